This design comes from an exercise in tuning for small area on the open sky130 flow, not from production work.
The RTL was checked by simulation tests, not by an equivalence proof against the original design.
The runs stand in the order in which they began. Some may have run side by side, so a run need not build on the results above it, and the first need not be the original design.
Some runs may be left out. An edit can pass the tests and still lose a function that they never use.
In run 27 the design's own scripts or RTL, not TritonCTS, make the clock network.
The clock port is modelled as an ideal driver, which makes a skipped or thinned clock tree look cheaper than it is; a real chip needs a root buffer or a tree.
Power is estimated from default activity; no workload was simulated.

===== design.v =====
module adc128spiController (
input  wire        clk_40MHz,
input  wire        nReset,
output reg         spi_cs_n,      
output reg         spi_sclk,      
output reg         spi_din,       
input  wire        spi_dout,      
output reg  [11:0] audio_left,
output reg  [11:0] audio_right,
output reg         audio_ready    
);
reg [2:0] clk_div;
wire sclk_tick = (clk_div == 3'd7);
always @(posedge clk_40MHz or negedge nReset) begin
	if (!nReset)
		clk_div <= 3'd0;
	else
		clk_div <= clk_div + 3'd1;  
end
localparam ST_IDLE  = 2'd0;
localparam ST_PREP  = 2'd1;  
localparam ST_SHIFT = 2'd2;  
reg [1:0]  state;
reg [7:0] ctrl;
reg [4:0] rise_count;
reg [11:0] shift_reg;
reg [11:0] sample_word;
reg [2:0] prev_channel;
reg [2:0] next_channel;
always @(posedge clk_40MHz or negedge nReset) begin
	if (!nReset) begin
		spi_cs_n     <= 1'b1;
		spi_sclk     <= 1'b0;
		spi_din      <= 1'b0;
		audio_left   <= 12'd0;
		audio_right  <= 12'd0;
		audio_ready  <= 1'b0;
		state        <= ST_IDLE;
		rise_count   <= 5'd0;
		shift_reg    <= 12'd0;
		sample_word  <= 12'd0;
		ctrl         <= 8'h00;
		prev_channel <= 3'd0;  
		next_channel <= 3'd0;  
	end else begin
		audio_ready <= 1'b0;  
		case (state)
			ST_IDLE: begin
				ctrl       <= {2'b00, next_channel, 3'b000};
				spi_cs_n   <= 1'b0;
				spi_sclk   <= 1'b0;
				spi_din    <= ctrl[7];
				rise_count <= 5'd0;
				shift_reg  <= 12'd0;
				state <= ST_PREP;
			end
			ST_PREP: begin
				if (sclk_tick) begin
					state <= ST_SHIFT;
				end
			end
			ST_SHIFT: begin
				if (sclk_tick) begin
					if (spi_sclk == 1'b0) begin
						if (rise_count >= 5'd4 && rise_count <= 5'd15) begin
							shift_reg <= {shift_reg[10:0], spi_dout};
							if (rise_count == 5'd15) begin
								sample_word <= {shift_reg[10:0], spi_dout};
							end
						end
						ctrl <= {ctrl[6:0], 1'b0};
						rise_count <= rise_count + 5'd1;
						if (rise_count == 5'd15) begin
							case (prev_channel)
								3'd0: audio_left  <= sample_word;  
								3'd1: audio_right <= sample_word;  
								default: ;  
							endcase
							if (prev_channel == 3'd1) begin
								audio_ready <= 1'b1;
							end
							prev_channel <= next_channel;
							next_channel <= (next_channel == 3'd0) ? 3'd1 : 3'd0;
							spi_cs_n <= 1'b1;
							spi_sclk <= 1'b0;
							state    <= ST_IDLE;
						end else begin
							spi_sclk <= 1'b1;
						end
					end else begin
						spi_din  <= ctrl[7];
						spi_sclk <= 1'b0;
					end
				end
			end
			default: state <= ST_IDLE;
		endcase
	end
end
endmodule
module pcm1802Slave (
input  wire        clk_40MHz,
input  wire        nReset,
output reg         bck,
output reg         lrck,
output reg         scki,
input  wire        dout,
output reg  [23:0] left_out,
output reg  [23:0] right_out,
output reg         sample_ready
);
always @(posedge clk_40MHz or negedge nReset) begin
    if (!nReset)
        scki <= 1'b0;
    else
        scki <= ~scki;
end
reg [2:0] bck_div;
wire bck_tick = (bck_div == 3'd3);  
wire bck_rise = bck_tick & ~bck;
always @(posedge clk_40MHz or negedge nReset) begin
    if (!nReset) begin
        bck_div <= 3'd0;
        bck <= 1'b0;
    end else begin
        bck_div <= bck_div + 3'd1;
        if (bck_tick) begin
            bck_div <= 3'd0;
            bck <= ~bck;
        end
    end
end
reg [5:0] bck_count;
always @(posedge clk_40MHz or negedge nReset) begin
    if (!nReset) begin
        bck_count <= 6'd0;
        lrck <= 1'b0;
    end else if (bck_rise) begin
        if (bck_count == 6'd31) begin
            bck_count <= 6'd0;
            lrck <= ~lrck;
        end else begin
            bck_count <= bck_count + 6'd1;
        end
    end
end
reg [4:0] bit_index;
reg [23:0] shift_reg;
reg        capture_active;
reg        lrck_d;
reg        current_left;
always @(posedge clk_40MHz or negedge nReset) begin
    if (!nReset) begin
        bit_index <= 5'd0;
        shift_reg <= 24'd0;
        left_out <= 24'd0;
        right_out <= 24'd0;
        sample_ready <= 1'b0;
        capture_active <= 1'b0;
        lrck_d <= 1'b0;
        current_left <= 1'b1;
    end else if (bck_rise) begin
        sample_ready <= 1'b0;
        lrck_d <= lrck;
        if (lrck_d != lrck) begin
            capture_active <= 1'b1;
            shift_reg <= {shift_reg[22:0], dout};
            bit_index <= 5'd1;  
            current_left <= (lrck == 1'b0);
        end else if (capture_active) begin
            if (bit_index < 5'd24) begin
                shift_reg <= {shift_reg[22:0], dout};
                if (bit_index == 5'd23) begin
                    if (current_left) begin
                        left_out <= {shift_reg[22:0], dout};
                    end else begin
                        right_out <= {shift_reg[22:0], dout};
                        sample_ready <= 1'b1;  
                    end
                    capture_active <= 1'b0;  
                end
                bit_index <= bit_index + 5'd1;
            end
        end
    end
end
endmodule
module dataGenerator (
	input nReset,
	input clock,
	input [9:0] adc_databus,
	input testModeFlag,
	input seqLoad,           
	input [11:0] audio_left_in,
	input [11:0] audio_right_in,
	input audio_ready,
	input [23:0] pcm_left_in,
	input [23:0] pcm_right_in,
	input pcm_ready,
	output [15:0] dataOut
);
reg [9:0] adcData;
reg [9:0] testData;
reg [47:0] sequenceCount;
reg [8:0] sample_in_frame;
reg [11:0] audio_left_latch;
reg [11:0] audio_right_latch;
reg [23:0] pcm_left_latch;
reg [23:0] pcm_right_latch;
reg [5:0] top_6_bits;
localparam [191:0] SYNC_PATTERN = 192'hDDDF20251015DDDF20251015DDDF20251016FEDCBA987654;
assign dataOut[15:10] = top_6_bits;
assign dataOut[9:0] = testModeFlag ? testData : adcData;
always @ (posedge clock, negedge nReset) begin
	if (!nReset) begin
		adcData <= 10'd0;
		testData <= 10'd0;
		sequenceCount <= 48'd0;
		sample_in_frame <= 9'd0;
		audio_left_latch <= 12'd0;
		audio_right_latch <= 12'd0;
		pcm_left_latch <= 24'd0;
		pcm_right_latch <= 24'd0;
		top_6_bits <= 6'd0;
	end else begin
		adcData <= adc_databus;
		if (testData == 10'd1021 - 1)
			testData <= 10'd0;
		else
			testData <= testData + 10'd1;
		if (audio_ready) begin
			audio_left_latch <= audio_left_in;
			audio_right_latch <= audio_right_in;
		end
		if (pcm_ready) begin
			pcm_left_latch <= pcm_left_in;
			pcm_right_latch <= pcm_right_in;
		end
        case (sample_in_frame)
            9'd0:  top_6_bits <= SYNC_PATTERN[5:0];
            9'd1:  top_6_bits <= SYNC_PATTERN[11:6];
            9'd2:  top_6_bits <= SYNC_PATTERN[17:12];
            9'd3:  top_6_bits <= SYNC_PATTERN[23:18];
            9'd4:  top_6_bits <= SYNC_PATTERN[29:24];
            9'd5:  top_6_bits <= SYNC_PATTERN[35:30];
            9'd6:  top_6_bits <= SYNC_PATTERN[41:36];
            9'd7:  top_6_bits <= SYNC_PATTERN[47:42];
            9'd8:  top_6_bits <= SYNC_PATTERN[53:48];
            9'd9:  top_6_bits <= SYNC_PATTERN[59:54];
            9'd10: top_6_bits <= SYNC_PATTERN[65:60];
            9'd11: top_6_bits <= SYNC_PATTERN[71:66];
            9'd12: top_6_bits <= SYNC_PATTERN[77:72];
            9'd13: top_6_bits <= SYNC_PATTERN[83:78];
            9'd14: top_6_bits <= SYNC_PATTERN[89:84];
            9'd15: top_6_bits <= SYNC_PATTERN[95:90];
            9'd16: top_6_bits <= SYNC_PATTERN[101:96];
            9'd17: top_6_bits <= SYNC_PATTERN[107:102];
            9'd18: top_6_bits <= SYNC_PATTERN[113:108];
            9'd19: top_6_bits <= SYNC_PATTERN[119:114];
            9'd20: top_6_bits <= SYNC_PATTERN[125:120];
            9'd21: top_6_bits <= SYNC_PATTERN[131:126];
            9'd22: top_6_bits <= SYNC_PATTERN[137:132];
            9'd23: top_6_bits <= SYNC_PATTERN[143:138];
            9'd24: top_6_bits <= SYNC_PATTERN[149:144];
            9'd25: top_6_bits <= SYNC_PATTERN[155:150];
            9'd26: top_6_bits <= SYNC_PATTERN[161:156];
            9'd27: top_6_bits <= SYNC_PATTERN[167:162];
            9'd28: top_6_bits <= SYNC_PATTERN[173:168];
            9'd29: top_6_bits <= SYNC_PATTERN[179:174];
            9'd30: top_6_bits <= SYNC_PATTERN[185:180];
            9'd31: top_6_bits <= SYNC_PATTERN[191:186];
            9'd32: top_6_bits <= audio_left_latch[11:6];
            9'd33: top_6_bits <= audio_left_latch[5:0];
            9'd34: top_6_bits <= audio_right_latch[11:6];
            9'd35: top_6_bits <= audio_right_latch[5:0];
            9'd36: top_6_bits <= 6'd0;
            9'd37: top_6_bits <= 6'd0;
            9'd38: top_6_bits <= pcm_left_latch[23:18];
            9'd39: top_6_bits <= pcm_left_latch[17:12];
            9'd40: top_6_bits <= pcm_left_latch[11:6];
            9'd41: top_6_bits <= pcm_left_latch[5:0];
            9'd42: top_6_bits <= pcm_right_latch[23:18];
            9'd43: top_6_bits <= pcm_right_latch[17:12];
            9'd44: top_6_bits <= pcm_right_latch[11:6];
            9'd45: top_6_bits <= pcm_right_latch[5:0];
            9'd46: top_6_bits <= 6'd0;
            9'd47: top_6_bits <= 6'd0;
            default: begin
                case ((sample_in_frame - 9'd48) % 9'd8)
                    9'd0: top_6_bits <= sequenceCount[5:0];
                    9'd1: top_6_bits <= sequenceCount[11:6];
                    9'd2: top_6_bits <= sequenceCount[17:12];
                    9'd3: top_6_bits <= sequenceCount[23:18];
                    9'd4: top_6_bits <= sequenceCount[29:24];
                    9'd5: top_6_bits <= sequenceCount[35:30];
                    9'd6: top_6_bits <= sequenceCount[41:36];
                    9'd7: top_6_bits <= sequenceCount[47:42];
                endcase
            end
        endcase
		if (sample_in_frame == 9'd511) begin
			sample_in_frame <= 9'd0;
		end else begin
			sample_in_frame <= sample_in_frame + 9'd1;
		end
		if (seqLoad) begin
			sequenceCount <= {sequenceCount[37:0], adc_databus};
		end else if (sample_in_frame >= 9'd48 && ((sample_in_frame - 9'd48) % 9'd8 == 9'd7)) begin
			sequenceCount <= sequenceCount + 48'd1;
		end
	end
end
endmodule
module ddCapture (
	input         clk,           
	input         nReset,        
	input  [9:0]  adc_databus,   
	input         testMode,      
	input         seqLoad,       
	input         adc128_sdat,   
	input         pcm_dout,      
	output [15:0] dataOut,       
	output        adc128_cs_n,
	output        adc128_sclk,
	output        adc128_din,
	output        pcm_bck,
	output        pcm_lrck,
	output        pcm_scki
);
wire [11:0] audio_left;
wire [11:0] audio_right;
wire        audio_ready;
wire [23:0] pcm_left;
wire [23:0] pcm_right;
wire        pcm_ready;
adc128spiController audioController0 (
	.clk_40MHz(clk),
	.nReset(nReset),
	.spi_dout(adc128_sdat),
	.spi_cs_n(adc128_cs_n),
	.spi_sclk(adc128_sclk),
	.spi_din(adc128_din),
	.audio_left(audio_left),
	.audio_right(audio_right),
	.audio_ready(audio_ready)
);
pcm1802Slave pcm1802_0 (
	.clk_40MHz(clk),
	.nReset(nReset),
	.bck(pcm_bck),
	.lrck(pcm_lrck),
	.scki(pcm_scki),
	.dout(pcm_dout),
	.left_out(pcm_left),
	.right_out(pcm_right),
	.sample_ready(pcm_ready)
);
dataGenerator dataGenerator0 (
	.nReset(nReset),
	.clock(clk),
	.adc_databus(adc_databus),
	.testModeFlag(testMode),
	.seqLoad(seqLoad),
	.audio_left_in(audio_left),
	.audio_right_in(audio_right),
	.audio_ready(audio_ready),
	.pcm_left_in(pcm_left),
	.pcm_right_in(pcm_right),
	.pcm_ready(pcm_ready),
	.dataOut(dataOut)
);
endmodule

===== constraint.sdc =====
create_clock -name core_clock -period 25.0 [get_ports {clk}]
set_input_delay 5.0000 -clock core_clock [delete_from_list [all_inputs] [get_ports {clk}]]
set_output_delay 5.0000 -clock core_clock [all_outputs]
set_load 0.01 [all_outputs]

===== config.mk =====
export PLATFORM = sky130hd
export DESIGN_NAME = ddCapture
export DESIGN_NICKNAME = ddCapture
export VERILOG_FILES = /design/flow/design.v
export SDC_FILE = /design/flow/constraint.sdc
export NUM_CORES = 4
export LEC_CHECK = 0
export CAP_MARGIN = 20
export CORE_MARGIN = 2
export CORE_UTILIZATION = 40
export SLEW_MARGIN = 20

===== run.sh =====
#!/bin/bash
# synth_recipe.tcl (not shown) runs the flow's synth.tcl, then flattens the netlist and writes it again
# the make line also repeats each setting of config.mk as NAME=value (left out here)
make -C /OpenROAD-flow-scripts/flow DESIGN_CONFIG=/design/flow/config.mk WORK_HOME=/design/flow/orfs CLKGATE_MAP_FILE= SYNTH_SCRIPT=/design/flow/synth_recipe.tcl finish

==> results of run 1 <==
report_power, final:
| group | internal [mW] | switching (mW) | total (mW) | leakage [nW] |
|---|---|---|---|---|
| combinational | 0.0183 | 0.0235 | 0.0418 | 2.71 |
| sequential | 0.521 | 0.0188 | 0.540 | 4.21 |
| clock | 0.319 | 0.210 | 0.528 | 0.603 |
| total | 0.859 | 0.252 | 1.11 | 7.52 |
final cells by class:
type	instances	area [um2]	share of cell area (%)
inverters	24	90.1	0.545
clock inverters	13	134	0.810
flip-flops and latches	315	7890	47.8
well taps	461	577	3.49
repair buffers	50	468	2.83
multi-input cells	883	6290	38.1
clock buffers	51	1070	6.46
logic make-up (layout without fill, tap and decap cells):
kind of cell	after synthesis	in the layout	synth area share, %
mux	185	185	14.3
buf+inv	100	138	3.03
flops	315	315	54.0
simple gates	395	395	12.9
compound gates	222	222	10.5
xor+xnor	63	63	3.78
fa+ha+maj	18	18	1.54
worst max-delay path: stages:
cell             delay (ns)
clkdlybuf4s50_1        0.71
mux2_2                 0.39
clkdlybuf4s50_1        0.49
worst min-delay path by stage:
stage | from | endpoint | depth (start not counted)
floorplan | audioController0.clk_div[0]$_DFF_PN0_ | audioController0.clk_div[0]$_DFF_PN0_ | 1
global placement | pcm1802_0.scki$_DFF_PN0_ | pcm1802_0.scki$_DFF_PN0_ | 1
detailed placement | pcm1802_0.scki$_DFF_PN0_ | pcm1802_0.scki$_DFF_PN0_ | 1
CTS | pcm1802_0.scki$_DFF_PN0_ | pcm1802_0.scki$_DFF_PN0_ | 1
global route | pcm1802_0.bck_div[0]$_DFF_PN0_ | pcm1802_0.bck_div[0]$_DFF_PN0_ | 1
finish | audioController0.clk_div[0]$_DFF_PN0_ | audioController0.clk_div[0]$_DFF_PN0_ | 1
layout by cell type, fill, tap and decap left out, drive strengths merged, types with 9 or more instances in the layout:
cell	count
a211oi	10
a21oi	32
a221oi	9
a222oi	11
a22o	28
a22oi	18
and3	12
buf	15
clkbuf	51
clkdlybuf4s50	35
clkinv	10
dfrtp	313
ha	18
inv	25
mux2	176
nand2	177
nand3	38
nand4	22
nor2	60
nor3	34
o21ai	70
xnor2	40
xor2	23
metrics by stage:
| step | worst slack (ns) | utilization (%) |
|---|---|---|
| 2_1_floorplan | 14.28 | - |
| 3_3_place_gp | 13.46 | 42.8 |
| 3_5_place_dp | 13.41 | 42.8 |
| 4_1_cts | 13.41 | 46.2 |
| 5_1_grt | 13.36 | 46.2 |
| 6_report | 13.41 | 46.2 |
metal layers:
metal | wire length [um] | part of all wire, % | vias to the layer above | global-route usage [%]
li1 | - | - | 4661 | -
met1 | 15900 | 47 | 5001 | 26.2
met2 | 15000 | 45 | 264 | 28.1
met3 | 1780 | 5.3 | 63 | 3.21
met4 | 991 | 2.9 | 0 | 6.25
met5 | 0 | 0 | - | 0
==> flow_summary.yaml, run 1 <==
sta:
  whs_ns: 0.427
  rsz0062_at_grt: "false"
  final_max_slew_viol_count: 0
  tns_ns: 0
  slew_headroom_pct: 30.9
  setup_viol: 0
  clock.fmax_mhz: 86.3
  min_period_ns: 11.59
  fin_crit_sh_pct: 46.4
  fin_skew_ns: 0.00730
  worst_pin_slew_ns: 1.04
  report.final.hold_viol_count: 0
worst_setup_path:
  crit_end: "dataOut[4]"
  crit_start: "testMode"
  critPathLaunchType: "input pin"
  required_ns: 20.00
  critical_path_class: "in2out"
  r2r-start: "dataGenerator0.sample_in_frame[1]$_DFF_PN0_"
  cp.arrival_ns: 6.59
  cp-end-kind: "output port"
  cp_max_fo: 10
  r2r_slack_ns: 21.87
  r2r_cells: 9
  r2r_end: "dataGenerator0.top_6_bits[0]$_DFFE_PN0P_"
die:
  dieWidth_um: 195
  die_h_um: 195
  die-area_um2: 38100
  row_count: 69
  initial_core_util_pct: 40.9
  io_pins: 38
  core_um2: 35700
global_routing:
  gr-total-overflow: 0
  grt_first_pass_wirelength_um: 56500
  grt_max_degree: 109
  grt_use_total_pct: 18.3
  antenna_found_initial: 0
  grt_pass1_vias: 10100
logic_synthesis:
  avgSynthCellArea_um2: 11.3
  ys_top_cells_by_area: "dfrtp_1 54%, mux2_2 14%, nand2_1 4.5%, xnor2_1 2.4%, o21ai_0 2.3%"
  synth_cell_types: 77
  synthTopCellsByCount: "313 x dfrtp_1, 177 x nand2_1, 176 x mux2_2"
  synthArstFlopShare_pct: 100
  synth_nets: 1332
  ys_warn_count: 3
  synth_edf_count: 0
  syn_inst: 1298
  synth.cell_area_um2: 14600
  synthFlopType: "dfrtp_1"
  synth_most_common_cell: "dfrtp_1"
  yosys.area.top_type_share_pct: 53.6
  ys_seq_elements: 315
  yosysSeqAreaShare_pct: 54.0
  synth_top_cell_by_area: "dfrtp_1"
route:
  drtIter0Drc: 811
  wl_per_cell_um: 18.7
  drc: 0
  ant_nets: 0
  routed_wl_um: 33700
  vias_per_cell: 5.56
  num_vias: 9989
  drt_first_pass_iters: 6
layout:
  drive_gt1_share_pct: 21.0
  area_growth_pct: 13.1
  fin_area_um2: 16500
  largest_reg_flops: 48
  fillers: 3282
  antenna_cells: 0
  final_cells: 1797
  max_flop_register: "dataGenerator0.sequenceCount"
  nets: 1344
clock_tree:
  clkSlewWorstSetupHoldPaths_ns: 0.05
  root_buffer: "clkbuf_16"
  cts_tree: "yes"
  clock_latency_ns: 0.53
  clk_path_buf_depth: 3
  post_cts_resized: 0
  clock-sinks: 315
  cts_buffers: 36
  htree_levels: 2
  postCtsSetupBuffers: 0
  postCtsHoldBufs: 0
flow_run:
  cap_violations: 0
power:
  power.leakage_nw: 7.52
  p_per_area_nw_per_um2: 67.2
  vdd_drop_max_mv: 0.0434
  fin_total_pwr_mw: 1.11
placed_design:
  io_buffers: 37
  dp_hpwl_um: 21500
  placed_area_um2: 15300
  routabilityCongestion: 0.874
  place_inst: 1733
outcome:
  outcome: "finished clean"
worst_hold_path:
  min_path_type: "reg2reg"
==> run 2, diff against run 1 <==
==> design.v (replaced) <==
module adc128spiController (
input  wire        clk_40MHz,
input  wire [8:0]  pos,
output wire        spi_cs_n,
output wire        spi_sclk,
output wire        spi_din,
input  wire        spi_dout,
output reg  [47:0] words
);
assign spi_cs_n = (pos[7:0] == 8'd0);
assign spi_sclk = ~pos[3] & (pos[7:4] != 4'd0);
assign spi_din  = pos[8] & (pos[7:0] >= 8'd72) & (pos[7:0] <= 8'd87);
wire sample = (pos[3:0] == 4'd15) & (pos[7:6] != 2'd0);
always @(posedge clk_40MHz) begin
	if (sample)
		words <= {words[46:0], spi_dout};
end
endmodule
module pcm1802Slave (
input  wire        clk_40MHz,
input  wire [8:0]  pos,
output wire        bck,
output wire        lrck,
output wire        scki,
input  wire        dout,
output reg  [52:0] words
);
assign scki = pos[0];
assign bck  = pos[2];
assign lrck = pos[8] ? (pos[7:0] < 8'd252) : (pos[7:0] >= 8'd252);
wire sample = (pos[2:0] == 3'd3) & ~(pos[7] & pos[6]);
always @(posedge clk_40MHz) begin
	if (sample)
		words <= {words[51:0], dout};
end
endmodule
module dataGenerator (
	input nReset,
	input clock,
	input [8:0] pos,          
	input frame1,             
	input frame2,             
	input [9:0] adc_databus,
	input testModeFlag,
	input seqLoad,           
	input [23:0] adc_words,
	input [52:0] pcm_words,
	output [15:0] dataOut
);
reg [9:0] adcData;
reg [9:0] testData;
reg [47:0] sequenceCount;
reg [5:0] top_6_bits;
localparam [191:0] SYNC_PATTERN = 192'hDDDF20251015DDDF20251015DDDF20251016FEDCBA987654;
assign dataOut[15:10] = top_6_bits;
assign dataOut[9:0] = testModeFlag ? testData : adcData;
wire [23:0] adc_shown   = frame2 ? adc_words : 24'd0;
wire [23:0] pcm_l_shown = frame2 ? pcm_words[52:29] : 24'd0;
reg [5:0] field;
always @(*) begin
	field = 6'd0;
	if (pos < 9'd32)
		field = SYNC_PATTERN[pos[4:0]*6 +: 6];
	else if (pos >= 9'd48)
		field = sequenceCount[pos[2:0]*6 +: 6];
	else case (pos[3:0])
		4'd0:  field = adc_shown[23:18];
		4'd1:  field = adc_shown[17:12];
		4'd2:  field = adc_shown[11:6];
		4'd3:  field = adc_shown[5:0];
		4'd6:  field = pcm_l_shown[23:18];
		4'd7:  field = pcm_l_shown[17:12];
		4'd8:  field = pcm_l_shown[11:6];
		4'd9:  field = pcm_l_shown[5:0];
		4'd10: field = frame1 ? pcm_words[28:23] : 6'd0;
		4'd11: field = frame1 ? pcm_words[22:17] : 6'd0;
		4'd12: field = frame1 ? pcm_words[17:12] : 6'd0;
		4'd13: field = frame1 ? pcm_words[11:6]  : 6'd0;
		default: field = 6'd0;
	endcase
end
always @ (posedge clock, negedge nReset) begin
	if (!nReset) begin
		adcData <= 10'd0;
		testData <= 10'd0;
		sequenceCount <= 48'd0;
		top_6_bits <= 6'd0;
	end else begin
		adcData <= adc_databus;
		if (testData == 10'd1020)
			testData <= 10'd0;
		else
			testData <= testData + 10'd1;
		top_6_bits <= field;
		if (seqLoad)
			sequenceCount <= {sequenceCount[37:0], adc_databus};
		else if (pos >= 9'd48 && pos[2:0] == 3'd7)
			sequenceCount <= sequenceCount + 48'd1;
	end
end
endmodule
module ddCapture (
	input         clk,           
	input         nReset,        
	input  [9:0]  adc_databus,   
	input         testMode,      
	input         seqLoad,       
	input         adc128_sdat,   
	input         pcm_dout,      
	output [15:0] dataOut,       
	output        adc128_cs_n,
	output        adc128_sclk,
	output        adc128_din,
	output        pcm_bck,
	output        pcm_lrck,
	output        pcm_scki
);
reg [8:0] pos;
reg       frame1, frame2;
always @(posedge clk or negedge nReset) begin
	if (!nReset) begin
		pos    <= 9'd0;
		frame1 <= 1'b0;
		frame2 <= 1'b0;
	end else begin
		pos <= pos + 9'd1;
		if (pos == 9'd511) begin
			frame1 <= 1'b1;
			frame2 <= frame1;
		end
	end
end
wire [47:0] adc_words;
wire [52:0] pcm_words;
adc128spiController audioController0 (
	.clk_40MHz(clk),
	.pos(pos),
	.spi_dout(adc128_sdat),
	.spi_cs_n(adc128_cs_n),
	.spi_sclk(adc128_sclk),
	.spi_din(adc128_din),
	.words(adc_words)
);
pcm1802Slave pcm1802_0 (
	.clk_40MHz(clk),
	.pos(pos),
	.bck(pcm_bck),
	.lrck(pcm_lrck),
	.scki(pcm_scki),
	.dout(pcm_dout),
	.words(pcm_words)
);
dataGenerator dataGenerator0 (
	.nReset(nReset),
	.clock(clk),
	.pos(pos),
	.frame1(frame1),
	.frame2(frame2),
	.adc_databus(adc_databus),
	.testModeFlag(testMode),
	.seqLoad(seqLoad),
	.adc_words(adc_words[47:24]),
	.pcm_words(pcm_words),
	.dataOut(dataOut)
);
endmodule
==> run 2 against run 1 <==
  * Highest routed layer unchanged
  * Combinational power is 9.3% lower
  * Clock power is 45% lower
  * Via count is 42% lower
  * Still clean
  * Sequential share of layout area is 4.9 points higher
  * Design area is 41% lower
  * Clock skew is 0.0051 ns higher
  * Fmax is 0.46% lower
  * Critical path type unchanged
  * Die area is 41% lower
  * Largest cell class unchanged
  * Synthesized area is 41% lower
  * Count of clock-buffer cells in the layout is 34 lower
==> flow_summary.yaml, run 2 <==
outcome:
  outcome: "finished clean"
sta:
  final_max_slew_viol_count: 0
  report.final.hold_viol_count: 0
  setup_viol: 0
  whs_ns: 0.416
  rsz0062_at_grt: "false"
  slew_headroom_pct: 41.0
  finalWorstSetupSlack_ns: 13.36
  fin_skew_ns: 0.0124
  min_period_ns: 11.64
  tns_ns: 0
  worst_pin_slew_ns: 0.882
  fin_crit_sh_pct: 46.6
  clock.fmax_mhz: 85.9
logic_synthesis:
  ys_warn_count: 4
  avgSynthCellArea_um2: 12.2
  synthFlopType: "edfxtp_1"
  ys_top_cells_by_area: "edfxtp_1 35%, dfrtp_1 25%, xnor2_1 3.6%, mux4_2 3.4%, nand2_1 3.3%"
  synthTopCellsByCount: "101 x edfxtp_1, 85 x dfrtp_1, 75 x nand2_1"
  synthArstFlopShare_pct: 45.7
  yosysSeqAreaShare_pct: 60.3
  yosys.area.top_type_share_pct: 35.5
  synth_most_common_cell: "edfxtp_1"
  synth_edf_count: 101
  syn_inst: 699
  synth_cell_types: 56
  synth.cell_area_um2: 8550
  synth_nets: 726
  synth_top_cell_by_area: "edfxtp_1"
  ys_seq_elements: 186
global_routing:
  antenna_found_initial: 0
  grt_max_degree: 87
  gr-total-overflow: 0
  grt_first_pass_wirelength_um: 31200
  grt_pass1_vias: 5602
  grt_use_total_pct: 17.8
layout:
  antenna_cells: 0
  fillers: 1845
  nets: 742
  largest_reg_flops: 53
  drive_gt1_share_pct: 11.0
  final_common_cell: "edfxtp_1"
  final_cell_mix: "101 x edfxtp_1, 85 x dfrtp_1, 75 x nand2_1"
  final_util_pct: 46.6
  max_flop_register: "pcm1802_0.words"
  fin_area_um2: 9800
  area_growth_pct: 14.6
  reg_top3: "pcm1802_0.words: 53 flops, audioController0.words: 48 flops, dataGenerator0.sequenceCount: 48 flops"
placed_design:
  pre_cts_slack_ns: 13.35
  io_buffers: 37
  routabilityCongestion: 0.820
  dp_hpwl_um: 12300
  placed_area_um2: 9150
die:
  dieWidth_um: 150
  io_pins: 38
  row_count: 53
  die_h_um: 150
  die-area_um2: 22600
  initial_core_util_pct: 40.7
  core_um2: 21000
route:
  ant_nets: 0
  drtIter0Drc: 758
  routed_wl_um: 19000
  vias_per_cell: 5.73
  wl_per_cell_um: 19.0
  num_vias: 5748
  drt_first_pass_iters: 6
  drc: 0
power:
  p_comb_share_pct: 5.6
  switchingPower_uw: 166
  p_per_area_nw_per_um2: 69.6
  vdd_drop_max_mv: 0.0372
  p_int_uw: 516
  p_clk_share_pct: 42.9
  swShare_pct: 24.3
  power.leakage_nw: 3.44
  seqPwrFrac_pct: 51.6
worst_setup_path:
  cp_slowest_cell: "clkdlybuf4s50_1"
  critical_path_class: "in2out"
  crit_buf_inv: 2
  cp_max_fo: 10
  required_ns: 20.00
  critPathTopFamily: "buffers and inverters"
  critPathLaunchType: "input pin"
  cp-end-kind: "output port"
  max_stage_delay_ns: 0.75
  cpMostUsedCell: "clkdlybuf4s50_1"
  cp_cell_sequence: "clkdlybuf4s50_1 -> mux2_2 -> clkdlybuf4s50_1"
  cp.arrival_ns: 6.64
clock_tree:
  clock-sinks: 186
  clock_latency_ns: 0.43
  postCtsHoldBufs: 0
  cts_tree: "yes"
  htree_levels: 4
  postCtsSetupBuffers: 0
  post_cts_resized: 0
  clkSlewWorstSetupHoldPaths_ns: 0.08
  clk_path_buf_depth: 2
  cts_buffers: 17
  root_buffer: "clkbuf_16"
flow_run:
  cap_violations: 0
worst_hold_path:
  min_path_type: "reg2reg"
## run 2: changes by cell type after synthesis, moves of 10 or more
| cell | before | now |
|---|---|---|
| nand2_1 | 177 | 75 |
| dfrtp_1 | 313 | 85 |
| mux2_2 | 176 | 16 |
| o211ai_1 | 2 | 12 |
| edfxtp_1 | 0 | 101 |
| a22o_1 | 28 | 1 |
| buf_2 | 19 | 3 |
| a21oi_1 | 32 | 10 |
| nor4_1 | 7 | 18 |
| o21ai_0 | 67 | 45 |
| mux4_2 | 1 | 13 |
| nor3_1 | 30 | 14 |
| nor2_1 | 58 | 27 |
## run 2: kinds of logic (layout without fill, tap and decap cells)
| kind of cell | count (synthesis) | in the layout | synth area share [%] |
|---|---|---|---|
| simple gates | 229 | 229 | 13.7 |
| buf+inv | 62 | 91 | 2.76 |
| flops | 186 | 186 | 60.3 |
| xor+xnor | 52 | 52 | 5.32 |
| mux | 38 | 38 | 6.58 |
| fa+ha+maj | 11 | 11 | 1.61 |
| compound gates | 121 | 121 | 9.73 |
## run 2: worst paths after layout
check,depth (start not counted),to,slack (ns),startpoint
setup / recovery,3,dataOut[1],13.36,testMode
hold / removal,0,audioController0.words[16]$_DFFE_PP_,0.42,audioController0.words[15]$_DFFE_PP_
setup reg to reg,6,dataGenerator0.sequenceCount[43]$_DFFE_PN0P_,20.64,pos[1]$_DFF_PN0_
hold reg to reg,0,audioController0.words[16]$_DFFE_PP_,0.42,audioController0.words[15]$_DFFE_PP_
max in group asynchronous,1,dataGenerator0.adcData[2]$_DFF_PN0_,19.85,nReset
min in group asynchronous,1,dataGenerator0.sequenceCount[33]$_DFFE_PN0P_,4.63,nReset
## run 2: layer usage
layer	vias up	track usage, %	share of wire, %
li1	2672	-	-
met1	2876	26.1	47
met2	177	26.4	46
met3	23	3.18	4.9
met4	0	6.70	1.9
met5	-	0	0
## run 2: per-stage QoR
step                      instances  power (mW)
after global placement          971       0.394
after CTS                      1003       0.687
after detailed placement        971       0.396
after floorplan                 699       0.375
after global routing           1003       0.707
final                          1003       0.682
## run 2: power by group through the flow
stage | Clock, mW | Sequential (mW) | Combinational (mW)
6_report | 0.292 | 0.352 | 0.0379
3_5_place_dp | 0 | 0.358 | 0.0380
5_1_grt | 0.311 | 0.354 | 0.0428
4_1_cts | 0.298 | 0.351 | 0.0382
2_1_floorplan | 0 | 0.350 | 0.0255
3_3_place_gp | 0 | 0.357 | 0.0369
## run 2: layout make-up
class                      count  area, um2  area share, %
sequential                   186       5160           52.6
timing repair buffer          44        419           4.28
clock buffer                  17        425           4.34
clock inverter                15        218           2.22
tap                          275        344           3.51
multi-input combinational    451       3180           32.4
inverter                      15       56.3          0.574
==> run 3, diff against run 2 <==
--- a/config.mk
+++ b/config.mk
@@ -9,3 +9,6 @@
 export CORE_MARGIN = 2
-export CORE_UTILIZATION = 40
+export CORE_UTILIZATION = 70
+export CTS_BUF_LIST = sky130_fd_sc_hd__clkbuf_8
+export CTS_CLUSTER_DIAMETER = 100
+export CTS_CLUSTER_SIZE = 30
 export SLEW_MARGIN = 20
==> run 3 against run 2 <==
  * Count of clock-buffer cells in the layout unchanged
  * First-iteration DRC count grew 7.1%
  * Worst setup slack lost 0.0011 ns
  * Worst hold slack better by 0.0056 ns
  * Sequential share of layout area up 2.3 points
  * Synthesized area unchanged
  * Highest routed layer unchanged
  * Clock skew down 0.0032 ns
  * Design area fell by 4.2%
  * Synthesized cell count stayed put
  * Still clean on timing, DRC and antenna
  * Routed wire length is 4.3% lower
==> flow_summary.yaml, run 3 <==
layout:
  max_flop_register: "pcm1802_0.words"
  fillers: 736
  drive_gt1_share_pct: 10.3
  area_growth_pct: 9.80
  multiInputGateArea_um2: 3170
  reg_top3: "pcm1802_0.words: 53 flops, audioController0.words: 48 flops, dataGenerator0.sequenceCount: 48 flops"
  final_common_cell: "edfxtp_1"
  largest_reg_flops: 53
  ff_latch_area_um2: 5160
  final_cell_mix: "101 x edfxtp_1, 85 x dfrtp_1, 75 x nand2_1"
  nets: 740
  final_cells: 873
  antenna_cells: 0
  final_util_pct: 78.5
  fin_area_um2: 9390
logic_synthesis:
  ys_warn_count: 4
  yosysSeqAreaShare_pct: 60.3
  synth.cell_area_um2: 8550
  synthTopCellsByCount: "101 x edfxtp_1, 85 x dfrtp_1, 75 x nand2_1"
  syn_inst: 699
  synth_edf_count: 101
  avgSynthCellArea_um2: 12.2
  synth_top_cell_by_area: "edfxtp_1"
  synth_cell_types: 56
  synthFlopType: "edfxtp_1"
  synth_nets: 726
  synthArstFlopShare_pct: 45.7
  yosys.area.top_type_share_pct: 35.5
  synth_most_common_cell: "edfxtp_1"
  ys_seq_elements: 186
  ys_top_cells_by_area: "edfxtp_1 35%, dfrtp_1 25%, xnor2_1 3.6%, mux4_2 3.4%, nand2_1 3.3%"
clock_tree:
  clkSlewWorstSetupHoldPaths_ns: 0.10
  clock-sinks: 186
  clk_path_buf_depth: 2
  htree_levels: 4
  root_buffer: "clkbuf_8"
  cts_buffers: 17
  clock_latency_ns: 0.47
  post_cts_resized: 0
  cts_tree: "yes"
  postCtsSetupBuffers: 0
  postCtsHoldBufs: 0
placed_design:
  place_inst: 840
  io_buffers: 37
  routabilityCongestion: 0.925
  placed_area_um2: 8960
  dp_hpwl_um: 11700
sta:
  worst_pin_slew_ns: 1.01
  fin_crit_sh_pct: 46.6
  tns_ns: 0
  slew_headroom_pct: 32.7
  setup_viol: 0
  fin_skew_ns: 0.00917
  min_period_ns: 11.65
  clock.fmax_mhz: 85.9
  final_max_slew_viol_count: 0
  report.final.hold_viol_count: 0
  rsz0062_at_grt: "false"
route:
  vias_per_cell: 6.78
  num_vias: 5916
  drt_first_pass_iters: 5
  routed_wl_um: 18200
  wl_per_cell_um: 20.9
  ant_nets: 0
  drc: 0
  drtIter0Drc: 812
global_routing:
  grt_max_degree: 87
  grt_use_total_pct: 29.7
  grt_pass1_vias: 5766
  gr-total-overflow: 0
  antenna_found_initial: 0
  grt_first_pass_wirelength_um: 29900
worst_setup_path:
  cp.arrival_ns: 6.65
  cp-end-kind: "output port"
  cpMostUsedCell: "clkdlybuf4s50_1"
  cp_cell_sequence: "clkdlybuf4s50_1 -> mux2_2 -> clkdlybuf4s50_1"
  critical_path_class: "in2out"
  required_ns: 20.00
  cp_slowest_cell: "clkdlybuf4s50_1"
  max_stage_delay_ns: 0.74
  critPathLaunchType: "input pin"
  cp_max_fo: 10
die:
  initial_core_util_pct: 71.5
  row_count: 40
  core_um2: 12000
  io_pins: 38
  die_h_um: 115
  dieWidth_um: 115
  die-area_um2: 13100
power:
  p_per_area_nw_per_um2: 63.5
  fin_total_pwr_uw: 596
  power.leakage_nw: 3.33
  vdd_drop_max_mv: 0.0482
outcome:
  outcome: "finished clean"
worst_hold_path:
  min_path_type: "reg2reg"
flow_run:
  cap_violations: 0
==> run 3: cell counts after synthesis <==
No cell type changed its count.
==> run 3: final timing paths <==
path	start	to	slack [ns]	depth (start not counted)
setup / recovery	testMode	dataOut[3]	13.35	3
hold / removal	audioController0.words[2]$_DFFE_PP_	audioController0.words[3]$_DFFE_PP_	0.42	0
setup reg to reg	pos[0]$_DFF_PN0_	dataGenerator0.sequenceCount[43]$_DFFE_PN0P_	20.56	6
hold reg to reg	audioController0.words[2]$_DFFE_PP_	audioController0.words[3]$_DFFE_PP_	0.42	0
max in group asynchronous	nReset	pos[2]$_DFF_PN0_	19.90	1
min in group asynchronous	nReset	dataGenerator0.testData[8]$_DFF_PN0_	4.58	1
==> run 3: power by group <==
part	total, mW	switching [mW]	internal, mW
Sequential	0.352	0.0196	0.332
Combinational	0.0373	0.0168	0.0205
Clock	0.207	0.114	0.0931
==> run 3: cells by family (layout without fill, tap and decap cells) <==
family,count (synthesis),count (layout),share of synthesized area (%)
XOR/XNOR,52,52,5.32
multiplexers,38,38,6.58
buffers and inverters,62,89,2.76
adder cells (fa/ha/maj),11,11,1.61
flip-flops,186,186,60.3
AND/OR/NAND/NOR,229,229,13.7
AO/OA/AOI/OAI,121,121,9.73
==> run 3: critical path, delay by kind of cell <==
family	cells	cell delay, ns
mux	1	0.40
buf+inv	2	1.24
==> run 3: area by class of cell <==
class	count	share of cell area, %
clock buffer	17	2.49
clock inverter	15	1.96
inverter	15	0.599
multi-input combinational	451	33.8
sequential	186	54.9
tap	147	1.96
timing repair buffer	42	4.28
==> run 3: per-layer routing <==
| metal | wire length [um] | track usage [%] | share of wire (%) |
|---|---|---|---|
| met4 | 376 | 9.11 | 2.1 |
| met5 | 0 | 0 | 0 |
| met1 | 7540 | 42.5 | 41 |
| met3 | 1410 | 6.03 | 7.7 |
| met2 | 8900 | 46.8 | 49 |
==> run 3: metrics by stage <==
stage | setup WS [ns] | hold WS, ns
floorplan | 14.28 | 0.400
global placement | 13.42 | 0.406
detailed placement | 13.36 | 0.405
CTS | 13.35 | 0.427
global route | 13.30 | 0.430
finish | 13.35 | 0.422
==> run 4, diff against run 3 <==
--- a/design.v
+++ b/design.v
@@ -7,3 +7,3 @@
 input  wire        spi_dout,
-output reg  [47:0] words
+output reg  [60:0] loop
 );
@@ -13,6 +13,4 @@
 wire sample = (pos[3:0] == 4'd15) & (pos[7:6] != 2'd0);
-always @(posedge clk_40MHz) begin
-	if (sample)
-		words <= {words[46:0], spi_dout};
-end
+always @(posedge clk_40MHz)
+	loop <= {loop[59:0], sample ? spi_dout : loop[60]};
 endmodule
@@ -25,3 +23,4 @@
 input  wire        dout,
-output reg  [52:0] words
+output reg  [34:0] left_loop,
+output reg  [24:0] right_loop
 );
@@ -32,4 +31,4 @@
 always @(posedge clk_40MHz) begin
-	if (sample)
-		words <= {words[51:0], dout};
+	left_loop  <= {left_loop[33:0],  (sample & ~pos[8]) ? dout : left_loop[34]};
+	right_loop <= {right_loop[23:0], (sample &  pos[8]) ? dout : right_loop[24]};
 end
@@ -45,4 +44,5 @@
 	input seqLoad,           
-	input [23:0] adc_words,
-	input [52:0] pcm_words,
+	input [60:0] adc_loop,
+	input [34:0] pcm_left_loop,
+	input [24:0] pcm_right_loop,
 	output [15:0] dataOut
@@ -56,27 +56,67 @@
 assign dataOut[9:0] = testModeFlag ? testData : adcData;
-wire [23:0] adc_shown   = frame2 ? adc_words : 24'd0;
-wire [23:0] pcm_l_shown = frame2 ? pcm_words[52:29] : 24'd0;
-reg [5:0] field;
-always @(*) begin
-	field = 6'd0;
-	if (pos < 9'd32)
-		field = SYNC_PATTERN[pos[4:0]*6 +: 6];
-	else if (pos >= 9'd48)
-		field = sequenceCount[pos[2:0]*6 +: 6];
-	else case (pos[3:0])
-		4'd0:  field = adc_shown[23:18];
-		4'd1:  field = adc_shown[17:12];
-		4'd2:  field = adc_shown[11:6];
-		4'd3:  field = adc_shown[5:0];
-		4'd6:  field = pcm_l_shown[23:18];
-		4'd7:  field = pcm_l_shown[17:12];
-		4'd8:  field = pcm_l_shown[11:6];
-		4'd9:  field = pcm_l_shown[5:0];
-		4'd10: field = frame1 ? pcm_words[28:23] : 6'd0;
-		4'd11: field = frame1 ? pcm_words[22:17] : 6'd0;
-		4'd12: field = frame1 ? pcm_words[17:12] : 6'd0;
-		4'd13: field = frame1 ? pcm_words[11:6]  : 6'd0;
-		default: field = 6'd0;
-	endcase
-end
+wire [11:0] adc_left, adc_right;
+wire [23:0] pcm_left, pcm_right;
+genvar b;
+generate
+	for (b = 0; b < 12; b = b + 1) begin : adc_bits
+		assign adc_left[b]  = adc_loop[(1024 + 32 + (b < 6) - (79 + 16 * (11 - b)) - 1) % 61];
+		assign adc_right[b] = adc_loop[(1024 + 34 + (b < 6) - (335 + 16 * (11 - b)) - 1) % 61];
+	end
+	for (b = 0; b < 24; b = b + 1) begin : pcm_bits
+		assign pcm_left[b]  = pcm_left_loop[(512 + 38 + (23 - b) / 6 - (3 + 8 * (23 - b)) - 1) % 35];
+		assign pcm_right[b] = pcm_right_loop[(512 + 42 + (23 - b) / 6 - (259 + 8 * (23 - b)) - 1) % 25];
+	end
+endgenerate
+wire        in_sync = (pos[8:5] == 4'd0);
+wire        in_seq  = (pos[8:4] >= 5'd3);
+wire        in_aud  = (pos[8:4] == 5'd2);
+wire [5:0]  sync_field = SYNC_PATTERN[pos[4:0]*6 +: 6];
+wire [7:0]  seq_sel;
+wire [15:0] aud_sel;
+generate
+	for (b = 0; b < 8; b = b + 1) begin : seq_sels
+		assign seq_sel[b] = in_seq & (pos[2:0] == b);
+	end
+	for (b = 0; b < 16; b = b + 1) begin : aud_sels
+		assign aud_sel[b] = in_aud & (pos[3:0] == b);
+	end
+endgenerate
+wire adc_on = frame2;
+wire pl_on  = frame2;
+wire pr_on  = frame1;
+wire [5:0] field =
+	({6{in_sync}} & sync_field) |
+	({6{seq_sel[0]}} & sequenceCount[5:0]) |
+	({6{seq_sel[1]}} & sequenceCount[11:6]) |
+	({6{seq_sel[2]}} & sequenceCount[17:12]) |
+	({6{seq_sel[3]}} & sequenceCount[23:18]) |
+	({6{seq_sel[4]}} & sequenceCount[29:24]) |
+	({6{seq_sel[5]}} & sequenceCount[35:30]) |
+	({6{seq_sel[6]}} & sequenceCount[41:36]) |
+	({6{seq_sel[7]}} & sequenceCount[47:42]) |
+	({6{aud_sel[0]  & adc_on}} & adc_left[11:6]) |
+	({6{aud_sel[1]  & adc_on}} & adc_left[5:0]) |
+	({6{aud_sel[2]  & adc_on}} & adc_right[11:6]) |
+	({6{aud_sel[3]  & adc_on}} & adc_right[5:0]) |
+	({6{aud_sel[6]  & pl_on}}  & pcm_left[23:18]) |
+	({6{aud_sel[7]  & pl_on}}  & pcm_left[17:12]) |
+	({6{aud_sel[8]  & pl_on}}  & pcm_left[11:6]) |
+	({6{aud_sel[9]  & pl_on}}  & pcm_left[5:0]) |
+	({6{aud_sel[10] & pr_on}}  & pcm_right[23:18]) |
+	({6{aud_sel[11] & pr_on}}  & pcm_right[17:12]) |
+	({6{aud_sel[12] & pr_on}}  & pcm_right[11:6]) |
+	({6{aud_sel[13] & pr_on}}  & pcm_right[5:0]);
+wire        seq_inc = in_seq & (pos[2:0] == 3'd7);
+wire [48:0] seq_carry;
+wire [10:0] test_carry;
+assign seq_carry[0]  = seq_inc;
+assign test_carry[0] = 1'b1;
+generate
+	for (b = 0; b < 48; b = b + 1) begin : seq_add
+		assign seq_carry[b+1] = seq_carry[b] & sequenceCount[b];
+	end
+	for (b = 0; b < 10; b = b + 1) begin : test_add
+		assign test_carry[b+1] = test_carry[b] & testData[b];
+	end
+endgenerate
 always @ (posedge clock, negedge nReset) begin
@@ -92,3 +132,3 @@
 		else
-			testData <= testData + 10'd1;
+			testData <= testData ^ test_carry[9:0];
 		top_6_bits <= field;
@@ -96,4 +136,4 @@
 			sequenceCount <= {sequenceCount[37:0], adc_databus};
-		else if (pos >= 9'd48 && pos[2:0] == 3'd7)
-			sequenceCount <= sequenceCount + 48'd1;
+		else
+			sequenceCount <= sequenceCount ^ seq_carry[47:0];
 	end
@@ -119,2 +159,9 @@
 reg       frame1, frame2;
+wire [9:0] pos_carry;
+assign pos_carry[0] = 1'b1;
+genvar i;
+generate for (i = 0; i < 9; i = i + 1) begin : pos_inc
+	assign pos_carry[i+1] = pos_carry[i] & pos[i];
+end endgenerate
+wire [8:0] pos_next = pos ^ pos_carry[8:0];
 always @(posedge clk or negedge nReset) begin
@@ -125,3 +172,3 @@
 	end else begin
-		pos <= pos + 9'd1;
+		pos <= pos_next;
 		if (pos == 9'd511) begin
@@ -132,4 +179,5 @@
 end
-wire [47:0] adc_words;
-wire [52:0] pcm_words;
+wire [60:0] adc_loop;
+wire [34:0] pcm_left_loop;
+wire [24:0] pcm_right_loop;
 adc128spiController audioController0 (
@@ -141,3 +189,3 @@
 	.spi_din(adc128_din),
-	.words(adc_words)
+	.loop(adc_loop)
 );
@@ -150,3 +198,4 @@
 	.dout(pcm_dout),
-	.words(pcm_words)
+	.left_loop(pcm_left_loop),
+	.right_loop(pcm_right_loop)
 );
@@ -161,4 +210,5 @@
 	.seqLoad(seqLoad),
-	.adc_words(adc_words[47:24]),
-	.pcm_words(pcm_words),
+	.adc_loop(adc_loop),
+	.pcm_left_loop(pcm_left_loop),
+	.pcm_right_loop(pcm_right_loop),
 	.dataOut(dataOut)
--- a/config.mk
+++ b/config.mk
@@ -9,6 +9,4 @@
 export CORE_MARGIN = 2
-export CORE_UTILIZATION = 70
+export CORE_UTILIZATION = 40
 export CTS_BUF_LIST = sky130_fd_sc_hd__clkbuf_8
-export CTS_CLUSTER_DIAMETER = 100
-export CTS_CLUSTER_SIZE = 30
 export SLEW_MARGIN = 20
==> run 4 against run 3 <==
  * Final cell count rose by 2.2%
  * Synthesized area is 10% lower
  * Worst setup slack better by 0.051 ns
  * Register-to-register slack worse by 6.8 ns
  * Worst hold slack got worse by 0.12 ns
  * Fmax up 0.44%
  * Critical endpoint is now dataOut[8]
==> flow_summary.yaml, run 4 <==
route:
  drt_first_pass_iters: 5
  ant_nets: 0
  vias_per_cell: 5.38
  wl_per_cell_um: 18.6
  num_vias: 4795
  drc: 0
  drtIter0Drc: 421
  routed_wl_um: 16600
logic_synthesis:
  synth.cell_area_um2: 7670
  syn_inst: 585
  synth_nets: 673
  synth_most_common_cell: "dfxtp_1"
  synthTopCellsByCount: "121 x dfxtp_1, 85 x dfrtp_1, 72 x ha_1"
  yosysSeqAreaShare_pct: 59.3
  synth_edf_count: 0
  avgSynthCellArea_um2: 13.1
  ys_top_cells_by_area: "dfxtp_1 32%, dfrtp_1 28%, ha_1 12%, mux2_2 9.2%, a22oi_1 2.0%"
  ys_warn_count: 4
  yosys.area.top_type_share_pct: 31.6
  ys_seq_elements: 206
  synth_top_cell_by_area: "dfxtp_1"
  synthArstFlopShare_pct: 41.3
  synth_cell_types: 52
  synthFlopType: "dfxtp_1"
worst_setup_path:
  crit_start: "testMode"
  required_ns: 20.00
  cp_max_fo: 10
  critical_path_class: "in2out"
  critPathLaunchType: "input pin"
  r2r-start: "pos[2]$_DFF_PN0_"
  cp.arrival_ns: 6.59
  cp-end-kind: "output port"
die:
  initial_core_util_pct: 40.9
  die_h_um: 142
  io_pins: 38
  dieWidth_um: 142
  die-area_um2: 20300
  core_um2: 18800
  row_count: 50
sta:
  report.final.hold_viol_count: 0
  min_period_ns: 11.59
  setup_viol: 0
  rsz0062_at_grt: "false"
  clock.fmax_mhz: 86.2
  fin_skew_ns: 0.0218
  final_max_slew_viol_count: 0
  fin_crit_sh_pct: 46.4
  slew_headroom_pct: 40.2
  tns_ns: 0
  worst_pin_slew_ns: 0.897
layout:
  area_growth_pct: 16.4
  max_flop_register: "audioController0.loop"
  final_common_cell: "dfxtp_1"
  final_cells: 892
  nets: 721
  largest_reg_flops: 61
  final_cell_mix: "121 x dfxtp_1, 85 x dfrtp_1, 72 x ha_1"
  fillers: 1686
  antenna_cells: 0
  drive_gt1_share_pct: 20.1
  reg_top3: "audioController0.loop: 61 flops, dataGenerator0.sequenceCount: 48 flops, pcm1802_0.left_loop: 35 flops"
clock_tree:
  htree_levels: 2
  clk_path_buf_depth: 3
  cts_buffers: 34
  clkSlewWorstSetupHoldPaths_ns: 0.06
  postCtsSetupBuffers: 0
  cts_tree: "yes"
  clock-sinks: 206
  postCtsHoldBufs: 0
  post_cts_resized: 0
  root_buffer: "clkbuf_8"
  clock_latency_ns: 0.53
global_routing:
  gr-total-overflow: 0
  grt_pass1_vias: 4919
  grt_first_pass_wirelength_um: 26800
  grt_use_total_pct: 17.0
  grt_max_degree: 69
  antenna_found_initial: 0
power:
  vdd_drop_max_mv: 0.0446
  p_per_area_nw_per_um2: 77.9
  power.leakage_nw: 3.92
worst_hold_path:
  min_path_type: "reg2reg"
  hold_start: "audioController0.loop[16]$_DFF_P_"
placed_design:
  io_buffers: 37
  place_inst: 831
  dp_hpwl_um: 11100
  routabilityCongestion: 0.841
outcome:
  outcome: "finished clean"
flow_run:
  cap_violations: 0
run 4: changes by cell type in the layout (fill, tap and decap cells not counted), moves of 30 or more:
cell and change:
ha_1 +61, xnor2_1 -32, nand2_1 -54, dfxtp_1 +121, mux2_2 +47, o21ai_0 -30, edfxtp_1 -101
run 4: path summary, 6_finish.rpt:
kind	end	slack (ns)	cells past startpoint
worst min register to register	audioController0.loop[17]$_DFF_P_	0.31	0
worst max-delay path	dataOut[8]	13.41	3
worst min-delay path	audioController0.loop[17]$_DFF_P_	0.31	0
worst max register to register	dataGenerator0.sequenceCount[46]$_DFF_PN0_	13.77	51
max in group asynchronous	dataGenerator0.sequenceCount[41]$_DFF_PN0_	19.50	2
min in group asynchronous	dataGenerator0.testData[4]$_DFF_PN0_	4.34	1
run 4: stage by stage:
| step | power [mW] | cell area, um2 | util (%) | setup WS [ns] | hold slack (ns) |
|---|---|---|---|---|---|
| finish | 0.696 | 8930 | 47.6 | 13.41 | 0.306 |
| global placement | 0.409 | 8230 | 43.8 | 13.43 | 0.310 |
| floorplan | 0.389 | 7670 | - | 14.28 | 0.310 |
| detailed placement | 0.411 | 8230 | 43.8 | 13.39 | 0.312 |
| CTS | 0.706 | 8920 | 47.5 | 13.38 | 0.304 |
| global route | 0.730 | 8930 | 47.6 | 13.21 | 0.312 |
run 4: logic make-up (layout without fill, tap and decap cells):
| family | Yosys count | in the layout | share of synthesized area [%] |
|---|---|---|---|
| and+or+nand+nor | 96 | 96 | 6.57 |
| DFF | 206 | 206 | 59.3 |
| muxes | 66 | 66 | 9.64 |
| xor gates and xnor gates | 5 | 5 | 0.571 |
| adders and majority gates | 72 | 72 | 11.7 |
| buffers and inverters | 42 | 115 | 2.46 |
| AOI/OAI and AO/OA | 98 | 98 | 9.71 |
run 4: cell type report:
class	instances	area (um2)	area share [%]
clock buffers	41	564	6.32
clock inverters	20	130	1.46
inverters	10	37.5	0.420
multi-input cells	337	2940	32.9
flip-flops and latches	206	4550	50.9
well taps	234	293	3.28
repair buffers	44	418	4.68
run 4: routing by layer:
| layer | GRT usage (%) | up-vias | part of all wire, % |
|---|---|---|---|
| met5 | 0 | - | 0 |
| met4 | 6.15 | 0 | 1.9 |
| met3 | 3.90 | 24 | 4.9 |
| met2 | 26.7 | 120 | 47 |
| met1 | 23.2 | 2397 | 46 |
| li1 | - | 2254 | - |
run 4: critical path, cell delays in order:
cell and delay [ns]:
clkdlybuf4s50_1 0.73, mux2_2 0.39, clkdlybuf4s50_1 0.48
run 4: report_power, final:
group          internal, mW  switching, mW
Sequential            0.348         0.0153
Clock                 0.161          0.131
Combinational        0.0237         0.0167
==> run 5, diff against run 4 <==
--- a/config.mk
+++ b/config.mk
@@ -10,3 +10,3 @@
 export CORE_UTILIZATION = 40
-export CTS_BUF_LIST = sky130_fd_sc_hd__clkbuf_8
+export CTS_BUF_LIST = sky130_fd_sc_hd__clkbuf_4 sky130_fd_sc_hd__clkbuf_8
 export SLEW_MARGIN = 20
==> run 5 against run 4 <==
  * Clock skew is 0.0024 ns lower
  * Global-route usage hardly changed
  * Clock power is 5% higher
  * Non-clock buffer count stayed put
  * Largest power group unchanged
  * Count of clock-buffer cells in the layout is 11 higher
  * Register-to-register slack hardly changed
  * Sequential share of layout area is 0.23 points lower
  * Final cell count stayed put
  * Fmax hardly changed
==> flow_summary.yaml, run 5 <==
outcome:
  outcome: "finished clean"
clock_tree:
  postCtsSetupBuffers: 0
  clkSlewWorstSetupHoldPaths_ns: 0.06
  cts_buffers: 34
  cts_tree: "yes"
  clock-sinks: 206
  clock_latency_ns: 0.52
  htree_levels: 2
  postCtsHoldBufs: 0
  post_cts_resized: 0
  clk_path_buf_depth: 3
  root_buffer: "clkbuf_8"
placed_design:
  routabilityCongestion: 0.841
  pre_cts_slack_ns: 13.39
  place_inst: 831
  dp_hpwl_um: 11100
  io_buffers: 37
layout:
  max_flop_register: "audioController0.loop"
  fillers: 1682
  largest_reg_flops: 61
  final_common_cell: "dfxtp_1"
  reg_top3: "audioController0.loop: 61 flops, dataGenerator0.sequenceCount: 48 flops, pcm1802_0.left_loop: 35 flops"
  area_growth_pct: 16.9
  nets: 721
  drive_gt1_share_pct: 21.7
  final_cell_mix: "121 x dfxtp_1, 85 x dfrtp_1, 72 x ha_1"
  ff_latch_area_um2: 4550
  final_util_pct: 47.8
  final_cells: 892
  multiInputGateArea_um2: 2940
  antenna_cells: 0
logic_synthesis:
  ys_top_cells_by_area: "dfxtp_1 32%, dfrtp_1 28%, ha_1 12%, mux2_2 9.2%, a22oi_1 2.0%"
  synthFlopType: "dfxtp_1"
  yosys.area.top_type_share_pct: 31.6
  ys_seq_elements: 206
  synth_edf_count: 0
  synth_cell_types: 52
  ys_warn_count: 4
  synth_top_cell_by_area: "dfxtp_1"
  synthArstFlopShare_pct: 41.3
  avgSynthCellArea_um2: 13.1
  synth_nets: 673
  synth_most_common_cell: "dfxtp_1"
  synth.cell_area_um2: 7670
  yosysSeqAreaShare_pct: 59.3
  synthTopCellsByCount: "121 x dfxtp_1, 85 x dfrtp_1, 72 x ha_1"
  syn_inst: 585
power:
  power.leakage_nw: 3.91
  vdd_drop_max_mv: 0.0445
  p_per_area_nw_per_um2: 79.3
worst_setup_path:
  critPathLaunchType: "input pin"
  r2r_cells: 51
  cp_max_fo: 10
  cp-end-kind: "output port"
  required_ns: 20.00
  cp.arrival_ns: 6.60
  r2r_end: "dataGenerator0.sequenceCount[46]$_DFF_PN0_"
  critical_path_class: "in2out"
  r2r_slack_ns: 13.76
  r2r-start: "pos[8]$_DFF_PN0_"
sta:
  finalWorstSetupSlack_ns: 13.40
  setup_viol: 0
  report.final.hold_viol_count: 0
  fin_crit_sh_pct: 46.4
  slew_headroom_pct: 39.8
  final_max_slew_viol_count: 0
  worst_pin_slew_ns: 0.903
  min_period_ns: 11.60
  fin_skew_ns: 0.0194
  tns_ns: 0
  whs_ns: 0.306
  rsz0062_at_grt: "false"
  clock.fmax_mhz: 86.2
route:
  vias_per_cell: 5.37
  num_vias: 4794
  wl_met2_um: 7830
  wl_met3_um: 936
  routed_wl_um: 16600
  drtIter0Drc: 404
  wl_per_cell_um: 18.6
  wl_met1_um: 7560
  drc: 0
  dr.max_layer_used: "met4"
  ant_nets: 0
  drt_first_pass_iters: 6
global_routing:
  grt_max_degree: 69
  grt_first_pass_wirelength_um: 26800
  grt_pass1_vias: 4921
  antenna_found_initial: 0
  grt_use_total_pct: 17.1
  gr-total-overflow: 0
die:
  initial_core_util_pct: 40.9
  core_um2: 18800
  die_h_um: 142
  die-area_um2: 20300
  row_count: 50
  io_pins: 38
  dieWidth_um: 142
flow_run:
  cap_violations: 0
worst_hold_path:
  min_path_type: "reg2reg"
  min_to: "audioController0.loop[17]$_DFF_P_"
  hold_start: "audioController0.loop[16]$_DFF_P_"
  holdPathStages: 0
## run 5: logic make-up after synthesis
logic type      after synthesis  synth area share (%)
simple gates                 96                  6.57
buf+inv                      42                  2.46
fa+ha+maj                    72                  11.7
mux                          66                  9.64
xor+xnor                      5                 0.571
compound gates               98                  9.71
flops                       206                  59.3
## run 5: worst max-delay path by stage
stage                                start                                    endpoint  slack (ns)  cells after the start
after floorplan                   testMode                                  dataOut[0]       14.28                      2
after global placement            testMode                                  dataOut[4]       13.43                      3
after detailed placement          testMode                                  dataOut[8]       13.39                      3
after CTS                         testMode                                  dataOut[8]       13.38                      3
after global routing      pos[8]$_DFF_PN0_  dataGenerator0.sequenceCount[47]$_DFF_PN0_       13.21                     52
final                             testMode                                  dataOut[8]       13.40                      3
## run 5: metal layers
layer  track usage (%)  vias to the layer above
li1                  -                     2254
met1              23.1                     2389
met2              26.8                      131
met3              4.17                       20
met4              6.10                        0
met5                 0                        -
## run 5: critical path: stages
cell             delay [ns]
clkdlybuf4s50_1        0.73
mux2_2                 0.39
clkdlybuf4s50_1        0.48
## run 5: cell type report
| type | count | share of cell area [%] |
|---|---|---|
| sequential | 206 | 50.7 |
| multi-input combinational | 337 | 32.7 |
| clock buffer | 52 | 7.21 |
| timing repair buffer | 44 | 4.66 |
| tap | 234 | 3.26 |
| clock inverter | 9 | 0.990 |
| inverter | 10 | 0.418 |
## run 5: power breakdown
part	switching, mW	leakage (nW)	internal (mW)
Clock	0.130	0.395	0.178
Combinational	0.0167	1.52	0.0238
Sequential	0.0152	2.00	0.348
## run 5: through the flow
stage	power (mW)	instance area, um2
detailed placement	0.411	8230
global route	0.746	8970
global placement	0.409	8230
floorplan	0.389	7670
CTS	0.723	8960
finish	0.711	8970
==> run 6, diff against run 5 <==
--- a/design.v
+++ b/design.v
@@ -7,4 +7,6 @@
 input  wire        spi_dout,
-output reg  [60:0] loop
-);
+output wire [11:0] left_shown,
+output wire [11:0] right_shown
+);
+localparam integer LEN = 51;
 assign spi_cs_n = (pos[7:0] == 8'd0);
@@ -13,4 +15,24 @@
 wire sample = (pos[3:0] == 4'd15) & (pos[7:6] != 2'd0);
-always @(posedge clk_40MHz)
-	loop <= {loop[59:0], sample ? spi_dout : loop[60]};
+wire first6 = (pos[7:4] <= 4'd9);
+wire [3:0] ins;
+assign ins[0] = sample & ~pos[8] &  first6;
+assign ins[1] = sample & ~pos[8] & ~first6;
+assign ins[2] = sample &  pos[8] &  first6;
+assign ins[3] = sample &  pos[8] & ~first6;
+reg [LEN-1:0] loop;
+wire [LEN-1:0] prev = {loop[LEN-2:0], loop[LEN-1]};
+always @(posedge clk_40MHz) begin
+	loop    <= prev;
+	loop[0] <= ins[0] ? spi_dout : prev[0];
+	loop[2] <= ins[1] ? spi_dout : prev[2];
+	loop[5] <= ins[2] ? spi_dout : prev[5];
+	loop[7] <= ins[3] ? spi_dout : prev[7];
+end
+genvar i;
+generate
+	for (i = 0; i < 12; i = i + 1) begin : shown
+		assign left_shown[11-i]  = loop[((i < 6 ? 0 : 2) + 1024 + 32 + (i >= 6) - (79 + 16 * i) - 1) % LEN];
+		assign right_shown[11-i] = loop[((i < 6 ? 5 : 7) + 1024 + 34 + (i >= 6) - (335 + 16 * i) - 1) % LEN];
+	end
+endgenerate
 endmodule
@@ -23,5 +45,7 @@
 input  wire        dout,
-output reg  [34:0] left_loop,
-output reg  [24:0] right_loop
-);
+output wire [23:0] left_shown,
+output wire [23:0] right_shown
+);
+localparam integer LLEN = 29;
+localparam integer RLEN = 25;
 assign scki = pos[0];
@@ -30,6 +54,24 @@
 wire sample = (pos[2:0] == 3'd3) & ~(pos[7] & pos[6]);
+wire [2:0] lins;
+assign lins[0] = sample & ~pos[8] & (pos[7:3] <= 5'd5);
+assign lins[1] = sample & ~pos[8] & (pos[7:3] >= 5'd6) & (pos[7:3] <= 5'd11);
+assign lins[2] = sample & ~pos[8] & (pos[7:3] >= 5'd12);
+wire rins = sample & pos[8];
+reg [LLEN-1:0] lloop;
+reg [RLEN-1:0] rloop;
+wire [LLEN-1:0] lprev = {lloop[LLEN-2:0], lloop[LLEN-1]};
 always @(posedge clk_40MHz) begin
-	left_loop  <= {left_loop[33:0],  (sample & ~pos[8]) ? dout : left_loop[34]};
-	right_loop <= {right_loop[23:0], (sample &  pos[8]) ? dout : right_loop[24]};
-end
+	lloop    <= lprev;
+	lloop[0] <= lins[0] ? dout : lprev[0];
+	lloop[9] <= lins[1] ? dout : lprev[9];
+	lloop[8] <= lins[2] ? dout : lprev[8];
+	rloop    <= {rloop[RLEN-2:0], rins ? dout : rloop[RLEN-1]};
+end
+genvar i;
+generate
+	for (i = 0; i < 24; i = i + 1) begin : shown
+		assign left_shown[23-i]  = lloop[((i < 6 ? 0 : i < 12 ? 9 : 8) + 512 + 38 + i / 6 - (3 + 8 * i) - 1) % LLEN];
+		assign right_shown[23-i] = rloop[(512 + 42 + i / 6 - (259 + 8 * i) - 1) % RLEN];
+	end
+endgenerate
 endmodule
@@ -44,5 +86,6 @@
 	input seqLoad,           
-	input [60:0] adc_loop,
-	input [34:0] pcm_left_loop,
-	input [24:0] pcm_right_loop,
+	input [11:0] adc_left,
+	input [11:0] adc_right,
+	input [23:0] pcm_left,
+	input [23:0] pcm_right,
 	output [15:0] dataOut
@@ -56,15 +99,3 @@
 assign dataOut[9:0] = testModeFlag ? testData : adcData;
-wire [11:0] adc_left, adc_right;
-wire [23:0] pcm_left, pcm_right;
 genvar b;
-generate
-	for (b = 0; b < 12; b = b + 1) begin : adc_bits
-		assign adc_left[b]  = adc_loop[(1024 + 32 + (b < 6) - (79 + 16 * (11 - b)) - 1) % 61];
-		assign adc_right[b] = adc_loop[(1024 + 34 + (b < 6) - (335 + 16 * (11 - b)) - 1) % 61];
-	end
-	for (b = 0; b < 24; b = b + 1) begin : pcm_bits
-		assign pcm_left[b]  = pcm_left_loop[(512 + 38 + (23 - b) / 6 - (3 + 8 * (23 - b)) - 1) % 35];
-		assign pcm_right[b] = pcm_right_loop[(512 + 42 + (23 - b) / 6 - (259 + 8 * (23 - b)) - 1) % 25];
-	end
-endgenerate
 wire        in_sync = (pos[8:5] == 4'd0);
@@ -179,5 +210,4 @@
 end
-wire [60:0] adc_loop;
-wire [34:0] pcm_left_loop;
-wire [24:0] pcm_right_loop;
+wire [11:0] adc_left, adc_right;
+wire [23:0] pcm_left, pcm_right;
 adc128spiController audioController0 (
@@ -189,3 +219,4 @@
 	.spi_din(adc128_din),
-	.loop(adc_loop)
+	.left_shown(adc_left),
+	.right_shown(adc_right)
 );
@@ -198,4 +229,4 @@
 	.dout(pcm_dout),
-	.left_loop(pcm_left_loop),
-	.right_loop(pcm_right_loop)
+	.left_shown(pcm_left),
+	.right_shown(pcm_right)
 );
@@ -210,5 +241,6 @@
 	.seqLoad(seqLoad),
-	.adc_loop(adc_loop),
-	.pcm_left_loop(pcm_left_loop),
-	.pcm_right_loop(pcm_right_loop),
+	.adc_left(adc_left),
+	.adc_right(adc_right),
+	.pcm_left(pcm_left),
+	.pcm_right(pcm_right),
 	.dataOut(dataOut)
--- a/config.mk
+++ b/config.mk
@@ -10,3 +10,5 @@
 export CORE_UTILIZATION = 40
-export CTS_BUF_LIST = sky130_fd_sc_hd__clkbuf_4 sky130_fd_sc_hd__clkbuf_8
+export CTS_BUF_LIST = sky130_fd_sc_hd__clkbuf_8
+export CTS_CLUSTER_DIAMETER = 200
+export CTS_CLUSTER_SIZE = 40
 export SLEW_MARGIN = 20
==> run 6 against run 5 <==
  * Still clean on timing, DRC and antenna
  * Clock skew fell by 0.0069 ns
  * Worst setup slack got worse by 0.050 ns
  * Via count fell by 2.8%
  * Design area is 5.8% lower
  * Clock power decreased by 38%
  * Final cell count fell by 3.1%
  * Synthesized cell count decreased by 0.34%
  * Critical path type unchanged
==> flow_summary.yaml, run 6 <==
outcome:
  outcome: "finished clean"
sta:
  whs_ns: 0.328
  fin_crit_sh_pct: 46.6
  setup_viol: 0
  rsz0062_at_grt: "false"
  tns_ns: 0
  slew_headroom_pct: 47.0
  worst_pin_slew_ns: 0.788
  fin_skew_ns: 0.0125
  report.final.hold_viol_count: 0
  clock.fmax_mhz: 85.9
  final_max_slew_viol_count: 0
  min_period_ns: 11.65
worst_setup_path:
  r2r-start: "pos[4]$_DFF_PN0_"
  cp_cell_sequence: "clkdlybuf4s50_1 -> mux2_2 -> clkdlybuf4s50_1"
  cp.depth: 3
  critPathTopFamily: "buffers and inverters"
  r2r_cells: 50
  max_stage_delay_ns: 0.77
  cp.arrival_ns: 6.65
  r2r_slack_ns: 14.19
  r2r_end: "dataGenerator0.sequenceCount[46]$_DFF_PN0_"
  crit_buf_inv: 2
  cp_max_fo: 10
  crit_end: "dataOut[6]"
  cpMostUsedCell: "clkdlybuf4s50_1"
  cp-end-kind: "output port"
  cp_slowest_cell: "clkdlybuf4s50_1"
  critical_path_class: "in2out"
  critPathLaunchType: "input pin"
  crit_start: "testMode"
  required_ns: 20.00
die:
  core_um2: 18500
  io_pins: 38
  initial_core_util_pct: 40.5
  dieWidth_um: 141
  die-area_um2: 19800
  row_count: 50
  die_h_um: 141
power:
  p_int_uw: 422
  vdd_drop_max_mv: 0.0342
  swShare_pct: 26.1
  p_clk_share_pct: 33.5
  seqPwrFrac_pct: 59.1
  fin_total_pwr_uw: 571
  switchingPower_uw: 149
  p_per_area_nw_per_um2: 67.6
  p_comb_share_pct: 7.4
  power.leakage_nw: 3.66
global_routing:
  antenna_found_initial: 0
  grt_use_total_pct: 17.2
  grt_first_pass_wirelength_um: 26400
  gr-total-overflow: 0
  grt_max_degree: 86
  grt_pass1_vias: 4813
route:
  num_vias: 4662
  ant_nets: 0
  drt_first_pass_iters: 8
  drtIter0Drc: 439
  routed_wl_um: 16100
  drc: 0
  wl_per_cell_um: 18.6
  vias_per_cell: 5.40
clock_tree:
  cts_tree: "yes"
  cts_buffers: 17
  post_cts_resized: 0
  postCtsHoldBufs: 0
  postCtsSetupBuffers: 0
  root_buffer: "clkbuf_8"
  clk_path_buf_depth: 2
  clock_latency_ns: 0.47
  htree_levels: 4
  clkSlewWorstSetupHoldPaths_ns: 0.11
  clock-sinks: 190
logic_synthesis:
  synth_most_common_cell: "dfxtp_1"
  synth_nets: 671
  ys_top_cells_by_area: "dfrtp_1 28%, dfxtp_1 28%, ha_1 12%, mux2_2 9.8%, a22oi_1 2.0%"
  synthFlopType: "dfxtp_1"
  synthTopCellsByCount: "105 x dfxtp_1, 85 x dfrtp_1, 72 x ha_1"
  ys_seq_elements: 190
  synth_top_cell_by_area: "dfrtp_1"
  syn_inst: 583
  synth_cell_types: 58
  synthArstFlopShare_pct: 44.7
  avgSynthCellArea_um2: 12.8
  yosys.area.top_type_share_pct: 28.4
  synth.cell_area_um2: 7490
  yosysSeqAreaShare_pct: 56.5
  ys_warn_count: 4
  synth_edf_count: 0
layout:
  area_growth_pct: 12.8
  final_cell_mix: "105 x dfxtp_1, 85 x dfrtp_1, 72 x ha_1"
  drive_gt1_share_pct: 18.7
  fillers: 1694
  nets: 705
  final_common_cell: "dfxtp_1"
  reg_top3: "audioController0.loop: 51 flops, dataGenerator0.sequenceCount: 48 flops, pcm1802_0.lloop: 29 flops"
  antenna_cells: 0
  max_flop_register: "audioController0.loop"
  largest_reg_flops: 51
placed_design:
  routabilityCongestion: 0.888
  dp_hpwl_um: 11200
  io_buffers: 37
worst_hold_path:
  min_path_type: "reg2reg"
flow_run:
  cap_violations: 0
-- run 6: cell types whose count changed after synthesis, sizes merged, moves of 4 or more --
cell / previous run / this run
buf: 17 / 11
nand2: 21 / 17
o21ai: 15 / 9
nor3: 6 / 11
nand3: 18 / 13
dfxtp: 121 / 105
a21oi: 11 / 20
nand2b: 1 / 6
a22o: 3 / 7
-- run 6: cell type report --
| class | count | area [um2] | area share (%) |
|---|---|---|---|
| Clock buffer | 18 | 248 | 2.93 |
| Tap cell | 234 | 293 | 3.47 |
| Multi-Input combinational cell | 354 | 3100 | 36.7 |
| Inverter | 11 | 41.3 | 0.489 |
| Clock inverter | 14 | 126 | 1.50 |
| Sequential cell | 190 | 4230 | 50.1 |
| Timing Repair Buffer | 43 | 412 | 4.87 |
-- run 6: cell families (layout without fill, tap and decap cells) --
| group | after synthesis | in the layout | synth area share, % |
|---|---|---|---|
| adder cells (fa/ha/maj) | 72 | 72 | 12.0 |
| AND/OR/NAND/NOR | 113 | 113 | 8.52 |
| XOR/XNOR | 5 | 5 | 0.585 |
| flip-flops | 190 | 190 | 56.5 |
| AO/OA/AOI/OAI | 94 | 94 | 9.45 |
| buffers and inverters | 39 | 86 | 2.17 |
| multiplexers | 70 | 70 | 10.8 |
-- run 6: through the flow --
step	cells	area (um2)	util [%]	worst slack (ns)
3_5_place_dp	831	8060	43.5	13.36
2_1_floorplan	583	7490	-	14.28
5_1_grt	864	8450	45.6	13.27
3_3_place_gp	831	8060	43.5	13.39
6_report	864	8450	45.6	13.35
4_1_cts	863	8440	45.6	13.35
-- run 6: power by group through the flow --
stage                     Sequential [mW]  Clock [mW]  Combinational (mW)
after detailed placement            0.345           0              0.0429
after global placement              0.344           0              0.0414
after CTS                           0.338       0.198              0.0430
after global routing                0.340       0.211              0.0485
after floorplan                     0.338           0              0.0273
final                               0.338       0.191              0.0421
-- run 6: metal layers --
layer,wire length [um],global-route usage (%),vias up
met3,638,4.04,25
met4,367,7.11,0
li1,-,-,2206
met2,7490,26.4,122
met5,0,0,-
met1,7560,23.6,2309
-- run 6: how the worst min path moves through the flow --
stage	start	end	slack [ns]	cells past startpoint
global route	audioController0.loop[11]$_DFF_P_	audioController0.loop[12]$_DFF_P_	0.33	0
global placement	pcm1802_0.lloop[5]$_DFF_P_	pcm1802_0.lloop[6]$_DFF_P_	0.31	0
detailed placement	audioController0.loop[23]$_DFF_P_	audioController0.loop[24]$_DFF_P_	0.31	0
CTS	audioController0.loop[36]$_DFF_P_	audioController0.loop[37]$_DFF_P_	0.33	0
floorplan	audioController0.loop[11]$_DFF_P_	audioController0.loop[12]$_DFF_P_	0.31	0
finish	audioController0.loop[11]$_DFF_P_	audioController0.loop[12]$_DFF_P_	0.33	0
==> run 7, diff against run 6 <==
--- a/config.mk
+++ b/config.mk
@@ -10,5 +10,5 @@
 export CORE_UTILIZATION = 40
-export CTS_BUF_LIST = sky130_fd_sc_hd__clkbuf_8
-export CTS_CLUSTER_DIAMETER = 200
-export CTS_CLUSTER_SIZE = 40
+export CTS_BUF_LIST = sky130_fd_sc_hd__clkbuf_16
+export CTS_CLUSTER_DIAMETER = 300
+export CTS_CLUSTER_SIZE = 50
 export SLEW_MARGIN = 20
==> run 7 against run 6 <==
  * Count of clock-buffer cells in the layout shrank 1
  * Sequential share of layout area shrank 1.1 points
  * Critical endpoint is now dataOut[0]
  * Worst hold slack worse by 0.0013 ns
  * Register-to-register slack improved by 0.04 ns
  * Total power increased by 11%
  * Largest power group unchanged
  * Fmax about the same
  * Synthesized area is the same
==> flow_summary.yaml, run 7 <==
outcome:
  outcome: "finished clean"
sta:
  report.final.hold_viol_count: 0
  tns_ns: 0
  finalWorstSetupSlack_ns: 13.36
  fin_skew_ns: 0.00668
  worst_pin_slew_ns: 0.801
  clock.fmax_mhz: 85.9
  setup_viol: 0
  fin_crit_sh_pct: 46.6
  final_max_slew_viol_count: 0
  slew_headroom_pct: 46.6
  min_period_ns: 11.64
  rsz0062_at_grt: "false"
layout:
  largest_reg_flops: 51
  antenna_cells: 0
  max_flop_register: "audioController0.loop"
  fillers: 1669
  drive_gt1_share_pct: 18.6
  multiInputGateArea_um2: 3100
  fin_area_um2: 8630
  final_common_cell: "dfxtp_1"
  area_growth_pct: 15.2
  final_cells: 864
  reg_top3: "audioController0.loop: 51 flops, dataGenerator0.sequenceCount: 48 flops, pcm1802_0.lloop: 29 flops"
  final_cell_mix: "105 x dfxtp_1, 85 x dfrtp_1, 72 x ha_1"
  nets: 705
  ff_latch_area_um2: 4230
placed_design:
  pre_cts_slack_ns: 13.36
  placed_area_um2: 8060
  dp_hpwl_um: 11200
  routabilityCongestion: 0.888
  io_buffers: 37
  place_inst: 831
global_routing:
  gr-total-overflow: 0
  grt_pass1_vias: 4804
  grt_first_pass_wirelength_um: 26500
  antenna_found_initial: 0
  grt_use_total_pct: 17.3
  grt_max_degree: 86
flow_run:
  cap_violations: 0
clock_tree:
  clock-sinks: 190
  postCtsHoldBufs: 0
  cts_tree: "yes"
  postCtsSetupBuffers: 0
  clk_path_buf_depth: 2
  clkSlewWorstSetupHoldPaths_ns: 0.07
  cts_buffers: 17
  clock_latency_ns: 0.43
  root_buffer: "clkbuf_16"
  htree_levels: 4
  post_cts_resized: 0
route:
  drc: 0
  drtIter0Drc: 418
  ant_nets: 0
  drt_first_pass_iters: 7
  wl_per_cell_um: 18.8
  num_vias: 4652
  vias_per_cell: 5.38
  routed_wl_um: 16200
logic_synthesis:
  yosys.area_share.xor_xnor_pct: 0.585
  synthArstFlopShare_pct: 44.7
  syn_inst: 583
  synth_most_common_cell: "dfxtp_1"
  ys_seq_elements: 190
  ys_warn_count: 4
  synth.cell_area_um2: 7490
  avgSynthCellArea_um2: 12.8
  yosys.area.top_type_share_pct: 28.4
  synth_top_family_by_area: "adder cells"
  synth_compound_area_share_pct: 9.45
  synthTopCellsByCount: "105 x dfxtp_1, 85 x dfrtp_1, 72 x ha_1"
  synth_top_cell_by_area: "dfrtp_1"
  synth_edf_count: 0
  synth_cell_types: 58
  synthFlopType: "dfxtp_1"
  synth_mux_area_share_pct: 10.8
  ys_top_cells_by_area: "dfrtp_1 28%, dfxtp_1 28%, ha_1 12%, mux2_2 9.8%, a22oi_1 2.0%"
  synth_nets: 671
  yosysSeqAreaShare_pct: 56.5
  synthAdderAreaFrac_pct: 12.0
  synthSimpleGateAreaFrac_pct: 8.52
power:
  p_per_area_nw_per_um2: 73.7
  power.leakage_nw: 3.74
  vdd_drop_max_mv: 0.0448
worst_setup_path:
  crit_start: "testMode"
  r2r_slack_ns: 14.23
  critPathLaunchType: "input pin"
  cp-end-kind: "output port"
  required_ns: 20.00
  r2r-start: "pos[4]$_DFF_PN0_"
  cp_max_fo: 10
  r2r_end: "dataGenerator0.sequenceCount[46]$_DFF_PN0_"
  critical_path_class: "in2out"
  cp.arrival_ns: 6.64
  r2r_cells: 50
  crit_end: "dataOut[0]"
die:
  row_count: 50
  die-area_um2: 19800
  io_pins: 38
  core_um2: 18500
  die_h_um: 141
  initial_core_util_pct: 40.5
  dieWidth_um: 141
worst_hold_path:
  min_path_type: "reg2reg"
==> run 7: logic make-up (layout without fill, tap and decap cells) <==
family	count (synthesis)	count (layout)
flops	190	190
simple gates	113	113
compound gates	94	94
fa+ha+maj	72	72
mux	70	70
buf+inv	39	86
xor+xnor	5	5
==> run 7: worst min path at each step <==
stage | cells after the start | from | slack (ns) | end
2_1_floorplan | 0 | audioController0.loop[11]$_DFF_P_ | 0.31 | audioController0.loop[12]$_DFF_P_
3_3_place_gp | 0 | pcm1802_0.lloop[5]$_DFF_P_ | 0.31 | pcm1802_0.lloop[6]$_DFF_P_
3_5_place_dp | 0 | audioController0.loop[23]$_DFF_P_ | 0.31 | audioController0.loop[24]$_DFF_P_
4_1_cts | 0 | audioController0.loop[36]$_DFF_P_ | 0.32 | audioController0.loop[37]$_DFF_P_
5_1_grt | 0 | audioController0.loop[11]$_DFF_P_ | 0.33 | audioController0.loop[12]$_DFF_P_
6_report | 0 | pcm1802_0.rloop[2]$_DFF_P_ | 0.33 | pcm1802_0.rloop[3]$_DFF_P_
==> run 7: area by class of cell <==
| class | instances | area share [%] |
|---|---|---|
| Sequential cell | 190 | 49.0 |
| Multi-Input combinational cell | 354 | 35.9 |
| Clock buffer | 17 | 4.93 |
| Timing Repair Buffer | 43 | 4.77 |
| Tap cell | 234 | 3.39 |
| Clock inverter | 15 | 1.51 |
| Inverter | 11 | 0.478 |
==> run 7: per-stage QoR <==
step / power, mW / util [%] / hold slack [ns]
floorplan: 0.365 / - / 0.310
global placement: 0.386 / 43.5 / 0.311
detailed placement: 0.388 / 43.5 / 0.312
CTS: 0.643 / 46.5 / 0.324
global route: 0.664 / 46.6 / 0.330
finish: 0.636 / 46.6 / 0.327
==> run 7: worst max-delay path, stage by stage <==
cell,delay (ns)
clkdlybuf4s50_1,0.76
mux2_2,0.40
clkdlybuf4s50_1,0.49
==> run 7: power breakdown <==
| group | switching, mW | internal (mW) | total (mW) |
|---|---|---|---|
| combinational | 0.0176 | 0.0247 | 0.0423 |
| sequential | 0.0160 | 0.322 | 0.338 |
| clock | 0.124 | 0.131 | 0.256 |
| total | 0.158 | 0.478 | 0.636 |
==> run 7: layer usage <==
metal | track usage (%) | share of wire [%] | up-vias
met5 | 0 | 0 | -
met1 | 23.6 | 46 | 2291
met4 | 6.21 | 1.8 | 0
met3 | 4.14 | 4.5 | 19
li1 | - | - | 2208
met2 | 27.0 | 47 | 134
==> run 8, diff against run 7 <==
--- a/config.mk
+++ b/config.mk
@@ -10,5 +10,3 @@
 export CORE_UTILIZATION = 40
-export CTS_BUF_LIST = sky130_fd_sc_hd__clkbuf_16
-export CTS_CLUSTER_DIAMETER = 300
-export CTS_CLUSTER_SIZE = 50
+export CTS_BUF_LIST = sky130_fd_sc_hd__clkbuf_8
 export SLEW_MARGIN = 20
==> run 8 against run 7 <==
  * Sequential power barely moved
  * Critical path depth unchanged
  * Synthesized cell count stayed put
  * Synthesized area unchanged
  * Global-route usage is 0.068 points lower
  * Die area unchanged
  * Flip-flop and latch count unchanged
  * Critical path type unchanged
  * Largest power group unchanged
==> flow_summary.yaml, run 8 <==
logic_synthesis:
  syn_inst: 583
  ys_warn_count: 4
  synth_cell_types: 58
  synthTopCellsByCount: "105 x dfxtp_1, 85 x dfrtp_1, 72 x ha_1"
  synth_top_cell_by_area: "dfrtp_1"
  synthArstFlopShare_pct: 44.7
  yosys.area.top_type_share_pct: 28.4
  synth_most_common_cell: "dfxtp_1"
  synth_edf_count: 0
  synth_nets: 671
  synth.cell_area_um2: 7490
  ys_top_cells_by_area: "dfrtp_1 28%, dfxtp_1 28%, ha_1 12%, mux2_2 9.8%, a22oi_1 2.0%"
  synthFlopType: "dfxtp_1"
  yosysSeqAreaShare_pct: 56.5
  ys_seq_elements: 190
  avgSynthCellArea_um2: 12.8
sta:
  final_max_slew_viol_count: 0
  tns_ns: 0
  fin_skew_ns: 0.0125
  setup_viol: 0
  min_period_ns: 11.65
  worst_pin_slew_ns: 0.788
  clock.fmax_mhz: 85.9
  report.final.hold_viol_count: 0
  fin_crit_sh_pct: 46.6
  slew_headroom_pct: 47.0
  rsz0062_at_grt: "false"
clock_tree:
  post_cts_resized: 0
  root_buffer: "clkbuf_8"
  cts_tree: "yes"
  postCtsSetupBuffers: 0
  clk_path_buf_depth: 2
  htree_levels: 4
  postCtsHoldBufs: 0
  cts_buffers: 17
  clkSlewWorstSetupHoldPaths_ns: 0.11
  clock-sinks: 190
  clock_latency_ns: 0.47
die:
  row_count: 50
  die_h_um: 141
  core_um2: 18500
  dieWidth_um: 141
  io_pins: 38
  die-area_um2: 19800
  initial_core_util_pct: 40.5
worst_setup_path:
  r2r_slack_ns: 14.19
  critical_path_class: "in2out"
  required_ns: 20.00
  r2r_cells: 50
  cp_max_fo: 10
  crit_end: "dataOut[6]"
  r2r-start: "pos[4]$_DFF_PN0_"
  cp.arrival_ns: 6.65
  r2r_end: "dataGenerator0.sequenceCount[46]$_DFF_PN0_"
  critPathLaunchType: "input pin"
  crit_start: "testMode"
  cp-end-kind: "output port"
power:
  power.leakage_nw: 3.66
  p_per_area_nw_per_um2: 67.6
  swShare_pct: 26.1
  vdd_drop_max_mv: 0.0342
  seqPwrFrac_pct: 59.1
  switchingPower_uw: 149
  p_clk_share_pct: 33.5
  p_comb_share_pct: 7.4
  p_int_uw: 422
global_routing:
  antenna_found_initial: 0
  grt_pass1_vias: 4813
  grt_use_total_pct: 17.2
  top_usage_layer: "met2"
  grt_first_pass_wirelength_um: 26400
  gr-total-overflow: 0
  grt_max_degree: 86
  met1_usage_pct: 23.6
  use_met3_pct: 4.04
  grt_use_met2_pct: 26.4
route:
  drt_first_pass_iters: 8
  num_vias: 4662
  vias_per_cell: 5.40
  drtIter0Drc: 439
  routed_wl_um: 16100
  drc: 0
  ant_nets: 0
  wl_per_cell_um: 18.6
placed_design:
  dp_hpwl_um: 11200
  routabilityCongestion: 0.888
  io_buffers: 37
  place_inst: 831
flow_run:
  cap_violations: 0
layout:
  nets: 705
  final_common_cell: "dfxtp_1"
  final_cells: 864
  drive_gt1_share_pct: 18.7
  reg_top3: "audioController0.loop: 51 flops, dataGenerator0.sequenceCount: 48 flops, pcm1802_0.lloop: 29 flops"
  largest_reg_flops: 51
  final_cell_mix: "105 x dfxtp_1, 85 x dfrtp_1, 72 x ha_1"
  area_growth_pct: 12.8
  max_flop_register: "audioController0.loop"
  antenna_cells: 0
worst_hold_path:
  holdPathStages: 0
  min_path_type: "reg2reg"
outcome:
  outcome: "finished clean"
## run 8: worst max-delay path, cell delays in order
cell and delay (ns):
clkdlybuf4s50_1 0.77, mux2_2 0.39, clkdlybuf4s50_1 0.48
## run 8: metal layers
metal,routed length (um),up-vias
li1,-,2206
met1,7560,2309
met2,7490,122
met3,638,25
met4,367,0
met5,0,-
## run 8: final cells by class
class	count	area, um2
clock buffers	18	248
well taps	234	293
inverters	11	41.3
repair buffers	43	412
multi-input cells	354	3100
flip-flops and latches	190	4230
fillers	1694	10100
clock inverters	14	126
## run 8: cell families after synthesis
kind of cell	after synthesis	share of synthesized area, %
buffers and inverters	39	2.17
multiplexers	70	10.8
AO/OA/AOI/OAI	94	9.45
adder cells (fa/ha/maj)	72	12.0
AND/OR/NAND/NOR	113	8.52
flip-flops	190	56.5
XOR/XNOR	5	0.585
## run 8: power groups by stage
stage | Sequential, mW | Combinational (mW) | Clock (mW)
2_1_floorplan | 0.338 | 0.0273 | 0
3_3_place_gp | 0.344 | 0.0414 | 0
5_1_grt | 0.340 | 0.0485 | 0.211
4_1_cts | 0.338 | 0.0430 | 0.198
6_report | 0.338 | 0.0421 | 0.191
3_5_place_dp | 0.345 | 0.0429 | 0
## run 8: how the worst min path moves through the flow
stage | from | to | slack, ns
2_1_floorplan | audioController0.loop[11]$_DFF_P_ | audioController0.loop[12]$_DFF_P_ | 0.31
3_3_place_gp | pcm1802_0.lloop[5]$_DFF_P_ | pcm1802_0.lloop[6]$_DFF_P_ | 0.31
3_5_place_dp | audioController0.loop[23]$_DFF_P_ | audioController0.loop[24]$_DFF_P_ | 0.31
4_1_cts | audioController0.loop[36]$_DFF_P_ | audioController0.loop[37]$_DFF_P_ | 0.33
5_1_grt | audioController0.loop[11]$_DFF_P_ | audioController0.loop[12]$_DFF_P_ | 0.33
6_report | audioController0.loop[11]$_DFF_P_ | audioController0.loop[12]$_DFF_P_ | 0.33
## run 8: through the flow
step	cell area [um2]	setup WS, ns	hold WS, ns	util, %	power [mW]
6_report	8450	13.35	0.328	45.6	0.571
5_1_grt	8450	13.27	0.329	45.6	0.600
4_1_cts	8440	13.35	0.328	45.6	0.579
3_5_place_dp	8060	13.36	0.312	43.5	0.388
3_3_place_gp	8060	13.39	0.311	43.5	0.386
2_1_floorplan	7490	14.28	0.310	-	0.365
==> run 9, diff against run 8 <==
==> flow/run.sh (new file) <==
#!/bin/bash
# Own layout flow: the standard flow (standard.sh), with two changes to how
# the layout is made:
#  - clock tree: larger sink clusters and no dummy loads (CTS_ARGS)
#  - port buffers: the smallest buffer cell (BUFFER_PORTS_ARGS)
# Everything else (synthesis, floorplan, power grid, taps, placement, routing,
# finish) is the standard flow unchanged. Full tool logs stay under orfs/logs/;
# the make output goes to flow_make.log in the work folder.
set -euo pipefail
export CTS_ARGS="-sink_clustering_enable -repair_clock_nets -dont_use_dummy_load -buf_list sky130_fd_sc_hd__clkbuf_8"
export BUFFER_PORTS_ARGS="-buffer_cell sky130_fd_sc_hd__buf_1"
bash standard.sh > flow_make.log 2>&1
==> standard.sh (new file) <==
#!/bin/bash
# synth_recipe.tcl (not shown) runs the flow's synth.tcl, then flattens the netlist and writes it again
# the make line also repeats each setting of config.mk as NAME=value (left out here)
make -C /OpenROAD-flow-scripts/flow DESIGN_CONFIG=/design/flow/config.mk WORK_HOME=/design/flow/orfs CLKGATE_MAP_FILE= SYNTH_SCRIPT=/design/flow/synth_recipe.tcl "${@:-finish}"
--- a/config.mk
+++ b/config.mk
@@ -10,3 +10,2 @@
 export CORE_UTILIZATION = 40
-export CTS_BUF_LIST = sky130_fd_sc_hd__clkbuf_8
 export SLEW_MARGIN = 20
removed: run.sh
==> run 9 against run 8 <==
  * Fmax is 5.9% higher
  * Synthesized area stayed put
  * Sequential share of layout area is 2.2 points higher
  * Critical path type unchanged
  * Still clean
==> flow_summary.yaml, run 9 <==
logic_synthesis:
  synth_edf_count: 0
  synth.cell_area_um2: 7490
  ys_seq_elements: 190
  synth_top_family_by_area: "adder cells"
  avgSynthCellArea_um2: 12.8
  synth_nets: 671
  yosysSeqAreaShare_pct: 56.5
  synth_top_cell_by_area: "dfrtp_1"
  syn_inst: 583
  synthFlopType: "dfxtp_1"
  synth_most_common_cell: "dfxtp_1"
  synthTopCellsByCount: "105 x dfxtp_1, 85 x dfrtp_1, 72 x ha_1"
  yosys.area.top_type_share_pct: 28.4
  synth_mux_area_share_pct: 10.8
  yosys.area_share.xor_xnor_pct: 0.585
  ys_warn_count: 4
  ys_top_cells_by_area: "dfrtp_1 28%, dfxtp_1 28%, ha_1 12%, mux2_2 9.8%, a22oi_1 2.0%"
  synthArstFlopShare_pct: 44.7
  synthAdderAreaFrac_pct: 12.0
  synth_compound_area_share_pct: 9.45
  synthSimpleGateAreaFrac_pct: 8.52
  synth_cell_types: 58
worst_setup_path:
  cp.arrival_ns: 6.00
  cp_max_fo: 10
  critPathLaunchType: "input pin"
  required_ns: 20.00
  cp-end-kind: "output port"
  critical_path_class: "in2out"
flow_run:
  cap_violations: 0
clock_tree:
  clkSlewWorstSetupHoldPaths_ns: 0.10
  postCtsSetupBuffers: 0
  post_cts_resized: 0
  cts_buffers: 17
  clk_path_buf_depth: 2
  root_buffer: "clkbuf_8"
  clock_latency_ns: 0.46
  cts_tree: "yes"
  clock-sinks: 190
  htree_levels: 4
  postCtsHoldBufs: 0
layout:
  drive_gt1_share_pct: 17.1
  area_growth_pct: 8.00
  max_flop_register: "audioController0.loop"
  final_common_cell: "dfxtp_1"
  antenna_cells: 0
  fin_area_um2: 8090
  final_cells: 849
  fillers: 1731
  largest_reg_flops: 51
  nets: 705
  final_cell_mix: "105 x dfxtp_1, 85 x dfrtp_1, 72 x ha_1"
  reg_top3: "audioController0.loop: 51 flops, dataGenerator0.sequenceCount: 48 flops, pcm1802_0.lloop: 29 flops"
route:
  ant_nets: 0
  vias_per_cell: 5.56
  num_vias: 4720
  wl_per_cell_um: 19.1
  drt_first_pass_iters: 6
  drc: 0
  drtIter0Drc: 350
  routed_wl_um: 16200
placed_design:
  io_buffers: 37
  placed_area_um2: 7850
  place_inst: 832
  routabilityCongestion: 0.917
  dp_hpwl_um: 11400
worst_hold_path:
  min_path_type: "reg2reg"
die:
  row_count: 50
  io_pins: 38
  initial_core_util_pct: 40.5
  dieWidth_um: 141
  core_um2: 18500
  die-area_um2: 19800
  die_h_um: 141
global_routing:
  grt_pass1_vias: 4996
  grt_max_degree: 57
  gr-total-overflow: 0
  grt_use_total_pct: 17.5
  antenna_found_initial: 0
  grt_first_pass_wirelength_um: 26900
power:
  power.leakage_nw: 3.49
  vdd_drop_max_mv: 0.0345
  p_per_area_nw_per_um2: 65.1
sta:
  report.final.hold_viol_count: 0
  clock.fmax_mhz: 90.9
  fin_skew_ns: 0.0299
  min_period_ns: 11.00
  fin_crit_sh_pct: 44.0
  rsz0062_at_grt: "false"
  tns_ns: 0
  final_max_slew_viol_count: 0
  worst_pin_slew_ns: 0.899
  slew_headroom_pct: 40.1
  setup_viol: 0
  whs_ns: 0.294
outcome:
  outcome: "finished clean"
## run 9: cell counts after synthesis
Identical to the previous run, type by type.
## run 9: path summary, 6_finish.rpt
kind                                             from                                         end  slack, ns  depth (start not counted)
max                                          testMode                                  dataOut[7]      14.00                          3
min                        pcm1802_0.lloop[5]$_DFF_P_                  pcm1802_0.lloop[6]$_DFF_P_       0.29                          0
max reg2reg                          pos[1]$_DFF_PN0_  dataGenerator0.sequenceCount[46]$_DFF_PN0_      14.11                         51
min reg2reg                pcm1802_0.lloop[5]$_DFF_P_                  pcm1802_0.lloop[6]$_DFF_P_       0.29                          0
max in group asynchronous                      nReset  dataGenerator0.sequenceCount[12]$_DFF_PN0_      19.42                          2
min in group asynchronous                      nReset      dataGenerator0.top_6_bits[4]$_DFF_PN0_       4.50                          1
## run 9: layout make-up
type                    count  area (um2)  share of cell area [%]
flip-flops and latches    190        4230                    52.3
multi-input cells         354        3100                    38.4
well taps                 234         293                    3.62
clock buffers              17         234                    2.89
repair buffers             43         189                    2.34
inverters                  11        41.3                   0.510
## run 9: cells by family (layout without fill, tap and decap cells)
logic type	after synthesis	count (layout)
AO/OA/AOI/OAI	94	94
adder cells (fa/ha/maj)	72	72
multiplexers	70	70
XOR/XNOR	5	5
flip-flops	190	190
AND/OR/NAND/NOR	113	113
buffers and inverters	39	71
## run 9: power breakdown
group          internal (mW)  switching, mW
combinational         0.0212         0.0176
sequential             0.322         0.0157
clock                 0.0602         0.0900
total                  0.404          0.123
## run 9: per-layer routing
| layer | wire length [um] | track usage, % | vias to the layer above |
|---|---|---|---|
| li1 | - | - | 2185 |
| met1 | 7320 | 23.3 | 2347 |
| met2 | 7590 | 27.1 | 145 |
| met3 | 825 | 4.86 | 43 |
| met4 | 506 | 7.37 | 0 |
| met5 | 0 | 0 | - |
## run 9: critical path: stages
cell and delay, ns:
buf_1 0.45, mux2_2 0.41, buf_1 0.13
## run 9: through the flow
stage | utilization (%) | power [mW] | setup slack, ns
after floorplan | - | 0.365 | 14.28
after global placement | 42.4 | 0.382 | 14.08
after detailed placement | 42.4 | 0.384 | 14.01
after CTS | 43.7 | 0.533 | 14.01
after global routing | 43.7 | 0.553 | 13.56
final | 43.7 | 0.527 | 14.00
==> run 10, diff against run 9 <==
--- a/design.v
+++ b/design.v
@@ -7,11 +7,10 @@
 input  wire        spi_dout,
-output wire [11:0] left_shown,
-output wire [11:0] right_shown
-);
-localparam integer LEN = 51;
+output wire [5:0]  shown
+);
+localparam integer LEN = 52;
 assign spi_cs_n = (pos[7:0] == 8'd0);
 assign spi_sclk = ~pos[3] & (pos[7:4] != 4'd0);
-assign spi_din  = pos[8] & (pos[7:0] >= 8'd72) & (pos[7:0] <= 8'd87);
+assign spi_din  = pos[8] & ~pos[7] & pos[6] & ~pos[5] & (pos[4] ^ pos[3]);
 wire sample = (pos[3:0] == 4'd15) & (pos[7:6] != 2'd0);
-wire first6 = (pos[7:4] <= 4'd9);
+wire first6 = ~pos[7] | ~(pos[6] | pos[5]);    
 wire [3:0] ins;
@@ -25,14 +24,8 @@
 	loop    <= prev;
-	loop[0] <= ins[0] ? spi_dout : prev[0];
-	loop[2] <= ins[1] ? spi_dout : prev[2];
-	loop[5] <= ins[2] ? spi_dout : prev[5];
-	loop[7] <= ins[3] ? spi_dout : prev[7];
-end
-genvar i;
-generate
-	for (i = 0; i < 12; i = i + 1) begin : shown
-		assign left_shown[11-i]  = loop[((i < 6 ? 0 : 2) + 1024 + 32 + (i >= 6) - (79 + 16 * i) - 1) % LEN];
-		assign right_shown[11-i] = loop[((i < 6 ? 5 : 7) + 1024 + 34 + (i >= 6) - (335 + 16 * i) - 1) % LEN];
-	end
-endgenerate
+	loop[12] <= ins[0] ? spi_dout : prev[12];
+	loop[3]  <= ins[1] ? spi_dout : prev[3];
+	loop[6]  <= ins[2] ? spi_dout : prev[6];
+	loop[49] <= ins[3] ? spi_dout : prev[49];
+end
+assign shown = {loop[0], loop[36], loop[20], loop[4], loop[40], loop[24]};
 endmodule
@@ -52,8 +45,10 @@
 assign bck  = pos[2];
-assign lrck = pos[8] ? (pos[7:0] < 8'd252) : (pos[7:0] >= 8'd252);
+assign lrck = pos[8] ^ (&pos[7:2]);    
 wire sample = (pos[2:0] == 3'd3) & ~(pos[7] & pos[6]);
 wire [2:0] lins;
-assign lins[0] = sample & ~pos[8] & (pos[7:3] <= 5'd5);
-assign lins[1] = sample & ~pos[8] & (pos[7:3] >= 5'd6) & (pos[7:3] <= 5'd11);
-assign lins[2] = sample & ~pos[8] & (pos[7:3] >= 5'd12);
+wire lfirst  = ~pos[7] & ~pos[6] & ~(pos[5] & pos[4]);
+wire lsecond = ~pos[7] & ((~pos[6] & pos[5] & pos[4]) | (pos[6] & ~pos[5]));
+assign lins[0] = sample & ~pos[8] & lfirst;
+assign lins[1] = sample & ~pos[8] & lsecond;
+assign lins[2] = sample & ~pos[8] & ~lfirst & ~lsecond;
 wire rins = sample & pos[8];
@@ -86,4 +81,3 @@
 	input seqLoad,           
-	input [11:0] adc_left,
-	input [11:0] adc_right,
+	input [5:0] adc_shown,         
 	input [23:0] pcm_left,
@@ -100,6 +94,42 @@
 genvar b;
-wire        in_sync = (pos[8:5] == 4'd0);
-wire        in_seq  = (pos[8:4] >= 5'd3);
-wire        in_aud  = (pos[8:4] == 5'd2);
-wire [5:0]  sync_field = SYNC_PATTERN[pos[4:0]*6 +: 6];
+wire        in_sync = ~(pos[8] | pos[7] | pos[6] | pos[5]);                 
+wire        in_aud  = ~(pos[8] | pos[7] | pos[6]) & pos[5] & ~pos[4];        
+wire        in_seq  = pos[8] | pos[7] | pos[6] | (pos[5] & pos[4]);         
+reg [5:0] sync_field;
+always @(*) begin
+	case (pos[4:0])
+		5'd0: sync_field = SYNC_PATTERN[5:0];
+		5'd1: sync_field = SYNC_PATTERN[11:6];
+		5'd2: sync_field = SYNC_PATTERN[17:12];
+		5'd3: sync_field = SYNC_PATTERN[23:18];
+		5'd4: sync_field = SYNC_PATTERN[29:24];
+		5'd5: sync_field = SYNC_PATTERN[35:30];
+		5'd6: sync_field = SYNC_PATTERN[41:36];
+		5'd7: sync_field = SYNC_PATTERN[47:42];
+		5'd8: sync_field = SYNC_PATTERN[53:48];
+		5'd9: sync_field = SYNC_PATTERN[59:54];
+		5'd10: sync_field = SYNC_PATTERN[65:60];
+		5'd11: sync_field = SYNC_PATTERN[71:66];
+		5'd12: sync_field = SYNC_PATTERN[77:72];
+		5'd13: sync_field = SYNC_PATTERN[83:78];
+		5'd14: sync_field = SYNC_PATTERN[89:84];
+		5'd15: sync_field = SYNC_PATTERN[95:90];
+		5'd16: sync_field = SYNC_PATTERN[101:96];
+		5'd17: sync_field = SYNC_PATTERN[107:102];
+		5'd18: sync_field = SYNC_PATTERN[113:108];
+		5'd19: sync_field = SYNC_PATTERN[119:114];
+		5'd20: sync_field = SYNC_PATTERN[125:120];
+		5'd21: sync_field = SYNC_PATTERN[131:126];
+		5'd22: sync_field = SYNC_PATTERN[137:132];
+		5'd23: sync_field = SYNC_PATTERN[143:138];
+		5'd24: sync_field = SYNC_PATTERN[149:144];
+		5'd25: sync_field = SYNC_PATTERN[155:150];
+		5'd26: sync_field = SYNC_PATTERN[161:156];
+		5'd27: sync_field = SYNC_PATTERN[167:162];
+		5'd28: sync_field = SYNC_PATTERN[173:168];
+		5'd29: sync_field = SYNC_PATTERN[179:174];
+		5'd30: sync_field = SYNC_PATTERN[185:180];
+		5'd31: sync_field = SYNC_PATTERN[191:186];
+	endcase
+end
 wire [7:0]  seq_sel;
@@ -127,6 +157,3 @@
 	({6{seq_sel[7]}} & sequenceCount[47:42]) |
-	({6{aud_sel[0]  & adc_on}} & adc_left[11:6]) |
-	({6{aud_sel[1]  & adc_on}} & adc_left[5:0]) |
-	({6{aud_sel[2]  & adc_on}} & adc_right[11:6]) |
-	({6{aud_sel[3]  & adc_on}} & adc_right[5:0]) |
+	({6{(aud_sel[0] | aud_sel[1] | aud_sel[2] | aud_sel[3]) & adc_on}} & adc_shown) |
 	({6{aud_sel[6]  & pl_on}}  & pcm_left[23:18]) |
@@ -210,3 +237,3 @@
 end
-wire [11:0] adc_left, adc_right;
+wire [5:0]  adc_shown;
 wire [23:0] pcm_left, pcm_right;
@@ -219,4 +246,3 @@
 	.spi_din(adc128_din),
-	.left_shown(adc_left),
-	.right_shown(adc_right)
+	.shown(adc_shown)
 );
@@ -241,4 +267,3 @@
 	.seqLoad(seqLoad),
-	.adc_left(adc_left),
-	.adc_right(adc_right),
+	.adc_shown(adc_shown),
 	.pcm_left(pcm_left),
==> run 10 against run 9 <==
  * Still clean on timing, DRC and antenna
  * Total power is 0.76% higher
  * Fmax is 2.1% lower
  * Flip-flop and latch count up 1
  * Die area shrank 2.7%
  * Synthesized cell count shrank 5.5%
  * First-iteration DRC count rose by 1.1%
  * Synthesized area down 2.8%
  * Core utilization rose by 0.31 points
  * Final cell count is 4.5% lower
  * Routed wire length fell by 7.0%
  * Worst hold slack got worse by 0.00067 ns
  * Critical path type is now reg2reg
  * Largest cell class unchanged
  * Largest power group unchanged
==> flow_summary.yaml, run 10 <==
outcome:
  outcome: "finished clean"
die:
  dieWidth_um: 139
  core_um2: 17900
  die-area_um2: 19300
  row_count: 49
  initial_core_util_pct: 40.7
  die_h_um: 139
  io_pins: 38
placed_design:
  pre_cts_slack_ns: 13.79
  io_buffers: 37
  routabilityCongestion: 0.857
  placed_area_um2: 7610
  dp_hpwl_um: 10700
logic_synthesis:
  synthArstFlopShare_pct: 44.5
  synthFlopType: "dfxtp_1"
  synth_edf_count: 0
  yosys.area.top_type_share_pct: 29.2
  synth.cell_area_um2: 7280
  synth_nets: 637
  ys_top_cells_by_area: "dfrtp_1 29%, dfxtp_1 29%, ha_1 12%, mux2_2 11%, a221oi_1 2.0%"
  synth_top_cell_by_area: "dfrtp_1"
  synthTopCellsByCount: "106 x dfxtp_1, 85 x dfrtp_1, 70 x ha_1"
  yosysSeqAreaShare_pct: 58.3
  synth_cell_types: 56
  synth_most_common_cell: "dfxtp_1"
  syn_inst: 551
  ys_warn_count: 4
  ys_seq_elements: 191
  avgSynthCellArea_um2: 13.2
global_routing:
  grt_pass1_vias: 4611
  grt_max_degree: 86
  grt_first_pass_wirelength_um: 24600
  antenna_found_initial: 0
  gr-total-overflow: 0
  grt_use_total_pct: 16.3
layout:
  fillers: 1693
  area_growth_pct: 8.12
  max_flop_register: "audioController0.loop"
  drive_gt1_share_pct: 16.8
  nets: 670
  fin_area_um2: 7880
  final_common_cell: "dfxtp_1"
  antenna_cells: 0
  final_cell_mix: "106 x dfxtp_1, 85 x dfrtp_1, 70 x ha_1"
  largest_reg_flops: 52
  reg_top3: "audioController0.loop: 52 flops, dataGenerator0.sequenceCount: 48 flops, pcm1802_0.lloop: 29 flops"
worst_setup_path:
  critical_path_class: "reg2reg"
  cp-end-kind: "flop"
  r2r_cells: 52
  cp_slowest_cell: "ha_1"
  cp.arrival_ns: 11.55
  crit_buf_inv: 1
  max_stage_delay_ns: 0.48
  critPathTopFamily: "adder cells"
  cp.depth: 52
  required_ns: 25.31
  cpMostUsedCell: "ha_1"
  cp_max_fo: 20
  critPathLaunchType: "flop"
sta:
  final_max_slew_viol_count: 0
  min_period_ns: 11.23
  fin_crit_sh_pct: 44.9
  finalWorstSetupSlack_ns: 13.77
  fin_skew_ns: 0.0434
  tns_ns: 0
  slew_headroom_pct: 35.9
  setup_viol: 0
  worst_pin_slew_ns: 0.962
  clock.fmax_mhz: 89.0
  report.final.hold_viol_count: 0
  rsz0062_at_grt: "false"
clock_tree:
  clk_path_buf_depth: 2
  clock_latency_ns: 0.47
  postCtsSetupBuffers: 0
  clock-sinks: 191
  clkSlewWorstSetupHoldPaths_ns: 0.11
  cts_tree: "yes"
  post_cts_resized: 0
  htree_levels: 4
  cts_buffers: 17
  postCtsHoldBufs: 0
  root_buffer: "clkbuf_8"
power:
  p_per_area_nw_per_um2: 67.4
  p_comb_share_pct: 7.4
  vdd_drop_max_mv: 0.0373
  seqPwrFrac_pct: 64.5
  power.leakage_nw: 3.35
  p_int_uw: 406
  swShare_pct: 23.6
  switchingPower_uw: 125
  fin_total_pwr_uw: 531
  p_clk_share_pct: 28.1
worst_hold_path:
  holdPathStages: 0
  min_path_type: "reg2reg"
route:
  ant_nets: 0
  drtIter0Drc: 354
  num_vias: 4470
  routed_wl_um: 15100
  drc: 0
  drt_first_pass_iters: 5
  wl_per_cell_um: 18.6
  vias_per_cell: 5.51
flow_run:
  cap_violations: 0
[run 10: cell types whose count changed in the layout (fill, tap and decap cells not counted), sizes merged, moves of 4 or more]
cell    previous run  this run
nand2             17        22
a22oi             20        13
nand3             13         8
and3               7         3
a21oi             20        16
o22ai              2         6
mux2              66        72
nor2              20         9
a22o               7         1
a221oi            11        17
[run 10: routing by layer]
layer / vias to the layer above / track usage [%] / wire length (um)
met2: 139 / 24.9 / 6900
li1: 2073 / - / -
met3: 22 / 3.25 / 655
met1: 2236 / 23.1 / 7250
met5: - / 0 / 0
met4: 0 / 6.22 / 308
[run 10: worst paths after layout]
path | slack (ns) | startpoint | to
setup / recovery | 13.77 | pos[1]$_DFF_PN0_ | dataGenerator0.sequenceCount[46]$_DFF_PN0_
hold / removal | 0.29 | pcm1802_0.lloop[10]$_DFF_P_ | pcm1802_0.lloop[11]$_DFF_P_
min in group asynchronous | 4.70 | nReset | dataGenerator0.adcData[9]$_DFF_PN0_
hold reg to reg | 0.29 | pcm1802_0.lloop[10]$_DFF_P_ | pcm1802_0.lloop[11]$_DFF_P_
setup reg to reg | 13.77 | pos[1]$_DFF_PN0_ | dataGenerator0.sequenceCount[46]$_DFF_PN0_
max in group asynchronous | 19.70 | nReset | dataGenerator0.sequenceCount[39]$_DFF_PN0_
[run 10: through the flow]
stage,hold slack [ns],util (%),std cells
floorplan,0.310,-,551
global placement,0.310,42.5,793
detailed placement,0.312,42.5,793
CTS,0.298,43.8,810
global route,0.302,44.0,811
finish,0.293,44.0,811
[run 10: layout make-up]
class                           instances  area, um2  share of cell area, %
Inverter                               10       37.5                  0.477
Sequential cell                       191       4250                   53.9
Multi-Input combinational cell        324       2890                   36.6
Tap cell                              229        287                   3.64
Clock buffer                           17        234                   2.97
Timing Repair Buffer                   40        183                   2.32
[run 10: logic make-up (layout without fill, tap and decap cells)]
family,count (synthesis),count (layout),synth area share (%)
compound gates,90,90,9.09
xor+xnor,5,5,0.601
fa+ha+maj,70,70,12.0
buf+inv,36,67,2.11
flops,191,191,58.3
mux,73,73,11.3
simple gates,86,86,6.58
[run 10: power by group through the flow]
| stage | clock, mW | combinational (mW) | sequential [mW] |
|---|---|---|---|
| floorplan | 0 | 0.0266 | 0.339 |
| CTS | 0.154 | 0.0400 | 0.342 |
| finish | 0.149 | 0.0395 | 0.342 |
| global placement | 0 | 0.0386 | 0.349 |
| detailed placement | 0 | 0.0398 | 0.349 |
| global route | 0.166 | 0.0450 | 0.344 |
==> run 11, diff against run 10 <==
--- a/design.v
+++ b/design.v
@@ -38,4 +38,7 @@
 input  wire        dout,
-output wire [23:0] left_shown,
-output wire [23:0] right_shown
+output wire [5:0]  left_g01,
+output wire [5:0]  left_g2,
+output wire [5:0]  left_g3,
+output wire [5:0]  right_g02,
+output wire [5:0]  right_g13
 );
@@ -47,9 +50,6 @@
 wire sample = (pos[2:0] == 3'd3) & ~(pos[7] & pos[6]);
-wire [2:0] lins;
-wire lfirst  = ~pos[7] & ~pos[6] & ~(pos[5] & pos[4]);
-wire lsecond = ~pos[7] & ((~pos[6] & pos[5] & pos[4]) | (pos[6] & ~pos[5]));
-assign lins[0] = sample & ~pos[8] & lfirst;
-assign lins[1] = sample & ~pos[8] & lsecond;
-assign lins[2] = sample & ~pos[8] & ~lfirst & ~lsecond;
-wire rins = sample & pos[8];
+wire g0 = ~pos[7] & ~pos[6] & ~(pos[5] & pos[4]);
+wire g3 = pos[7] & ~(~pos[6] & ~pos[5] & ~pos[4]);
+wire lsample = sample & ~pos[8];
+wire rsample = sample &  pos[8];
 reg [LLEN-1:0] lloop;
@@ -57,16 +57,17 @@
 wire [LLEN-1:0] lprev = {lloop[LLEN-2:0], lloop[LLEN-1]};
+wire [RLEN-1:0] rprev = {rloop[RLEN-2:0], rloop[RLEN-1]};
 always @(posedge clk_40MHz) begin
-	lloop    <= lprev;
-	lloop[0] <= lins[0] ? dout : lprev[0];
-	lloop[9] <= lins[1] ? dout : lprev[9];
-	lloop[8] <= lins[2] ? dout : lprev[8];
-	rloop    <= {rloop[RLEN-2:0], rins ? dout : rloop[RLEN-1]};
-end
-genvar i;
-generate
-	for (i = 0; i < 24; i = i + 1) begin : shown
-		assign left_shown[23-i]  = lloop[((i < 6 ? 0 : i < 12 ? 9 : 8) + 512 + 38 + i / 6 - (3 + 8 * i) - 1) % LLEN];
-		assign right_shown[23-i] = rloop[(512 + 42 + i / 6 - (259 + 8 * i) - 1) % RLEN];
-	end
-endgenerate
+	lloop     <= lprev;
+	lloop[0]  <= (lsample &  g0) ? dout : lprev[0];
+	lloop[18] <= (lsample & ~g0) ? dout : lprev[18];
+	rloop     <= rprev;
+	rloop[0]  <= (rsample &  g0) ? dout : rprev[0];
+	rloop[19] <= (rsample & ~g0 & ~g3) ? dout : rprev[19];
+	rloop[13] <= (rsample &  g3) ? dout : rprev[13];
+end
+assign left_g01  = {lloop[24], lloop[16], lloop[8],  lloop[0],  lloop[21], lloop[13]};
+assign left_g2   = {lloop[6],  lloop[27], lloop[19], lloop[11], lloop[3],  lloop[24]};
+assign left_g3   = {lloop[17], lloop[9],  lloop[1],  lloop[22], lloop[14], lloop[6]};
+assign right_g02 = {rloop[19], rloop[11], rloop[3],  rloop[20], rloop[12], rloop[4]};
+assign right_g13 = {rloop[16], rloop[8],  rloop[0],  rloop[17], rloop[9],  rloop[1]};
 endmodule
@@ -82,4 +83,7 @@
 	input [5:0] adc_shown,         
-	input [23:0] pcm_left,
-	input [23:0] pcm_right,
+	input [5:0] pcm_left_g01,
+	input [5:0] pcm_left_g2,
+	input [5:0] pcm_left_g3,
+	input [5:0] pcm_right_g02,
+	input [5:0] pcm_right_g13,
 	output [15:0] dataOut
@@ -158,10 +162,7 @@
 	({6{(aud_sel[0] | aud_sel[1] | aud_sel[2] | aud_sel[3]) & adc_on}} & adc_shown) |
-	({6{aud_sel[6]  & pl_on}}  & pcm_left[23:18]) |
-	({6{aud_sel[7]  & pl_on}}  & pcm_left[17:12]) |
-	({6{aud_sel[8]  & pl_on}}  & pcm_left[11:6]) |
-	({6{aud_sel[9]  & pl_on}}  & pcm_left[5:0]) |
-	({6{aud_sel[10] & pr_on}}  & pcm_right[23:18]) |
-	({6{aud_sel[11] & pr_on}}  & pcm_right[17:12]) |
-	({6{aud_sel[12] & pr_on}}  & pcm_right[11:6]) |
-	({6{aud_sel[13] & pr_on}}  & pcm_right[5:0]);
+	({6{(aud_sel[6] | aud_sel[7]) & pl_on}} & pcm_left_g01) |
+	({6{aud_sel[8] & pl_on}} & pcm_left_g2) |
+	({6{aud_sel[9] & pl_on}} & pcm_left_g3) |
+	({6{(aud_sel[10] | aud_sel[12]) & pr_on}} & pcm_right_g02) |
+	({6{(aud_sel[11] | aud_sel[13]) & pr_on}} & pcm_right_g13);
 wire        seq_inc = in_seq & (pos[2:0] == 3'd7);
@@ -238,3 +239,3 @@
 wire [5:0]  adc_shown;
-wire [23:0] pcm_left, pcm_right;
+wire [5:0]  pcm_left_g01, pcm_left_g2, pcm_left_g3, pcm_right_g02, pcm_right_g13;
 adc128spiController audioController0 (
@@ -255,4 +256,7 @@
 	.dout(pcm_dout),
-	.left_shown(pcm_left),
-	.right_shown(pcm_right)
+	.left_g01(pcm_left_g01),
+	.left_g2(pcm_left_g2),
+	.left_g3(pcm_left_g3),
+	.right_g02(pcm_right_g02),
+	.right_g13(pcm_right_g13)
 );
@@ -268,4 +272,7 @@
 	.adc_shown(adc_shown),
-	.pcm_left(pcm_left),
-	.pcm_right(pcm_right),
+	.pcm_left_g01(pcm_left_g01),
+	.pcm_left_g2(pcm_left_g2),
+	.pcm_left_g3(pcm_left_g3),
+	.pcm_right_g02(pcm_right_g02),
+	.pcm_right_g13(pcm_right_g13),
 	.dataOut(dataOut)
==> run 11 against run 10 <==
  * Design area decreased by 1.4%
  * Critical path type unchanged
  * Synthesized area fell by 1.6%
  * Clock power about the same
  * Critical endpoint unchanged
  * Clock skew increased by 0.0025 ns
  * Largest cell class unchanged
  * Still clean
==> flow_summary.yaml, run 11 <==
global_routing:
  grt_first_pass_wirelength_um: 23900
  gr-total-overflow: 0
  antenna_found_initial: 0
  grt_use_total_pct: 16.8
  grt_max_degree: 74
  grt_pass1_vias: 4475
logic_synthesis:
  synthTopCellsByCount: "106 x dfxtp_1, 85 x dfrtp_1, 70 x ha_1"
  ys_warn_count: 4
  synthFlopType: "dfxtp_1"
  synth_most_common_cell: "dfxtp_1"
  synth_cell_types: 56
  synth_top_cell_by_area: "dfrtp_1"
  syn_inst: 524
  synth.cell_area_um2: 7170
  yosys.area.top_type_share_pct: 29.7
  yosysSeqAreaShare_pct: 59.3
  avgSynthCellArea_um2: 13.7
  synth_edf_count: 0
  synth_nets: 610
  synthArstFlopShare_pct: 44.5
  ys_seq_elements: 191
  ys_top_cells_by_area: "dfrtp_1 30%, dfxtp_1 30%, ha_1 12%, mux2_2 11%, a22oi_1 2.0%"
sta:
  whs_ns: 0.273
  setup_viol: 0
  tns_ns: 0
  min_period_ns: 11.05
  fin_crit_sh_pct: 44.2
  finalWorstSetupSlack_ns: 13.95
  clock.fmax_mhz: 90.5
  final_max_slew_viol_count: 0
  worst_pin_slew_ns: 1.02
  fin_skew_ns: 0.0459
  report.final.hold_viol_count: 0
  rsz0062_at_grt: "false"
  slew_headroom_pct: 31.8
worst_hold_path:
  min_path_type: "reg2reg"
clock_tree:
  htree_levels: 4
  clock_latency_ns: 0.46
  cts_buffers: 17
  clock-sinks: 191
  root_buffer: "clkbuf_8"
  clk_path_buf_depth: 2
  postCtsSetupBuffers: 0
  post_cts_resized: 0
  clkSlewWorstSetupHoldPaths_ns: 0.10
  postCtsHoldBufs: 0
  cts_tree: "yes"
power:
  power.leakage_nw: 3.36
  vdd_drop_max_mv: 0.0575
  p_per_area_nw_per_um2: 68.1
  fin_total_pwr_uw: 529
layout:
  multiInputGateArea_um2: 2800
  area_growth_pct: 8.32
  max_flop_register: "audioController0.loop"
  final_common_cell: "dfxtp_1"
  fillers: 1572
  nets: 647
  antenna_cells: 0
  largest_reg_flops: 52
  ff_latch_area_um2: 4250
  fin_area_um2: 7770
  final_cell_mix: "106 x dfxtp_1, 85 x dfrtp_1, 70 x ha_1"
  reg_top3: "audioController0.loop: 52 flops, dataGenerator0.sequenceCount: 48 flops, pcm1802_0.lloop: 29 flops"
  drive_gt1_share_pct: 17.7
placed_design:
  io_buffers: 37
  placed_area_um2: 7530
  pre_cts_slack_ns: 13.92
  dp_hpwl_um: 10300
  routabilityCongestion: 0.848
route:
  num_vias: 4184
  routed_wl_um: 14700
  vias_per_cell: 5.34
  ant_nets: 0
  drt_first_pass_iters: 5
  drtIter0Drc: 273
  drc: 0
  wl_per_cell_um: 18.8
worst_setup_path:
  critPathTopFamily: "adder cells"
  critical_path_class: "reg2reg"
  cp_max_fo: 9
  cp_slowest_cell: "dfrtp_1"
  required_ns: 25.36
  cp.arrival_ns: 11.41
  cpMostUsedCell: "ha_1"
  max_stage_delay_ns: 0.46
  cp-end-kind: "flop"
  critPathLaunchType: "flop"
  crit_buf_inv: 0
die:
  die_h_um: 138
  row_count: 48
  initial_core_util_pct: 41.2
  core_um2: 17400
  dieWidth_um: 138
  io_pins: 38
  die-area_um2: 19000
flow_run:
  cap_violations: 0
outcome:
  outcome: "finished clean"
[run 11: cell families after synthesis]
group                      Yosys count  synth area share, %
buffers and inverters               32                 1.78
xor gates and xnor gates             5                0.611
AOI/OAI and AO/OA                   77                 8.43
DFF                                191                 59.3
and+or+nand+nor                     76                 5.79
adders and majority gates           70                 12.2
muxes                               73                 11.9
[run 11: layer usage]
| layer | track usage [%] | vias to the layer above | wire, um |
|---|---|---|---|
| met5 | 0 | - | 0 |
| met4 | 5.73 | 0 | 222 |
| met3 | 4.39 | 16 | 589 |
| met2 | 27.1 | 91 | 7120 |
| met1 | 21.9 | 2111 | 6780 |
| li1 | - | 1966 | - |
[run 11: worst paths after layout]
kind,start,end,slack (ns),cells after the start
max in group asynchronous,nReset,dataGenerator0.sequenceCount[45]$_DFF_PN0_,19.37,2
hold reg to reg,audioController0.loop[27]$_DFF_P_,audioController0.loop[28]$_DFF_P_,0.27,0
min in group asynchronous,nReset,dataGenerator0.top_6_bits[5]$_DFF_PN0_,4.42,1
hold / removal,audioController0.loop[27]$_DFF_P_,audioController0.loop[28]$_DFF_P_,0.27,0
setup / recovery,pos[1]$_DFF_PN0_,dataGenerator0.sequenceCount[46]$_DFF_PN0_,13.95,51
setup reg to reg,pos[1]$_DFF_PN0_,dataGenerator0.sequenceCount[46]$_DFF_PN0_,13.95,51
[run 11: stage by stage]
step | utilization (%) | instances
2_1_floorplan | - | 524
3_3_place_gp | 43.2 | 767
3_5_place_dp | 43.2 | 767
4_1_cts | 44.6 | 784
5_1_grt | 44.6 | 784
6_report | 44.6 | 784
[run 11: where the power goes]
group / internal, mW / switching, mW / total, mW / leakage, nW
sequential: 0.324 / 0.0173 / 0.341 / 1.88
clock: 0.0602 / 0.0893 / 0.149 / 0.122
combinational: 0.0207 / 0.0178 / 0.0385 / 1.36
[run 11: worst register-to-register path, delay by kind of cell (launching register included)]
| kind | cells | cell delay, ns |
|---|---|---|
| mux | 1 | 0.26 |
| simple gates | 1 | 0.19 |
| fa+ha+maj | 49 | 10.08 |
| flops | 1 | 0.46 |
[run 11: final cells by class]
type                    count  share of cell area (%)
multi-input cells         301                    36.0
repair buffers             40                    2.14
clock buffers              17                    3.01
flip-flops and latches    191                    54.7
inverters                  10                   0.483
well taps                 225                    3.62
==> run 12, diff against run 11 <==
--- a/config.mk
+++ b/config.mk
@@ -9,3 +9,3 @@
 export CORE_MARGIN = 2
-export CORE_UTILIZATION = 40
+export CORE_UTILIZATION = 65
 export SLEW_MARGIN = 20
==> run 12 against run 11 <==
  * Core utilization increased by 26 points
  * Via count shrank 0.33%
  * Critical path depth stayed put
  * Fmax shrank 0.17%
  * Flip-flop and latch count unchanged
  * Worst hold slack improved by 0.021 ns
  * Count of clock-buffer cells in the layout did not move
  * Sequential power barely moved
  * Critical path type unchanged
==> flow_summary.yaml, run 12 <==
logic_synthesis:
  synth.cell_area_um2: 7170
  ys_warn_count: 4
  syn_inst: 524
  ys_top_cells_by_area: "dfrtp_1 30%, dfxtp_1 30%, ha_1 12%, mux2_2 11%, a22oi_1 2.0%"
  synth_edf_count: 0
  synth_nets: 610
  yosys.area.top_type_share_pct: 29.7
  yosysSeqAreaShare_pct: 59.3
  synthTopCellsByCount: "106 x dfxtp_1, 85 x dfrtp_1, 70 x ha_1"
  synthFlopType: "dfxtp_1"
  synth_cell_types: 56
  avgSynthCellArea_um2: 13.7
  synth_top_cell_by_area: "dfrtp_1"
  ys_seq_elements: 191
  synthArstFlopShare_pct: 44.5
  synth_most_common_cell: "dfxtp_1"
global_routing:
  gr-total-overflow: 0
  grt_pass1_vias: 4261
  grt_use_total_pct: 25.2
  antenna_found_initial: 0
  grt_first_pass_wirelength_um: 21900
  grt_max_degree: 82
layout:
  reg_top3: "audioController0.loop: 52 flops, dataGenerator0.sequenceCount: 48 flops, pcm1802_0.lloop: 29 flops"
  largest_reg_flops: 52
  area_growth_pct: 6.79
  fin_area_um2: 7660
  final_cell_mix: "106 x dfxtp_1, 85 x dfrtp_1, 70 x ha_1"
  nets: 646
  fillers: 729
  drive_gt1_share_pct: 17.6
  max_flop_register: "audioController0.loop"
  antenna_cells: 0
  final_common_cell: "dfxtp_1"
  final_util_pct: 70.9
  final_cells: 698
worst_setup_path:
  cp.arrival_ns: 11.41
  max_stage_delay_ns: 0.46
  r2r_cells: 51
  cp_max_fo: 9
  r2r_end: "dataGenerator0.sequenceCount[46]$_DFF_PN0_"
  critPathLaunchType: "flop"
  critical_path_class: "reg2reg"
  required_ns: 25.34
  cp-end-kind: "flop"
  cp_slowest_cell: "dfrtp_1"
  cpMostUsedCell: "ha_1"
  r2r_slack_ns: 13.93
  r2r-start: "pos[1]$_DFF_PN0_"
power:
  power.leakage_nw: 3.36
  p_comb_share_pct: 7.3
  vdd_drop_max_mv: 0.0590
  seqPwrFrac_pct: 64.7
  switchingPower_uw: 122
  p_per_area_nw_per_um2: 68.8
  swShare_pct: 23.1
  p_clk_share_pct: 28.0
  p_int_uw: 405
clock_tree:
  postCtsSetupBuffers: 0
  clock_latency_ns: 0.46
  cts_tree: "yes"
  clock-sinks: 191
  cts_buffers: 17
  htree_levels: 4
  clk_path_buf_depth: 2
  post_cts_resized: 0
  postCtsHoldBufs: 0
  root_buffer: "clkbuf_8"
  clkSlewWorstSetupHoldPaths_ns: 0.10
route:
  wl_met1_um: 6210
  drc: 0
  wl_met2_um: 6640
  wl_per_cell_um: 19.7
  vias_per_cell: 5.97
  wl_met3_um: 661
  num_vias: 4170
  drt_first_pass_iters: 5
  dr.max_layer_used: "met4"
  drtIter0Drc: 307
  ant_nets: 0
  routed_wl_um: 13700
worst_hold_path:
  min_to: "audioController0.loop[27]$_DFF_P_"
  min_path_type: "reg2reg"
  hold_start: "audioController0.loop[26]$_DFF_P_"
  holdPathStages: 0
placed_design:
  place_inst: 681
  dp_hpwl_um: 9830
  io_buffers: 37
  placed_area_um2: 7410
  routabilityCongestion: 0.868
sta:
  slew_headroom_pct: 30.2
  fin_crit_sh_pct: 44.3
  fin_skew_ns: 0.0336
  rsz0062_at_grt: "false"
  tns_ns: 0
  whs_ns: 0.294
  clock.fmax_mhz: 90.3
  report.final.hold_viol_count: 0
  worst_pin_slew_ns: 1.05
  final_max_slew_viol_count: 0
  setup_viol: 0
  min_period_ns: 11.07
die:
  die_h_um: 109
  core_um2: 10800
  row_count: 38
  initial_core_util_pct: 66.4
  die-area_um2: 11900
  io_pins: 38
  dieWidth_um: 109
outcome:
  outcome: "finished clean"
flow_run:
  cap_violations: 0
-- run 12: cell counts after synthesis --
No cell type changed its count.
-- run 12: kinds of logic after synthesis --
group | share of synthesized area, %
fa+ha+maj | 12.2
compound gates | 8.43
xor+xnor | 0.611
flops | 59.3
buf+inv | 1.78
mux | 11.9
simple gates | 5.79
-- run 12: worst max path at each step --
stage	from	endpoint	slack, ns	cells after the start
after floorplan	testMode	dataOut[0]	14.28	2
after global placement	testMode	dataOut[3]	14.07	3
after detailed placement	pos[1]$_DFF_PN0_	dataGenerator0.sequenceCount[46]$_DFF_PN0_	13.99	51
after CTS	pos[1]$_DFF_PN0_	dataGenerator0.sequenceCount[46]$_DFF_PN0_	13.91	51
after global routing	pos[1]$_DFF_PN0_	dataGenerator0.sequenceCount[46]$_DFF_PN0_	13.46	51
final	pos[1]$_DFF_PN0_	dataGenerator0.sequenceCount[46]$_DFF_PN0_	13.93	51
-- run 12: critical path, delay by kind of cell, from the launching register on --
family | cells | cell delay [ns]
DFF | 1 | 0.46
muxes | 1 | 0.26
adders and majority gates | 49 | 10.08
and+or+nand+nor | 1 | 0.19
-- run 12: power groups by stage --
stage	clock network [mW]	registers (mW)	logic, mW
2_1_floorplan	0	0.339	0.0258
3_3_place_gp	0	0.348	0.0383
3_5_place_dp	0	0.347	0.0386
4_1_cts	0.151	0.340	0.0392
5_1_grt	0.161	0.342	0.0438
6_report	0.147	0.341	0.0384
-- run 12: area by class of cell --
type                       count  area [um2]  area share (%)
tap                          140         175            2.29
clock buffer                  17         234            3.06
timing repair buffer          39         163            2.12
sequential                   191        4250            55.5
inverter                      10        37.5           0.490
multi-input combinational    301        2800            36.5
-- run 12: metrics by stage --
stage | worst slack [ns] | power, mW
after global placement | 14.07 | 0.386
after CTS | 13.91 | 0.531
after floorplan | 14.28 | 0.365
final | 13.93 | 0.526
after detailed placement | 13.99 | 0.386
after global routing | 13.46 | 0.547
-- run 12: routing by layer --
metal,vias up,global-route usage (%)
met5,-,0
met4,0,8.70
met3,14,6.46
met2,126,40.2
met1,2047,33.5
li1,1983,-
==> run 13, diff against run 12 <==
--- a/design.v
+++ b/design.v
@@ -96,3 +96,4 @@
 assign dataOut[15:10] = top_6_bits;
-assign dataOut[9:0] = testModeFlag ? testData : adcData;
+wire adc_valid = frame1 | (pos != 9'd0);
+assign dataOut[9:0] = testModeFlag ? testData : (adcData & {10{adc_valid}});
 genvar b;
@@ -180,5 +181,6 @@
 endgenerate
+always @(posedge clock)
+	adcData <= adc_databus;
 always @ (posedge clock, negedge nReset) begin
 	if (!nReset) begin
-		adcData <= 10'd0;
 		testData <= 10'd0;
@@ -187,3 +189,2 @@
 	end else begin
-		adcData <= adc_databus;
 		if (testData == 10'd1020)
--- a/config.mk
+++ b/config.mk
@@ -9,3 +9,3 @@
 export CORE_MARGIN = 2
-export CORE_UTILIZATION = 65
+export CORE_UTILIZATION = 40
 export SLEW_MARGIN = 20
==> run 13 against run 12 <==
  * Still clean
  * Total power grew 0.80%
  * Die area grew 59%
  * Non-clock buffer count grew 2
  * Flip-flop and latch count is the same
  * Critical path type unchanged
  * Critical endpoint unchanged
==> flow_summary.yaml, run 13 <==
layout:
  largest_reg_flops: 52
  final_common_cell: "dfxtp_1"
  drive_gt1_share_pct: 16.7
  antenna_cells: 0
  max_flop_register: "audioController0.loop"
  reg_top3: "audioController0.loop: 52 flops, dataGenerator0.sequenceCount: 48 flops, pcm1802_0.lloop: 29 flops"
  final_cell_mix: "116 x dfxtp_1, 75 x dfrtp_1, 70 x ha_1"
  nets: 657
  area_growth_pct: 8.31
clock_tree:
  clkSlewWorstSetupHoldPaths_ns: 0.11
  root_buffer: "clkbuf_8"
  postCtsSetupBuffers: 0
  cts_buffers: 17
  htree_levels: 4
  postCtsHoldBufs: 0
  clock_latency_ns: 0.48
  clock-sinks: 191
  post_cts_resized: 0
  cts_tree: "yes"
  clk_path_buf_depth: 2
global_routing:
  grt_pass1_vias: 4431
  met1_usage_pct: 23.0
  grt_first_pass_wirelength_um: 24300
  grt_use_met2_pct: 27.8
  gr-total-overflow: 0
  antenna_found_initial: 0
  top_usage_layer: "met2"
  grt_use_total_pct: 17.5
  use_met3_pct: 4.75
  grt_max_degree: 50
worst_setup_path:
  critPathLaunchType: "flop"
  cp.arrival_ns: 11.45
  cp_slowest_cell: "dfrtp_1"
  cp-end-kind: "flop"
  required_ns: 25.36
  r2r_end: "dataGenerator0.sequenceCount[46]$_DFF_PN0_"
  cpMostUsedCell: "ha_1"
  r2r_cells: 51
  r2r-start: "pos[1]$_DFF_PN0_"
  max_stage_delay_ns: 0.44
  cp_max_fo: 13
  r2r_slack_ns: 13.90
  critical_path_class: "reg2reg"
sta:
  slew_headroom_pct: 46.0
  fin_skew_ns: 0.0244
  fin_crit_sh_pct: 44.4
  worst_pin_slew_ns: 0.811
  clock.fmax_mhz: 90.1
  finalWorstSetupSlack_ns: 13.90
  setup_viol: 0
  final_max_slew_viol_count: 0
  min_period_ns: 11.10
  report.final.hold_viol_count: 0
  tns_ns: 0
  rsz0062_at_grt: "false"
logic_synthesis:
  synthTopCellsByCount: "116 x dfxtp_1, 75 x dfrtp_1, 70 x ha_1"
  synth_nets: 621
  yosys.area.top_type_share_pct: 32.5
  avgSynthCellArea_um2: 13.3
  ys_warn_count: 4
  synth_top_cell_by_area: "dfxtp_1"
  yosysSeqAreaShare_pct: 58.8
  ys_seq_elements: 191
  synthArstFlopShare_pct: 39.3
  synth_most_common_cell: "dfxtp_1"
  syn_inst: 535
  synthFlopType: "dfxtp_1"
  synth_cell_types: 49
  synth_edf_count: 0
  ys_top_cells_by_area: "dfxtp_1 33%, dfrtp_1 26%, ha_1 12%, mux2_2 9.6%, a22o_1 2.0%"
  synth.cell_area_um2: 7140
flow_run:
  cap_violations: 0
die:
  core_um2: 17400
  die_h_um: 138
  row_count: 48
  dieWidth_um: 138
  io_pins: 38
  die-area_um2: 18900
  initial_core_util_pct: 41.1
power:
  vdd_drop_max_mv: 0.0559
  fin_total_pwr_uw: 531
  p_per_area_nw_per_um2: 68.6
  power.leakage_nw: 3.31
placed_design:
  pre_cts_slack_ns: 13.92
  io_buffers: 37
  dp_hpwl_um: 11100
  routabilityCongestion: 0.950
outcome:
  outcome: "finished clean"
route:
  routed_wl_um: 15400
  drc: 0
  ant_nets: 0
  drt_first_pass_iters: 5
  wl_per_cell_um: 19.4
  vias_per_cell: 5.39
  drtIter0Drc: 416
  num_vias: 4278
worst_hold_path:
  holdPathStages: 0
  hold_start: "audioController0.loop[31]$_DFF_P_"
  min_path_type: "reg2reg"
  min_to: "audioController0.loop[32]$_DFF_P_"
[run 13: changes by cell type after synthesis, moves of 7 or more]
cell	delta
dfrtp_1	-10
dfxtp_1	+10
nand3_1	+10
a22oi_1	-8
nand4_1	+8
mux2_2	-7
[run 13: layout make-up]
cell class / count / area [um2]
sequential: 191 / 4200
multi-input combinational: 307 / 2800
timing repair buffer: 41 / 174
fill: 1576 / 9620
inverter: 13 / 48.8
clock buffer: 17 / 234
tap: 225 / 282
[run 13: how the worst max path moves through the flow]
| stage | startpoint | cells past startpoint | endpoint | slack [ns] |
|---|---|---|---|---|
| after detailed placement | pos[0]$_DFF_PN0_ | 51 | dataGenerator0.sequenceCount[46]$_DFF_PN0_ | 13.92 |
| final | pos[1]$_DFF_PN0_ | 51 | dataGenerator0.sequenceCount[46]$_DFF_PN0_ | 13.90 |
| after CTS | pos[1]$_DFF_PN0_ | 51 | dataGenerator0.sequenceCount[46]$_DFF_PN0_ | 13.88 |
| after global routing | pos[1]$_DFF_PN0_ | 51 | dataGenerator0.sequenceCount[46]$_DFF_PN0_ | 13.40 |
| after floorplan | testMode | 2 | dataOut[0] | 14.52 |
| after global placement | testMode | 4 | dataOut[6] | 13.99 |
[run 13: routing by layer]
metal	part of all wire [%]	vias to the layer above
li1	-	2017
met3	4.9	21
met4	1.8	0
met2	47	129
met1	47	2111
met5	0	-
[run 13: cells by family (layout without fill, tap and decap cells)]
family	Yosys count	after routing	share of synthesized area [%]
flops	191	191	58.8
simple gates	88	88	6.40
compound gates	77	77	8.64
fa+ha+maj	70	70	12.3
mux	67	67	11.2
buf+inv	37	71	2.10
xor+xnor	5	5	0.614
[run 13: report_power, final]
group          leakage [nW]  internal (mW)  switching (mW)  total, mW
clock                 0.122         0.0602          0.0900      0.150
sequential             1.85          0.324          0.0181      0.342
combinational          1.34         0.0207          0.0182     0.0389
[run 13: stage by stage]
stage	hold slack [ns]	instance area [um2]	utilization (%)	cells
floorplan	0.310	7140	-	535
global placement	0.312	7490	43.2	777
detailed placement	0.312	7490	43.2	777
CTS	0.302	7730	44.5	794
global route	0.304	7730	44.6	794
finish	0.303	7730	44.6	794
[run 13: worst max-delay path, delay by kind of cell (launching register included)]
family / cells / cell delay (ns)
AND/OR/NAND/NOR: 1 / 0.19
flip-flops: 1 / 0.44
adder cells (fa/ha/maj): 49 / 10.14
multiplexers: 1 / 0.25
==> run 14, diff against run 13 <==
==> flow/run.sh (replaced) <==
#!/bin/bash
# Own layout flow: the standard flow (standard.sh) with three changes to
# how the layout is made; the floorplan, power grid, taps, placement, routing
# and finish are the standard flow's, unchanged.
#  - synthesis: synth_recipe.tcl unchanged, except that the final ABC mapping
#    uses flow/abc_area.script (area-oriented mapping) instead of ORFS's speed
#    script. Registers are mapped by the same steps, so they keep their names
#    and cell types.
#  - clock tree: no dummy loads, clkbuf_8 buffers (CTS_ARGS)
#  - port buffers: the smallest buffer cell (BUFFER_PORTS_ARGS)
# Tool logs stay under orfs/logs/; make's output goes to flow_make.log.
set -euo pipefail
here=$(pwd)
export CTS_ARGS="-sink_clustering_enable -repair_clock_nets -dont_use_dummy_load -buf_list sky130_fd_sc_hd__clkbuf_8"
export BUFFER_PORTS_ARGS="-buffer_cell sky130_fd_sc_hd__buf_1"
{
  echo "proc abc {args} { set i [lsearch -exact \$args -script]; if {\$i >= 0} { lset args [expr {\$i + 1}] $here/flow/abc_area.script }; yosys abc {*}\$args }"
  cat synth_recipe.tcl
} > flow_synth.tcl
grep -q "SYNTH_SCRIPT=$here/synth_recipe.tcl" standard.sh
sed "s#SYNTH_SCRIPT=$here/synth_recipe.tcl#SYNTH_SCRIPT=$here/flow_synth.tcl#" standard.sh > flow_standard.sh
bash flow_standard.sh > flow_make.log 2>&1
==> flow/abc_area.script (new file) <==
strash
dch -f
map -a
strash
dch -f
map -a
topo
stime -c
==> run 14 against run 13 <==
  * Die area decreased by 2.7%
  * Flip-flop and latch count unchanged
  * Final cell count increased by 19%
  * Clock skew increased by 0.0074 ns
  * Sequential power decreased by 4%
==> flow_summary.yaml, run 14 <==
route:
  vias_per_cell: 5.05
  drtIter0Drc: 396
  drc: 0
  routed_wl_um: 15100
  ant_nets: 0
  num_vias: 4788
  drt_first_pass_iters: 5
  wl_per_cell_um: 15.9
placed_design:
  placed_area_um2: 7380
  routabilityCongestion: 0.971
  place_inst: 930
  io_buffers: 37
  pre_cts_slack_ns: 13.92
  dp_hpwl_um: 11200
worst_hold_path:
  min_path_type: "reg2reg"
  hold_start: "pcm1802_0.lloop[10]$_DFF_P_"
layout:
  final_cells: 948
  area_growth_pct: 10.3
  nets: 811
  final_cell_mix: "158 x nand2_1, 116 x dfxtp_1, 75 x dfrtp_1"
  antenna_cells: 0
  multiInputGateArea_um2: 2540
  drive_gt1_share_pct: 3.87
  max_flop_register: "audioController0.loop"
  fin_area_um2: 7650
  final_common_cell: "nand2_1"
  final_util_pct: 44.7
  ff_latch_area_um2: 4200
  largest_reg_flops: 52
  reg_top3: "audioController0.loop: 52 flops, dataGenerator0.sequenceCount: 48 flops, pcm1802_0.lloop: 29 flops"
  fillers: 1671
sta:
  worst_pin_slew_ns: 0.970
  fin_crit_sh_pct: 44.6
  fin_skew_ns: 0.0319
  whs_ns: 0.311
  finalWorstSetupSlack_ns: 13.86
  setup_viol: 0
  slew_headroom_pct: 35.3
  min_period_ns: 11.14
  final_max_slew_viol_count: 0
  clock.fmax_mhz: 89.7
  report.final.hold_viol_count: 0
  tns_ns: 0
  rsz0062_at_grt: "false"
worst_setup_path:
  crit_start: "pos[7]$_DFF_PN0_"
  critical_path_class: "reg2reg"
  required_ns: 25.31
  cp-end-kind: "flop"
  cpMostUsedCell: "ha_1"
  r2r-start: "pos[7]$_DFF_PN0_"
  max_stage_delay_ns: 0.44
  cp_slowest_cell: "dfrtp_1"
  cp_max_fo: 7
  critPathLaunchType: "flop"
  cp.arrival_ns: 11.45
logic_synthesis:
  synthFlopType: "dfxtp_1"
  synth_nets: 752
  ys_top_cells_by_area: "dfxtp_1 33%, dfrtp_1 27%, ha_1 13%, nand2_1 8.5%, nor2_1 3.4%"
  synth_top_cell_by_area: "dfxtp_1"
  ys_seq_elements: 191
  yosysSeqAreaShare_pct: 60.5
  synthTopCellsByCount: "158 x nand2_1, 116 x dfxtp_1, 75 x dfrtp_1"
  synth.cell_area_um2: 6940
  avgSynthCellArea_um2: 10.4
  ys_warn_count: 4
  yosys.area.top_type_share_pct: 33.5
  synthArstFlopShare_pct: 39.3
  synth_most_common_cell: "nand2_1"
  syn_inst: 666
  synth_cell_types: 26
  synth_edf_count: 0
clock_tree:
  cts_buffers: 17
  postCtsHoldBufs: 0
  htree_levels: 4
  clkSlewWorstSetupHoldPaths_ns: 0.08
  root_buffer: "clkbuf_8"
  cts_tree: "yes"
  post_cts_resized: 0
  clock-sinks: 191
  clock_latency_ns: 0.47
  postCtsSetupBuffers: 0
  clk_path_buf_depth: 2
die:
  row_count: 48
  dieWidth_um: 136
  die-area_um2: 18400
  core_um2: 17100
  die_h_um: 136
  initial_core_util_pct: 40.6
  io_pins: 38
power:
  swShare_pct: 23.7
  seqPwrFrac_pct: 64.6
  p_comb_share_pct: 5.6
  p_clk_share_pct: 29.7
  switchingPower_uw: 120
  p_int_uw: 388
  p_per_area_nw_per_um2: 66.4
  fin_total_pwr_uw: 508
  vdd_drop_max_mv: 0.0318
  power.leakage_nw: 3.51
global_routing:
  grt_use_total_pct: 17.8
  grt_max_degree: 76
  antenna_found_initial: 0
  gr-total-overflow: 0
  grt_pass1_vias: 4887
  grt_first_pass_wirelength_um: 25000
outcome:
  outcome: "finished clean"
flow_run:
  cap_violations: 0
-- run 14: changes by cell type after synthesis, sizes merged, moves of 7 or more --
cell / before / now
nand2: 18 / 158
mux2: 61 / 0
clkinv: 0 / 56
nor2: 14 / 63
o21ai: 6 / 26
a221oi: 0 / 17
buf: 14 / 0
a21oi: 7 / 20
inv: 13 / 0
a22o: 16 / 4
clkbuf: 10 / 0
nor2b: 10 / 0
a222oi: 9 / 0
a22oi: 11 / 4
-- run 14: final timing paths --
check	end	slack [ns]	cells past startpoint
worst min-delay path	pcm1802_0.lloop[11]$_DFF_P_	0.31	0
worst min register to register	pcm1802_0.lloop[11]$_DFF_P_	0.31	0
min in group asynchronous	dataGenerator0.top_6_bits[2]$_DFF_PN0_	4.69	1
worst max register to register	dataGenerator0.sequenceCount[46]$_DFF_PN0_	13.86	55
worst max-delay path	dataGenerator0.sequenceCount[46]$_DFF_PN0_	13.86	55
max in group asynchronous	frame2$_DFFE_PN0N_	19.67	1
-- run 14: area by class of cell --
cell class                 instances  area share (%)
sequential                       191            54.9
multi-input combinational        419            33.2
tap                              225            3.68
clock buffer                      17            3.06
inverter                          56            2.75
timing repair buffer              40            2.44
-- run 14: logic make-up (layout without fill, tap and decap cells) --
| kind of cell | Yosys count | in the layout | synth area share, % |
|---|---|---|---|
| AOI/OAI and AO/OA | 90 | 90 | 8.78 |
| xor gates and xnor gates | 4 | 4 | 0.505 |
| adders and majority gates | 70 | 70 | 12.6 |
| buffers and inverters | 56 | 113 | 3.03 |
| DFF | 191 | 191 | 60.5 |
| and+or+nand+nor | 255 | 255 | 14.6 |
-- run 14: routing by layer --
layer | track usage, % | part of all wire, %
met5 | 0 | 0
met4 | 6.94 | 2.3
met2 | 28.2 | 47
met3 | 4.19 | 4.9
met1 | 23.8 | 46
-- run 14: critical path: cells and delay by family (launching register included) --
| family | cells | cell delay [ns] |
|---|---|---|
| AOI/OAI and AO/OA | 1 | 0.06 |
| DFF | 1 | 0.44 |
| adders and majority gates | 47 | 9.36 |
| and+or+nand+nor | 5 | 0.91 |
| buffers and inverters | 2 | 0.21 |
-- run 14: power by group through the flow --
| stage | logic (mW) | clock network, mW | registers, mW |
|---|---|---|---|
| global placement | 0.0278 | 0 | 0.335 |
| floorplan | 0.0164 | 0 | 0.330 |
| CTS | 0.0286 | 0.156 | 0.329 |
| global route | 0.0339 | 0.169 | 0.330 |
| finish | 0.0286 | 0.151 | 0.329 |
| detailed placement | 0.0285 | 0 | 0.335 |
==> run 15, diff against run 14 <==
==> flow/abc_area.script (replaced) <==
strash
&get -n
&st
&synch2
&nf
&put
strash
dch -f
map -a
topo
stime -c
==> run 15 against run 14 <==
  * Still clean
  * Flip-flop and latch count unchanged
  * Worst setup slack got worse by 0.24 ns
  * First-iteration DRC count grew 24%
  * Fmax fell by 2.1%
  * Total power decreased by 0.60%
  * Non-clock buffer count shrank 2
  * Clock power about the same
  * Synthesized cell count fell by 0.30%
  * Sequential share of layout area up 0.41 points
  * Die area fell by 0.23%
  * Largest cell class unchanged
==> flow_summary.yaml, run 15 <==
worst_setup_path:
  max_stage_delay_ns: 0.67
  cpMostUsedCell: "ha_1"
  cp-end-kind: "flop"
  r2r_end: "dataGenerator0.sequenceCount[47]$_DFF_PN0_"
  cp_max_fo: 10
  critPathLaunchType: "flop"
  r2r-start: "pos[7]$_DFF_PN0_"
  critical_path_class: "reg2reg"
  required_ns: 25.28
  r2r_cells: 53
  cp_slowest_cell: "nor2_1"
  r2r_slack_ns: 13.61
  cp.arrival_ns: 11.67
die:
  row_count: 48
  core_um2: 17100
  io_pins: 38
  dieWidth_um: 136
  die-area_um2: 18400
  die_h_um: 136
  initial_core_util_pct: 40.5
clock_tree:
  root_buffer: "clkbuf_8"
  clk_path_buf_depth: 2
  clock-sinks: 191
  postCtsSetupBuffers: 0
  htree_levels: 4
  cts_buffers: 17
  clkSlewWorstSetupHoldPaths_ns: 0.11
  cts_tree: "yes"
  postCtsHoldBufs: 0
  clock_latency_ns: 0.47
  post_cts_resized: 0
worst_hold_path:
  hold_start: "audioController0.loop[14]$_DFF_P_"
  min_to: "audioController0.loop[15]$_DFF_P_"
  holdPathStages: 0
  min_path_type: "reg2reg"
sta:
  clock.fmax_mhz: 87.8
  rsz0062_at_grt: "false"
  fin_skew_ns: 0.0421
  worst_pin_slew_ns: 1.02
  final_max_slew_viol_count: 0
  report.final.hold_viol_count: 0
  tns_ns: 0
  fin_crit_sh_pct: 45.5
  setup_viol: 0
  slew_headroom_pct: 31.2
  min_period_ns: 11.39
layout:
  max_flop_register: "audioController0.loop"
  final_cells: 944
  largest_reg_flops: 52
  fillers: 1640
  area_growth_pct: 9.72
  multiInputGateArea_um2: 2570
  drive_gt1_share_pct: 3.48
  antenna_cells: 0
  nets: 807
  reg_top3: "audioController0.loop: 52 flops, dataGenerator0.sequenceCount: 48 flops, pcm1802_0.lloop: 29 flops"
  ff_latch_area_um2: 4200
  final_common_cell: "nand2_1"
  final_cell_mix: "177 x nand2_1, 116 x dfxtp_1, 75 x dfrtp_1"
placed_design:
  place_inst: 927
  io_buffers: 37
  routabilityCongestion: 0.927
  dp_hpwl_um: 10900
global_routing:
  antenna_found_initial: 0
  grt_first_pass_wirelength_um: 24700
  grt_pass1_vias: 4854
  grt_max_degree: 76
  grt_use_total_pct: 17.6
  gr-total-overflow: 0
route:
  drtIter0Drc: 492
  num_vias: 4792
  ant_nets: 0
  drc: 0
  wl_per_cell_um: 15.6
  vias_per_cell: 5.08
  routed_wl_um: 14700
  drt_first_pass_iters: 5
logic_synthesis:
  synth_most_common_cell: "nand2_1"
  ys_warn_count: 4
  synthTopCellsByCount: "177 x nand2_1, 116 x dfxtp_1, 75 x dfrtp_1"
  syn_inst: 664
  synth_top_cell_by_area: "dfxtp_1"
  synth.cell_area_um2: 6930
  yosysSeqAreaShare_pct: 60.6
  synth_cell_types: 26
  synth_nets: 750
  synthArstFlopShare_pct: 39.3
  synth_edf_count: 0
  ys_top_cells_by_area: "dfxtp_1 34%, dfrtp_1 27%, ha_1 13%, nand2_1 9.6%, a22oi_1 3.0%"
  avgSynthCellArea_um2: 10.4
  yosys.area.top_type_share_pct: 33.5
  ys_seq_elements: 191
  synthFlopType: "dfxtp_1"
outcome:
  outcome: "finished clean"
power:
  vdd_drop_max_mv: 0.0391
  power.leakage_nw: 3.55
  p_per_area_nw_per_um2: 66.5
flow_run:
  cap_violations: 0
[run 15: layout make-up]
type                    instances  share of cell area [%]
multi-input cells             430                    33.8
repair buffers                 38                    1.99
well taps                     225                    3.70
inverters                      43                    2.12
clock buffers                  17                    3.08
flip-flops and latches        191                    55.3
[run 15: cell families (layout without fill, tap and decap cells)]
logic type / after synthesis / count (layout) / share of synthesized area [%]
simple gates: 267 / 267 / 15.4
flops: 191 / 191 / 60.6
compound gates: 89 / 89 / 8.51
fa+ha+maj: 70 / 70 / 12.6
buf+inv: 43 / 98 / 2.33
xor+xnor: 4 / 4 / 0.506
[run 15: how the worst max path moves through the flow]
stage,from,endpoint,slack [ns],cells past startpoint
finish,pos[7]$_DFF_PN0_,dataGenerator0.sequenceCount[47]$_DFF_PN0_,13.61,53
global route,pos[7]$_DFF_PN0_,dataGenerator0.sequenceCount[47]$_DFF_PN0_,13.09,53
CTS,pos[7]$_DFF_PN0_,dataGenerator0.sequenceCount[47]$_DFF_PN0_,13.68,53
detailed placement,pos[7]$_DFF_PN0_,dataGenerator0.sequenceCount[47]$_DFF_PN0_,13.69,53
global placement,testMode,dataOut[0],13.98,4
floorplan,testMode,dataOut[0],14.51,2
[run 15: through the flow]
step | instance area [um2] | hold WS [ns] | total power [mW] | setup WS [ns] | util [%]
floorplan | 6930 | 0.310 | 0.347 | 14.51 | -
global placement | 7360 | 0.310 | 0.363 | 13.98 | 43.0
detailed placement | 7360 | 0.312 | 0.363 | 13.69 | 43.0
CTS | 7590 | 0.296 | 0.513 | 13.68 | 44.4
global route | 7600 | 0.298 | 0.532 | 13.09 | 44.4
finish | 7600 | 0.290 | 0.505 | 13.61 | 44.4
[run 15: worst max-delay path: cells and delay by family, from the launching register on]
kind / cells / cell delay (ns)
compound gates: 1 / 0.10
flops: 1 / 0.46
fa+ha+maj: 47 / 9.26
xor+xnor: 1 / 0.13
simple gates: 4 / 1.24
[run 15: power by group]
group          switching, mW  total [mW]  leakage, nW  internal, mW
Clock                 0.0885       0.149        0.122        0.0602
Sequential            0.0113       0.329         1.90         0.318
Combinational         0.0175      0.0278         1.53        0.0103
[run 15: layer usage]
metal | share of wire (%) | track usage, % | wire, um
met2 | 46 | 27.4 | 6810
met5 | 0 | 0 | 0
met3 | 5.1 | 4.71 | 753
met4 | 2.0 | 5.73 | 290
met1 | 47 | 23.9 | 6870
==> run 16, diff against run 15 <==
==> flow/abc_area.script (replaced) <==
strash
&get -n
&st
&synch2
&nf
&put
strash
dch -f
amap
topo
stime -c
==> run 16 against run 15 <==
  * Design area shrank 1.5%
  * Global-route usage is 0.078 points lower
  * Still clean on timing, DRC and antenna
  * Largest power group unchanged
  * Synthesized area shrank 2.1%
==> flow_summary.yaml, run 16 <==
outcome:
  outcome: "finished clean"
clock_tree:
  clock-sinks: 191
  clkSlewWorstSetupHoldPaths_ns: 0.08
  htree_levels: 4
  clk_path_buf_depth: 2
  cts_tree: "yes"
  root_buffer: "clkbuf_8"
  cts_buffers: 17
  post_cts_resized: 0
  postCtsHoldBufs: 0
  clock_latency_ns: 0.45
  postCtsSetupBuffers: 0
placed_design:
  routabilityCongestion: 0.942
  place_inst: 810
  io_buffers: 37
  dp_hpwl_um: 10600
global_routing:
  antenna_found_initial: 0
  grt_max_degree: 76
  grt_first_pass_wirelength_um: 24000
  grt_pass1_vias: 4428
  grt_use_total_pct: 17.5
  gr-total-overflow: 0
logic_synthesis:
  synthArstFlopShare_pct: 39.3
  synthAdderAreaFrac_pct: 12.9
  syn_inst: 550
  synth_top_family_by_area: "compound AO/OA/AOI/OAI gates"
  ys_top_cells_by_area: "dfxtp_1 34%, dfrtp_1 28%, ha_1 13%, o22a_1 5.9%, nor2_1 2.4%"
  synth_mux_area_share_pct: 0
  synth_most_common_cell: "dfxtp_1"
  synth_nets: 636
  synth.cell_area_um2: 6780
  yosys.area_share.xor_xnor_pct: 0
  synth_edf_count: 0
  ys_warn_count: 4
  ys_seq_elements: 191
  avgSynthCellArea_um2: 12.3
  yosys.area.top_type_share_pct: 34.3
  synth_top_cell_by_area: "dfxtp_1"
  yosysSeqAreaShare_pct: 62.0
  synthFlopType: "dfxtp_1"
  synthSimpleGateAreaFrac_pct: 7.86
  synth_compound_area_share_pct: 15.5
  synth_cell_types: 35
  synthTopCellsByCount: "116 x dfxtp_1, 75 x dfrtp_1, 70 x ha_1"
die:
  dieWidth_um: 134
  row_count: 47
  die-area_um2: 18000
  initial_core_util_pct: 40.9
  core_um2: 16600
  io_pins: 38
  die_h_um: 134
route:
  ant_nets: 0
  drt_first_pass_iters: 8
  routed_wl_um: 14800
  drc: 0
  drtIter0Drc: 397
  wl_per_cell_um: 17.9
  vias_per_cell: 5.32
  num_vias: 4404
worst_setup_path:
  r2r_slack_ns: 13.67
  cp_slowest_cell: "nor2_1"
  cp-end-kind: "flop"
  critPathLaunchType: "flop"
  cp.arrival_ns: 11.65
  cpMostUsedCell: "ha_1"
  required_ns: 25.32
  cp_max_fo: 10
  critical_path_class: "reg2reg"
  max_stage_delay_ns: 0.52
sta:
  tns_ns: 0
  report.final.hold_viol_count: 0
  rsz0062_at_grt: "false"
  setup_viol: 0
  worst_pin_slew_ns: 1.07
  final_max_slew_viol_count: 0
  fin_crit_sh_pct: 45.3
  whs_ns: 0.307
  clock.fmax_mhz: 88.3
  slew_headroom_pct: 28.0
  fin_skew_ns: 0.0324
  min_period_ns: 11.33
layout:
  max_flop_register: "audioController0.loop"
  final_cell_mix: "116 x dfxtp_1, 75 x dfrtp_1, 70 x ha_1"
  fillers: 1569
  final_cells: 828
  largest_reg_flops: 52
  reg_top3: "audioController0.loop: 52 flops, dataGenerator0.sequenceCount: 48 flops, pcm1802_0.lloop: 29 flops"
  drive_gt1_share_pct: 3.95
  area_growth_pct: 10.4
  final_common_cell: "dfxtp_1"
  final_util_pct: 45.1
  nets: 696
  antenna_cells: 0
power:
  p_per_area_nw_per_um2: 67.8
  power.leakage_nw: 3.11
  fin_total_pwr_uw: 508
  vdd_drop_max_mv: 0.0381
flow_run:
  cap_violations: 0
worst_hold_path:
  min_path_type: "reg2reg"
-- run 16: layout make-up --
class                      instances  area, um2  share of cell area (%)
clock buffer                      17        234                    3.13
inverter                          32        120                    1.60
multi-input combinational        327       2460                    32.9
sequential                       191       4200                    56.1
tap                              220        275                    3.68
timing repair buffer              41        194                    2.59
-- run 16: logic make-up (layout without fill, tap and decap cells) --
family | Yosys count | in the layout
flip-flops | 191 | 191
AO/OA/AOI/OAI | 139 | 139
AND/OR/NAND/NOR | 118 | 118
buffers and inverters | 32 | 90
adder cells (fa/ha/maj) | 70 | 70
-- run 16: layer usage --
layer | up-vias | global-route usage (%) | routed length (um)
met1 | 2151 | 24.2 | 7090
met5 | - | 0 | 0
met3 | 17 | 4.69 | 600
met4 | 0 | 5.20 | 206
li1 | 2143 | - | -
met2 | 93 | 27.1 | 6900
-- run 16: path summary, 6_finish.rpt --
path                                              startpoint                                    endpoint  cells past startpoint
setup / recovery                            pos[4]$_DFF_PN0_  dataGenerator0.sequenceCount[46]$_DFF_PN0_                     53
hold / removal             audioController0.loop[25]$_DFF_P_           audioController0.loop[26]$_DFF_P_                      0
setup reg to reg                            pos[4]$_DFF_PN0_  dataGenerator0.sequenceCount[46]$_DFF_PN0_                     53
hold reg to reg            audioController0.loop[25]$_DFF_P_           audioController0.loop[26]$_DFF_P_                      0
max in group asynchronous                             nReset  dataGenerator0.sequenceCount[42]$_DFF_PN0_                      3
min in group asynchronous                             nReset      dataGenerator0.top_6_bits[1]$_DFF_PN0_                      2
-- run 16: where the power goes --
group | switching (mW) | internal [mW]
clock | 0.0884 | 0.0602
combinational | 0.0158 | 0.0140
sequential | 0.0114 | 0.318
total | 0.116 | 0.392
-- run 16: stage by stage --
step	area, um2	worst slack, ns
6_report	7490	13.67
5_1_grt	7490	13.15
4_1_cts	7450	13.67
3_5_place_dp	7220	13.69
3_3_place_gp	7220	13.94
2_1_floorplan	6780	14.38
-- run 16: critical path: cells and delay by family, from the launching register on --
family                     cells  cell delay (ns)
and+or+nand+nor                4             1.10
AOI/OAI and AO/OA              1             0.21
buffers and inverters          1             0.11
DFF                            1             0.45
adders and majority gates     47             9.34
==> run 17, diff against run 16 <==
==> flow/abc_area.script (replaced) <==
strash
&get -n
&st
&synch2
&nf
&put
strash
dc2
dch -f
amap
topo
stime -c
==> run 17 against run 16 <==
  * Synthesized area decreased by 0.31%
  * Still clean
  * Flip-flop and latch count stayed put
  * Count of clock-buffer cells in the layout is the same
  * Highest routed layer unchanged
==> flow_summary.yaml, run 17 <==
outcome:
  outcome: "finished clean"
placed_design:
  io_buffers: 37
  dp_hpwl_um: 10200
  routabilityCongestion: 0.890
logic_synthesis:
  synthArstFlopShare_pct: 39.3
  synth_cell_types: 30
  ys_warn_count: 4
  synth_nets: 631
  yosysSeqAreaShare_pct: 62.1
  ys_seq_elements: 191
  yosys.area.top_type_share_pct: 34.4
  synthTopCellsByCount: "116 x dfxtp_1, 75 x dfrtp_1, 70 x ha_1"
  synth_most_common_cell: "dfxtp_1"
  syn_inst: 545
  synth.cell_area_um2: 6760
  synth_top_cell_by_area: "dfxtp_1"
  synth_edf_count: 0
  synthFlopType: "dfxtp_1"
  ys_top_cells_by_area: "dfxtp_1 34%, dfrtp_1 28%, ha_1 13%, a22o_1 6.2%, clkinv_1 2.2%"
  avgSynthCellArea_um2: 12.4
layout:
  antenna_cells: 0
  nets: 688
  largest_reg_flops: 52
  max_flop_register: "audioController0.loop"
  final_cell_mix: "116 x dfxtp_1, 75 x dfrtp_1, 70 x ha_1"
  final_common_cell: "dfxtp_1"
  reg_top3: "audioController0.loop: 52 flops, dataGenerator0.sequenceCount: 48 flops, pcm1802_0.lloop: 29 flops"
  drive_gt1_share_pct: 3.50
  area_growth_pct: 9.87
  fillers: 1525
power:
  power.leakage_nw: 3.31
  fin_total_pwr_uw: 504
  p_int_uw: 391
  p_per_area_nw_per_um2: 67.9
  swShare_pct: 22.5
  vdd_drop_max_mv: 0.0265
  switchingPower_uw: 114
  p_clk_share_pct: 29.4
  p_comb_share_pct: 5.5
  seqPwrFrac_pct: 65.1
clock_tree:
  cts_buffers: 17
  clk_path_buf_depth: 2
  clock_latency_ns: 0.46
  postCtsHoldBufs: 0
  cts_tree: "yes"
  post_cts_resized: 0
  htree_levels: 4
  clock-sinks: 191
  clkSlewWorstSetupHoldPaths_ns: 0.09
  root_buffer: "clkbuf_8"
  postCtsSetupBuffers: 0
route:
  drt_first_pass_iters: 6
  routed_wl_um: 14400
  ant_nets: 0
  drtIter0Drc: 441
  drc: 0
  vias_per_cell: 5.38
  num_vias: 4409
  wl_per_cell_um: 17.5
sta:
  fin_skew_ns: 0.0317
  tns_ns: 0
  setup_viol: 0
  worst_pin_slew_ns: 0.982
  final_max_slew_viol_count: 0
  min_period_ns: 11.22
  slew_headroom_pct: 34.0
  fin_crit_sh_pct: 44.9
  report.final.hold_viol_count: 0
  rsz0062_at_grt: "false"
  clock.fmax_mhz: 89.1
global_routing:
  gr-total-overflow: 0
  grt_pass1_vias: 4422
  grt_first_pass_wirelength_um: 23100
  grt_max_degree: 76
  grt_use_total_pct: 17.0
  antenna_found_initial: 0
die:
  dieWidth_um: 134
  die_h_um: 134
  row_count: 47
  initial_core_util_pct: 40.9
  die-area_um2: 17900
  io_pins: 38
  core_um2: 16500
worst_setup_path:
  r2r_slack_ns: 13.79
  required_ns: 20.00
  r2r_cells: 52
  r2r-start: "pos[1]$_DFF_PN0_"
  r2r_end: "dataGenerator0.sequenceCount[47]$_DFF_PN0_"
  critPathLaunchType: "input pin"
  cp-end-kind: "output port"
  cp.arrival_ns: 6.22
  cp_max_fo: 13
  critical_path_class: "in2out"
worst_hold_path:
  holdPathStages: 0
  min_to: "pcm1802_0.rloop[14]$_DFF_P_"
  min_path_type: "reg2reg"
  hold_start: "pcm1802_0.rloop[13]$_DFF_P_"
flow_run:
  cap_violations: 0
-- run 17: cell types whose count changed after synthesis, sizes merged, moves of 3 or more --
cell / before / now
o22a: 46 / 0
a22o: 6 / 48
a32o: 0 / 8
clkinv: 32 / 40
nand2: 31 / 38
o2111ai: 1 / 8
nor2: 44 / 39
a221oi: 2 / 6
nor3: 12 / 8
nor4: 6 / 2
o22ai: 8 / 4
a221o: 3 / 0
-- run 17: cell families (layout without fill, tap and decap cells) --
group / Yosys count / in the layout / synth area share (%)
and+or+nand+nor: 107 / 107 / 6.83
buffers and inverters: 40 / 95 / 2.22
adders and majority gates: 70 / 70 / 13.0
DFF: 191 / 191 / 62.1
AOI/OAI and AO/OA: 137 / 137 / 15.8
-- run 17: metrics by stage --
stage / utilization [%] / hold slack (ns) / std cells / setup slack (ns) / cell area [um2]
2_1_floorplan: - / 0.310 / 545 / 14.56 / 6760
3_3_place_gp: 43.5 / 0.310 / 803 / 13.84 / 7180
3_5_place_dp: 43.5 / 0.312 / 803 / 13.76 / 7180
4_1_cts: 44.9 / 0.298 / 820 / 13.76 / 7420
5_1_grt: 44.9 / 0.312 / 820 / 13.37 / 7420
6_report: 44.9 / 0.296 / 820 / 13.78 / 7420
-- run 17: worst max-delay path, cell delays in order --
cell      delay, ns
buf_1          0.39
clkinv_1       0.37
a32o_1         0.33
buf_1          0.12
-- run 17: power groups by stage --
stage               Combinational, mW  Sequential (mW)  Clock (mW)
floorplan                      0.0170            0.330           0
global placement               0.0270            0.334           0
detailed placement             0.0279            0.334           0
CTS                            0.0280            0.328       0.155
global route                   0.0313            0.330       0.167
finish                         0.0276            0.328       0.148
-- run 17: final cells by class --
type                    instances  area, um2  share of cell area, %
flip-flops and latches        191       4200                   56.6
multi-input cells             314       2410                   32.5
well taps                     220        275                   3.71
clock buffers                  17        234                   3.15
repair buffers                 38        151                   2.04
inverters                      40        150                   2.02
-- run 17: how the worst max path moves through the flow --
stage | endpoint | cells past startpoint | startpoint
final | dataOut[7] | 4 | testMode
after CTS | dataOut[7] | 4 | testMode
after floorplan | dataOut[7] | 2 | testMode
after global routing | dataGenerator0.sequenceCount[47]$_DFF_PN0_ | 52 | pos[1]$_DFF_PN0_
after detailed placement | dataOut[7] | 4 | testMode
after global placement | dataOut[7] | 4 | testMode
-- run 17: routing by layer --
layer  vias to the layer above  share of wire (%)  GRT usage (%)
met5                         -                  0              0
met3                        18                5.3           4.08
met1                      2138                 47           23.1
met2                       139                 45           25.8
met4                         0                2.3           7.62
li1                       2114                  -              -
==> run 18, diff against run 17 <==
==> flow/abc_area.script (replaced) <==
strash
&get -n
&st
&synch2
&nf
&put
strash
dc2
dch -f
amap -E 0.5
topo
stime -c
==> run 18 against run 17 <==
  * Largest cell class unchanged
  * Worst hold slack worse by 0.0035 ns
  * Count of clock-buffer cells in the layout did not move
  * Non-clock buffer count did not move
  * Register-to-register slack improved by 0.06 ns
  * Critical path depth is the same
==> flow_summary.yaml, run 18 <==
route:
  drt_first_pass_iters: 7
  routed_wl_um: 14500
  ant_nets: 0
  drc: 0
  drtIter0Drc: 397
  num_vias: 4389
  wl_per_cell_um: 18.3
  vias_per_cell: 5.55
worst_setup_path:
  required_ns: 20.00
  crit_buf_inv: 3
  critPathTopFamily: "buffers and inverters"
  cp_cell_sequence: "buf_1 -> clkinv_1 -> a32o_1 -> buf_1"
  critical_path_class: "in2out"
  critPathLaunchType: "input pin"
  cp_max_fo: 11
  cp-end-kind: "output port"
  max_stage_delay_ns: 0.37
  cpMostUsedCell: "buf_1"
  cp_slowest_cell: "clkinv_1"
  cp.arrival_ns: 6.21
global_routing:
  grt_pass1_vias: 4358
  grt_first_pass_wirelength_um: 23700
  grt_max_degree: 76
  grt_use_total_pct: 17.2
  gr-total-overflow: 0
  antenna_found_initial: 0
logic_synthesis:
  syn_inst: 516
  yosys.area.top_type_share_pct: 34.5
  yosysSeqAreaShare_pct: 62.4
  synth_nets: 602
  synth.cell_area_um2: 6720
  synth_most_common_cell: "dfxtp_1"
  ys_top_cells_by_area: "dfxtp_1 35%, dfrtp_1 28%, ha_1 13%, a22o_1 6.9%, a222oi_1 1.6%"
  ys_seq_elements: 191
  synth_edf_count: 0
  ys_warn_count: 4
  avgSynthCellArea_um2: 13.0
  synth_top_cell_by_area: "dfxtp_1"
  synthFlopType: "dfxtp_1"
  synthTopCellsByCount: "116 x dfxtp_1, 75 x dfrtp_1, 70 x ha_1"
  synth_cell_types: 39
  synthArstFlopShare_pct: 39.3
power:
  seqPwrFrac_pct: 65.1
  switchingPower_uw: 114
  power.leakage_nw: 3.30
  swShare_pct: 22.6
  vdd_drop_max_mv: 0.0400
  p_per_area_nw_per_um2: 68.1
  p_comb_share_pct: 5.5
  fin_total_pwr_uw: 505
  p_clk_share_pct: 29.4
  p_int_uw: 391
clock_tree:
  cts_tree: "yes"
  post_cts_resized: 0
  postCtsSetupBuffers: 0
  postCtsHoldBufs: 0
  clk_path_buf_depth: 2
  htree_levels: 4
  cts_buffers: 17
  root_buffer: "clkbuf_8"
  clock-sinks: 191
  clkSlewWorstSetupHoldPaths_ns: 0.10
  clock_latency_ns: 0.46
die:
  initial_core_util_pct: 40.7
  die-area_um2: 17900
  row_count: 47
  die_h_um: 134
  core_um2: 16500
  io_pins: 38
  dieWidth_um: 134
layout:
  reg_top3: "audioController0.loop: 52 flops, dataGenerator0.sequenceCount: 48 flops, pcm1802_0.lloop: 29 flops"
  final_cell_mix: "116 x dfxtp_1, 75 x dfrtp_1, 70 x ha_1"
  area_growth_pct: 10.2
  largest_reg_flops: 52
  final_common_cell: "dfxtp_1"
  drive_gt1_share_pct: 4.20
  final_util_pct: 44.8
  nets: 659
  max_flop_register: "audioController0.loop"
  antenna_cells: 0
sta:
  slew_headroom_pct: 28.3
  clock.fmax_mhz: 89.2
  fin_skew_ns: 0.0364
  worst_pin_slew_ns: 1.07
  report.final.hold_viol_count: 0
  min_period_ns: 11.21
  rsz0062_at_grt: "false"
  setup_viol: 0
  fin_crit_sh_pct: 44.8
  final_max_slew_viol_count: 0
  tns_ns: 0
worst_hold_path:
  min_path_type: "reg2reg"
flow_run:
  cap_violations: 0
outcome:
  outcome: "finished clean"
placed_design:
  io_buffers: 37
  dp_hpwl_um: 10400
  routabilityCongestion: 0.921
==> run 18: final timing paths <==
path / startpoint / to / slack [ns] / depth (start not counted)
setup / recovery: testMode / dataOut[7] / 13.79 / 4
hold / removal: pcm1802_0.rloop[14]$_DFF_P_ / pcm1802_0.rloop[15]$_DFF_P_ / 0.29 / 0
setup reg to reg: pos[1]$_DFF_PN0_ / dataGenerator0.sequenceCount[46]$_DFF_PN0_ / 13.85 / 51
hold reg to reg: pcm1802_0.rloop[14]$_DFF_P_ / pcm1802_0.rloop[15]$_DFF_P_ / 0.29 / 0
max in group asynchronous: nReset / dataGenerator0.sequenceCount[42]$_DFF_PN0_ / 19.64 / 1
min in group asynchronous: nReset / dataGenerator0.sequenceCount[6]$_DFF_PN0_ / 4.72 / 1
==> run 18: power groups by stage <==
stage | Combinational [mW] | Clock (mW) | Sequential (mW)
4_1_cts | 0.0280 | 0.154 | 0.329
3_5_place_dp | 0.0279 | 0 | 0.335
3_3_place_gp | 0.0267 | 0 | 0.335
5_1_grt | 0.0317 | 0.167 | 0.330
6_report | 0.0277 | 0.148 | 0.329
2_1_floorplan | 0.0171 | 0 | 0.330
==> run 18: per-stage QoR <==
step | std cells | setup WS (ns) | hold WS, ns | cell area, um2
after floorplan | 516 | 14.52 | 0.310 | 6720
after global placement | 774 | 13.96 | 0.310 | 7150
after detailed placement | 774 | 13.82 | 0.312 | 7160
after CTS | 791 | 13.75 | 0.293 | 7390
after global routing | 791 | 13.32 | 0.291 | 7410
final | 791 | 13.79 | 0.292 | 7410
==> run 18: final cells by class <==
class	count	area, um2
fill	1500	9120
sequential	191	4200
multi-input combinational	297	2440
tap	220	275
clock buffer	17	234
timing repair buffer	38	151
inverter	28	105
==> run 18: cells by family after synthesis <==
logic type               after synthesis  synth area share, %
AO/OA/AOI/OAI                        136                 16.7
adder cells (fa/ha/maj)               70                 13.0
buffers and inverters                 28                 1.56
flip-flops                           191                 62.4
AND/OR/NAND/NOR                       91                 6.31
==> run 18: layer usage <==
metal / vias to the layer above / GRT usage, % / share of wire, %
li1: 2059 / - / -
met1: 2176 / 23.8 / 47
met2: 127 / 25.8 / 46
met3: 27 / 4.83 / 5.2
met4: 0 / 6.50 / 2.3
met5: - / 0 / 0
==> run 18: worst register-to-register path: cells and delay by family, from the launching register on <==
family / cells / cell delay [ns]
DFF: 1 / 0.45
and+or+nand+nor: 1 / 0.21
adders and majority gates: 49 / 10.23
AOI/OAI and AO/OA: 1 / 0.17
==> run 19, diff against run 18 <==
==> flow/abc_area.script (replaced) <==
strash
&get -n
&st
&synch2
&nf
&put
strash
dc2
dch -f
amap -F 4 -A 4
topo
stime -c
==> run 19 against run 18 <==
  * Fmax is 0.67% higher
  * Critical path type unchanged
  * Combinational power increased by 1%
  * Design area up 0.13%
  * Worst hold slack gained 0.015 ns
  * Die area grew 0.33%
  * Largest cell class unchanged
==> flow_summary.yaml, run 19 <==
worst_hold_path:
  holdPathStages: 0
  min_path_type: "reg2reg"
clock_tree:
  root_buffer: "clkbuf_8"
  post_cts_resized: 0
  clock-sinks: 191
  postCtsHoldBufs: 0
  cts_tree: "yes"
  clk_path_buf_depth: 2
  postCtsSetupBuffers: 0
  cts_buffers: 17
  htree_levels: 4
  clock_latency_ns: 0.47
  clkSlewWorstSetupHoldPaths_ns: 0.11
route:
  drc: 0
  ant_nets: 0
  drtIter0Drc: 477
  vias_per_cell: 5.48
  num_vias: 4425
  wl_per_cell_um: 18.1
  drt_first_pass_iters: 6
  routed_wl_um: 14700
sta:
  fin_skew_ns: 0.0406
  slew_headroom_pct: 30.7
  report.final.hold_viol_count: 0
  rsz0062_at_grt: "false"
  min_period_ns: 11.13
  fin_crit_sh_pct: 44.5
  final_max_slew_viol_count: 0
  setup_viol: 0
  worst_pin_slew_ns: 1.03
  tns_ns: 0
  whs_ns: 0.307
  clock.fmax_mhz: 89.8
layout:
  area_growth_pct: 9.96
  final_common_cell: "dfxtp_1"
  max_flop_register: "audioController0.loop"
  reg_top3: "audioController0.loop: 52 flops, dataGenerator0.sequenceCount: 48 flops, pcm1802_0.lloop: 29 flops"
  largest_reg_flops: 52
  antenna_cells: 0
  ff_latch_area_um2: 4200
  fillers: 1534
  drive_gt1_share_pct: 3.74
  nets: 676
  multiInputGateArea_um2: 2420
  final_cell_mix: "116 x dfxtp_1, 75 x dfrtp_1, 70 x ha_1"
worst_setup_path:
  critical_path_class: "in2out"
  crit_buf_inv: 3
  critPathTopFamily: "buffers and inverters"
  cp.arrival_ns: 6.13
  cp_slowest_cell: "buf_1"
  cpMostUsedCell: "buf_1"
  max_stage_delay_ns: 0.37
  critPathLaunchType: "input pin"
  cp_cell_sequence: "buf_1 -> clkinv_1 -> a32o_1 -> buf_1"
  required_ns: 20.00
  cp-end-kind: "output port"
  cp.depth: 4
  r2r_cells: 53
  cp_max_fo: 13
logic_synthesis:
  synthArstFlopShare_pct: 39.3
  synth_top_cell_by_area: "dfxtp_1"
  synth_most_common_cell: "dfxtp_1"
  yosys.area_share.xor_xnor_pct: 0
  synthSimpleGateAreaFrac_pct: 6.55
  synthAdderAreaFrac_pct: 13.0
  synth_top_family_by_area: "compound AO/OA/AOI/OAI gates"
  avgSynthCellArea_um2: 12.7
  ys_seq_elements: 191
  synth_mux_area_share_pct: 0
  ys_top_cells_by_area: "dfxtp_1 34%, dfrtp_1 28%, ha_1 13%, a22o_1 5.8%, clkinv_1 2.0%"
  yosysSeqAreaShare_pct: 62.2
  synthFlopType: "dfxtp_1"
  yosys.area.top_type_share_pct: 34.4
  synth_nets: 619
  ys_warn_count: 4
  synth_edf_count: 0
  synthTopCellsByCount: "116 x dfxtp_1, 75 x dfrtp_1, 70 x ha_1"
  synth_compound_area_share_pct: 16.2
  synth_cell_types: 35
  synth.cell_area_um2: 6750
  syn_inst: 533
global_routing:
  grt_first_pass_wirelength_um: 23900
  grt_use_total_pct: 17.5
  grt_pass1_vias: 4477
  antenna_found_initial: 0
  gr-total-overflow: 0
  grt_max_degree: 76
power:
  vdd_drop_max_mv: 0.0513
  fin_total_pwr_uw: 507
  power.leakage_nw: 3.30
  p_per_area_nw_per_um2: 68.3
flow_run:
  cap_violations: 0
die:
  io_pins: 38
  die-area_um2: 17900
  initial_core_util_pct: 40.8
  die_h_um: 134
  core_um2: 16500
  dieWidth_um: 134
  row_count: 47
placed_design:
  io_buffers: 37
  dp_hpwl_um: 10600
  routabilityCongestion: 0.926
outcome:
  outcome: "finished clean"
[run 19: metrics by stage]
step	utilization [%]	setup slack, ns	instances	cell area [um2]
floorplan	-	14.56	533	6750
global placement	43.4	13.93	791	7170
detailed placement	43.4	13.87	791	7170
CTS	44.8	13.87	808	7410
global route	44.9	13.34	808	7420
finish	44.9	13.87	808	7420
[run 19: logic make-up (layout without fill, tap and decap cells)]
group                      count (synthesis)  after routing
AOI/OAI and AO/OA                        141            141
buffers and inverters                     36             91
and+or+nand+nor                           95             95
adders and majority gates                 70             70
DFF                                      191            191
[run 19: worst paths after layout]
check                                             startpoint                                    endpoint  slack [ns]
setup / recovery                                    testMode                                  dataOut[7]       13.87
hold / removal             audioController0.loop[51]$_DFF_P_            audioController0.loop[0]$_DFF_P_        0.31
setup reg to reg                            pos[4]$_DFF_PN0_  dataGenerator0.sequenceCount[47]$_DFF_PN0_       14.02
hold reg to reg            audioController0.loop[51]$_DFF_P_            audioController0.loop[0]$_DFF_P_        0.31
max in group asynchronous                             nReset                            pos[5]$_DFF_PN0_       19.69
min in group asynchronous                             nReset      dataGenerator0.top_6_bits[2]$_DFF_PN0_        4.69
[run 19: worst register-to-register path, delay by kind of cell, from the launching register on]
family                   cells  cell delay (ns)
AND/OR/NAND/NOR              4             0.94
flip-flops                   1             0.49
adder cells (fa/ha/maj)     47             9.19
AO/OA/AOI/OAI                2             0.21
[run 19: report_power, final]
part	switching, mW	total (mW)	internal [mW]
registers	0.0124	0.330	0.318
logic	0.0151	0.0281	0.0130
clock network	0.0887	0.149	0.0602
total	0.116	0.507	0.391
[run 19: layout make-up]
cell class | count | area share (%)
clock buffer | 17 | 3.15
inverter | 36 | 1.82
sequential | 191 | 56.6
tap | 220 | 3.71
timing repair buffer | 38 | 2.04
multi-input combinational | 306 | 32.7
[run 19: metal layers]
layer | GRT usage [%] | up-vias | part of all wire, %
met5 | 0 | - | 0
met3 | 5.14 | 23 | 7.0
li1 | - | 2095 | -
met2 | 26.3 | 166 | 45
met1 | 24.2 | 2141 | 46
met4 | 5.61 | 0 | 1.7
==> run 20, diff against run 19 <==
==> flow/abc_area.script (replaced) <==
strash
&get -n
&st
&synch2
&nf
&put
strash
dc2
dch -f
amap
topo
stime -c
--- a/config.mk
+++ b/config.mk
@@ -9,3 +9,4 @@
 export CORE_MARGIN = 2
-export CORE_UTILIZATION = 40
+export CORE_UTILIZATION = 60
+export PLACE_DENSITY = 0.8
 export SLEW_MARGIN = 20
==> run 20 against run 19 <==
  * Die area fell by 32%
  * Routed wire length fell by 5.2%
  * Clock skew fell by 0.018 ns
  * Clock power barely moved
  * Design area fell by 1.3%
  * Flip-flop and latch count did not move
  * Critical endpoint unchanged
  * Largest cell class unchanged
  * Highest routed layer unchanged
==> flow_summary.yaml, run 20 <==
outcome:
  outcome: "finished clean"
sta:
  worst_pin_slew_ns: 1.05
  fin_skew_ns: 0.0228
  min_period_ns: 11.28
  slew_headroom_pct: 29.5
  report.final.hold_viol_count: 0
  fin_crit_sh_pct: 45.1
  final_max_slew_viol_count: 0
  finalWorstSetupSlack_ns: 13.72
  tns_ns: 0
  rsz0062_at_grt: "false"
  setup_viol: 0
  clock.fmax_mhz: 88.7
route:
  drt_first_pass_iters: 6
  num_vias: 4450
  vias_per_cell: 6.01
  drc: 0
  drtIter0Drc: 415
  ant_nets: 0
  wl_per_cell_um: 18.8
  routed_wl_um: 13900
logic_synthesis:
  synth_edf_count: 0
  ys_top_cells_by_area: "dfxtp_1 34%, dfrtp_1 28%, ha_1 13%, a22o_1 6.2%, clkinv_1 2.2%"
  synthTopCellsByCount: "116 x dfxtp_1, 75 x dfrtp_1, 70 x ha_1"
  synth_most_common_cell: "dfxtp_1"
  synth_nets: 631
  synthFlopType: "dfxtp_1"
  synth_top_cell_by_area: "dfxtp_1"
  yosysSeqAreaShare_pct: 62.1
  yosys.area.top_type_share_pct: 34.4
  ys_warn_count: 4
  syn_inst: 545
  synth_cell_types: 30
  synthArstFlopShare_pct: 39.3
  ys_seq_elements: 191
  synth.cell_area_um2: 6760
  avgSynthCellArea_um2: 12.4
die:
  io_pins: 38
  initial_core_util_pct: 61.8
  row_count: 38
  dieWidth_um: 110
  die-area_um2: 12100
  core_um2: 10900
  die_h_um: 110
layout:
  max_flop_register: "audioController0.loop"
  multiInputGateArea_um2: 2410
  area_growth_pct: 8.39
  nets: 688
  antenna_cells: 0
  largest_reg_flops: 52
  reg_top3: "audioController0.loop: 52 flops, dataGenerator0.sequenceCount: 48 flops, pcm1802_0.lloop: 29 flops"
  final_cell_mix: "116 x dfxtp_1, 75 x dfrtp_1, 70 x ha_1"
  final_util_pct: 67.0
  final_cells: 740
  final_common_cell: "dfxtp_1"
  drive_gt1_share_pct: 3.50
  fillers: 865
  ff_latch_area_um2: 4200
placed_design:
  pre_cts_slack_ns: 13.74
  place_inst: 723
  routabilityCongestion: 0.876
  io_buffers: 37
  dp_hpwl_um: 10000
global_routing:
  grt_first_pass_wirelength_um: 23100
  grt_max_degree: 76
  antenna_found_initial: 0
  grt_pass1_vias: 4462
  grt_use_total_pct: 25.6
  gr-total-overflow: 0
clock_tree:
  clock_latency_ns: 0.44
  root_buffer: "clkbuf_8"
  postCtsHoldBufs: 0
  clock-sinks: 191
  htree_levels: 4
  cts_tree: "yes"
  clk_path_buf_depth: 2
  postCtsSetupBuffers: 0
  cts_buffers: 17
  post_cts_resized: 0
  clkSlewWorstSetupHoldPaths_ns: 0.09
worst_setup_path:
  r2r-start: "pos[1]$_DFF_PN0_"
  critical_path_class: "in2out"
  cp_max_fo: 13
  required_ns: 20.00
  cp.arrival_ns: 6.28
  cp-end-kind: "output port"
  crit_start: "testMode"
  critPathLaunchType: "input pin"
power:
  power.leakage_nw: 3.31
  vdd_drop_max_mv: 0.0557
  fin_total_pwr_uw: 502
  p_per_area_nw_per_um2: 68.5
flow_run:
  cap_violations: 0
worst_hold_path:
  hold_start: "pcm1802_0.lloop[18]$_DFF_P_"
  min_path_type: "reg2reg"
==> run 20: final cells by class <==
cell class,count,area share (%)
inverter,40,2.05
sequential,191,57.3
timing repair buffer,38,2.07
tap,140,2.39
multi-input combinational,314,33.0
clock buffer,17,3.19
==> run 20: final timing paths <==
kind / end / slack (ns) / depth (start not counted)
max in group asynchronous: frame2$_DFFE_PN0N_ / 19.68 / 1
min in group asynchronous: dataGenerator0.sequenceCount[36]$_DFF_PN0_ / 4.70 / 1
hold reg to reg: pcm1802_0.lloop[19]$_DFF_P_ / 0.31 / 0
hold / removal: pcm1802_0.lloop[19]$_DFF_P_ / 0.31 / 0
setup reg to reg: dataGenerator0.sequenceCount[46]$_DFF_PN0_ / 13.84 / 51
setup / recovery: dataOut[7] / 13.72 / 4
==> run 20: worst max-delay path, stage by stage <==
cell and delay, ns:
buf_1 0.42, clkinv_1 0.39, a32o_1 0.34, buf_1 0.12
==> run 20: per-layer routing <==
metal	wire length, um	track usage (%)	up-vias
li1	-	-	2100
met1	6320	37.2	2152
met2	6160	37.2	171
met3	1060	7.29	27
met4	357	8.21	0
met5	0	0	-
==> run 20: cells by family after synthesis <==
family | after synthesis | share of synthesized area, %
flip-flops | 191 | 62.1
AO/OA/AOI/OAI | 137 | 15.8
AND/OR/NAND/NOR | 107 | 6.83
adder cells (fa/ha/maj) | 70 | 13.0
buffers and inverters | 40 | 2.22
==> run 20: metrics by stage <==
stage               cell area (um2)  hold WS [ns]
floorplan                      6760         0.310
finish                         7320         0.305
global route                   7320         0.324
detailed placement             7080         0.312
global placement               7080         0.310
CTS                            7320         0.309
==> run 20: power by group <==
part	switching (mW)	internal [mW]	leakage, nW
registers	0.0106	0.318	1.90
logic	0.0148	0.0129	1.29
clock network	0.0860	0.0602	0.122
==> run 21, diff against run 20 <==
--- a/config.mk
+++ b/config.mk
@@ -9,4 +9,4 @@
 export CORE_MARGIN = 2
-export CORE_UTILIZATION = 60
-export PLACE_DENSITY = 0.8
+export CORE_UTILIZATION = 40
+export GPL_TIMING_DRIVEN = 0
 export SLEW_MARGIN = 20
==> run 21 against run 20 <==
  * Global-route usage is 8.4 points lower
  * Clock power increased by 3%
  * Via count shrank 0.81%
  * Routed wire length up 3.7%
  * Sequential power hardly changed
  * Synthesized cell count is the same
==> flow_summary.yaml, run 21 <==
outcome:
  outcome: "finished clean"
clock_tree:
  post_cts_resized: 0
  cts_buffers: 17
  clkSlewWorstSetupHoldPaths_ns: 0.09
  postCtsSetupBuffers: 0
  root_buffer: "clkbuf_8"
  clock-sinks: 191
  cts_tree: "yes"
  htree_levels: 4
  clk_path_buf_depth: 2
  postCtsHoldBufs: 0
  clock_latency_ns: 0.46
worst_setup_path:
  cp_max_fo: 13
  critPathLaunchType: "input pin"
  cp-end-kind: "output port"
  required_ns: 20.00
  critical_path_class: "in2out"
  cp.arrival_ns: 6.29
die:
  die_h_um: 134
  dieWidth_um: 134
  die-area_um2: 17900
  io_pins: 38
  row_count: 47
  initial_core_util_pct: 40.9
  core_um2: 16500
layout:
  final_cell_mix: "116 x dfxtp_1, 75 x dfrtp_1, 70 x ha_1"
  max_flop_register: "audioController0.loop"
  final_util_pct: 45.3
  largest_reg_flops: 52
  final_cells: 822
  reg_top3: "audioController0.loop: 52 flops, dataGenerator0.sequenceCount: 48 flops, pcm1802_0.lloop: 29 flops"
  nets: 690
  drive_gt1_share_pct: 3.99
  area_growth_pct: 10.9
  final_common_cell: "dfxtp_1"
  antenna_cells: 0
global_routing:
  gr-total-overflow: 0
  antenna_found_initial: 0
  grt_pass1_vias: 4477
  grt_max_degree: 53
  grt_first_pass_wirelength_um: 23500
  grt_use_total_pct: 17.1
logic_synthesis:
  syn_inst: 545
  synth_top_cell_by_area: "dfxtp_1"
  synth_nets: 631
  synth.cell_area_um2: 6760
  synthArstFlopShare_pct: 39.3
  yosys.area.top_type_share_pct: 34.4
  synthTopCellsByCount: "116 x dfxtp_1, 75 x dfrtp_1, 70 x ha_1"
  yosysSeqAreaShare_pct: 62.1
  avgSynthCellArea_um2: 12.4
  ys_seq_elements: 191
  synth_edf_count: 0
  synthFlopType: "dfxtp_1"
  ys_top_cells_by_area: "dfxtp_1 34%, dfrtp_1 28%, ha_1 13%, a22o_1 6.2%, clkinv_1 2.2%"
  ys_warn_count: 4
  synth_cell_types: 30
  synth_most_common_cell: "dfxtp_1"
sta:
  rsz0062_at_grt: "false"
  worst_pin_slew_ns: 0.965
  report.final.hold_viol_count: 0
  slew_headroom_pct: 35.2
  min_period_ns: 11.29
  fin_skew_ns: 0.0362
  final_max_slew_viol_count: 0
  clock.fmax_mhz: 88.6
  fin_crit_sh_pct: 45.2
  setup_viol: 0
  tns_ns: 0
route:
  wl_met3_um: 723
  wl_met2_um: 6560
  wl_met1_um: 6760
  drc: 0
  routed_wl_um: 14400
  dr.max_layer_used: "met4"
  wl_per_cell_um: 17.5
  num_vias: 4414
  drtIter0Drc: 407
  ant_nets: 0
  drt_first_pass_iters: 6
  vias_per_cell: 5.37
placed_design:
  place_inst: 805
  dp_hpwl_um: 10600
  io_buffers: 37
  routabilityCongestion: 0.878
power:
  p_int_uw: 392
  swShare_pct: 22.8
  p_per_area_nw_per_um2: 67.7
  vdd_drop_max_mv: 0.0330
  power.leakage_nw: 3.34
  switchingPower_uw: 115
  seqPwrFrac_pct: 64.7
  p_clk_share_pct: 29.5
  p_comb_share_pct: 5.7
flow_run:
  cap_violations: 0
worst_hold_path:
  min_path_type: "reg2reg"
run 21: cell types whose count changed in the layout (fill, tap and decap cells not counted):
cell	change
buf_12	+1
clkinv_1	-1
buf_16	+2
buf_4	-2
buf_2	+2
clkbuf_2	-1
clkinv_2	+1
run 21: power by group through the flow:
stage	Combinational (mW)	Clock [mW]	Sequential, mW
5_1_grt	0.0330	0.167	0.330
3_5_place_dp	0.0293	0	0.335
6_report	0.0290	0.150	0.328
3_3_place_gp	0.0269	0	0.335
2_1_floorplan	0.0170	0	0.330
4_1_cts	0.0296	0.155	0.328
run 21: cells by family (layout without fill, tap and decap cells):
group	Yosys count	in the layout	share of synthesized area [%]
flip-flops	191	191	62.1
AO/OA/AOI/OAI	137	137	15.8
AND/OR/NAND/NOR	107	107	6.83
adder cells (fa/ha/maj)	70	70	13.0
buffers and inverters	40	97	2.22
run 21: final cells by class:
class / count / area (um2)
fillers: 1514 / 9030
flip-flops and latches: 191 / 4200
multi-input cells: 314 / 2410
well taps: 220 / 275
clock buffers: 17 / 234
repair buffers: 40 / 216
inverters: 40 / 151
run 21: worst max-delay path, cell delays in order:
cell and delay [ns]:
buf_1 0.43, clkinv_1 0.39, a32o_1 0.34, buf_1 0.12
run 21: worst paths after layout:
path | to | slack [ns] | start | cells past startpoint
worst max register to register | dataGenerator0.sequenceCount[46]$_DFF_PN0_ | 13.75 | pos[0]$_DFF_PN0_ | 51
min in group asynchronous | dataGenerator0.sequenceCount[6]$_DFF_PN0_ | 4.56 | nReset | 1
max in group asynchronous | dataGenerator0.sequenceCount[39]$_DFF_PN0_ | 19.64 | nReset | 3
worst min register to register | pcm1802_0.rloop[14]$_DFF_P_ | 0.30 | pcm1802_0.rloop[13]$_DFF_P_ | 0
worst min-delay path | pcm1802_0.rloop[14]$_DFF_P_ | 0.30 | pcm1802_0.rloop[13]$_DFF_P_ | 0
worst max-delay path | dataOut[7] | 13.71 | testMode | 4
run 21: per-layer routing:
layer	up-vias	track usage [%]
li1	2124	-
met1	2142	23.7
met2	125	25.9
met3	23	4.16
met4	0	7.03
met5	-	0
run 21: through the flow:
stage | cell area [um2] | hold slack [ns] | worst slack, ns | power [mW]
global placement | 7170 | 0.310 | 13.79 | 0.361
CTS | 7480 | 0.302 | 13.68 | 0.513
finish | 7490 | 0.301 | 13.71 | 0.507
detailed placement | 7250 | 0.312 | 13.71 | 0.364
floorplan | 6760 | 0.310 | 14.56 | 0.347
global route | 7490 | 0.306 | 13.24 | 0.529
==> run 22, diff against run 21 <==
--- a/design.v
+++ b/design.v
@@ -189,3 +189,3 @@
 	end else begin
-		if (testData == 10'd1020)
+		if (&testData[9:2])    
 			testData <= 10'd0;
--- a/config.mk
+++ b/config.mk
@@ -10,3 +10,2 @@
 export CORE_UTILIZATION = 40
-export GPL_TIMING_DRIVEN = 0
 export SLEW_MARGIN = 20
==> run 22 against run 21 <==
  * Core utilization is 0.51 points lower
  * Die area is 0.28% lower
  * Worst setup slack better by 0.14 ns
  * Largest power group unchanged
  * Highest routed layer unchanged
  * Design area is 1.1% lower
  * Total power is 0.35% lower
  * Still clean on timing, DRC and antenna
  * Largest cell class unchanged
==> flow_summary.yaml, run 22 <==
route:
  ant_nets: 0
  drtIter0Drc: 416
  drc: 0
  num_vias: 4468
  drt_first_pass_iters: 5
  vias_per_cell: 5.46
  routed_wl_um: 14700
  wl_per_cell_um: 17.9
global_routing:
  antenna_found_initial: 0
  gr-total-overflow: 0
  grt_use_total_pct: 17.5
  grt_pass1_vias: 4467
  grt_max_degree: 76
  grt_first_pass_wirelength_um: 24000
worst_setup_path:
  r2r_slack_ns: 14.08
  r2r-start: "pos[0]$_DFF_PN0_"
  critical_path_class: "in2out"
  required_ns: 20.00
  cp.arrival_ns: 6.15
  cp_max_fo: 11
  critPathLaunchType: "input pin"
  cp-end-kind: "output port"
  r2r_end: "dataGenerator0.sequenceCount[46]$_DFF_PN0_"
  r2r_cells: 51
logic_synthesis:
  ys_seq_elements: 191
  synth.cell_area_um2: 6740
  synth_nets: 627
  synth_cell_types: 33
  yosys.area.top_type_share_pct: 34.5
  ys_warn_count: 4
  avgSynthCellArea_um2: 12.4
  synth_edf_count: 0
  yosysSeqAreaShare_pct: 62.3
  syn_inst: 542
  synth_most_common_cell: "dfxtp_1"
  synthTopCellsByCount: "116 x dfxtp_1, 75 x dfrtp_1, 69 x ha_1"
  synthFlopType: "dfxtp_1"
  synth_top_cell_by_area: "dfxtp_1"
  synthArstFlopShare_pct: 39.3
  ys_top_cells_by_area: "dfxtp_1 34%, dfrtp_1 28%, ha_1 13%, a22o_1 5.5%, nor2_1 2.1%"
die:
  dieWidth_um: 134
  io_pins: 38
  die_h_um: 134
  die-area_um2: 17900
  core_um2: 16500
  row_count: 47
  initial_core_util_pct: 40.8
sta:
  clock.fmax_mhz: 89.7
  setup_viol: 0
  fin_crit_sh_pct: 44.6
  worst_pin_slew_ns: 0.960
  tns_ns: 0
  report.final.hold_viol_count: 0
  rsz0062_at_grt: "false"
  min_period_ns: 11.15
  final_max_slew_viol_count: 0
  slew_headroom_pct: 35.5
  fin_skew_ns: 0.0426
clock_tree:
  postCtsHoldBufs: 0
  cts_buffers: 17
  clock-sinks: 191
  clock_latency_ns: 0.44
  root_buffer: "clkbuf_8"
  cts_tree: "yes"
  clkSlewWorstSetupHoldPaths_ns: 0.09
  htree_levels: 4
  post_cts_resized: 0
  clk_path_buf_depth: 2
  postCtsSetupBuffers: 0
worst_hold_path:
  min_path_type: "reg2reg"
  min_to: "pcm1802_0.rloop[11]$_DFF_P_"
  holdPathStages: 0
  hold_start: "pcm1802_0.rloop[10]$_DFF_P_"
layout:
  final_common_cell: "dfxtp_1"
  max_flop_register: "audioController0.loop"
  drive_gt1_share_pct: 3.51
  antenna_cells: 0
  final_cells: 818
  area_growth_pct: 9.92
  final_cell_mix: "116 x dfxtp_1, 75 x dfrtp_1, 69 x ha_1"
  fillers: 1520
  nets: 685
  largest_reg_flops: 52
  reg_top3: "audioController0.loop: 52 flops, dataGenerator0.sequenceCount: 48 flops, pcm1802_0.lloop: 29 flops"
power:
  vdd_drop_max_mv: 0.0342
  p_per_area_nw_per_um2: 68.2
  power.leakage_nw: 3.33
placed_design:
  io_buffers: 37
  dp_hpwl_um: 10700
  routabilityCongestion: 0.900
  place_inst: 801
outcome:
  outcome: "finished clean"
flow_run:
  cap_violations: 0
[run 22: metrics by stage]
step / util, % / cell area [um2] / total power, mW / setup slack, ns / hold slack, ns
floorplan: - / 6740 / 0.347 / 14.52 / 0.310
global placement: 43.4 / 7170 / 0.364 / 13.95 / 0.310
detailed placement: 43.4 / 7170 / 0.364 / 13.90 / 0.312
CTS: 44.8 / 7400 / 0.511 / 13.90 / 0.302
global route: 44.8 / 7400 / 0.528 / 13.54 / 0.302
finish: 44.8 / 7400 / 0.505 / 13.85 / 0.301
[run 22: worst max-delay path by stage]
stage                          start                                    endpoint  slack, ns  cells past startpoint
finish                      testMode                                  dataOut[6]      13.85                      4
CTS                         testMode                                  dataOut[7]      13.90                      4
global placement            testMode                                  dataOut[7]      13.95                      4
detailed placement          testMode                                  dataOut[7]      13.90                      4
global route        pos[0]$_DFF_PN0_  dataGenerator0.sequenceCount[47]$_DFF_PN0_      13.54                     52
floorplan                   testMode                                  dataOut[7]      14.52                      2
[run 22: critical path, cell delays in order]
cell      delay (ns)
buf_1           0.34
clkinv_1        0.35
a32o_1          0.33
buf_1           0.13
[run 22: layout make-up]
cell class                 instances  area, um2  share of cell area (%)
sequential                       191       4200                    56.7
multi-input combinational        314       2400                    32.4
tap                              220        275                    3.72
clock buffer                      17        234                    3.16
timing repair buffer              39        159                    2.15
inverter                          37        139                    1.88
[run 22: logic make-up after synthesis]
group / synth area share, %
fa+ha+maj: 12.8
compound gates: 15.5
buf+inv: 2.06
simple gates: 7.24
flops: 62.3
[run 22: routing by layer]
layer | vias to the layer above | share of wire [%] | wire, um | GRT usage (%)
li1 | 2102 | - | - | -
met5 | - | 0 | 0 | 0
met3 | 21 | 6.1 | 899 | 4.57
met4 | 0 | 1.5 | 227 | 5.50
met1 | 2177 | 48 | 6970 | 24.5
met2 | 168 | 45 | 6580 | 26.7
[run 22: report_power, final]
| part | switching (mW) | total [mW] | internal, mW |
|---|---|---|---|
| clock network | 0.0879 | 0.148 | 0.0602 |
| logic | 0.0155 | 0.0282 | 0.0126 |
| registers | 0.0115 | 0.329 | 0.317 |
| total | 0.115 | 0.505 | 0.390 |
==> run 23, diff against run 22 <==
--- a/design.v
+++ b/design.v
@@ -181,4 +181,8 @@
 endgenerate
-always @(posedge clock)
+wire [47:0] seq_sum = sequenceCount ^ seq_carry[47:0];
+always @(posedge clock) begin
 	adcData <= adc_databus;
+	sequenceCount <= seqLoad ? {sequenceCount[37:0] & {38{adc_valid}}, adc_databus}
+	                         : seq_sum & {48{adc_valid}};
+end
 always @ (posedge clock, negedge nReset) begin
@@ -186,3 +190,2 @@
 		testData <= 10'd0;
-		sequenceCount <= 48'd0;
 		top_6_bits <= 6'd0;
@@ -194,6 +197,2 @@
 		top_6_bits <= field;
-		if (seqLoad)
-			sequenceCount <= {sequenceCount[37:0], adc_databus};
-		else
-			sequenceCount <= sequenceCount ^ seq_carry[47:0];
 	end
==> flow/abc_area.script (replaced) <==
strash
&get -n
&st
&synch2
&nf
&put
strash
dc2
dch -f
amap -E 0.5
topo
stime -c
==> run 23 against run 22 <==
  * Fmax fell by 1.4%
  * Worst setup slack got worse by 0.16 ns
  * Combinational power fell by 5%
  * Critical path type unchanged
  * Count of clock-buffer cells in the layout did not move
==> flow_summary.yaml, run 23 <==
power:
  seqPwrFrac_pct: 65.4
  switchingPower_uw: 112
  p_per_area_nw_per_um2: 69.2
  swShare_pct: 22.4
  vdd_drop_max_mv: 0.0410
  power.leakage_nw: 3.10
  p_clk_share_pct: 29.3
  p_int_uw: 389
  p_comb_share_pct: 5.3
placed_design:
  io_buffers: 37
  pre_cts_slack_ns: 13.77
  routabilityCongestion: 0.930
  place_inst: 813
  dp_hpwl_um: 10400
worst_hold_path:
  min_path_type: "reg2reg"
  holdPathStages: 0
logic_synthesis:
  yosys.area.top_type_share_pct: 49.9
  synth.cell_area_um2: 6580
  synth_nets: 643
  synthTopCellsByCount: "164 x dfxtp_1, 72 x nor2_1, 69 x ha_1"
  synth_most_common_cell: "dfxtp_1"
  avgSynthCellArea_um2: 11.8
  synthFlopType: "dfxtp_1"
  ys_seq_elements: 191
  ys_top_cells_by_area: "dfxtp_1 50%, ha_1 13%, dfrtp_1 10%, a22oi_1 5.4%, nor2_1 4.1%"
  yosysSeqAreaShare_pct: 60.2
  synth_top_cell_by_area: "dfxtp_1"
  synth_cell_types: 35
  synthArstFlopShare_pct: 14.1
  syn_inst: 558
  ys_warn_count: 4
  synth_edf_count: 0
die:
  die_h_um: 132
  io_pins: 38
  die-area_um2: 17500
  initial_core_util_pct: 41.1
  core_um2: 16000
  row_count: 46
  dieWidth_um: 132
layout:
  fillers: 1527
  antenna_cells: 0
  final_util_pct: 45.3
  area_growth_pct: 10.1
  drive_gt1_share_pct: 3.58
  largest_reg_flops: 52
  nets: 701
  final_common_cell: "dfxtp_1"
  final_cells: 830
  max_flop_register: "audioController0.loop"
  reg_top3: "audioController0.loop: 52 flops, dataGenerator0.sequenceCount: 48 flops, pcm1802_0.lloop: 29 flops"
  final_cell_mix: "164 x dfxtp_1, 72 x nor2_1, 69 x ha_1"
global_routing:
  met1_usage_pct: 23.5
  top_usage_layer: "met2"
  gr-total-overflow: 0
  grt_pass1_vias: 4538
  grt_first_pass_wirelength_um: 23900
  grt_use_total_pct: 17.5
  use_met3_pct: 4.96
  antenna_found_initial: 0
  grt_max_degree: 50
  grt_use_met2_pct: 27.0
sta:
  worst_pin_slew_ns: 1.19
  report.final.hold_viol_count: 0
  fin_skew_ns: 0.0274
  slew_headroom_pct: 19.9
  tns_ns: 0
  clock.fmax_mhz: 88.4
  min_period_ns: 11.31
  fin_crit_sh_pct: 45.2
  rsz0062_at_grt: "false"
  setup_viol: 0
  final_max_slew_viol_count: 0
  finalWorstSetupSlack_ns: 13.69
clock_tree:
  clock_latency_ns: 0.45
  clock-sinks: 191
  cts_buffers: 17
  htree_levels: 4
  postCtsHoldBufs: 0
  postCtsSetupBuffers: 0
  clkSlewWorstSetupHoldPaths_ns: 0.09
  clk_path_buf_depth: 2
  root_buffer: "clkbuf_8"
  post_cts_resized: 0
  cts_tree: "yes"
route:
  drtIter0Drc: 448
  routed_wl_um: 14600
  vias_per_cell: 5.46
  ant_nets: 0
  drt_first_pass_iters: 6
  drc: 0
  wl_per_cell_um: 17.6
  num_vias: 4534
worst_setup_path:
  critical_path_class: "in2out"
  r2r_cells: 55
  cp-end-kind: "output port"
  required_ns: 20.00
  cp_max_fo: 11
  critPathLaunchType: "input pin"
  cp.arrival_ns: 6.31
flow_run:
  cap_violations: 0
outcome:
  outcome: "finished clean"
-- run 23: changes by cell type in the layout (fill, tap and decap cells not counted), sizes merged, moves of 5 or more --
cell	change
nand2	-15
dfrtp	-48
clkinv	-5
a22oi	+38
a32o	+10
o31ai	+5
nor3	-5
a22o	-42
dfxtp	+48
o21ai	-9
nor2	+34
-- run 23: power groups by stage --
stage	registers, mW	logic [mW]	clock network [mW]
global placement	0.334	0.0259	0
global route	0.329	0.0311	0.165
floorplan	0.330	0.0174	0
detailed placement	0.334	0.0269	0
CTS	0.327	0.0269	0.153
finish	0.328	0.0268	0.147
-- run 23: per-layer routing --
layer	routed length (um)	vias to the layer above
li1	-	2191
met4	193	0
met5	0	-
met2	6780	116
met1	6840	2213
met3	756	14
-- run 23: worst max-delay path, stage by stage --
cell      delay [ns]
buf_1           0.39
clkinv_1        0.43
a32o_1          0.36
buf_1           0.13
-- run 23: final cells by class --
type                       instances  area (um2)  area share (%)
sequential                       191        3960            54.7
inverter                          33         124            1.71
tap                              216         270            3.73
multi-input combinational        334        2500            34.5
clock buffer                      17         234            3.23
timing repair buffer              39         155            2.14
-- run 23: kinds of logic after synthesis --
| logic type | Yosys count | synth area share [%] |
|---|---|---|
| AOI/OAI and AO/OA | 139 | 16.4 |
| adders and majority gates | 69 | 13.1 |
| and+or+nand+nor | 126 | 8.41 |
| DFF | 191 | 60.2 |
| buffers and inverters | 33 | 1.88 |
-- run 23: worst paths after layout --
kind	from	end	slack [ns]
max	testMode	dataOut[7]	13.69
min	pcm1802_0.lloop[18]$_DFF_P_	pcm1802_0.lloop[19]$_DFF_P_	0.30
max reg2reg	pos[7]$_DFF_PN0_	dataGenerator0.sequenceCount[47]$_DFF_P_	14.17
min reg2reg	pcm1802_0.lloop[18]$_DFF_P_	pcm1802_0.lloop[19]$_DFF_P_	0.30
max in group asynchronous	nReset	pos[1]$_DFF_PN0_	20.16
min in group asynchronous	nReset	pos[7]$_DFF_PN0_	4.54
-- run 23: stage by stage --
step | total power [mW] | instance area (um2) | hold WS, ns
after floorplan | 0.347 | 6580 | 0.310
after global placement | 0.360 | 7000 | 0.310
after detailed placement | 0.361 | 7000 | 0.312
after CTS | 0.507 | 7240 | 0.300
after global routing | 0.525 | 7240 | 0.306
final | 0.501 | 7240 | 0.301
==> run 24, diff against run 23 <==
--- a/design.v
+++ b/design.v
@@ -74,3 +74,2 @@
 module dataGenerator (
-	input nReset,
 	input clock,
@@ -95,5 +94,5 @@
 localparam [191:0] SYNC_PATTERN = 192'hDDDF20251015DDDF20251015DDDF20251016FEDCBA987654;
-assign dataOut[15:10] = top_6_bits;
-wire adc_valid = frame1 | (pos != 9'd0);
-assign dataOut[9:0] = testModeFlag ? testData : (adcData & {10{adc_valid}});
+wire started = frame1 | (pos != 9'd0);
+assign dataOut[15:10] = top_6_bits & {6{started}};
+assign dataOut[9:0] = (testModeFlag ? testData : adcData) & {10{started}};
 genvar b;
@@ -184,16 +183,11 @@
 	adcData <= adc_databus;
-	sequenceCount <= seqLoad ? {sequenceCount[37:0] & {38{adc_valid}}, adc_databus}
-	                         : seq_sum & {48{adc_valid}};
-end
-always @ (posedge clock, negedge nReset) begin
-	if (!nReset) begin
+	top_6_bits <= field;
+	if (!started)
+		testData <= 10'd1;
+	else if (&testData[9:2])    
 		testData <= 10'd0;
-		top_6_bits <= 6'd0;
-	end else begin
-		if (&testData[9:2])    
-			testData <= 10'd0;
-		else
-			testData <= testData ^ test_carry[9:0];
-		top_6_bits <= field;
-	end
+	else
+		testData <= testData ^ test_carry[9:0];
+	sequenceCount <= seqLoad ? {sequenceCount[37:0] & {38{started}}, adc_databus}
+	                         : seq_sum & {48{started}};
 end
@@ -263,3 +257,2 @@
 dataGenerator dataGenerator0 (
-	.nReset(nReset),
 	.clock(clk),
==> run 24 against run 23 <==
  * Still clean on timing, DRC and antenna
  * Clock skew is 0.015 ns higher
  * Clock power about the same
  * Combinational power up 2%
  * Critical path depth increased by 1
  * Design area fell by 0.66%
  * Largest cell class unchanged
==> flow_summary.yaml, run 24 <==
outcome:
  outcome: "finished clean"
worst_hold_path:
  min_to: "pcm1802_0.rloop[11]$_DFF_P_"
  hold_start: "pcm1802_0.rloop[10]$_DFF_P_"
  holdPathStages: 0
  min_path_type: "reg2reg"
worst_setup_path:
  cp_slowest_cell: "clkinv_1"
  cp.arrival_ns: 6.14
  cp_max_fo: 11
  max_stage_delay_ns: 0.34
  r2r-start: "pos[7]$_DFF_PN0_"
  r2r_slack_ns: 14.42
  required_ns: 20.00
  critical_path_class: "in2out"
  critPathLaunchType: "input pin"
  r2r_end: "dataGenerator0.sequenceCount[47]$_DFF_P_"
  r2r_cells: 53
  cp-end-kind: "output port"
  cp_cell_sequence: "buf_1 -> clkinv_1 -> o22ai_1 -> nor2_1 -> buf_1"
  cpMostUsedCell: "buf_1"
global_routing:
  gr-total-overflow: 0
  grt_use_total_pct: 17.1
  grt_pass1_vias: 4558
  grt_use_met2_pct: 26.9
  grt_max_degree: 50
  use_met3_pct: 4.00
  grt_first_pass_wirelength_um: 23600
  met1_usage_pct: 23.1
  top_usage_layer: "met2"
  antenna_found_initial: 0
layout:
  fillers: 1513
  reg_top3: "audioController0.loop: 52 flops, dataGenerator0.sequenceCount: 48 flops, pcm1802_0.lloop: 29 flops"
  drive_gt1_share_pct: 3.32
  fin_area_um2: 7200
  final_common_cell: "dfxtp_1"
  max_flop_register: "audioController0.loop"
  nets: 720
  antenna_cells: 0
  largest_reg_flops: 52
  final_util_pct: 45.1
  area_growth_pct: 10.2
  final_cell_mix: "180 x dfxtp_1, 80 x nor2_1, 69 x ha_1"
clock_tree:
  post_cts_resized: 0
  postCtsHoldBufs: 0
  cts_tree: "yes"
  clock_latency_ns: 0.47
  htree_levels: 4
  clkSlewWorstSetupHoldPaths_ns: 0.09
  root_buffer: "clkbuf_8"
  clk_path_buf_depth: 2
  cts_buffers: 17
  clock-sinks: 191
  postCtsSetupBuffers: 0
logic_synthesis:
  synth_cell_types: 43
  synth_nets: 662
  ys_warn_count: 4
  synthFlopType: "dfxtp_1"
  yosysSeqAreaShare_pct: 59.4
  synth_top_cell_by_area: "dfxtp_1"
  synth_edf_count: 0
  synth_most_common_cell: "dfxtp_1"
  yosys.area.top_type_share_pct: 55.2
  synthTopCellsByCount: "180 x dfxtp_1, 80 x nor2_1, 69 x ha_1"
  ys_seq_elements: 191
  synth.cell_area_um2: 6530
  synthArstFlopShare_pct: 5.76
  ys_top_cells_by_area: "dfxtp_1 55%, ha_1 13%, o22ai_1 4.7%, nor2_1 4.6%, dfrtp_1 4.2%"
  syn_inst: 577
  avgSynthCellArea_um2: 11.3
sta:
  worst_pin_slew_ns: 1.05
  final_max_slew_viol_count: 0
  fin_crit_sh_pct: 44.6
  rsz0062_at_grt: "false"
  fin_skew_ns: 0.0427
  clock.fmax_mhz: 89.8
  slew_headroom_pct: 29.8
  tns_ns: 0
  report.final.hold_viol_count: 0
  setup_viol: 0
  min_period_ns: 11.14
die:
  row_count: 46
  die-area_um2: 17400
  dieWidth_um: 132
  core_um2: 15900
  die_h_um: 132
  io_pins: 38
  initial_core_util_pct: 41.0
route:
  ant_nets: 0
  drc: 0
  routed_wl_um: 14200
  drt_first_pass_iters: 7
  vias_per_cell: 5.45
  drtIter0Drc: 383
  wl_per_cell_um: 16.7
  num_vias: 4623
power:
  power.leakage_nw: 2.96
  vdd_drop_max_mv: 0.0410
  p_per_area_nw_per_um2: 69.8
placed_design:
  dp_hpwl_um: 10300
  placed_area_um2: 6960
  routabilityCongestion: 0.921
  io_buffers: 37
flow_run:
  cap_violations: 0
[run 24: cell types whose count changed after synthesis, moves of 5 or more]
cell | previous run | this run
a32o_1 | 20 | 10
nor2b_1 | 8 | 18
clkinv_1 | 33 | 26
dfrtp_1 | 27 | 11
a22o_1 | 0 | 7
nor2_1 | 72 | 80
dfxtp_1 | 164 | 180
o22ai_1 | 4 | 49
a22oi_1 | 47 | 9
nand3_1 | 7 | 2
a222oi_1 | 14 | 7
[run 24: critical path: cells and delay by family]
kind | cells | cell delay, ns
buffers and inverters | 3 | 0.80
AO/OA/AOI/OAI | 1 | 0.27
AND/OR/NAND/NOR | 1 | 0.06
[run 24: per-stage QoR]
step	instances	hold slack (ns)	power, mW	setup slack (ns)
2_1_floorplan	577	0.310	0.348	14.57
3_3_place_gp	832	0.310	0.360	14.03
3_5_place_dp	832	0.312	0.361	13.89
4_1_cts	849	0.321	0.508	13.88
5_1_grt	849	0.318	0.526	13.70
6_report	849	0.320	0.502	13.86
[run 24: power breakdown]
group / internal (mW) / switching, mW
clock network: 0.0601 / 0.0876
logic: 0.0126 / 0.0147
registers: 0.317 / 0.0105
total: 0.389 / 0.113
[run 24: metal layers]
| metal | wire length [um] | vias to the layer above |
|---|---|---|
| met3 | 644 | 23 |
| met2 | 6550 | 134 |
| li1 | - | 2229 |
| met5 | 0 | - |
| met1 | 6710 | 2237 |
| met4 | 303 | 0 |
[run 24: logic make-up after synthesis]
family                     synth area share, %
and+or+nand+nor                           10.5
adders and majority gates                 13.2
DFF                                       59.4
xor gates and xnor gates                 0.134
buffers and inverters                     1.49
AOI/OAI and AO/OA                         15.3
[run 24: cell type report]
class | count | area, um2 | area share [%]
flip-flops and latches | 191 | 3880 | 53.9
multi-input cells | 360 | 2560 | 35.6
well taps | 216 | 270 | 3.76
clock buffers | 17 | 234 | 3.25
repair buffers | 39 | 155 | 2.16
inverters | 26 | 97.6 | 1.36
[run 24: how the worst max path moves through the flow]
stage | startpoint | end | slack [ns] | cells past startpoint
floorplan | testMode | dataOut[0] | 14.57 | 3
CTS | testMode | dataOut[9] | 13.88 | 5
finish | testMode | dataOut[9] | 13.86 | 5
global placement | testMode | dataOut[4] | 14.03 | 5
detailed placement | testMode | dataOut[9] | 13.89 | 5
global route | testMode | dataOut[3] | 13.70 | 5
==> run 25, diff against run 24 <==
==> flow/abc_area.script (replaced) <==
strash
&get -n
&st
&synch2
&nf
&put
strash
dc2
dch -f
amap
topo
stime -c
==> run 25 against run 24 <==
  * Worst hold slack got worse by 0.0086 ns
  * Combinational power about the same
  * Sequential power about the same
  * Routed wire length increased by 5.9%
  * Non-clock buffer count increased by 1
  * First-iteration DRC count increased by 18%
  * Fmax decreased by 0.61%
  * Critical path type unchanged
==> flow_summary.yaml, run 25 <==
clock_tree:
  clock-sinks: 191
  root_buffer: "clkbuf_8"
  postCtsSetupBuffers: 0
  cts_buffers: 17
  postCtsHoldBufs: 0
  post_cts_resized: 0
  htree_levels: 4
  cts_tree: "yes"
  clk_path_buf_depth: 2
  clkSlewWorstSetupHoldPaths_ns: 0.10
  clock_latency_ns: 0.46
logic_synthesis:
  synthFlopType: "dfxtp_1"
  synthArstFlopShare_pct: 5.76
  yosys.area.top_type_share_pct: 54.9
  ys_top_cells_by_area: "dfxtp_1 55%, ha_1 13%, nor2_1 5.2%, o22ai_1 4.7%, dfrtp_1 4.2%"
  synth_cell_types: 34
  yosysSeqAreaShare_pct: 59.1
  synthTopCellsByCount: "180 x dfxtp_1, 91 x nor2_1, 69 x ha_1"
  synth.cell_area_um2: 6560
  synth_edf_count: 0
  synth_most_common_cell: "dfxtp_1"
  avgSynthCellArea_um2: 11.1
  synth_nets: 677
  synth_top_cell_by_area: "dfxtp_1"
  ys_warn_count: 4
  syn_inst: 592
  ys_seq_elements: 191
sta:
  tns_ns: 0
  fin_crit_sh_pct: 44.8
  worst_pin_slew_ns: 1.04
  fin_skew_ns: 0.0290
  final_max_slew_viol_count: 0
  slew_headroom_pct: 30.2
  min_period_ns: 11.21
  rsz0062_at_grt: "false"
  clock.fmax_mhz: 89.2
  report.final.hold_viol_count: 0
  setup_viol: 0
die:
  io_pins: 38
  row_count: 46
  core_um2: 15900
  dieWidth_um: 132
  initial_core_util_pct: 41.1
  die-area_um2: 17400
  die_h_um: 132
route:
  drtIter0Drc: 452
  num_vias: 4701
  drc: 0
  routed_wl_um: 15000
  vias_per_cell: 5.43
  ant_nets: 0
  wl_per_cell_um: 17.4
  drt_first_pass_iters: 5
layout:
  final_common_cell: "dfxtp_1"
  area_growth_pct: 10.2
  drive_gt1_share_pct: 3.24
  fillers: 1501
  max_flop_register: "audioController0.loop"
  nets: 736
  reg_top3: "audioController0.loop: 52 flops, dataGenerator0.sequenceCount: 48 flops, pcm1802_0.lloop: 29 flops"
  final_cell_mix: "180 x dfxtp_1, 91 x nor2_1, 69 x ha_1"
  antenna_cells: 0
  largest_reg_flops: 52
  fin_area_um2: 7230
placed_design:
  routabilityCongestion: 0.911
  io_buffers: 37
  placed_area_um2: 6990
  dp_hpwl_um: 10900
power:
  fin_total_pwr_uw: 505
  power.leakage_nw: 2.98
  p_per_area_nw_per_um2: 69.8
  vdd_drop_max_mv: 0.0323
worst_setup_path:
  cp-end-kind: "output port"
  r2r_cells: 51
  critPathLaunchType: "input pin"
  required_ns: 20.00
  cp_max_fo: 11
  critical_path_class: "in2out"
  cp.arrival_ns: 6.21
worst_hold_path:
  min_path_type: "reg2reg"
  holdPathStages: 0
global_routing:
  gr-total-overflow: 0
  grt_use_total_pct: 18.1
  antenna_found_initial: 0
  grt_pass1_vias: 4620
  grt_first_pass_wirelength_um: 24600
  grt_max_degree: 55
flow_run:
  cap_violations: 0
outcome:
  outcome: "finished clean"
## run 25: through the flow
| step | cells | util (%) | hold WS, ns | worst slack (ns) |
|---|---|---|---|---|
| after floorplan | 592 | - | 0.310 | 14.57 |
| after CTS | 865 | 45.3 | 0.307 | 13.79 |
| after detailed placement | 848 | 43.9 | 0.312 | 13.80 |
| final | 865 | 45.3 | 0.312 | 13.79 |
| after global placement | 848 | 43.9 | 0.310 | 13.92 |
| after global routing | 865 | 45.3 | 0.304 | 13.62 |
## run 25: final timing paths
kind / from / slack [ns] / endpoint
setup / recovery: testMode / 13.79 / dataOut[8]
hold / removal: pcm1802_0.lloop[2]$_DFF_P_ / 0.31 / pcm1802_0.lloop[3]$_DFF_P_
setup reg to reg: pos[2]$_DFF_PN0_ / 14.33 / dataGenerator0.sequenceCount[47]$_DFF_P_
hold reg to reg: pcm1802_0.lloop[2]$_DFF_P_ / 0.31 / pcm1802_0.lloop[3]$_DFF_P_
max in group asynchronous: nReset / 20.10 / pos[2]$_DFF_PN0_
min in group asynchronous: nReset / 4.52 / pos[5]$_DFF_PN0_
## run 25: routing by layer
layer,global-route usage (%),wire [um]
met1,24.7,7140
met2,27.5,6820
met3,5.04,765
met4,6.64,319
met5,0,0
## run 25: layout make-up
type / count / area, um2 / share of cell area (%)
repair buffers: 40 / 163 / 2.25
multi-input cells: 368 / 2560 / 35.4
well taps: 216 / 270 / 3.74
inverters: 33 / 124 / 1.71
flip-flops and latches: 191 / 3880 / 53.7
clock buffers: 17 / 234 / 3.24
## run 25: logic make-up after synthesis
family,Yosys count,synth area share (%)
flip-flops,191,59.1
AO/OA/AOI/OAI,132,14.4
XOR/XNOR,1,0.134
AND/OR/NAND/NOR,166,11.2
adder cells (fa/ha/maj),69,13.2
buffers and inverters,33,1.89
## run 25: power breakdown
| part | internal, mW | switching (mW) | total (mW) |
|---|---|---|---|
| clock | 0.0602 | 0.0894 | 0.150 |
| combinational | 0.0127 | 0.0148 | 0.0275 |
| sequential | 0.317 | 0.0109 | 0.328 |
## run 25: critical path, stage by stage
cell	delay, ns
buf_1	0.37
clkinv_1	0.38
o22ai_1	0.26
nor2_1	0.06
buf_1	0.15
==> run 26, diff against run 25 <==
==> flow/abc_area.script (replaced) <==
strash
&get -n
&st
&synch2
&nf
&put
strash
dc2
dch -f
amap -F 4 -A 4
topo
stime -c
==> run 26 against run 25 <==
  * Routed wire length fell by 5.5%
  * Largest power group unchanged
  * Synthesized area fell by 0.90%
  * Critical path type unchanged
  * Clock skew rose by 0.0056 ns
  * Core utilization fell by 0.21 points
  * Critical endpoint is now dataOut[9]
  * Count of clock-buffer cells in the layout did not move
==> flow_summary.yaml, run 26 <==
power:
  vdd_drop_max_mv: 0.0383
  seqPwrFrac_pct: 65.0
  p_comb_share_pct: 5.4
  power.leakage_nw: 2.98
  switchingPower_uw: 115
  p_per_area_nw_per_um2: 70.4
  p_int_uw: 390
  swShare_pct: 22.7
  p_clk_share_pct: 29.6
worst_setup_path:
  r2r-start: "pos[6]$_DFF_PN0_"
  r2r_end: "dataGenerator0.sequenceCount[47]$_DFF_P_"
  cp_slowest_cell: "clkinv_1"
  cpMostUsedCell: "buf_1"
  crit_buf_inv: 3
  cp.arrival_ns: 6.18
  critical_path_class: "in2out"
  r2r_slack_ns: 14.51
  max_stage_delay_ns: 0.37
  critPathTopFamily: "buffers and inverters"
  cp_max_fo: 11
  cp-end-kind: "output port"
  r2r_cells: 53
  required_ns: 20.00
  critPathLaunchType: "input pin"
  cp_cell_sequence: "buf_1 -> clkinv_1 -> o22ai_1 -> nor2_1 -> buf_1"
  crit_start: "testMode"
layout:
  largest_reg_flops: 52
  final_common_cell: "dfxtp_1"
  max_flop_register: "audioController0.loop"
  fin_area_um2: 7170
  reg_top3: "audioController0.loop: 52 flops, dataGenerator0.sequenceCount: 48 flops, pcm1802_0.lloop: 29 flops"
  final_cell_mix: "180 x dfxtp_1, 76 x nor2_1, 69 x ha_1"
  drive_gt1_share_pct: 3.35
  area_growth_pct: 10.2
  antenna_cells: 0
  nets: 713
clock_tree:
  postCtsSetupBuffers: 0
  postCtsHoldBufs: 0
  post_cts_resized: 0
  clock-sinks: 191
  cts_tree: "yes"
  clk_path_buf_depth: 2
  clock_latency_ns: 0.47
  clkSlewWorstSetupHoldPaths_ns: 0.09
  root_buffer: "clkbuf_8"
  htree_levels: 4
  cts_buffers: 17
sta:
  clock.fmax_mhz: 89.5
  tns_ns: 0
  worst_pin_slew_ns: 1.03
  setup_viol: 0
  report.final.hold_viol_count: 0
  final_max_slew_viol_count: 0
  rsz0062_at_grt: "false"
  min_period_ns: 11.18
  fin_skew_ns: 0.0346
  slew_headroom_pct: 31.5
  fin_crit_sh_pct: 44.7
outcome:
  outcome: "finished clean"
logic_synthesis:
  synthTopCellsByCount: "180 x dfxtp_1, 76 x nor2_1, 69 x ha_1"
  avgSynthCellArea_um2: 11.4
  synthArstFlopShare_pct: 5.76
  synthAdderAreaFrac_pct: 13.3
  synth_top_family_by_area: "compound AO/OA/AOI/OAI gates"
  yosys.area.top_type_share_pct: 55.4
  ys_top_cells_by_area: "dfxtp_1 55%, ha_1 13%, o22ai_1 4.6%, nor2_1 4.4%, dfrtp_1 4.2%"
  synth.cell_area_um2: 6500
  synth_mux_area_share_pct: 0
  synthFlopType: "dfxtp_1"
  synth_compound_area_share_pct: 15.7
  ys_seq_elements: 191
  synth_edf_count: 0
  synth_nets: 655
  synth_top_cell_by_area: "dfxtp_1"
  yosys.area_share.xor_xnor_pct: 0.135
  synthSimpleGateAreaFrac_pct: 9.39
  syn_inst: 570
  yosysSeqAreaShare_pct: 59.7
  synth_most_common_cell: "dfxtp_1"
  ys_warn_count: 4
  synth_cell_types: 36
route:
  drtIter0Drc: 437
  num_vias: 4527
  drt_first_pass_iters: 5
  wl_per_cell_um: 16.9
  drc: 0
  vias_per_cell: 5.38
  ant_nets: 0
  routed_wl_um: 14200
placed_design:
  placed_area_um2: 6930
  dp_hpwl_um: 10200
  routabilityCongestion: 0.894
  io_buffers: 37
die:
  io_pins: 38
  row_count: 46
  initial_core_util_pct: 40.9
  core_um2: 15900
  die-area_um2: 17300
  dieWidth_um: 131
  die_h_um: 131
worst_hold_path:
  min_to: "pcm1802_0.lloop[8]$_DFF_P_"
  min_path_type: "reg2reg"
  hold_start: "pcm1802_0.lloop[7]$_DFF_P_"
  holdPathStages: 0
global_routing:
  grt_use_total_pct: 17.1
  gr-total-overflow: 0
  antenna_found_initial: 0
  grt_pass1_vias: 4397
  grt_max_degree: 50
  grt_first_pass_wirelength_um: 23100
flow_run:
  cap_violations: 0
[run 26: power groups by stage]
| stage | Combinational (mW) | Clock, mW | Sequential, mW |
|---|---|---|---|
| after floorplan | 0.0191 | 0 | 0.330 |
| after global placement | 0.0263 | 0 | 0.334 |
| after detailed placement | 0.0274 | 0 | 0.334 |
| after CTS | 0.0276 | 0.155 | 0.328 |
| after global routing | 0.0317 | 0.168 | 0.329 |
| final | 0.0274 | 0.149 | 0.328 |
[run 26: per-stage QoR]
step / std cells / hold slack [ns] / utilization, % / total power, mW / setup WS (ns)
after floorplan: 570 / 0.310 / - / 0.349 / 14.57
after global placement: 825 / 0.310 / 43.6 / 0.360 / 13.87
after detailed placement: 825 / 0.312 / 43.6 / 0.362 / 13.82
after CTS: 842 / 0.308 / 45.1 / 0.510 / 13.82
after global routing: 842 / 0.312 / 45.1 / 0.528 / 13.65
final: 842 / 0.307 / 45.1 / 0.504 / 13.82
[run 26: worst max-delay path by stage]
stage,end,slack [ns],depth (start not counted)
2_1_floorplan,dataOut[0],14.57,3
3_3_place_gp,dataOut[1],13.87,5
3_5_place_dp,dataOut[2],13.82,5
4_1_cts,dataOut[2],13.82,5
5_1_grt,dataOut[2],13.65,5
6_report,dataOut[9],13.82,5
[run 26: logic make-up after synthesis]
group           Yosys count
flops                   191
xor+xnor                  1
simple gates            136
fa+ha+maj                69
buf+inv                  31
compound gates          142
[run 26: final cells by class]
type | instances | area (um2)
clock buffer | 17 | 234
timing repair buffer | 39 | 155
fill | 1563 | 8720
inverter | 31 | 116
tap | 216 | 270
sequential | 191 | 3880
multi-input combinational | 348 | 2510
[run 26: layer usage]
metal / global-route usage [%] / wire [um] / vias up
met5: 0 / 0 / -
met4: 7.79 / 329 / 0
li1: - / - / 2221
met2: 25.1 / 6280 / 131
met3: 4.24 / 685 / 26
met1: 23.7 / 6920 / 2149
==> run 27, diff against run 26 <==
--- a/flow/run.sh
+++ b/flow/run.sh
@@ -5,6 +5,10 @@
 #  - synthesis: synth_recipe.tcl unchanged, except that the final ABC mapping
-#    uses flow/abc_area.script (area-oriented mapping) instead of ORFS's speed
-#    script. Registers are mapped by the same steps, so they keep their names
-#    and cell types.
-#  - clock tree: no dummy loads, clkbuf_8 buffers (CTS_ARGS)
+#    uses flow/abc_area.script (area-oriented mapping with amap) instead of
+#    ORFS's speed script. Registers are mapped by the same steps, so they keep
+#    their names and cell types.
+#  - clock tree: clock_tree_synthesis builds its tree without dummy loads
+#    (CTS_ARGS), then flow/clock_tree.tcl (POST_CTS_TCL) replaces it with a
+#    two-level tree of clkbuf_8 over compact clusters of at most 16 clock
+#    pins; the CTS step's detailed placement and the later timing repair run
+#    as usual
 #  - port buffers: the smallest buffer cell (BUFFER_PORTS_ARGS)
@@ -14,2 +18,3 @@
 export CTS_ARGS="-sink_clustering_enable -repair_clock_nets -dont_use_dummy_load -buf_list sky130_fd_sc_hd__clkbuf_8"
+export POST_CTS_TCL="$here/flow/clock_tree.tcl"
 export BUFFER_PORTS_ARGS="-buffer_cell sky130_fd_sc_hd__buf_1"
==> flow/clock_tree.tcl (new file) <==
# Sourced by ORFS's CTS step after clock_tree_synthesis and its timing repair
# (POST_CTS_TCL). Replaces the H-tree that clock_tree_synthesis built with a
# two-level tree: the clock port drives one root clkbuf_8, which drives one
# clkbuf_8 per cluster of at most 16 flip-flop clock pins. The clusters come
# from recursive bisection of the pins' placed locations, so they are compact
# and of nearly equal size.
set mcts_max_sinks 16
set mcts_buffer sky130_fd_sc_hd__clkbuf_8

set mcts_block [ord::get_db_block]
set mcts_master [[ord::get_db] findMaster $mcts_buffer]
set mcts_clknet [[$mcts_block findBTerm clk] getNet]

# Walk the tree from the clock port: its buffers and the register clock pins.
set mcts_bufs {}
set mcts_sinks {}
set mcts_todo [list $mcts_clknet]
while {[llength $mcts_todo]} {
  set net [lindex $mcts_todo 0]
  set mcts_todo [lrange $mcts_todo 1 end]
  foreach it [$net getITerms] {
    if {[$it getIoType] ne "INPUT"} { continue }
    set inst [$it getInst]
    if {[string match "*clkbuf*" [[$inst getMaster] getName]]} {
      lappend mcts_bufs $inst
      foreach o [$inst getITerms] {
        if {[$o getIoType] eq "OUTPUT" && [$o getNet] ne "NULL"} { lappend mcts_todo [$o getNet] }
      }
    } else {
      lappend mcts_sinks $it
    }
  }
}
puts "clock tree: replacing [llength $mcts_bufs] buffers over [llength $mcts_sinks] clock pins"

foreach it $mcts_sinks { $it disconnect }
foreach inst $mcts_bufs {
  foreach it [$inst getITerms] {
    set net [$it getNet]
    if {$net eq "NULL"} { continue }
    $it disconnect
    if {[$it getIoType] eq "OUTPUT" && $net ne $mcts_clknet} { odb::dbNet_destroy $net }
  }
  odb::dbInst_destroy $inst
}

set ::mcts_pts {}
foreach it $mcts_sinks {
  set bb [[$it getInst] getBBox]
  lappend ::mcts_pts [list [expr {([$bb xMin] + [$bb xMax]) / 2}] [expr {([$bb yMin] + [$bb yMax]) / 2}]]
}

# Split idxs into k clusters: halve along the longer side of their bounding
# box, with sizes in proportion to the number of clusters on each side.
proc mcts_bisect {idxs k} {
  if {$k == 1} { return [list $idxs] }
  set xs [lmap i $idxs {lindex $::mcts_pts $i 0}]
  set ys [lmap i $idxs {lindex $::mcts_pts $i 1}]
  set dx [expr {[tcl::mathfunc::max {*}$xs] - [tcl::mathfunc::min {*}$xs]}]
  set dy [expr {[tcl::mathfunc::max {*}$ys] - [tcl::mathfunc::min {*}$ys]}]
  set axis [expr {$dx >= $dy ? 0 : 1}]
  set sorted [lsort -integer -command [list apply {{axis a b} {
    expr {[lindex $::mcts_pts $a $axis] - [lindex $::mcts_pts $b $axis]}
  }} $axis] $idxs]
  set k1 [expr {$k / 2}]
  set n1 [expr {int(round([llength $sorted] * double($k1) / $k))}]
  return [concat [mcts_bisect [lrange $sorted 0 [expr {$n1 - 1}]] $k1] \
                 [mcts_bisect [lrange $sorted $n1 end] [expr {$k - $k1}]]]
}

set n [llength $mcts_sinks]
set nleaf [expr {($n + $mcts_max_sinks - 1) / $mcts_max_sinks}]
set idxs {}
for {set i 0} {$i < $n} {incr i} { lappend idxs $i }
set clusters [mcts_bisect $idxs $nleaf]

set root [odb::dbInst_create $mcts_block $mcts_master clkbuf_root]
set rootnet [odb::dbNet_create $mcts_block clknet_root]
$rootnet setSigType CLOCK
[$root findITerm A] connect $mcts_clknet
[$root findITerm X] connect $rootnet
set rx 0
set ry 0
set k 0
foreach c $clusters {
  set sx 0
  set sy 0
  foreach i $c {
    incr sx [lindex $::mcts_pts $i 0]
    incr sy [lindex $::mcts_pts $i 1]
  }
  set x [expr {$sx / [llength $c]}]
  set y [expr {$sy / [llength $c]}]
  incr rx $x
  incr ry $y
  set leaf [odb::dbInst_create $mcts_block $mcts_master clkbuf_leaf_$k]
  $leaf setLocation $x $y
  $leaf setPlacementStatus PLACED
  set net [odb::dbNet_create $mcts_block clknet_leaf_$k]
  $net setSigType CLOCK
  [$leaf findITerm A] connect $rootnet
  [$leaf findITerm X] connect $net
  foreach i $c { [lindex $mcts_sinks $i] connect $net }
  puts "clock tree: leaf $k at ($x, $y) drives [llength $c] clock pins"
  incr k
}
$root setLocation [expr {$rx / $nleaf}] [expr {$ry / $nleaf}]
$root setPlacementStatus PLACED

detailed_placement
estimate_parasitics -placement
set m 0.0
foreach p [get_pins -hierarchical */CLK] {
  set s [get_property $p slew_max]
  if {$s > $m} { set m $s }
}
puts "clock tree: largest clock-pin slew $m"
==> run 27 against run 26 <==
  * Worst setup slack hardly changed
  * Critical path depth stayed put
  * Via count is 0.33% higher
  * Clock power is 12% lower
  * Synthesized cell count stayed put
  * Register-to-register slack better by 0.04 ns
  * Still clean on timing, DRC and antenna
  * Critical endpoint is now dataOut[2]
  * Sequential share of layout area is 0.42 points higher
  * Largest cell class unchanged
  * Flip-flop and latch count stayed put
==> flow_summary.yaml, run 27 <==
worst_setup_path:
  cp_cell_sequence: "buf_1 -> clkinv_1 -> o22ai_1 -> nor2_1 -> buf_1"
  crit_buf_inv: 3
  cp.arrival_ns: 6.18
  max_stage_delay_ns: 0.37
  cp_slowest_cell: "clkinv_1"
  critical_path_class: "in2out"
  required_ns: 20.00
  cp_max_fo: 11
  critPathLaunchType: "input pin"
  cpMostUsedCell: "buf_1"
  cp-end-kind: "output port"
  critPathTopFamily: "buffers and inverters"
logic_synthesis:
  synth.cell_area_um2: 6500
  synth_most_common_cell: "dfxtp_1"
  synthArstFlopShare_pct: 5.76
  synth_compound_area_share_pct: 15.7
  yosysSeqAreaShare_pct: 59.7
  synth_edf_count: 0
  ys_seq_elements: 191
  yosys.area_share.xor_xnor_pct: 0.135
  synth_nets: 655
  synthSimpleGateAreaFrac_pct: 9.39
  synth_top_cell_by_area: "dfxtp_1"
  synthTopCellsByCount: "180 x dfxtp_1, 76 x nor2_1, 69 x ha_1"
  ys_top_cells_by_area: "dfxtp_1 55%, ha_1 13%, o22ai_1 4.6%, nor2_1 4.4%, dfrtp_1 4.2%"
  yosys.area.top_type_share_pct: 55.4
  ys_warn_count: 4
  avgSynthCellArea_um2: 11.4
  synth_mux_area_share_pct: 0
  syn_inst: 570
  synth_top_family_by_area: "compound AO/OA/AOI/OAI gates"
  synthAdderAreaFrac_pct: 13.3
  synth_cell_types: 36
  synthFlopType: "dfxtp_1"
power:
  power.leakage_nw: 2.95
  seqPwrFrac_pct: 67.5
  vdd_drop_max_mv: 0.0424
  p_comb_share_pct: 5.6
  fin_total_pwr_uw: 486
  p_int_uw: 376
  p_clk_share_pct: 26.9
  p_per_area_nw_per_um2: 68.3
  switchingPower_uw: 110
  swShare_pct: 22.6
sta:
  final_max_slew_viol_count: 0
  min_period_ns: 11.18
  finalWorstSetupSlack_ns: 13.82
  clock.fmax_mhz: 89.5
  worst_pin_slew_ns: 1.01
  slew_headroom_pct: 32.9
  whs_ns: 0.328
  rsz0062_at_grt: "false"
  tns_ns: 0
  fin_crit_sh_pct: 44.7
  setup_viol: 0
  fin_skew_ns: 0.0176
  report.final.hold_viol_count: 0
route:
  vias_per_cell: 5.42
  wl_per_cell_um: 16.8
  drc: 0
  num_vias: 4542
  ant_nets: 0
  routed_wl_um: 14100
  drt_first_pass_iters: 5
  drtIter0Drc: 462
layout:
  area_growth_pct: 9.39
  multiInputGateArea_um2: 2510
  final_cell_mix: "180 x dfxtp_1, 76 x nor2_1, 69 x ha_1"
  drive_gt1_share_pct: 2.73
  final_cells: 838
  reg_top3: "audioController0.loop: 52 flops, dataGenerator0.sequenceCount: 48 flops, pcm1802_0.lloop: 29 flops"
  nets: 709
  max_flop_register: "audioController0.loop"
  fillers: 1570
  final_util_pct: 44.8
  ff_latch_area_um2: 3880
  fin_area_um2: 7110
  antenna_cells: 0
  final_common_cell: "dfxtp_1"
  largest_reg_flops: 52
global_routing:
  grt_max_degree: 50
  gr-total-overflow: 0
  grt_pass1_vias: 4354
  grt_use_total_pct: 16.1
  grt_first_pass_wirelength_um: 22900
  antenna_found_initial: 0
clock_tree:
  clkSlewWorstSetupHoldPaths_ns: 0.10
  clock-sinks: 191
  clock_latency_ns: 0.45
placed_design:
  io_buffers: 37
  pre_cts_slack_ns: 13.82
  place_inst: 825
  dp_hpwl_um: 10200
  placed_area_um2: 6930
  routabilityCongestion: 0.894
die:
  dieWidth_um: 131
  die_h_um: 131
  die-area_um2: 17300
  initial_core_util_pct: 40.9
  row_count: 46
  io_pins: 38
  core_um2: 15900
outcome:
  outcome: "finished clean"
flow_run:
  cap_violations: 0
worst_hold_path:
  min_path_type: "reg2reg"
-- run 27: cell counts after synthesis --
No cell type changed its count.
-- run 27: logic make-up (layout without fill, tap and decap cells) --
| logic type | count (synthesis) | in the layout |
|---|---|---|
| simple gates | 136 | 136 |
| flops | 191 | 191 |
| xor+xnor | 1 | 1 |
| fa+ha+maj | 69 | 69 |
| compound gates | 142 | 142 |
| buf+inv | 31 | 83 |
-- run 27: metal layers --
layer	track usage, %	share of wire [%]	up-vias	wire, um
met5	0	0	-	0
met4	4.47	2.6	0	368
met3	2.20	4.6	27	648
met2	24.8	45	122	6270
met1	23.7	48	2187	6790
li1	-	-	2206	-
-- run 27: final cells by class --
| class | count | area share (%) |
|---|---|---|
| inverters | 31 | 1.64 |
| flip-flops and latches | 191 | 54.5 |
| well taps | 216 | 3.80 |
| repair buffers | 39 | 2.18 |
| multi-input cells | 348 | 35.3 |
| plain buffers | 13 | 2.52 |
-- run 27: power by group through the flow --
stage / registers [mW] / logic, mW / clock network, mW
floorplan: 0.330 / 0.0191 / 0
global placement: 0.334 / 0.0263 / 0
detailed placement: 0.334 / 0.0274 / 0
global route: 0.329 / 0.0317 / 0.149
finish: 0.328 / 0.0274 / 0.131
-- run 27: final timing paths --
path | endpoint | slack, ns | cells after the start | from
max | dataOut[2] | 13.82 | 5 | testMode
min | pcm1802_0.lloop[13]$_DFF_P_ | 0.33 | 0 | pcm1802_0.lloop[12]$_DFF_P_
max reg2reg | dataGenerator0.sequenceCount[47]$_DFF_P_ | 14.55 | 53 | pos[6]$_DFF_PN0_
min reg2reg | pcm1802_0.lloop[13]$_DFF_P_ | 0.33 | 0 | pcm1802_0.lloop[12]$_DFF_P_
max in group asynchronous | pos[7]$_DFF_PN0_ | 20.10 | 1 | nReset
min in group asynchronous | pos[6]$_DFF_PN0_ | 4.52 | 1 | nReset
-- run 27: worst register-to-register path, delay by kind of cell (launching register included) --
kind / cells / cell delay, ns
adders and majority gates: 47 / 8.66
and+or+nand+nor: 3 / 0.78
DFF: 1 / 0.48
xor gates and xnor gates: 1 / 0.13
AOI/OAI and AO/OA: 2 / 0.35

[re-timing with driven ports]
The results above use ideal ports. As a check the final layouts listed here were re-extracted and re-timed, cells and wires unchanged.
Step 1 assumes that a clkbuf_16 drives the clock port and a buf_2 every other input.
Step 2, shift: input delay + t, output delay - t, t = (earliest + latest rising clock arrival at the registers) / 2. This alone moves slack from input paths to output paths.
Three values: ideal, step 1, step 2; two values: the first two.
run	t (ns)	setup slack, ns	latest minus earliest clock arrival (ns)
run 1	0.574	13.409 / 13.379 / 13.379	0.008 / 0.008
run 2	0.471	13.355 / 13.332 / 13.332	0.013 / 0.013
run 3	0.497	13.354 / 13.327 / 13.327	0.009 / 0.009
run 4	0.554	13.405 / 13.378 / 13.378	0.022 / 0.022
run 5	0.552	13.402 / 13.375 / 13.375	0.020 / 0.019
run 6	0.499	13.353 / 13.328 / 13.328	0.013 / 0.013
run 7	0.467	13.361 / 13.336 / 13.336	0.007 / 0.007
run 8	0.499	13.353 / 13.328 / 13.328	0.013 / 0.013
run 9	0.487	14.003 / 13.975 / 13.975	0.031 / 0.031
run 10	0.479	13.766 / 13.766 / 13.766	0.043 / 0.044
run 11	0.477	13.945 / 13.945 / 13.945	0.051 / 0.052
run 12	0.479	13.926 / 13.926 / 13.926	0.034 / 0.034
run 13	0.498	13.901 / 13.901 / 13.901	0.039 / 0.038
run 14	0.492	13.856 / 13.856 / 13.856	0.032 / 0.032
run 15	0.483	13.614 / 13.614 / 13.614	0.044 / 0.044
run 16	0.479	13.669 / 13.669 / 13.669	0.040 / 0.040
run 17	0.483	13.778 / 13.751 / 13.751	0.032 / 0.033
run 18	0.478	13.792 / 13.770 / 13.770	0.037 / 0.038
run 19	0.489	13.867 / 13.843 / 13.843	0.041 / 0.041
run 20	0.469	13.723 / 13.696 / 13.696	0.025 / 0.026
run 21	0.482	13.712 / 13.685 / 13.685	0.045 / 0.044
run 22	0.470	13.850 / 13.824 / 13.824	0.057 / 0.056
run 23	0.475	13.692 / 13.664 / 13.664	0.031 / 0.032
run 24	0.482	13.860 / 13.837 / 13.837	0.043 / 0.043
run 25	0.487	13.791 / 13.768 / 13.768	0.035 / 0.035
run 26	0.488	13.823 / 13.796 / 13.796	0.035 / 0.036
run 27	0.469	13.823 / 13.796 / 13.796	0.019 / 0.020
After both steps every run listed still meets setup and hold. For run 1, which loses most, drivers alone change the setup slack by -0.030 ns; drivers and shift together by -0.030 ns.
